This is an optimization exercise on Yosys and OpenROAD, whose aim is small area, not a production implementation. RTL that was checked went through simulation tests only; none was proved equivalent to the original. Order is by start time. A run may have started before the one above it ended, and the first run may already hold edits. Not every run is shown, and edits may drop behaviour that the tests do not exercise. No functional check of the RTL was part of run 4. Power is estimated from default activity; no workload was simulated.

==> design/flow/design.v <==
`timescale 1ns / 1ps
module ALU32Bit(ALUControl, A, B, Shamt, RS, ALUResult, HiLoEn, HiLoWrite, HiLoRead, RegWrite);
	input [5:0] ALUControl;  
	input [31:0] A, B;	     
	input [4:0] Shamt, RS;        
    input [63:0] HiLoRead;
    output reg HiLoEn;
    output reg [63:0] HiLoWrite;
    output reg RegWrite;
	output reg [31:0] ALUResult;	 
    localparam [5:0] ADD        = 'b000000,
                     ADDU       = 'b000001,
                     SUB        = 'b000010,
                     MULT       = 'b000011,
                     MULTU      = 'b000100,
                     AND        = 'b000101,
                     OR         = 'b000110,
                     NOR        = 'b000111,
                     XOR        = 'b001000,
                     SLL        = 'b001001,
                     SRL        = 'b001010,
                     SLLV       = 'b001011,
                     SLT        = 'b001100,
                     MOVN       = 'b001101,
                     MOVZ       = 'b001110,
                     SRLV       = 'b001111,
                     SRA        = 'b010000,
                     SRAV       = 'b010001,       
                     SLTU       = 'b010010,
                     MUL        = 'b010011,
                     MADD       = 'b010100,
                     MSUB       = 'b010101,
                     SEH_SEB    = 'b010110,
                     MFHI       = 'b010111,  
                     MFLO       = 'b011000,  
                     MTHI       = 'b011001,  
                     MTLO       = 'b011010,  
                     EQ         = 'b011011,  
                     BLTZ_BGEZ  = 'b011100,  
                     BGTZ       = 'b011101,  
                     BLEZ       = 'b011110,  
                     JR         = 'b011111,  
                     LUI        = 'b100000;
    reg [5:0] Operation;
    reg [31:0] temp_1, temp_2;
    reg [63:0] temp64;
    always @(*) begin
        HiLoEn = 0;
        HiLoWrite = 64'd0;
        RegWrite = 0;
        ALUResult = 32'd0;
        temp_1 = 32'd0;
        temp_2 = 32'd0;
        temp64 = 64'd0;
        case(Operation)
            ADD: begin
                RegWrite = 1;  
                ALUResult = $signed(A) + $signed(B);
            end
            ADDU: begin
                RegWrite = 1;  
                ALUResult = A + B;
            end
            SUB: begin
            	RegWrite = 1;  
                ALUResult = $signed(A) - $signed(B);
            end
            MULT: begin
            	RegWrite = 0;  
            	HiLoEn = 1;
                temp64 = $signed(A) * $signed(B);
                HiLoWrite = temp64;
                ALUResult = 0;  
            end
            MULTU: begin
                RegWrite = 0;  
                HiLoEn = 1;
                temp64 = A * B;
                HiLoWrite = temp64;
                ALUResult = 0;  
            end
            AND: begin
            	RegWrite = 1;  
                ALUResult = A & B;
            end
            OR: begin
            	RegWrite = 1;  
                ALUResult = A | B;
            end
            NOR: begin
            	RegWrite = 1;  
                ALUResult = ~(A | B);
            end
            XOR: begin
            	RegWrite = 1;  
                ALUResult = A ^ B;
            end
            SLL: begin
            	RegWrite = 1;  
                ALUResult = B << Shamt;
            end
            SLLV: begin
                RegWrite = 1;  
                ALUResult = B << A;
            end
            SRL: begin
            	RegWrite = 1;  
                if(RS == 5'd0) begin
                    ALUResult = B >> Shamt;
                end else if(RS == 5'd1) begin
                    temp_1 = B >> Shamt;
                    if(Shamt > 0) begin
                        temp_2 = B << (32 - Shamt);
                        temp_1 = temp_1 | temp_2;
                    end
                    ALUResult = temp_1;
                end
            end
            SRLV: begin
                RegWrite = 1;  
                if(Shamt == 0) begin
                    ALUResult = B >> A;
                end else begin
                    temp_1 = B >> A;
                    if(B > 0) begin
                        temp_2 = B << (32 - A);
                        temp_1 = temp_1 | temp_2;
                    end
                ALUResult = temp_1;
                end
            end
            SLT: begin
            	RegWrite = 1;  
                ALUResult = ($signed(A) < $signed(B)) ? 1 : 0; 
            end
            SLTU: begin
                RegWrite = 1;  
                ALUResult = ($unsigned(A) < $unsigned(B)) ? 1 : 0;
            end
            MOVN: begin
                if(B != 0) begin
                    RegWrite = 1;  
                    ALUResult = A;
                end else begin
                	RegWrite = 0;  
            	end
            end
            MOVZ: begin
                if(B == 0) begin
                    RegWrite = 1;  
                    ALUResult = A;
                end else begin
                    RegWrite = 0;  
                end
            end
            SRA: begin  
                RegWrite = 1;  
                ALUResult = (B[30:0] >> Shamt) | (B[31] << 31);
            end
            SRAV: begin
            	RegWrite = 1;  
                ALUResult = (B[30:0] >> A) | (B[31] << 31);
            end
            MUL: begin
            	RegWrite = 1;  
                ALUResult = ($signed(A) * $signed(B));
            end
            MADD: begin
            	RegWrite = 0;  
            	HiLoEn = 1;
                temp64 = $signed(A) * $signed(B);
                HiLoWrite = temp64 + HiLoRead[63:0];
                ALUResult = 0;  
            end
            MSUB: begin
            	RegWrite = 0;  
            	HiLoEn = 1;
                temp64 = ($signed(A) * $signed(B));
                HiLoWrite =  HiLoRead[63:0] - temp64;
                ALUResult = 0;  
            end
            SEH_SEB: begin
            	RegWrite = 1;  
                if(Shamt == 'b11000) begin
                    ALUResult = {{16{B[15]}},B[15:0]};
                end else if(Shamt == 'b10000) begin
                    ALUResult = {{24{B[7]}},B[7:0]};
                end
            end
            MFHI: begin
                RegWrite = 1;  
                ALUResult = HiLoRead[63:32];
            end
            MFLO: begin
                RegWrite = 1;  
                ALUResult = HiLoRead[31:0];
            end
            MTHI: begin
                RegWrite = 0;  
                HiLoEn = 1;
                HiLoWrite = {A,HiLoRead[31:0]};
                ALUResult = 0;
            end
            MTLO: begin
                RegWrite = 0;
                HiLoEn = 1;
                HiLoWrite = {HiLoRead[63:32],A}; 
                ALUResult = 0;
            end 
            EQ: begin  
                RegWrite = 0;
                if(A != B)
                    ALUResult = 0;
                else
                    ALUResult = 1;
            end
            BLTZ_BGEZ: begin
                RegWrite = 0;
                if(B == 0) begin  
                    if($signed(A) < 0)
                        ALUResult = 1;   
                    else
                        ALUResult = 0;
                end
                else begin  
                      if($signed(A) >= 0)
                          ALUResult = 1;  
                      else
                          ALUResult = 0;
                end
            end
            BGTZ: begin
                RegWrite = 0;
                if($signed(A) > 0)  
                    ALUResult = 0;   
                else
                    ALUResult = 1;   
            end
            BLEZ: begin
                RegWrite = 0;
                if($signed(A) <= 0)  
                    ALUResult = 0;   
                else
                    ALUResult = 1;   
            end
            JR: begin
                RegWrite = 0;
                ALUResult = 0;
            end
            LUI: begin
                RegWrite = 1;
                ALUResult = B << 16;
            end
            default: begin
            	RegWrite = 0;  
                ALUResult = 0;
                HiLoEn = 0;
            end
        endcase
    end
    always @(*) begin
        Operation = ALUControl;
    end
endmodule
`timescale 1ns / 1ps
module ALU_Controller(AluOp, Funct, ALUControl);
    input [4:0] AluOp;            
    input [5:0] Funct;            
    output reg [5:0] ALUControl;  
    localparam [4:0] ALUOP_DC 		= 'b00000,  
                     ALUOP_ADDI 	= 'b00001,  
                     ALUOP_SUBI 	= 'b00010,  
                     ALUOP_ORI 		= 'b00011,  
                     ALUOP_ANDI 	= 'b00100,  
                     ALUOP_XORI 	= 'b00101,  
                     ALUOP_NORI 	= 'b00110,  
                     ALUOP_ADDUI 	= 'b00111,  
                     ALUOP_SUBUI 	= 'b01000,  
                     ALUOP_MULTUI 	= 'b01001,  
                     ALUOP_SLTI 	= 'b01010,  
                     ALUOP_SLTIU 	= 'b01011,  
                     ALUOP_MUL		= 'b01100,  
                     ALUOP_SE 		= 'b01101,  
                     ALUOP_BEQ      = 'b01110,  
                     ALUOP_BNE      = 'b01111,  
                     ALUOP_BLTZ_BGEZ= 'b10000,  
                     ALUOP_BGTZ     = 'b10001,  
                     ALUOP_BLEZ     = 'b10010,  
                     ALUOP_LUI      = 'b10011;  
    localparam [5:0] FC_add  	=  'b100000,	 
                     FC_addu 	=  'b100001,	 
                     FC_sub  	=  'b100010,	 
                     FC_mult 	=  'b011000,	 
                     FC_multu	=  'b011001,	 
                     FC_and  	=  'b100100,	 
                     FC_or   	=  'b100101,	 
                     FC_nor  	=  'b100111,	 
                     FC_xor  	=  'b100110,	 
                     FC_sll  	=  'b000000,	 
                     FC_srl  	=  'b000010,	 
                     FC_sllv 	=  'b000100,	 
                     FC_slt  	=  'b101010,	 
                     FC_movn 	=  'b001011,  	 
                     FC_movz 	=  'b001010,  	 
                     FC_srlv 	=  'b000110,  	 
                     FC_sra  	=  'b000011,  	 
                     FC_srav 	=  'b000111,  	 
                     FC_sltu 	=  'b101011,  	 
                     FC_mul  	=  'b000010,  	 
                     FC_madd 	=  'b000000,  	 
                     FC_msub 	=  'b000100,  	 
                     FC_mfhi 	=  'b010000, 	 
                     FC_mflo 	=  'b010010, 	 
                     FC_mthi 	=  'b010001, 	 
                     FC_mtlo 	=  'b010011, 	 
                     FC_jr      =  'b001000;     
    localparam [5:0] ADD        = 'b000000,  
                     ADDU       = 'b000001,  
                     SUB        = 'b000010,  
                     MULT       = 'b000011,  
                     MULTU      = 'b000100,  
                     AND        = 'b000101,  
                     OR         = 'b000110,  
                     NOR        = 'b000111,  
                     XOR        = 'b001000,  
                     SLL        = 'b001001,  
                     SRL        = 'b001010,  
                     SLLV       = 'b001011,  
                     SLT        = 'b001100,  
                     MOVN       = 'b001101,  
                     MOVZ       = 'b001110,  
                     SRLV       = 'b001111,  
                     SRA        = 'b010000,  
                     SRAV       = 'b010001,  
                     SLTU       = 'b010010,  
                     MUL        = 'b010011,  
                     MADD       = 'b010100,  
                     MSUB       = 'b010101,  
                     SE         = 'b010110,  
                     MFHI       = 'b010111,  
                     MFLO       = 'b011000,  
                     MTHI       = 'b011001,  
                     MTLO       = 'b011010,  
                     EQ         = 'b011011,  
                     BLTZ_BGEZ  = 'b011100,  
                     BGTZ       = 'b011101,  
                     BLEZ       = 'b011110,  
                     JR         = 'b011111,  
                     LUI        = 'b100000;  
    always @(*) begin
        if(AluOp == ALUOP_DC) begin  
            case(Funct)
                FC_add: begin   
                    ALUControl = ADD;
                end
                FC_addu: begin   
                    ALUControl = ADDU;
                end
                FC_sub: begin   
                    ALUControl = SUB;
                end
                FC_mult: begin   
                    ALUControl = MULT;
                end
                FC_multu: begin   
                    ALUControl = MULTU;
                end
                FC_and: begin   
                    ALUControl = AND;
                end
                FC_or: begin   
                    ALUControl = OR;
                end
                FC_nor: begin   
                    ALUControl = NOR;
                end
                FC_xor: begin   
                    ALUControl = XOR;
                end
                FC_sll: begin   
                    ALUControl = SLL;
                end
                FC_srl: begin   
                    ALUControl = SRL;
                end
                FC_sllv: begin   
                    ALUControl = SLLV;
                end
                FC_slt: begin   
                    ALUControl = SLT;
                end
                FC_movn: begin   
                    ALUControl = MOVN;
                end
                FC_movz: begin   
                    ALUControl = MOVZ;
                end
                FC_srlv: begin   
                    ALUControl = SRLV;
                end
                FC_sra: begin   
                    ALUControl = SRA;
                end
                FC_srav: begin   
                    ALUControl = SRAV;
                end
                FC_sltu: begin   
                    ALUControl = SLTU;
                end
                FC_mfhi: begin   
                    ALUControl = MFHI;
                end
                FC_mflo: begin   
                    ALUControl = MFLO;
                end
                FC_mthi: begin   
                    ALUControl = MTHI;
                end
                FC_mtlo: begin   
                    ALUControl = MTLO;
                end
                FC_jr: begin  
                    ALUControl = JR;
                end 
                default: begin
                    ALUControl = ADD;
                end
            endcase
        end else begin  
            case(AluOp)  
                ALUOP_ADDI: begin
                    ALUControl = ADD;
                end
                ALUOP_SUBI: begin
                    ALUControl = SUB;
                end
                ALUOP_ORI: begin
                    ALUControl = OR;
                end
                ALUOP_ANDI: begin
                    ALUControl = AND;
                end
                ALUOP_XORI: begin
                    ALUControl = XOR;
                end
                ALUOP_NORI: begin
                    ALUControl = NOR;
                end
                ALUOP_ADDUI: begin
                    ALUControl = ADDU;
                end
                ALUOP_SUBUI: begin
                    ALUControl = SUB;
                end
                ALUOP_MULTUI: begin
                    ALUControl = MULT;
                end
                ALUOP_SLTI: begin
                    ALUControl = SLT;
                end
                ALUOP_SLTIU: begin
                    ALUControl = SLTU;
                end
                ALUOP_MUL: begin
                    if(Funct == FC_mul) begin
                    	ALUControl = MUL;
                    end
                    else if(Funct == FC_madd) begin
                    	ALUControl = MADD;
                    end
                    else if(Funct == FC_msub) begin
                        ALUControl = MSUB;
                    end
                    else begin
                        ALUControl = ADD;
                    end
                end
                ALUOP_SE: begin
                    ALUControl = SE;
                end
                ALUOP_BEQ: begin
                    ALUControl = SUB;
                end
                ALUOP_BNE: begin
                    ALUControl = EQ;
                end
                ALUOP_BLTZ_BGEZ: begin  
                    ALUControl = BLTZ_BGEZ;
                end
                ALUOP_BGTZ: begin  
                    ALUControl = BGTZ;
                end
                ALUOP_BLEZ: begin  
                    ALUControl = BLEZ;
                end
                ALUOP_LUI: begin  
                    ALUControl = LUI;
                end
                default: begin
                    ALUControl = ADD;
                end
            endcase
        end 
    end
endmodule
`timescale 1ns / 1ps
module Adder(InA, InB, Out);
    input [31:0] InA, InB;
    output [31:0] Out;
    assign Out = InA + InB;
endmodule
`timescale 1ns / 1ps
module Comparator(Clock, InA, InB, Result, Control);
    input Clock;
    input [31:0] InA, InB;
    input [2:0] Control;
    output reg Result;
    localparam [2:0]    BEQ  = 'b000,  
                        BGEZ = 'b001,
                        BGTZ = 'b010,  
                        BLEZ = 'b011,  
                        BLTZ = 'b100,
                        BNE  = 'b101;  
    always @(*)begin
        Result = 0;
        case (Control)
            BEQ: begin
                Result = (InA == InB) ? 1 : 0;
            end
            BGEZ, BLTZ: begin
                if(InB == 32'd0)begin
                    Result = ($signed(InA) < 0) ? 1 : 0;
                end else if(InB == 32'd1) begin
                    Result = ($signed(InA) >= 0) ? 1 : 0;
                end
            end
            BGTZ: begin
                Result = ($signed(InA) > $signed(InB)) ? 1 : 0;
            end
            BLEZ: begin
                Result = ($signed(InA) <= $signed(InB)) ? 1 : 0;
            end
            BNE: begin
                Result = (InA != InB) ? 1 : 0;
            end
        endcase
    end
endmodule
`timescale 1ns / 1ps
module DatapathController(
    Clock, 
    OpCode, Funct,
    RegDest, RegWrite, AluSrc, AluOp, MemWrite, MemRead, Branch, MemToReg, SignExt, Jump, JumpMux, ByteSel, BCControl, BranchSourceMux, JAL
    );
    input Clock;
    input[5:0] OpCode, Funct;
    output reg RegWrite, AluSrc, MemWrite, MemRead, Branch, SignExt, Jump, JumpMux, BranchSourceMux, JAL;
    output reg [1:0] RegDest, MemToReg, ByteSel;
    output reg [2:0] BCControl;
    output reg [4:0] AluOp;
    localparam [5:0] INITIAL = 'b111111,     
                    OP_000000 = 'b000000,    
                    OP_000001 = 'b000001,    
                    OP_000010 = 'b000010,    
                    OP_000011 = 'b000011,    
                    OP_000100 = 'b000100,    
                    OP_000101 = 'b000101,    
                    OP_000110 = 'b000110,    
                    OP_000111 = 'b000111,    
                    OP_001000 = 'b001000,    
                    OP_001001 = 'b001001,    
                    OP_001010 = 'b001010,    
                    OP_001011 = 'b001011,    
                    OP_001100 = 'b001100,    
                    OP_001101 = 'b001101,    
                    OP_001110 = 'b001110,    
                    OP_001111 = 'b001111,    
                    OP_011100 = 'b011100,    
                    OP_011111 = 'b011111,    
                    OP_100000 = 'b100000,    
                    OP_100001 = 'b100001,	 
                    OP_100011 = 'b100011,	 
                    OP_101000 = 'b101000,	 
                    OP_101001 = 'b101001,	 
                    OP_101011 = 'b101011;    
    reg [5:0] State;
    always @ (*) begin
        case(State)
            INITIAL: begin 
                RegDest = 2'b00; RegWrite = 0; AluSrc = 0; 
                MemWrite = 0; MemRead = 0; Branch = 0; 
                MemToReg = 2'b00; SignExt = 0; AluOp = 'b00001;
                Jump = 0; JumpMux = 0; ByteSel = 2'b00;
                BCControl = 'b000; BranchSourceMux = 0; JAL = 0;
            end
            OP_000000: begin  
                RegDest = 2'b00; RegWrite = 1; AluSrc = 0; 
                MemWrite = 0; MemRead = 0; Branch = 0; 
                MemToReg = 2'b00; SignExt = 1; AluOp = 'b00000;
                JumpMux = 1; ByteSel = 2'b00;
                BCControl = 'b000; BranchSourceMux = 0; JAL = 0;
                Jump = (Funct == 6'b001000) ? 1 : 0;
            end
            OP_000001: begin  
                RegDest = 2'b01; RegWrite = 0; AluSrc = 0;
                MemWrite = 0; MemRead = 0; Branch = 1;
                MemToReg = 2'b11; SignExt = 1; AluOp = 'b10000;
                Jump = 0; JumpMux = 0; ByteSel = 2'b00;
                BCControl = 'b001; BranchSourceMux = 1; JAL = 0;
            end
            OP_000010: begin  
                RegDest = 2'b00; RegWrite = 0; AluSrc = 0; 
                MemWrite = 0; MemRead = 0; Branch = 0; 
                MemToReg = 2'b00; SignExt = 1; AluOp = 'b00000;
                Jump = 1; JumpMux = 0; ByteSel = 2'b00;
                BCControl = 'b000; BranchSourceMux = 0; JAL = 0;
            end
            OP_000011: begin  
                RegDest = 2'b10; RegWrite = 0; AluSrc = 0; 
                MemWrite = 0; MemRead = 0; Branch = 0; 
                MemToReg = 2'b10; SignExt = 1; AluOp = 'b00000;
                Jump = 1; JumpMux = 0; ByteSel = 2'b00;
                BCControl = 'b000; BranchSourceMux = 0; JAL = 1;
            end
            OP_000100: begin  
                RegDest = 2'b01; RegWrite = 0; AluSrc = 0;
                MemWrite = 0; MemRead = 0; Branch = 1;
                MemToReg = 2'b11; SignExt = 1; AluOp = 'b01110;
                Jump = 0; JumpMux = 0; ByteSel = 2'b00;
                BCControl = 'b000; BranchSourceMux = 0; JAL = 0;
            end
            OP_000101: begin  
                RegDest = 2'b01; RegWrite = 0; AluSrc = 0;
                MemWrite = 0; MemRead = 0; Branch = 1;
                MemToReg = 2'b11; SignExt = 1; AluOp = 'b01111;
                Jump = 0; JumpMux = 0; ByteSel = 2'b00;
                BCControl = 'b101; BranchSourceMux = 0; JAL = 0;
            end
            OP_000110: begin  
               RegDest = 2'b01; RegWrite = 0; AluSrc = 0;
                MemWrite = 0; MemRead = 0; Branch = 1;
                MemToReg = 2'b11; SignExt = 1; AluOp = 'b10010;
                Jump = 0; JumpMux = 0; ByteSel = 2'b00;
                BCControl = 'b011; BranchSourceMux = 0; JAL = 0;
            end
            OP_000111: begin  
                RegDest = 2'b01; RegWrite = 0; AluSrc = 0;
                MemWrite = 0; MemRead = 0; Branch = 1;
                MemToReg = 2'b11; SignExt = 1; AluOp = 'b10001;
                Jump = 0; JumpMux = 0; ByteSel = 2'b00;
                BCControl = 'b010; BranchSourceMux = 0; JAL = 0;
            end
            OP_001000: begin  
                RegDest = 2'b01; RegWrite = 1; AluSrc = 1; 
                MemWrite = 0; MemRead = 0; Branch = 0; 
                MemToReg = 2'b00; SignExt = 1; AluOp = 'b00001;
                Jump = 0; JumpMux = 0; ByteSel = 2'b00;
                BCControl = 'b000; BranchSourceMux = 0; JAL = 0;
            end
            OP_001001: begin  
                RegDest = 2'b01; RegWrite = 1; AluSrc = 1; 
                MemWrite = 0; MemRead = 0; Branch = 0; 
                MemToReg = 2'b00; SignExt = 1; AluOp = 'b00111;
                Jump = 0; JumpMux = 0; ByteSel = 2'b00;
                BCControl = 'b000; BranchSourceMux = 0; JAL = 0;
            end
            OP_001010: begin  
                RegDest = 2'b01; RegWrite = 1; AluSrc = 1; 
                MemWrite = 0; MemRead = 0; Branch = 0; 
                MemToReg = 2'b00; SignExt = 1; AluOp = 'b01010;
                Jump = 0; JumpMux = 0; ByteSel = 2'b00;
                BCControl = 'b000; BranchSourceMux = 0; JAL = 0;
            end
            OP_001011: begin  
                RegDest = 2'b01; RegWrite = 1; AluSrc = 1; 
                MemWrite = 0; MemRead = 0; Branch = 0; 
                MemToReg = 2'b00; SignExt = 1; AluOp = 'b01011;
                Jump = 0; JumpMux = 0; ByteSel = 2'b00;
                BCControl = 'b000; BranchSourceMux = 0; JAL = 0;
            end
            OP_001100: begin  
                RegDest = 2'b01; RegWrite = 1; AluSrc = 1; 
                MemWrite = 0; MemRead = 0; Branch = 0; 
                MemToReg = 2'b00; SignExt = 0; AluOp = 'b00100;
                Jump = 0; JumpMux = 0; ByteSel = 2'b00;
                BCControl = 'b000; BranchSourceMux = 0; JAL = 0;
            end
            OP_001101: begin  
                RegDest = 2'b01; RegWrite = 1; AluSrc = 1; 
                MemWrite = 0; MemRead = 0; Branch = 0; 
                MemToReg = 2'b000; SignExt = 0; AluOp = 'b00011;
                Jump = 0; JumpMux = 0; ByteSel = 2'b00;
                BCControl = 'b00; BranchSourceMux = 0; JAL = 0;
            end
            OP_001110: begin  
                RegDest = 2'b01; RegWrite = 1; AluSrc = 1; 
                MemWrite = 0; MemRead = 0; Branch = 0; 
                MemToReg = 2'b00; SignExt = 0; AluOp = 'b00101;
                Jump = 0; JumpMux = 0; ByteSel = 2'b00;
                BCControl = 'b000; BranchSourceMux = 0; JAL = 0;
            end
            OP_001111: begin  
                RegDest = 2'b01; RegWrite = 1; AluSrc = 1;
                MemWrite = 0; MemRead = 0; Branch = 0;
                MemToReg = 2'b00; SignExt = 1; AluOp = 'b01010;
                Jump = 0; JumpMux =0; ByteSel = 2'b00;
                BCControl = 'b000; BranchSourceMux = 0; JAL = 0;
            end
            OP_011100: begin  
                RegDest = 2'b00; RegWrite = 1; AluSrc = 0; 
                MemWrite = 0; MemRead = 0; Branch = 0; 
                MemToReg = 2'b00; SignExt = 1; AluOp = 'b01100;
                Jump = 0; JumpMux = 0; ByteSel = 2'b00;
                BCControl = 'b000; BranchSourceMux = 0; JAL = 0;
            end
            OP_011111: begin  
                RegDest = 2'b00; RegWrite = 1; AluSrc = 0; 
                MemWrite = 0; MemRead = 0; Branch = 0; 
                MemToReg = 2'b00; SignExt = 0; AluOp = 'b01101;
                Jump = 0; JumpMux = 0; ByteSel = 2'b00;
                BCControl = 'b000; BranchSourceMux = 0; JAL = 0;
            end
            OP_100000: begin  
                RegDest = 2'b01; RegWrite = 1; AluSrc = 1;
                MemWrite = 0; MemRead = 1; Branch = 0;
                MemToReg = 2'b01; SignExt = 1; AluOp = 'b00001;  
                Jump = 0; JumpMux = 0; ByteSel = 2'b01;
                BCControl = 'b000; BranchSourceMux = 0; JAL = 0;
            end
            OP_100001: begin  
                RegDest = 2'b01; RegWrite = 1; AluSrc = 1;
                MemWrite = 0; MemRead = 1; Branch = 0;
                MemToReg = 2'b01; SignExt = 1; AluOp = 'b00001;  
                Jump = 0; JumpMux = 0; ByteSel = 2'b11;
                BCControl = 'b000; BranchSourceMux = 0; JAL = 0;
            end
            OP_100011: begin  
                RegDest = 2'b01; RegWrite = 1; AluSrc = 1;
                MemWrite = 0; MemRead = 1; Branch = 0;
                MemToReg = 2'b01; SignExt = 1; AluOp = 'b00001;  
                Jump = 0; JumpMux = 0; ByteSel = 2'b00;
                BCControl = 'b000; BranchSourceMux = 0; JAL = 0;
            end
            OP_101000: begin  
                RegDest = 2'b01; RegWrite = 0; AluSrc = 1;
                MemWrite = 1; MemRead = 0; Branch = 0;
                MemToReg = 2'b11; SignExt = 1; AluOp = 'b00001;  
                Jump = 0; JumpMux = 0; ByteSel = 2'b01;
                BCControl = 'b000; BranchSourceMux = 0; JAL = 0;
            end
            OP_101001: begin  
                RegDest = 2'b01; RegWrite = 0; AluSrc = 1;
                MemWrite = 1; MemRead = 0; Branch = 0;
                MemToReg = 2'b11; SignExt = 1; AluOp = 'b00001;  
                Jump = 0; JumpMux = 0; ByteSel = 2'b11;
                BCControl = 'b000; BranchSourceMux = 0; JAL = 0;
            end
            OP_101011: begin  
            	RegDest = 2'b01; RegWrite = 0; AluSrc = 1;
            	MemWrite = 1; MemRead = 0; Branch = 0;
            	MemToReg = 2'b11; SignExt = 1; AluOp = 'b00001;  
            	Jump = 0; JumpMux = 0; ByteSel = 2'b00;
            	BCControl = 'b000; BranchSourceMux = 0; JAL = 0;
            end
            default: begin  
                RegDest = 2'b00; RegWrite = 0; AluSrc = 0;
                MemWrite = 0; MemRead = 0; Branch = 0;
                MemToReg = 2'b00; SignExt = 0; AluOp = 'b00000;
                Jump = 0; JumpMux = 0; ByteSel = 2'b00;
                BCControl = 'b000; BranchSourceMux = 0; JAL = 0;
            end
        endcase
     end
     always @(*) begin
            State = OpCode;
     end 
endmodule
`timescale 1ns / 1ps
module EX_STAGE(
    Clock, Reset, 
    ALUSrc, RegDestMuxControl, ALUOp,  RegWrite_In, FWMuxAControl, FWMuxBControl,
    PC, Instruction, RF_RD1, RF_RD2, SE_In, FWFromMEM, FWFromWB, MEM_ReadData,
    RegDest, RegWrite_Out,
    ALUResult, FWMuxB_Out);
    input Clock, Reset, ALUSrc, RegWrite_In;
    input [1:0] RegDestMuxControl, FWMuxAControl, FWMuxBControl;
    input [4:0] ALUOp;
    input [31:0] PC, Instruction, RF_RD1, RF_RD2, SE_In, FWFromMEM, FWFromWB, MEM_ReadData;
    output RegWrite_Out;
    output [4:0] RegDest;
    output [31:0] ALUResult;
    output wire [31:0] FWMuxB_Out;
    wire [63:0] HiLoWrite, HiLoRead;
    wire [31:0]  ALUSrc_Out, FWMuxA_Out;
    wire [5:0] ALUControl;
    wire ALURegWrite;
    Mux32Bit4To1 FWMuxA(
        .In0(RF_RD1),
        .In1(FWFromMEM),
        .In2(FWFromWB),
        .In3(MEM_ReadData),
        .Out(FWMuxA_Out),
        .Sel(FWMuxAControl));
    Mux32Bit4To1 FWMuxB(
        .In0(RF_RD2),
        .In1(FWFromMEM),
        .In2(FWFromWB),
        .In3(MEM_ReadData),
        .Out(FWMuxB_Out),
        .Sel(FWMuxBControl));
    ALU_Controller ALUController(
        .AluOp(ALUOp),
        .Funct(Instruction[5:0]),
        .ALUControl(ALUControl));
    Mux32Bit2To1 ALUSrcMux(
        .Out(ALUSrc_Out),
        .In0(FWMuxB_Out),
        .In1(SE_In),
        .Sel(ALUSrc));
    ALU32Bit ALU(
        .ALUControl(ALUControl),
        .A(FWMuxA_Out),
        .B(ALUSrc_Out),
        .Shamt(Instruction[10:6]),
        .RS(Instruction[25:21]),
        .ALUResult(ALUResult),
        .HiLoEn(HiLoEn),
        .HiLoWrite(HiLoWrite), 
        .HiLoRead(HiLoRead),
        .RegWrite(ALURegWrite));
    HiLoRegister HiLo(
        .WriteEnable(HiLoEn) , 
        .WriteData(HiLoWrite), 
        .HiLoReg(HiLoRead), 
        .Clock(Clock), 
        .Reset(Reset));
    Mux32Bit4To1 RegDestMux(
        .In0({27'b0,Instruction[15:11]}),
        .In1({27'b0,Instruction[20:16]}),
        .In2(32'b11111),
        .In3(32'b0),
        .Out(RegDest),
        .Sel(RegDestMuxControl));
    assign RegWrite_Out = RegWrite_In & ALURegWrite;
endmodule
`timescale 1ns / 1ps
module Forwarder(
    Clock,
    Reset,
    RegWriteFromEXMEM, RegWriteFromMEMWB,
    EX_Instruction, ID_Instruction, RegDestFromEXMEM, RegDestFromMEMWB,
    EXFWMuxAControl, EXFWMuxBControl, IDFWMuxAControl, IDFWMuxBControl);
    input Clock, Reset, RegWriteFromEXMEM, RegWriteFromMEMWB;
    input [4:0] RegDestFromEXMEM, RegDestFromMEMWB;
    input [31:0] ID_Instruction, EX_Instruction;
    output reg [1:0] EXFWMuxAControl, EXFWMuxBControl, IDFWMuxAControl, IDFWMuxBControl;
    reg [4:0] EX_RegRS, EX_RegRT, ID_RegRS, ID_RegRT;
    always @(*) begin
        EX_RegRS = EX_Instruction[25:21];
        EX_RegRT = EX_Instruction[20:16];
        ID_RegRS = ID_Instruction[25:21];
        ID_RegRT = ID_Instruction[20:16];
        EXFWMuxAControl = 2'b00;
        EXFWMuxBControl = 2'b00;
        IDFWMuxAControl = 2'b00;
        IDFWMuxBControl = 2'b00;
        if(RegWriteFromMEMWB) begin
            if(EX_RegRS == RegDestFromMEMWB && EX_RegRS != 5'b00000) EXFWMuxAControl = 2'b10;
            if(EX_RegRT == RegDestFromMEMWB) EXFWMuxBControl = 2'b10;
            if(ID_RegRS == RegDestFromMEMWB && ID_RegRS != 5'b00000) IDFWMuxAControl = 2'b10;
            if(ID_RegRT == RegDestFromMEMWB) IDFWMuxBControl = 2'b10;
        end
        if(RegWriteFromEXMEM) begin
            if(EX_RegRS == RegDestFromEXMEM && EX_RegRS != 5'b00000) EXFWMuxAControl = 2'b01;
            if(EX_RegRT == RegDestFromEXMEM && EX_RegRT != 5'b00000) EXFWMuxBControl = 2'b01;
            if(ID_RegRS == RegDestFromEXMEM && ID_RegRS != 5'b00000) IDFWMuxAControl = 2'b01;
            if(ID_RegRT == RegDestFromEXMEM && ID_RegRT != 5'b00000) IDFWMuxBControl = 2'b01;
        end
    end
endmodule
`timescale 1ns / 1ps
module HazardDetectionUnit(
    Reset, MemReadFromEXMEM, MemReadFromIDEX, MemReadFromID, BranchFromController, BranchFromBC, RegWriteFromIDEX, JumpFromController,
    IDInstruction, EXInstruction, MEMInstruction,
    IDEXFlush, PCWriteEnable, IFIDWriteEnable, Branch, Jump);
    input Reset, MemReadFromEXMEM, MemReadFromIDEX, MemReadFromID, BranchFromController, BranchFromBC, RegWriteFromIDEX, JumpFromController;
    input [31:0] IDInstruction, EXInstruction, MEMInstruction;
    output reg IDEXFlush, PCWriteEnable, IFIDWriteEnable, Branch, Jump;
    reg stall;
    always @(*) begin
        if(BranchFromController && MemReadFromEXMEM) begin 
            if((MEMInstruction[31:26] == 6'd0 && MEMInstruction[15:11] == IDInstruction[25:21]) ||
               (MEMInstruction[31:26] != 6'd0 && MEMInstruction[20:16] == IDInstruction[25:21]) ||
               ((IDInstruction[31:26] == 6'b000100 || IDInstruction[31:26] == 6'b000101) && MEMInstruction[31:26] == 6'd0 && MEMInstruction[15:11] == IDInstruction[20:16]) || 
               ((IDInstruction[31:26] == 6'b000100 || IDInstruction[31:26] == 6'b000101) && MEMInstruction[31:26] != 6'd0 && MEMInstruction[20:16] == IDInstruction[20:16])) begin 
                PCWriteEnable = 0;
                IFIDWriteEnable = 0;
                IDEXFlush = 1;
                Branch = 0;
                Jump = JumpFromController;
                stall = 1;
            end else begin
                PCWriteEnable = 1;
                IFIDWriteEnable = 1;
                IDEXFlush = 0;
                Branch = BranchFromController & BranchFromBC;
                Jump = JumpFromController;
                stall = 0;
            end
        end else if(BranchFromController && (RegWriteFromIDEX || MemReadFromIDEX)) begin  
            if((EXInstruction[31:26] == 6'd0 && EXInstruction[15:11] == IDInstruction[25:21]) ||
               (EXInstruction[31:26] != 6'd0 && EXInstruction[20:16] == IDInstruction[25:21]) ||
               ((IDInstruction[31:26] == 6'b000100 || IDInstruction[31:26] == 6'b000101) && EXInstruction[31:26] == 6'd0 && EXInstruction[15:11] == IDInstruction[20:16]) || 
               ((IDInstruction[31:26] == 6'b000100 || IDInstruction[31:26] == 6'b000101) && EXInstruction[31:26] != 6'd0 && EXInstruction[20:16] == IDInstruction[20:16])) begin 
                PCWriteEnable = 0;
                IFIDWriteEnable = 0;
                IDEXFlush = 1;
                Branch = 0;
                Jump = JumpFromController;
                stall = 1;
            end else begin
                PCWriteEnable = 1;
                IFIDWriteEnable = 1;
                IDEXFlush = 0;
                Branch = BranchFromController & BranchFromBC;
                Jump = JumpFromController;
                stall = 0;
            end
        end else if(JumpFromController && RegWriteFromIDEX) begin
            if((EXInstruction[31:26] == 6'd0 && EXInstruction[15:11] == 5'd31) ||
               (EXInstruction[31:26] != 6'd0 && EXInstruction[20:16] == 5'd31))begin
               PCWriteEnable = 0;
               IFIDWriteEnable = 0;
               IDEXFlush = 1;
               Branch = 0;
               Jump = 0;
               stall = 1;
            end else begin
               PCWriteEnable = 1;
               IFIDWriteEnable = 1;
               IDEXFlush = 0;
               Jump = JumpFromController;
               Branch = BranchFromController & BranchFromBC;
               stall = 0;
            end
        end else if((MemReadFromIDEX  )) begin  
            if((EXInstruction[31:26] == 6'd0 && EXInstruction[15:11] == IDInstruction[25:21]) ||  
               (EXInstruction[31:26] == 6'd0 && EXInstruction[15:11] == IDInstruction[20:16]) ||  
               (EXInstruction[31:26] != 6'd0 && EXInstruction[20:16] == IDInstruction[20:16]) ||  
               (EXInstruction[31:26] != 6'd0 && EXInstruction[20:16] == IDInstruction[25:21])) begin  
                PCWriteEnable = 0;
                IFIDWriteEnable = 0;
                IDEXFlush = 1;
                Branch = BranchFromController & BranchFromBC;
                Jump = JumpFromController;
                stall = 1;
            end else begin
                PCWriteEnable = 1;
                IFIDWriteEnable = 1;
                IDEXFlush = 0;
                Branch = BranchFromController & BranchFromBC;
                Jump = JumpFromController;
                stall = 0;
            end
        end else begin
            PCWriteEnable = 1;
            IFIDWriteEnable = 1;
            IDEXFlush = 0;
            Branch = BranchFromController & BranchFromBC;
            Jump = JumpFromController;
            stall = 0;
        end
    end
endmodule
`timescale 1ns / 1ps
module HiLoRegister(WriteEnable , WriteData, HiLoReg, Clock, Reset);
    input Reset, Clock, WriteEnable;
    input [63:0] WriteData;
    output reg [63:0] HiLoReg; 
    always @(posedge Clock) begin
        if(Reset) begin
            HiLoReg <= 64'd0;
        end else if(WriteEnable) begin
            HiLoReg <= WriteData;
        end
    end
endmodule
`timescale 1ns / 1ps
module ID_STAGE(
    Clock, Reset,
    RegWrite_In, MemReadFromEXMEM, MemReadFromIDEX, FWMuxAControl, FWMuxBControl, RegWriteFromIDEX,
    MEM_Instruction_In, EX_Instruction_In, Instruction, PC, WriteAddress, WriteData, FWFromMEM, FWFromWB,  
    IDEXFlush, ALUOp, RegWrite, ALUSrc, MemWrite, MemRead, Branch_Out, MemToReg, ByteSel, RegDestMuxControl, Jump, PC_WriteEnable, IFIDWriteEnable_Out, IFIDFlush,
    SE_Out, RF_RD1, RF_RD2, BranchDest, JumpDest);
    input Clock, Reset, RegWrite_In, MemReadFromIDEX, RegWriteFromIDEX, MemReadFromEXMEM;
    input [1:0] FWMuxAControl, FWMuxBControl;
    input [4:0] WriteAddress;
    input [31:0] Instruction, MEM_Instruction_In, EX_Instruction_In, WriteData, PC, FWFromMEM, FWFromWB;
    output wire [31:0] SE_Out, RF_RD1, RF_RD2, BranchDest;
    output IDEXFlush, RegWrite, ALUSrc, MemWrite, MemRead, Branch_Out, Jump, PC_WriteEnable, IFIDWriteEnable_Out, IFIDFlush;
    output [1:0] ByteSel, RegDestMuxControl, MemToReg;      
    output [4:0] ALUOp;
    output [31:0] JumpDest;
    wire SignExt, LoadMuxControl, Control_WriteEnableMux, Controller_Branch_Out, Controller_Jump_Out, JumpMuxSel, BC_Out, BranchSourceMuxControl, JAL;
    wire [2:0] BCControl;
    wire [31:0] BranchShift_Out, JumpShift_Out, WriteEnable, BranchSourceMux_Out, FWMuxA_Out, FWMuxB_Out;
    HazardDetectionUnit HDU(
        .Reset(Reset),
        .MemReadFromIDEX(MemReadFromIDEX),
        .MemReadFromID(MemRead),
        .MemReadFromEXMEM(MemReadFromEXMEM),
        .BranchFromController(Controller_Branch_Out),
        .BranchFromBC(BC_Out),
        .RegWriteFromIDEX(RegWriteFromIDEX),
        .JumpFromController(Controller_Jump_Out),
        .IDInstruction(Instruction),
        .EXInstruction(EX_Instruction_In),
        .MEMInstruction(MEM_Instruction_In),
        .PCWriteEnable(PC_WriteEnable),
        .IFIDWriteEnable(IFIDWriteEnable_Out),
        .IDEXFlush(IDEXFlush),
        .Branch(Branch_Out),
        .Jump(Jump));
    ShiftLeft JumpShift(
        .In({6'b0,Instruction[25:0]}),
        .Out(JumpShift_Out),
        .Shift(5'd2));
    Mux32Bit2To1 JumpMux(
        .In0({PC[31:28],JumpShift_Out[27:0]}),
        .In1(FWMuxA_Out),
        .Out(JumpDest),
        .Sel(JumpMuxSel));
    Adder BranchAdder(
        .InA(PC+4),
        .InB(BranchShift_Out),
        .Out(BranchDest));
    ShiftLeft BranchShift(
        .In(SE_Out),
        .Out(BranchShift_Out),
        .Shift(5'd2));
    Mux32Bit4To1 FWMuxA(
        .In0(RF_RD1),
        .In1(FWFromMEM),
        .In2(FWFromWB),
        .In3(32'b0),
        .Out(FWMuxA_Out),
        .Sel(FWMuxAControl));
    Mux32Bit4To1 FWMuxB(
        .In0(BranchSourceMux_Out),
        .In1(FWFromMEM),
        .In2(FWFromWB),
        .In3(32'b0),
        .Out(FWMuxB_Out),
        .Sel(FWMuxBControl));
    Mux32Bit2To1 BranchSourceMux(
        .In0(RF_RD2),
        .In1({27'b0,Instruction[20:16]}),
        .Out(BranchSourceMux_Out),
        .Sel(BranchSourceMuxControl));
    Comparator BranchComparator(
        .Clock(Clock),
        .InA(FWMuxA_Out),
        .InB(FWMuxB_Out),
        .Result(BC_Out),
        .Control(BCControl));
    DatapathController Controller(
        .Clock(Clock),
        .OpCode(Instruction[31:26]),
        .Funct(Instruction[5:0]),
        .AluOp(ALUOp),
        .RegDest(RegDestMuxControl),
        .RegWrite(RegWrite),
        .AluSrc(ALUSrc),
        .MemWrite(MemWrite),
        .MemRead(MemRead),
        .Branch(Controller_Branch_Out),
        .MemToReg(MemToReg),
        .SignExt(SignExt),
        .Jump(Controller_Jump_Out),
        .JumpMux(JumpMuxSel),
        .ByteSel(ByteSel),
        .BCControl(BCControl),
        .BranchSourceMux(BranchSourceMuxControl),
        .JAL(JAL));
     RegisterFile RF(
        .ReadRegister1(Instruction[25:21]),
        .ReadRegister2(Instruction[20:16]),
        .WriteRegister1(WriteAddress),
        .WriteRegister2(5'd31),
        .WriteData1(WriteData),
        .WriteData2(PC+4),
        .RegWrite(RegWrite_In),
        .JAL(JAL),
        .Clk(Clock),
        .ReadData1(RF_RD1),
        .ReadData2(RF_RD2),
        .Reset(Reset));
     SignExtension SE(
        .Control(SignExt),
        .In(Instruction[15:0]),
        .Out(SE_Out));
     assign IFIDFlush = Branch_Out | Jump;
endmodule
`timescale 1ns / 1ps
module IF_STAGE(Clock, Reset, Jump, Branch, BranchDest, JumpDest, Instruction_In, Instruction, PC_Out, WriteEnable);
    input Clock, Reset, Jump, Branch, WriteEnable;
    input [31:0] JumpDest, BranchDest;
    input [31:0] Instruction_In;       
    wire [31:0] NewPC, PC_Src_Out, JumpMux_Out;
    output wire [31:0] Instruction, PC_Out;            
    ProgramCounter PC(
        .WriteEnable(WriteEnable),
        .NewPC(PC_Src_Out),
        .PC(PC_Out),
        .Reset(Reset),
        .Clock(Clock)); 
    Adder PC_ADDER(
        .InA(PC_Out),
        .InB(32'd4),
        .Out(NewPC));
    assign Instruction = Instruction_In;
    Mux32Bit4To1 PC_Src_Mux(
        .Out(PC_Src_Out),
        .In0(NewPC),
        .In1(BranchDest),
        .In2(JumpDest),
        .In3(32'b0),
        .Sel({Jump, Branch}));    
endmodule
`timescale 1ns / 1ps
module MEM_STAGE(Clock, PC, WriteData, ReadData, WriteAddress, MemRead, MemWrite, ByteSel, Instruction,
                 DM_Addr, DM_Read, DM_WriteEn, DM_WriteData, DM_ReadData);
    input Clock, MemRead, MemWrite;
    input [1:0] ByteSel;     
    input [31:0] PC, WriteData, WriteAddress, Instruction;
    input [31:0] DM_ReadData;    
    output reg [31:0] ReadData;
    output [7:0] DM_Addr;
    output DM_Read;
    output reg [3:0] DM_WriteEn;
    output reg [31:0] DM_WriteData;
    wire [31:0] word = DM_ReadData;
    assign DM_Addr = WriteAddress[9:2];
    assign DM_Read = MemRead;
    always @(*) begin
        DM_WriteEn = 4'b0000;
        DM_WriteData = WriteData;
        if(MemWrite == 1) begin
            if(ByteSel == 'b00) begin  
                if(WriteAddress[1:0] == 'b00)
                    DM_WriteEn = 4'b1111;
            end else if(ByteSel == 'b01) begin   
                DM_WriteData = {4{WriteData[7:0]}};
                if(WriteAddress[1:0] == 'b00)
                    DM_WriteEn = 4'b0001;
                else if(WriteAddress[1:0] == 'b01)
                    DM_WriteEn = 4'b0010;
                else if(WriteAddress[1:0] == 'b10)
                    DM_WriteEn = 4'b0100;
                else
                    DM_WriteEn = 4'b1000;
            end else if(ByteSel == 'b11) begin  
                DM_WriteData = {2{WriteData[15:0]}};
                if(WriteAddress[1:0] == 'b00)
                    DM_WriteEn = 4'b0011;
                else if(WriteAddress[1:0] == 'b10)
                    DM_WriteEn = 4'b1100;
            end
        end
    end
    always @(*) begin
        ReadData = 32'd0;
        if(MemRead == 1) begin
            if(ByteSel == 'b00) begin
                if(WriteAddress[1:0] == 'b00)  
                    ReadData = word;
            end else if(ByteSel == 'b01) begin  
                if(WriteAddress[1:0] == 'b00)  
                    ReadData = {{24{word[7]}}, word[7:0]};
                else if(WriteAddress[1:0] == 'b01)  
                    ReadData = {{24{word[15]}}, word[15:8]};
                else if(WriteAddress[1:0] == 'b10)  
                    ReadData = {{24{word[15]}}, word[23:16]};
                else  
                    ReadData = {{24{word[15]}}, word[31:24]};
            end else if(ByteSel == 'b11) begin  
                if(WriteAddress[1:0] == 'b00)       
                    ReadData = {{16{word[15]}}, word[15:0]};
                else if(WriteAddress[1:0] == 'b10)  
                    ReadData = {{16{word[15]}}, word[31:16]};
            end
        end
    end
endmodule
`timescale 1ns / 1ps
module Mux32Bit2To1(Out, In0, In1, Sel);
    input [31:0] In0, In1;
    input Sel;
    output [31:0] Out;
    assign Out = (Sel) ? (In1):(In0);
endmodule
`timescale 1ns / 1ps
module Mux32Bit4To1(Out, In0, In1, In2, In3, Sel);
    output reg [31:0] Out;
    input [31:0] In0, In1, In2, In3;
    input [1:0] Sel;
    always @(*) begin
        case(Sel)
            2'b00: Out = In0;
            2'b01: Out = In1; 
            2'b10: Out = In2; 
            2'b11: Out = In3;
        endcase
    end
endmodule
`timescale 1ns / 1ps
 module ProgramCounter(NewPC, PC, Reset, Clock, WriteEnable);
 	input [31:0] NewPC;
 	input Reset, Clock, WriteEnable;
 	output reg [31:0] PC;
    reg hold;
    always @(posedge Clock, posedge Reset) begin
        if(Reset == 1)begin
            PC <= 0;
            hold <= 1;
        end else if(NewPC > 2048)begin
            PC <= 0;
        end else if(hold) begin
            hold <= 0;
            PC <= PC;
        end else if(WriteEnable) begin
            PC <= NewPC;
        end
    end
 endmodule
`timescale 1ns / 1ps
module RegisterFile(
    Clk, Reset,
    RegWrite, JAL,
    ReadRegister1, ReadRegister2, WriteRegister1, WriteRegister2, 
    WriteData1, WriteData2,  ReadData1, ReadData2);
    input [4:0] ReadRegister1, ReadRegister2, WriteRegister1, WriteRegister2;
    input [31:0] WriteData1, WriteData2;
    input RegWrite, Reset, JAL;
    input Clk;
    output reg [31:0] ReadData1, ReadData2;
    reg [31:0] registers [0:31];
    integer i;
    always @(posedge Clk, posedge Reset) begin
        if(Reset) begin
            for (i = 0; i < 32; i = i + 1)
                registers[i] <= 32'd0;
        end else begin
            for (i = 0; i < 32; i = i + 1) begin
                if(JAL && WriteRegister2 == i)
                    registers[i] <= WriteData2;
                else if(RegWrite && WriteRegister1 == i)
                    registers[i] <= WriteData1;
            end
        end
    end
    always @(*) begin
        if(RegWrite && WriteRegister1 == ReadRegister1)
            ReadData1 = WriteData1;
        else
            ReadData1 = registers[ReadRegister1];
        if(RegWrite && WriteRegister1 == ReadRegister2)
            ReadData2 = WriteData1;
        else
            ReadData2 = registers[ReadRegister2];
    end
endmodule
`timescale 1ns / 1ps
module IFID_Reg(Clock, Reset, Flush , WriteEnable, Instruction_In, Instruction_Out, PC_In, PC_Out);
    input Clock, Reset, Flush, WriteEnable;
    input [31:0] Instruction_In, PC_In;
    output reg [31:0] Instruction_Out, PC_Out;
    always @(posedge Clock) begin
        if(Reset || Flush) begin
            Instruction_Out <= 32'b0;
            PC_Out <= 32'b0;
        end else begin
            if(WriteEnable)begin
                PC_Out <= PC_In;
                Instruction_Out <= Instruction_In;
            end
        end
    end
endmodule
`timescale 1ns / 1ps
module IDEX_Reg(
    Clock, Reset,  Flush,
    RegWrite_In, ALUSrc_In, MemWrite_In, MemRead_In, MemToReg_In, ByteSel_In, RegDestMuxControl_In, ALUOp_In,
    Instruction_In,  SE_In, RF_RD1_In, RF_RD2_In, PC_In, 
    RegWrite_Out, ALUSrc_Out, MemWrite_Out, MemRead_Out, MemToReg_Out, ByteSel_Out, RegDestMuxControl_Out, ALUOp_Out,
    Instruction_Out, SE_Out, RF_RD1_Out, RF_RD2_Out, PC_Out);
    input Clock, Reset, Flush;
    input RegWrite_In, ALUSrc_In, MemWrite_In, MemRead_In;
    input [1:0] ByteSel_In, RegDestMuxControl_In, MemToReg_In;
    input [4:0] ALUOp_In;
    input [31:0] Instruction_In, SE_In, RF_RD1_In, RF_RD2_In, PC_In;
    output reg RegWrite_Out, ALUSrc_Out, MemWrite_Out, MemRead_Out;
    output reg [1:0] ByteSel_Out, RegDestMuxControl_Out, MemToReg_Out;
    output reg [4:0] ALUOp_Out;
    output reg [31:0] Instruction_Out, SE_Out, PC_Out, RF_RD1_Out, RF_RD2_Out;
    reg WriteEnable;
    always @(posedge Clock) begin
        if(Reset || Flush) begin
            RegWrite_Out            <= 0; 
            ALUSrc_Out              <= 0;
            MemWrite_Out            <= 0; 
            MemRead_Out             <= 0; 
            MemToReg_Out            <= 0; 
            ByteSel_Out             <= 0; 
            RegDestMuxControl_Out   <= 0; 
            ALUOp_Out               <= 0;
            PC_Out                  <= 0;
            RF_RD1_Out              <= 0;
            RF_RD2_Out              <= 0;
            SE_Out                  <= 0;
            Instruction_Out         <= 0;
        end else begin
                RegWrite_Out            <= RegWrite_In; 
                ALUSrc_Out              <= ALUSrc_In;
                MemWrite_Out            <= MemWrite_In; 
                MemRead_Out             <= MemRead_In; 
                MemToReg_Out            <= MemToReg_In; 
                ByteSel_Out             <= ByteSel_In; 
                RegDestMuxControl_Out   <= RegDestMuxControl_In; 
                ALUOp_Out               <= ALUOp_In;
                PC_Out                  <= PC_In;
                RF_RD1_Out              <= RF_RD1_In;
                RF_RD2_Out              <= RF_RD2_In;
                SE_Out                  <= SE_In;
                Instruction_Out         <= Instruction_In;
        end
    end       
endmodule
`timescale 1ns / 1ps
module EXMEM_Reg(
    Clock, Reset,
    MemRead_In, MemWrite_In,  ByteSel_In,
    ALUResult_In, Instruction_In, MemToReg_In, PC_In, RegDest_In, RegWrite_In, WriteData_In,
    MemRead_Out, MemWrite_Out, ByteSel_Out,
    ALUResult_Out, Instruction_Out, MemToReg_Out, PC_Out, RegDest_Out, RegWrite_Out, WriteData_Out);
    input Clock, Reset, MemRead_In, MemWrite_In, RegWrite_In;
    input [1:0] ByteSel_In, MemToReg_In;
    input [4:0] RegDest_In;
    input [31:0] ALUResult_In, Instruction_In, PC_In, WriteData_In;
    output reg MemRead_Out, MemWrite_Out, RegWrite_Out;
    output reg [1:0] ByteSel_Out, MemToReg_Out;
    output reg [4:0] RegDest_Out;
    output reg [31:0] ALUResult_Out, Instruction_Out, PC_Out, WriteData_Out;
    always @(posedge Clock) begin
        if(Reset) begin
            ALUResult_Out       <= 32'b0;
            ByteSel_Out         <= 2'b0;
            Instruction_Out     <= 32'b0;
            MemToReg_Out        <= 2'b0;
            MemRead_Out         <= 0;
            MemWrite_Out        <= 0;
            PC_Out              <= 32'b0;
            RegDest_Out         <= 5'b0;
            RegWrite_Out        <= 0;
            WriteData_Out       <= 32'b0;
        end else begin
            ALUResult_Out       <= ALUResult_In;
            ByteSel_Out         <= ByteSel_In;
            Instruction_Out     <= Instruction_In;
            MemToReg_Out        <= MemToReg_In;
            MemRead_Out         <= MemRead_In;
            MemWrite_Out        <= MemWrite_In;
            PC_Out              <= PC_In;
            RegDest_Out         <= RegDest_In;
            RegWrite_Out        <= RegWrite_In;
            WriteData_Out       <= WriteData_In;
        end
    end 
endmodule
`timescale 1ns / 1ps
module MEMWB_Reg(
    Clock, Reset,
    MemToReg_In, RegDest_In, RegWrite_In,
    ALUResult_In, PC_In, ReadData_In,  
    MemToReg_Out, RegDest_Out, RegWrite_Out,
    ALUResult_Out, PC_Out, ReadData_Out);
    input Clock, Reset, RegWrite_In;
    input [1:0] MemToReg_In;
    input [4:0] RegDest_In;
    input [31:0] ALUResult_In, PC_In, ReadData_In;
    output reg RegWrite_Out;
    output reg [1:0] MemToReg_Out;
    output reg [4:0] RegDest_Out;
    output reg [31:0] ALUResult_Out, PC_Out, ReadData_Out;
    always @(posedge Clock) begin
        if(Reset) begin
            ALUResult_Out       <= 0;
            MemToReg_Out        <= 0;
            PC_Out             <= 0;
            ReadData_Out        <= 0;
            RegDest_Out         <= 0;
            RegWrite_Out        <= 0;
        end else begin
            ALUResult_Out       <= ALUResult_In;
            MemToReg_Out        <= MemToReg_In;
            PC_Out              <= PC_In;
            ReadData_Out        <= ReadData_In;
            RegDest_Out         <= RegDest_In;
            RegWrite_Out        <= RegWrite_In;
        end
    end
endmodule
`timescale 1ns / 1ps
module ShiftLeft(In, Out, Shift);
    input [31:0] In;
    input [4:0] Shift;
    output [31:0] Out;
    assign Out = In <<< Shift;
endmodule
`timescale 1ns / 1ps
module SignExtension(In, Out, Control);
    input Control;
    input [15:0] In;
    output reg [31:0] Out;
    always @(*) begin
        if(Control) begin
            Out = {{16{In[15]}},In};
        end else begin
            Out = {16'b0, In};
        end
    end
endmodule
`timescale 1ns / 1ps
module WB_STAGE(MemToReg, ALUResult, ReadData, PC, MemToReg_Out);
    input [1:0] MemToReg;
    input [31:0] ALUResult, ReadData, PC;
    output [31:0] MemToReg_Out;
    Mux32Bit4To1 MemToRegMux(
        .Out(MemToReg_Out),
        .In0(ALUResult),
        .In1(ReadData),
        .In2(PC),
        .In3(32'b0),
        .Sel(MemToReg));
endmodule
`timescale 1ns / 1ps
module icarus_core(Clk, Rst, IM_Addr, IM_Data, DM_Addr, DM_Read, DM_WriteEn, DM_WriteData, DM_ReadData, WB_Enable, WB_Reg, WB_Data);
    input Clk, Rst;
    output [31:0] IM_Addr;
    input [31:0] IM_Data;
    output [7:0] DM_Addr;
    output DM_Read;
    output [3:0] DM_WriteEn;
    output [31:0] DM_WriteData;
    input [31:0] DM_ReadData;
    output WB_Enable;
    output [4:0] WB_Reg;
    output [31:0] WB_Data;
    wire ClkOut = Clk;
    wire [1:0] FU_EXFWMuxAControl_Out, FU_EXFWMuxBControl_Out, FU_IDFWMuxAControl_Out, FU_IDFWMuxBControl_Out;
    wire [31:0] IF_Instruction_Out, IF_PC_Out;
    wire [31:0] IFID_Instruction_Out, IFID_PC_Out;
    wire ID_IFIDFlush_Out, ID_Flush_Out, ID_RegWrite_Out, ID_ALUSrc_Out, ID_MemWrite_Out, ID_MemRead_Out, ID_Branch_Out, ID_SignExt_Out, ID_PCWriteEnable_Out, ID_IFIDWriteEnable_Out, ID_Jump_Out;
    wire [1:0] ID_ByteSel_Out, ID_RegDestMuxControl_Out, ID_MemToReg_Out;
    wire [4:0] ID_ALUOp_Out;
    wire [31:0] ID_RF_RD1_Out, ID_RF_RD2_Out, ID_SE_Out, ID_BranchDest_Out, ID_JumpDest_Out;
    wire IDEX_RegWrite_Out, IDEX_ALUSrc_Out, IDEX_MemWrite_Out, IDEX_MemRead_Out, IDEX_Branch_Out, IDEX_SignExt_Out;      
    wire [1:0] IDEX_ByteSel_Out, IDEX_RegDestMuxControl_Out, IDEX_MemToReg_Out;
    wire [4:0] IDEX_ALUOp_Out;
    wire [31:0] IDEX_Instruction_Out, IDEX_SE_Out, IDEX_RF_RD1_Out, IDEX_RF_RD2_Out, IDEX_PC_Out;
    wire EX_RegWrite_Out, EX_Zero_Out, EX_Jump_Out;
    wire [4:0] EX_RegDest_Out;
    wire [31:0] EX_ALUResult_Out, EX_WriteData_Out;
    wire EXMEM_RegWrite_Out, EXMEM_MemRead_Out, EXMEM_MemWrite_Out;
    wire [1:0] EXMEM_ByteSel_Out, EXMEM_MemToReg_Out;
    wire [4:0] EXMEM_RegDest_Out;
    wire [31:0] EXMEM_WriteData_Out, EXMEM_Instruction_Out;
    wire [31:0] EXMEM_ALUResult_Out, EXMEM_PC_Out;
    wire [31:0] MEM_ReadData_Out;
    wire MEMWB_RegWrite_Out;
    wire [1:0] MEMWB_MemToReg_Out;
    wire [4:0] MEMWB_RegDest_Out;
    wire [31:0] MEMWB_ALUResult_Out, MEMWB_ReadData_Out, MEMWB_WriteAddress_Out, MEMWB_PC_Out;
    wire [31:0] WB_MemToReg_Out;
    Forwarder FU(
        .Clock(ClkOut),
        .Reset(Rst),
        .RegWriteFromEXMEM(EXMEM_RegWrite_Out),
        .RegWriteFromMEMWB(MEMWB_RegWrite_Out),
        .RegDestFromMEMWB(MEMWB_RegDest_Out),
        .RegDestFromEXMEM(EXMEM_RegDest_Out),
        .ID_Instruction(IFID_Instruction_Out),
        .EX_Instruction(IDEX_Instruction_Out),
        .IDFWMuxAControl(FU_IDFWMuxAControl_Out),
        .IDFWMuxBControl(FU_IDFWMuxBControl_Out),
        .EXFWMuxAControl(FU_EXFWMuxAControl_Out),
        .EXFWMuxBControl(FU_EXFWMuxBControl_Out));
    IF_STAGE    IF(
        .Clock(ClkOut), 
        .Reset(Rst), 
        .Jump(ID_Jump_Out),
        .Branch(ID_Branch_Out), 
        .BranchDest(ID_BranchDest_Out), 
        .JumpDest(ID_JumpDest_Out),
        .WriteEnable(ID_PCWriteEnable_Out),
        .Instruction_In(IM_Data),
        .Instruction(IF_Instruction_Out),
        .PC_Out(IF_PC_Out));
    IFID_Reg     IFID_SR(
        .Clock(ClkOut), 
        .Reset(Rst),
        .Flush(ID_IFIDFlush_Out),
        .WriteEnable(ID_IFIDWriteEnable_Out),
        .Instruction_In(IF_Instruction_Out),
        .PC_In(IF_PC_Out),
        .Instruction_Out(IFID_Instruction_Out), 
        .PC_Out(IFID_PC_Out));
    ID_STAGE    ID(
        .Clock(ClkOut),
        .Reset(Rst),
        .FWMuxAControl(FU_IDFWMuxAControl_Out),
        .FWMuxBControl(FU_IDFWMuxBControl_Out),
        .RegWrite_In(MEMWB_RegWrite_Out),
        .RegWriteFromIDEX(IDEX_RegWrite_Out),
        .MemReadFromIDEX(IDEX_MemRead_Out),
        .MemReadFromEXMEM(EXMEM_MemRead_Out),
        .Instruction(IFID_Instruction_Out),
        .EX_Instruction_In(IDEX_Instruction_Out),
        .MEM_Instruction_In(EXMEM_Instruction_Out),
        .WriteAddress(MEMWB_RegDest_Out),
        .WriteData(WB_MemToReg_Out),
        .PC(IFID_PC_Out),
        .FWFromMEM(EXMEM_ALUResult_Out),
        .FWFromWB(WB_MemToReg_Out),
        .Jump(ID_Jump_Out),
        .ALUOp(ID_ALUOp_Out),
        .RegWrite(ID_RegWrite_Out),
        .ALUSrc(ID_ALUSrc_Out),
        .MemWrite(ID_MemWrite_Out),
        .MemRead(ID_MemRead_Out), 
        .Branch_Out(ID_Branch_Out),
        .MemToReg(ID_MemToReg_Out),
        .ByteSel(ID_ByteSel_Out), 
        .RegDestMuxControl(ID_RegDestMuxControl_Out),
        .PC_WriteEnable(ID_PCWriteEnable_Out),
        .IFIDWriteEnable_Out(ID_IFIDWriteEnable_Out),
        .IDEXFlush(ID_Flush_Out),
        .SE_Out(ID_SE_Out),
        .RF_RD1(ID_RF_RD1_Out),
        .RF_RD2(ID_RF_RD2_Out),
        .IFIDFlush(ID_IFIDFlush_Out),
        .JumpDest(ID_JumpDest_Out),
        .BranchDest(ID_BranchDest_Out));
     IDEX_Reg    IDEX_SR(
        .Clock(ClkOut),
        .Reset(Rst),
        .Flush(ID_Flush_Out),
        .RegWrite_In(ID_RegWrite_Out),
        .ALUSrc_In(ID_ALUSrc_Out),
        .MemWrite_In(ID_MemWrite_Out),
        .MemRead_In(ID_MemRead_Out),
        .MemToReg_In(ID_MemToReg_Out),
        .ByteSel_In(ID_ByteSel_Out),
        .RegDestMuxControl_In(ID_RegDestMuxControl_Out),
        .ALUOp_In(ID_ALUOp_Out), 
        .Instruction_In(IFID_Instruction_Out),
        .SE_In(ID_SE_Out),
        .PC_In(IFID_PC_Out),
        .RF_RD1_In(ID_RF_RD1_Out),
        .RF_RD2_In(ID_RF_RD2_Out),
        .RegWrite_Out(IDEX_RegWrite_Out),
        .ALUSrc_Out(IDEX_ALUSrc_Out),
        .MemWrite_Out(IDEX_MemWrite_Out),
        .MemRead_Out(IDEX_MemRead_Out),
        .MemToReg_Out(IDEX_MemToReg_Out),
        .ByteSel_Out(IDEX_ByteSel_Out),
        .RegDestMuxControl_Out(IDEX_RegDestMuxControl_Out),
        .ALUOp_Out(IDEX_ALUOp_Out),
        .Instruction_Out(IDEX_Instruction_Out),
        .PC_Out(IDEX_PC_Out),
        .RF_RD1_Out(IDEX_RF_RD1_Out),
        .RF_RD2_Out(IDEX_RF_RD2_Out),
        .SE_Out(IDEX_SE_Out));
    EX_STAGE    EX(
        .Clock(ClkOut),
        .Reset(Rst),
        .ALUSrc(IDEX_ALUSrc_Out),
        .Instruction(IDEX_Instruction_Out),
        .ALUOp(IDEX_ALUOp_Out),
        .RegDestMuxControl(IDEX_RegDestMuxControl_Out),
        .RegWrite_In(IDEX_RegWrite_Out),
        .FWMuxAControl(FU_EXFWMuxAControl_Out),
        .FWMuxBControl(FU_EXFWMuxBControl_Out),
        .PC(IDEX_PC_Out),
        .FWFromMEM(EXMEM_ALUResult_Out),
        .FWFromWB(WB_MemToReg_Out),
        .RF_RD1(IDEX_RF_RD1_Out),
        .RF_RD2(IDEX_RF_RD2_Out),
        .SE_In(IDEX_SE_Out),
        .MEM_ReadData(MEM_ReadData_Out),
        .RegWrite_Out(EX_RegWrite_Out),
        .ALUResult(EX_ALUResult_Out),
        .RegDest(EX_RegDest_Out),
        .FWMuxB_Out(EX_WriteData_Out));
    EXMEM_Reg EXMEM_SR(
        .Clock(ClkOut),
        .Reset(Rst),
        .Instruction_In(IDEX_Instruction_Out),
        .MemToReg_In(IDEX_MemToReg_Out),
        .RegWrite_In(EX_RegWrite_Out),
        .MemRead_In(IDEX_MemRead_Out),
        .MemWrite_In(IDEX_MemWrite_Out),
        .ByteSel_In(IDEX_ByteSel_Out),
        .ALUResult_In(EX_ALUResult_Out),
        .PC_In(IDEX_PC_Out),
        .WriteData_In(EX_WriteData_Out),
        .RegDest_In(EX_RegDest_Out),
        .MemToReg_Out(EXMEM_MemToReg_Out),
        .RegWrite_Out(EXMEM_RegWrite_Out),
        .MemRead_Out(EXMEM_MemRead_Out),
        .MemWrite_Out(EXMEM_MemWrite_Out),
        .ByteSel_Out(EXMEM_ByteSel_Out),
        .ALUResult_Out(EXMEM_ALUResult_Out),
        .Instruction_Out(EXMEM_Instruction_Out),
        .PC_Out(EXMEM_PC_Out),
        .WriteData_Out(EXMEM_WriteData_Out),
        .RegDest_Out(EXMEM_RegDest_Out));
    MEM_STAGE   MEM(
        .Clock(ClkOut),
        .MemRead(EXMEM_MemRead_Out),
        .MemWrite(EXMEM_MemWrite_Out),
        .ByteSel(EXMEM_ByteSel_Out),
        .Instruction(EXMEM_Instruction_Out),
        .PC(EXMEM_PC_Out),
        .WriteData(EXMEM_WriteData_Out),
        .WriteAddress(EXMEM_ALUResult_Out),
        .DM_ReadData(DM_ReadData),
        .ReadData(MEM_ReadData_Out),
        .DM_Addr(DM_Addr),
        .DM_Read(DM_Read),
        .DM_WriteEn(DM_WriteEn),
        .DM_WriteData(DM_WriteData));
    MEMWB_Reg   MEMWB_SR(
        .Clock(ClkOut),
        .Reset(Rst),
        .MemToReg_In(EXMEM_MemToReg_Out),
        .RegWrite_In(EXMEM_RegWrite_Out),
        .ALUResult_In(EXMEM_ALUResult_Out),
        .ReadData_In(MEM_ReadData_Out),
        .PC_In(EXMEM_PC_Out),
        .RegDest_In(EXMEM_RegDest_Out),
        .MemToReg_Out(MEMWB_MemToReg_Out),
        .RegWrite_Out(MEMWB_RegWrite_Out),
        .ALUResult_Out(MEMWB_ALUResult_Out),
        .ReadData_Out(MEMWB_ReadData_Out),
        .RegDest_Out(MEMWB_RegDest_Out),
        .PC_Out(MEMWB_PC_Out));
    WB_STAGE    WB(
        .MemToReg(MEMWB_MemToReg_Out),
        .ALUResult(MEMWB_ALUResult_Out),
        .ReadData(MEMWB_ReadData_Out),
        .PC(MEMWB_PC_Out),
        .MemToReg_Out(WB_MemToReg_Out));
    assign IM_Addr = IF_PC_Out;
    assign WB_Enable = MEMWB_RegWrite_Out;
    assign WB_Reg = MEMWB_RegDest_Out;
    assign WB_Data = WB_MemToReg_Out;
endmodule
==> design/flow/run.sh <==
#!/bin/bash
# synth_recipe.tcl (not shown) runs the flow's synth.tcl, then flattens the netlist and writes it again
# the make line also repeats each setting of config.mk as NAME=value (left out here)
make -C /OpenROAD-flow-scripts/flow DESIGN_CONFIG=/design/flow/config.mk WORK_HOME=/design/flow/orfs CLKGATE_MAP_FILE= SYNTH_SCRIPT=/design/flow/synth_recipe.tcl finish
==> design/flow/config.mk <==
export PLATFORM = sky130hd
export DESIGN_NAME = icarus_core
export DESIGN_NICKNAME = icarus_core
export VERILOG_FILES = /design/flow/design.v
export SDC_FILE = /design/flow/constraint.sdc
export NUM_CORES = 4
export LEC_CHECK = 0
export CAP_MARGIN = 20
export CORE_MARGIN = 2
export CORE_UTILIZATION = 25
export PLACE_DENSITY = 0.45
export SLEW_MARGIN = 20
==> design/flow/constraint.sdc <==
create_clock -name core_clock -period 20.0 [get_ports {Clk}]
set_input_delay 4.0000 -clock core_clock [delete_from_list [all_inputs] [get_ports {Clk}]]
set_output_delay 4.0000 -clock core_clock [all_outputs]
set_load 0.01 [all_outputs]
==> results of run 1 <==
-- placed cells by master, fill, tap and decap left out, drive strengths merged, types with 72 or more instances in the layout --
cell / netlist / layout
nor2: 2037 / 2037
nand2: 1883 / 1883
inv: 1788 / 1797
fa: 1477 / 1477
a21oi: 1421 / 1421
dfrtp: 1056 / 1056
o21ai: 1038 / 1038
nand3: 726 / 726
buf: 343 / 648
ha: 620 / 620
a22oi: 596 / 596
dfxtp: 506 / 506
nand4: 293 / 293
nor3: 275 / 275
clkbuf: 1038 / 265
xnor2: 263 / 263
mux2i: 215 / 215
and3: 207 / 207
nor2b: 193 / 193
clkdlybuf4s50: 0 / 179
a21o: 164 / 164
xor2: 162 / 162
a221oi: 145 / 145
nor4: 127 / 127
and2: 112 / 112
a211oi: 105 / 105
a31oi: 104 / 104
o211ai: 86 / 86
nand2b: 82 / 82
diode: 0 / 80
o31ai: 74 / 74
o22ai: 72 / 72
-- kinds of logic after synthesis --
group / after synthesis
simple gates: 6184
compound gates: 4417
buf+inv: 3189
fa+ha+maj: 2098
flops: 1563
xor+xnor: 426
mux: 304
-- routing by layer --
metal  GRT usage [%]  share of wire [%]  vias up
met5           0.345              0.075        -
met4            18.1                7.5       56
met3            9.19                 12     2484
met2            41.0                 39    10192
met1            40.6                 41    75611
li1                -                  -    61226
-- worst max-delay path: cells and delay by family (launching register included) --
family / cells / cell delay [ns]
and+or+nand+nor: 14 / 4.52
adders and majority gates: 10 / 4.60
xor gates and xnor gates: 3 / 0.64
AOI/OAI and AO/OA: 15 / 5.40
DFF: 1 / 0.84
buffers and inverters: 6 / 1.59
-- metrics by stage --
| step | area [um2] | power (mW) | setup slack, ns | hold slack [ns] | std cells |
|---|---|---|---|---|---|
| floorplan | 150000 | 10.9 | 4.92 | 0.414 | 18181 |
| global placement | 163000 | 15.9 | 2.79 | 0.417 | 25633 |
| detailed placement | 163000 | 15.8 | 2.93 | 0.420 | 25636 |
| CTS | 169000 | 19.5 | 2.85 | 0.425 | 25973 |
| global route | 169000 | 20.7 | 1.79 | 0.438 | 26020 |
| finish | 169000 | 19.9 | 2.20 | 0.419 | 26053 |
-- layout make-up --
cell class | instances | area share (%)
flip-flops and latches | 1563 | 21.6
multi-input cells | 13429 | 60.6
repair buffers | 828 | 4.06
clock buffers | 264 | 3.21
well taps | 8008 | 5.92
inverters | 1808 | 4.02
clock inverters | 73 | 0.441
diodes | 80 | 0.118
-- path summary, 6_finish.rpt --
path | end | from
hold reg to reg | MEMWB_SR.PC_Out[20] | EXMEM_SR.PC_Out[20]
setup / recovery | EX.HiLo.HiLoReg[62] | MEMWB_SR.RegDest_Out[2]
max in group asynchronous | ID.RF.registers[14][7] | Rst
setup reg to reg | EX.HiLo.HiLoReg[62] | MEMWB_SR.RegDest_Out[2]
min in group asynchronous | ID.RF.registers[31][20] | Rst
hold / removal | MEMWB_SR.PC_Out[20] | EXMEM_SR.PC_Out[20]
-- synth_stat cells, drive strengths merged (105+ instances only) --
master,instances,area [um2]
nor2,2037,7650
inv,1788,6710
a211oi,105,788
nor4,127,826
and2,112,703
nand3,726,3640
fa,1477,29600
buf,343,1720
a21o,164,1230
xor2,162,1420
and3,207,1290
dfrtp,1056,26400
a21oi,1421,7150
nand4,293,1830
xnor2,263,2300
mux2i,215,2150
nor3,275,1400
nor2b,193,1210
nand2,1883,7070
dfxtp,506,10100
a22oi,596,4470
ha,620,7760
a221oi,145,1300
clkbuf,1038,3900
o21ai,1038,5210
-- flip-flops by register name, summed over array words and instances (netlist names), 18 cells and up, named ones only --
signal and flops:
MEMWB_SR.PC_Out 32, IDEX_SR.RF_RD1_Out 32, MEMWB_SR.ALUResult_Out 32, EXMEM_SR.WriteData_Out 32, EX.HiLo.HiLoReg 64, IDEX_SR.SE_Out 18, IFID_SR.Instruction_Out 32, MEMWB_SR.ReadData_Out 32
EXMEM_SR.PC_Out 32, IFID_SR.PC_Out 32, EXMEM_SR.ALUResult_Out 32, IF.PC.PC 32, IDEX_SR.PC_Out 32, ID.RF.registers 1024, IDEX_SR.RF_RD2_Out 32
-- where the power goes --
group          total, mW  switching (mW)  internal [mW]
Sequential          3.63           0.339           3.29
Clock               3.63            1.62           2.02
Combinational       12.6            8.63           4.02
==> out/metrics.csv, run 1 <==
stage,metric,value,unit
critical_path,kind of critical path,register to register,
finish,fin util,28.3,%
synth,Synth Area in XOR/XNOR,2.50,%
route,DR vias,149569,
global_route,largest net degree at the start of global routing,158,
critical_path,CP Launch Type,register,
critical_path,Reg2Reg Setup Slack,2.20,ns
timing,RSZ-0062 raised after global routing,no,
hold_path,Hold WC Path Type,register to register,
floorplan,height of the chip,778,um
power_and_ir_drop,Pwr Density,118,nW/um2
clock_tree,clock buffer depth,4,
clock_tree,Num CTS Buffers,186,
route,DR vias/cell,5.74,
critical_path,"Top cell by count, worst path",fa_1,
global_route,GRT Residual Overflow,0,
timing,final-report setup violation count,0,
synth,post-synthesis compound-gate area fraction,18.7,%
timing,Fin Clk Skew,0.122,ns
finish,Storage cell area,36600,um2
synth,synthesized instance count,18181,
floorplan,# IOs,181,
floorplan,Die ar.,605000,um2
placement,RD Place Congestion,1.07,
floorplan,core area,597000,um2
critical_path,Critical Path RT,20.81,ns
route,1st-pass router iterations,8,
clock_tree,Root Driver,clkbuf_16,
route,WL/cell,35.8,um
clock_tree,Post-CTS Hold Buffers,0,
timing,Relative slew margins,14.1,%
timing,crit path time final,17.80,ns
synth,post-synthesis sequential area ratio,24.4,%
critical_path,R2R cell count,48,
status,status,timing/DRC/antenna clean,
run,total of max-cap violations,0,
finish,fraction of layout cells with a size suffix above 1,8.04,%
critical_path,Critical Path AT,18.61,ns
finish,fill count,64709,
timing,Fin. Hold Viols,0,
synth,synth warn,19,
synth,Simple-Gate Fraction of Synth Area,18.8,%
route,Antenna Nets Post-Route,0,
synth,"flops & latches, synth",1563,
critical_path,CP max FO,19,
global_route,antenna violations before repair,120,
clock_tree,clock latency (worst-skew pair),1.01,ns
power_and_ir_drop,Max VDD drop,0.000139,V
power_and_ir_drop,P_leak,73.5,nW
hold_path,Hold Path Depth,1,
critical_path,"Max stage delay cell, worst path",clkinv_1,
timing,max-slew violations,0,
synth,Mapped Area,150000,um2
synth,Mean Syn Cell Area,8.23,um2
synth,mux cell area share after synthesis,2.33,%
floorplan,std cell rows,284,
clock_tree,# Post-CTS Setup Buffers,0,
timing,Max Fclk,0.0562,GHz
placement,PortBufs,180,
synth,Post-Synth Adder-Cell Area,24.9,%
critical_path,Crit path largest cell delay,1.03,ns
floorplan,initial core utilization,25.1,%
global_route,vias in the first global route,142680,
clock_tree,clk slew on worst S/H paths,0.07,ns
clock_tree,CTS tree,yes,
clock_tree,PostCTS Resize Cnt,0,
route,DRC viols,0,
route,post-detailed-routing wire length,933,mm
finish,Area growth syn-to-layout,13.0,%
clock_tree,CTS HTree Levels,4,
clock_tree,clk sinks,1563,
route,DR iter-0 viols,21450,
synth,largest family of logic cells by synthesized area,adder cells,
placement,DP HPWL,685,mm
synth,prevailing post-synth register cell,dfrtp_1,
global_route,first-pass GRT wire length,1260,mm
finish,footprint of the multi-input gates,103000,um2
finish,fin nets,19979,
synth,"EDFF count, synth",0,
timing,Worst Max-Slew Pin Slew,1.28,ns
timing,Tcrit/Tclk final,89.0,%
timing,final setup TNS,0,ns
synth,Netlist cell types,117,
floorplan,Die Width,778,um
synth,asr flop ratio synth,67.6,%
global_route,gr usage total,29.8,%
critical_path,CP Capture Type,register,
## Run 2: large edit since run 1, in outline
design/flow/design.v: 1668 -> 2211 lines; modules unchanged: 0
  booth_mac: new, 1819 lines, shown in part
  mac_fa: new, 6 lines
  mac_ha: new, 6 lines
  rf_rdport: new, 27 lines
  g_aoi222: new, 5 lines
  g_nand4: new, 5 lines
  g_nand3: new, 5 lines
  g_or3: new, 5 lines
  icarus_core: edited, 222 -> 332 lines
  removed: ALU32Bit, ALU_Controller, Adder, Comparator, DatapathController, EX_STAGE, Forwarder, HazardDetectionUnit, HiLoRegister, ID_STAGE, IF_STAGE, MEM_STAGE, Mux32Bit2To1, Mux32Bit4To1, ProgramCounter, RegisterFile, IFID_Reg, IDEX_Reg, EXMEM_Reg, MEMWB_Reg, ShiftLeft, SignExtension, WB_STAGE
  code outside the modules changed too, not shown
==> module booth_mac as of run 2, first 35 of 1819 lines <==
module booth_mac(X, Y, n, C, P);
    input [32:0] X;
    input [32:0] Y;
    input n;
    input [63:0] C;
    output [63:0] P;
    wire one0 = Y[0] ^ 1'b0;
    wire two0 = (Y[1] & ~Y[0] & ~1'b0) | (~Y[1] & Y[0] & 1'b0);
    wire neg0 = Y[1] ^ n;
    wire pp0_0 = ((one0 & X[0]) | (two0 & 1'b0)) ^ neg0;
    wire pp0_1 = ((one0 & X[1]) | (two0 & X[0])) ^ neg0;
    wire pp0_2 = ((one0 & X[2]) | (two0 & X[1])) ^ neg0;
    wire pp0_3 = ((one0 & X[3]) | (two0 & X[2])) ^ neg0;
    wire pp0_4 = ((one0 & X[4]) | (two0 & X[3])) ^ neg0;
    wire pp0_5 = ((one0 & X[5]) | (two0 & X[4])) ^ neg0;
    wire pp0_6 = ((one0 & X[6]) | (two0 & X[5])) ^ neg0;
    wire pp0_7 = ((one0 & X[7]) | (two0 & X[6])) ^ neg0;
    wire pp0_8 = ((one0 & X[8]) | (two0 & X[7])) ^ neg0;
    wire pp0_9 = ((one0 & X[9]) | (two0 & X[8])) ^ neg0;
    wire pp0_10 = ((one0 & X[10]) | (two0 & X[9])) ^ neg0;
    wire pp0_11 = ((one0 & X[11]) | (two0 & X[10])) ^ neg0;
    wire pp0_12 = ((one0 & X[12]) | (two0 & X[11])) ^ neg0;
    wire pp0_13 = ((one0 & X[13]) | (two0 & X[12])) ^ neg0;
    wire pp0_14 = ((one0 & X[14]) | (two0 & X[13])) ^ neg0;
    wire pp0_15 = ((one0 & X[15]) | (two0 & X[14])) ^ neg0;
    wire pp0_16 = ((one0 & X[16]) | (two0 & X[15])) ^ neg0;
    wire pp0_17 = ((one0 & X[17]) | (two0 & X[16])) ^ neg0;
    wire pp0_18 = ((one0 & X[18]) | (two0 & X[17])) ^ neg0;
    wire pp0_19 = ((one0 & X[19]) | (two0 & X[18])) ^ neg0;
    wire pp0_20 = ((one0 & X[20]) | (two0 & X[19])) ^ neg0;
    wire pp0_21 = ((one0 & X[21]) | (two0 & X[20])) ^ neg0;
    wire pp0_22 = ((one0 & X[22]) | (two0 & X[21])) ^ neg0;
    wire pp0_23 = ((one0 & X[23]) | (two0 & X[22])) ^ neg0;
    wire pp0_24 = ((one0 & X[24]) | (two0 & X[23])) ^ neg0;
    wire pp0_25 = ((one0 & X[25]) | (two0 & X[24])) ^ neg0;
==> module mac_fa as of run 2 <==
module mac_fa(a, b, c, s, co);
    input a, b, c;
    output s, co;
    assign s = a ^ b ^ c;
    assign co = (a & b) | (a & c) | (b & c);
endmodule
==> module mac_ha as of run 2 <==
module mac_ha(a, b, s, co);
    input a, b;
    output s, co;
    assign s = a ^ b;
    assign co = a & b;
endmodule
==> module rf_rdport as of run 2 <==
module rf_rdport(q, sel, byp, wd, y);
    input [1023:0] q;
    input [31:0] sel;
    input byp;
    input [31:0] wd;
    output [31:0] y;
    genvar b;
    generate for (b = 0; b < 32; b = b + 1) begin : gb
        wire [10:0] t;
        g_aoi222 u0(.a1(sel[0]), .a2(q[0+b]), .b1(sel[1]), .b2(q[32+b]), .c1(sel[2]), .c2(q[64+b]), .y(t[0]));
        g_aoi222 u1(.a1(sel[3]), .a2(q[96+b]), .b1(sel[4]), .b2(q[128+b]), .c1(sel[5]), .c2(q[160+b]), .y(t[1]));
        g_aoi222 u2(.a1(sel[6]), .a2(q[192+b]), .b1(sel[7]), .b2(q[224+b]), .c1(sel[8]), .c2(q[256+b]), .y(t[2]));
        g_aoi222 u3(.a1(sel[9]), .a2(q[288+b]), .b1(sel[10]), .b2(q[320+b]), .c1(sel[11]), .c2(q[352+b]), .y(t[3]));
        g_aoi222 u4(.a1(sel[12]), .a2(q[384+b]), .b1(sel[13]), .b2(q[416+b]), .c1(sel[14]), .c2(q[448+b]), .y(t[4]));
        g_aoi222 u5(.a1(sel[15]), .a2(q[480+b]), .b1(sel[16]), .b2(q[512+b]), .c1(sel[17]), .c2(q[544+b]), .y(t[5]));
        g_aoi222 u6(.a1(sel[18]), .a2(q[576+b]), .b1(sel[19]), .b2(q[608+b]), .c1(sel[20]), .c2(q[640+b]), .y(t[6]));
        g_aoi222 u7(.a1(sel[21]), .a2(q[672+b]), .b1(sel[22]), .b2(q[704+b]), .c1(sel[23]), .c2(q[736+b]), .y(t[7]));
        g_aoi222 u8(.a1(sel[24]), .a2(q[768+b]), .b1(sel[25]), .b2(q[800+b]), .c1(sel[26]), .c2(q[832+b]), .y(t[8]));
        g_aoi222 u9(.a1(sel[27]), .a2(q[864+b]), .b1(sel[28]), .b2(q[896+b]), .c1(sel[29]), .c2(q[928+b]), .y(t[9]));
        g_aoi222 u10(.a1(sel[30]), .a2(q[960+b]), .b1(sel[31]), .b2(q[992+b]), .c1(byp), .c2(wd[b]), .y(t[10]));
        wire n0, n1, n2;
        g_nand4 v0(.a(t[0]), .b(t[1]), .c(t[2]), .d(t[3]), .y(n0));
        g_nand4 v1(.a(t[4]), .b(t[5]), .c(t[6]), .d(t[7]), .y(n1));
        g_nand3 v2(.a(t[8]), .b(t[9]), .c(t[10]), .y(n2));
        g_or3 v3(.a(n0), .b(n1), .c(n2), .y(y[b]));
    end endgenerate
endmodule
==> module g_aoi222 as of run 2 <==
module g_aoi222(a1, a2, b1, b2, c1, c2, y);
    input a1, a2, b1, b2, c1, c2;
    output y;
    assign y = ~((a1 & a2) | (b1 & b2) | (c1 & c2));
endmodule
==> module g_nand4 as of run 2 <==
module g_nand4(a, b, c, d, y);
    input a, b, c, d;
    output y;
    assign y = ~(a & b & c & d);
endmodule
==> module g_nand3 as of run 2 <==
module g_nand3(a, b, c, y);
    input a, b, c;
    output y;
    assign y = ~(a & b & c);
endmodule
==> module g_or3 as of run 2 <==
module g_or3(a, b, c, y);
    input a, b, c;
    output y;
    assign y = a | b | c;
endmodule
==> module icarus_core as of run 2 <==
module icarus_core(Clk, Rst, IM_Addr, IM_Data, DM_Addr, DM_Read, DM_WriteEn, DM_WriteData, DM_ReadData, WB_Enable, WB_Reg, WB_Data);
    input Clk, Rst;
    output [31:0] IM_Addr;
    input [31:0] IM_Data;
    output [7:0] DM_Addr;
    output DM_Read;
    output reg [3:0] DM_WriteEn;
    output [31:0] DM_WriteData;
    input [31:0] DM_ReadData;
    output WB_Enable;
    output [4:0] WB_Reg;
    output [31:0] WB_Data;
    localparam [3:0] C_ADD = 4'd0, C_SLT = 4'd1, C_SLTU = 4'd2, C_AND = 4'd3,
                     C_OR = 4'd4, C_XOR = 4'd5, C_R = 4'd6, C_M2 = 4'd7, C_SE = 4'd8;
    reg [11:0] pc;
    reg hold;
    reg [31:0] f_ins;
    reg [11:0] f_pc4;
    reg [31:0] e_rd1, e_rd2;
    reg [4:0] e_rs, e_rt;
    reg [15:0] e_imm;
    reg [3:0] e_cls;
    reg e_rw, e_mr, e_mw;
    reg [1:0] e_bs;
    reg [31:0] m_alu, m_wd;
    reg [4:0] m_dest;
    reg m_rw, m_mr, m_mw;
    reg [1:0] m_bs;
    reg [31:0] w_data;
    reg [4:0] w_dest;
    reg w_rw;
    reg [31:0] hi, lo;
    reg hv, lv;
    reg [1023:0] rf;
    reg [31:0] rv;
    wire [5:0] op = f_ins[31:26];
    wire [4:0] rs = f_ins[25:21];
    wire [4:0] rt = f_ins[20:16];
    wire [15:0] imm = f_ins[15:0];
    wire [5:0] fn = f_ins[5:0];
    wire op_ld = (op == 6'h20) | (op == 6'h21) | (op == 6'h23);
    wire op_st = (op == 6'h28) | (op == 6'h29) | (op == 6'h2b);
    wire op_immalu = (op[5:3] == 3'b001);
    wire d_rw = (op == 6'h00) | op_immalu | (op == 6'h1c) | (op == 6'h1f) | op_ld;
    wire d_br = (op == 6'h01) | (op[5:2] == 4'b0001);
    wire d_jmp = (op == 6'h02) | (op == 6'h03) | ((op == 6'h00) & (fn == 6'h08));
    wire d_jal = (op == 6'h03);
    wire d_beqne = (op == 6'h04) | (op == 6'h05);
    reg [3:0] d_cls;
    always @(*) begin
        case (op)
            6'h00, 6'h02, 6'h03: d_cls = C_R;
            6'h01, 6'h04, 6'h05, 6'h06, 6'h07: d_cls = C_ADD;
            6'h08, 6'h09: d_cls = C_ADD;
            6'h0a, 6'h0f: d_cls = C_SLT;
            6'h0b: d_cls = C_SLTU;
            6'h0c: d_cls = C_AND;
            6'h0d: d_cls = C_OR;
            6'h0e: d_cls = C_XOR;
            6'h1c: d_cls = C_M2;
            6'h1f: d_cls = C_SE;
            6'h20, 6'h21, 6'h23, 6'h28, 6'h29, 6'h2b, 6'h3f: d_cls = C_ADD;
            default: d_cls = C_R;
        endcase
    end
    wire byp_rs = w_rw & (w_dest == rs);
    wire byp_rt = w_rw & (w_dest == rt);
    reg [31:0] sel_rs, sel_rt;
    integer k;
    always @(*) begin
        for (k = 0; k < 32; k = k + 1) begin
            sel_rs[k] = (rs == k) & rv[k] & ~byp_rs;
            sel_rt[k] = (rt == k) & rv[k] & ~byp_rt;
        end
    end
    wire [31:0] rd1, rd2;
    rf_rdport rp1(.q(rf), .sel(sel_rs), .byp(byp_rs), .wd(w_data), .y(rd1));
    rf_rdport rp2(.q(rf), .sel(sel_rt), .byp(byp_rt), .wd(w_data), .y(rd2));
    wire idA_mem = m_rw & (m_dest == rs) & (rs != 5'd0);
    wire idB_mem = m_rw & (m_dest == rt) & (rt != 5'd0);
    wire [31:0] id_a = idA_mem ? m_alu : rd1;
    wire [31:0] id_b = idB_mem ? m_alu : (((op == 6'h01) & ~byp_rt) ? {27'd0, rt} : rd2);
    wire bc_eq = (id_a == id_b);
    wire bc_lt = ($signed(id_a) < $signed(id_b));
    reg bc;
    always @(*) begin
        case (op)
            6'h04: bc = bc_eq;
            6'h05: bc = ~bc_eq;
            6'h06: bc = bc_lt | bc_eq;
            6'h07: bc = ~(bc_lt | bc_eq);
            6'h01: bc = (id_b == 32'd0) ? id_a[31] : ((id_b == 32'd1) ? ~id_a[31] : 1'b0);
            default: bc = 1'b0;
        endcase
    end
    wire e_isR = (e_cls == C_R);
    wire [4:0] e_hd = e_isR ? e_imm[15:11] : e_rt;
    wire c1 = (m_dest == rs) | (d_beqne & (m_dest == rt));
    wire c2 = (e_hd == rs) | (d_beqne & (e_hd == rt));
    wire c3 = (e_hd == 5'd31);
    wire c4 = (e_hd == rs) | (e_hd == rt);
    reg stall, br_take, jmp_take;
    always @(*) begin
        stall = 1'b0;
        br_take = d_br & bc;
        jmp_take = d_jmp;
        if (d_br & m_mr) begin
            stall = c1;
            if (c1) br_take = 1'b0;
        end else if (d_br & (e_rw | e_mr)) begin
            stall = c2;
            if (c2) br_take = 1'b0;
        end else if (d_jmp & e_rw) begin
            stall = c3;
            if (c3) begin br_take = 1'b0; jmp_take = 1'b0; end
        end else if (e_mr) begin
            stall = c4;
        end
    end
    wire [11:0] pc4 = pc + 12'd4;
    wire signed [18:0] bd = $signed({7'd0, f_pc4}) + $signed({imm[15], imm, 2'b00});
    wire [31:0] jd = (op == 6'h00) ? id_a : {4'd0, f_ins[25:0], 2'b00};
    reg [31:0] npc;
    always @(*) begin
        case ({jmp_take, br_take})
            2'b00: npc = {20'd0, pc4};
            2'b01: npc = {{13{bd[18]}}, bd};
            2'b10: npc = jd;
            default: npc = 32'd0;
        endcase
    end
    wire npc_gt = (npc > 32'd2048);
    always @(posedge Clk or posedge Rst) begin
        if (Rst) begin
            pc <= 12'd0;
            hold <= 1'b1;
        end else if (npc_gt) begin
            pc <= 12'd0;
        end else if (hold) begin
            hold <= 1'b0;
        end else if (~stall) begin
            pc <= npc[11:0];
        end
    end
    assign IM_Addr = {20'd0, pc};
    always @(posedge Clk) begin
        if (Rst | br_take | jmp_take)
            f_ins <= 32'd0;
        else if (~stall)
            f_ins <= IM_Data;
        if (~stall)
            f_pc4 <= pc4;
    end
    always @(posedge Clk) begin
        if (Rst | stall) begin
            e_rw <= 1'b0; e_mr <= 1'b0; e_mw <= 1'b0; e_cls <= C_ADD;
        end else begin
            e_rw <= d_rw; e_mr <= op_ld; e_mw <= op_st; e_cls <= d_cls;
        end
        e_rd1 <= rd1;
        e_rd2 <= rd2;
        e_rs <= rs;
        e_rt <= rt;
        e_imm <= imm;
        e_bs <= op[1:0];
    end
    wire exA_mem = m_rw & (m_dest == e_rs) & (e_rs != 5'd0);
    wire exA_wb = w_rw & (w_dest == e_rs) & (e_rs != 5'd0);
    wire exB_mem = m_rw & (m_dest == e_rt) & (e_rt != 5'd0);
    wire exB_wb = w_rw & (w_dest == e_rt);
    wire [31:0] A = exA_mem ? m_alu : (exA_wb ? w_data : e_rd1);
    wire [31:0] FB = exB_mem ? m_alu : (exB_wb ? w_data : e_rd2);
    wire e_immcls = (e_cls <= C_XOR);
    wire e_sext = (e_cls <= C_SLTU);
    wire [31:0] SE = {e_sext ? {16{e_imm[15]}} : 16'd0, e_imm};
    wire [31:0] B = e_immcls ? SE : FB;
    wire [5:0] efn = e_imm[5:0];
    wire [4:0] esh = e_imm[10:6];
    wire [4:0] edest = e_immcls ? e_rt : e_imm[15:11];
    wire r = (e_cls == C_R);
    wire m2 = (e_cls == C_M2);
    wire fz = (efn[5:3] == 3'b000);
    wire f_mult  = r & (efn == 6'h18);
    wire f_multu = r & (efn == 6'h19);
    wire f_mthi  = r & (efn == 6'h11);
    wire f_mtlo  = r & (efn == 6'h13);
    wire f_mfhi  = r & (efn == 6'h10);
    wire f_mflo  = r & (efn == 6'h12);
    wire f_movn  = r & (efn == 6'h0b);
    wire f_movz  = r & (efn == 6'h0a);
    wire f_jr    = r & (efn == 6'h08);
    wire f_sub   = r & (efn == 6'h22);
    wire f_slt   = (r & (efn == 6'h2a)) | (e_cls == C_SLT);
    wire f_sltu  = (r & (efn == 6'h2b)) | (e_cls == C_SLTU);
    wire f_and   = (r & (efn == 6'h24)) | (e_cls == C_AND);
    wire f_or    = (r & (efn == 6'h25)) | (e_cls == C_OR);
    wire f_xor   = (r & (efn == 6'h26)) | (e_cls == C_XOR);
    wire f_nor   = r & (efn == 6'h27);
    wire f_sh    = r & fz & (efn[2:0] != 3'b001) & (efn[2:0] != 3'b101);
    wire f_madd  = m2 & (efn == 6'h00);
    wire f_msub  = m2 & (efn == 6'h04);
    wire f_mul   = m2 & (efn == 6'h02);
    wire f_se    = (e_cls == C_SE);
    wire f_add = ~(f_mult | f_multu | f_mthi | f_mtlo | f_mfhi | f_mflo | f_movn | f_movz | f_jr |
                   f_sub | f_slt | f_sltu | f_and | f_or | f_xor | f_nor | f_sh | f_madd | f_msub | f_mul | f_se);
    wire sh_var = efn[2], sh_right = efn[1], sh_arith = efn[0];
    wire [4:0] samt = sh_var ? A[4:0] : esh;
    wire sh_big = sh_var & (A[31:5] != 27'd0);
    wire sh_rot = sh_right & ~sh_arith & (sh_var ? (esh != 5'd0) : (e_rs == 5'd1));
    wire rot_ok = (A[31:6] == 26'd0) & (~A[5] | (A[4:0] == 5'd0));
    wire sh_zero = sh_rot ? (sh_var & ~rot_ok) : (sh_big | (~sh_var & sh_right & ~sh_arith & (e_rs[4:1] != 4'd0)));
    wire f_sra = f_sh & sh_arith;
    wire addlike = f_add | f_sub | f_slt | f_sltu;
    wire oh_en = addlike | (f_sh & ~sh_zero);
    wire a_en = f_mult | f_multu | f_mul | f_madd | f_msub;
    wire [4:0] kk = addlike ? 5'd0 : (sh_right ? (5'd0 - samt) : samt);
    reg [31:0] xoh;
    integer q;
    always @(*) begin
        for (q = 0; q < 32; q = q + 1)
            xoh[q] = oh_en & (kk == q);
    end
    wire msgn = ~(f_multu | f_sltu | f_sh);
    wire [32:0] mA = {a_en & msgn & A[31], ({32{a_en}} & A) | xoh};
    wire [32:0] mB = {msgn & B[31], B[31] & ~f_sra, B[30:0]};
    wire [31:0] hir = hv ? hi : 32'd0;
    wire [31:0] lor = lv ? lo : 32'd0;
    wire acc_hl = f_madd | f_msub | f_mfhi | f_mflo;
    wire acc_a = addlike | f_movn | f_movz | f_mtlo;
    wire [31:0] acc_lo = ({32{acc_hl}} & lor) | ({32{acc_a}} & A);
    wire [31:0] acc_hi = ({32{acc_hl}} & hir) | ({32{f_mthi}} & A) | {32{acc_a & ~f_sltu & A[31]}};
    wire mneg = f_msub | f_sub | f_slt | f_sltu;
    wire [63:0] P;
    booth_mac mac(.X(mA), .Y(mB), .n(mneg), .C({acc_hi, acc_lo}), .P(P));
    wire hi_we = f_mult | f_multu | f_madd | f_msub | f_mthi;
    wire lo_we = f_mult | f_multu | f_madd | f_msub | f_mtlo;
    always @(posedge Clk) begin
        if (Rst) begin
            hv <= 1'b0; lv <= 1'b0;
        end else begin
            if (hi_we) hv <= 1'b1;
            if (lo_we) lv <= 1'b1;
        end
        if (hi_we) hi <= P[63:32];
        if (lo_we) lo <= P[31:0];
    end
    wire lo_en = f_add | f_sub | f_mul | f_movn | f_movz | f_mflo |
                 (f_sh & (~sh_right | sh_rot | (samt == 5'd0)));
    wire hi_en = f_mfhi | (f_sh & sh_right);
    wire [31:0] logic_res = ({32{f_and}} & (A & B)) | ({32{f_or}} & (A | B)) |
                            ({32{f_xor}} & (A ^ B)) | ({32{f_nor}} & ~(A | B));
    wire se_h = f_se & (esh == 5'b11000);
    wire se_b = f_se & (esh == 5'b10000);
    wire [31:0] se_res = ({32{se_h}} & {{16{B[15]}}, B[15:0]}) | ({32{se_b}} & {{24{B[7]}}, B[7:0]});
    wire [31:0] res = ({32{lo_en}} & P[31:0]) | ({32{hi_en}} & P[63:32]) | logic_res | se_res |
                      {f_sra & B[31], 30'd0, (f_slt | f_sltu) & P[63]};
    wire alu_rw = ~(f_mult | f_multu | f_mthi | f_mtlo | f_jr | f_madd | f_msub |
                    (f_movn & (B == 32'd0)) | (f_movz & (B != 32'd0)));
    always @(posedge Clk) begin
        if (Rst) begin
            m_rw <= 1'b0; m_mr <= 1'b0; m_mw <= 1'b0;
        end else begin
            m_rw <= e_rw & alu_rw; m_mr <= e_mr; m_mw <= e_mw;
        end
        m_alu <= res;
        m_wd <= FB;
        m_dest <= edest;
        m_bs <= e_bs;
    end
    wire [1:0] ma = m_alu[1:0];
    assign DM_Addr = m_alu[9:2];
    assign DM_Read = m_mr;
    always @(*) begin
        DM_WriteEn = 4'b0000;
        if (m_mw) begin
            case (m_bs)
                2'b11: if (ma == 2'b00) DM_WriteEn = 4'b1111;
                2'b00: DM_WriteEn = 4'b0001 << ma;
                2'b01: if (ma == 2'b00) DM_WriteEn = 4'b0011; else if (ma == 2'b10) DM_WriteEn = 4'b1100;
                default: DM_WriteEn = 4'b0000;
            endcase
        end
    end
    assign DM_WriteData[7:0] = m_wd[7:0];
    assign DM_WriteData[15:8] = (m_bs == 2'b00) ? m_wd[7:0] : m_wd[15:8];
    assign DM_WriteData[23:16] = (m_bs == 2'b11) ? m_wd[23:16] : m_wd[7:0];
    assign DM_WriteData[31:24] = (m_bs == 2'b11) ? m_wd[31:24] : ((m_bs == 2'b00) ? m_wd[7:0] : m_wd[15:8]);
    wire [31:0] word = DM_ReadData;
    reg [31:0] ld;
    always @(*) begin
        ld = 32'd0;
        case (m_bs)
            2'b11: if (ma == 2'b00) ld = word;
            2'b00: case (ma)
                2'b00: ld = {{24{word[7]}}, word[7:0]};
                2'b01: ld = {{24{word[15]}}, word[15:8]};
                2'b10: ld = {{24{word[15]}}, word[23:16]};
                default: ld = {{24{word[15]}}, word[31:24]};
            endcase
            2'b01: if (ma == 2'b00) ld = {{16{word[15]}}, word[15:0]};
                   else if (ma == 2'b10) ld = {{16{word[15]}}, word[31:16]};
            default: ld = 32'd0;
        endcase
    end
    always @(posedge Clk) begin
        if (Rst) w_rw <= 1'b0;
        else w_rw <= m_rw;
        w_data <= m_mr ? ld : m_alu;
        w_dest <= m_dest;
    end
    assign WB_Enable = w_rw;
    assign WB_Reg = w_dest;
    assign WB_Data = w_data;
    integer i;
    always @(posedge Clk) begin
        for (i = 0; i < 32; i = i + 1) begin
            if (d_jal && i == 31)
                rf[i*32 +: 32] <= {20'd0, f_pc4};
            else if (w_rw && w_dest == i)
                rf[i*32 +: 32] <= w_data;
        end
    end
    always @(posedge Clk or posedge Rst) begin
        if (Rst)
            rv <= 32'd0;
        else begin
            for (i = 0; i < 32; i = i + 1)
                if ((d_jal && i == 31) || (w_rw && w_dest == i))
                    rv[i] <= 1'b1;
        end
    end
endmodule
--- a/design/flow/config.mk
+++ b/design/flow/config.mk
@@ -7,6 +7,11 @@
 export LEC_CHECK = 0
 export CAP_MARGIN = 20
 export CORE_MARGIN = 2
-export CORE_UTILIZATION = 25
+export CORE_UTILIZATION = 35
+export CTS_BUF_LIST = sky130_fd_sc_hd__clkbuf_16
+export CTS_CLUSTER_DIAMETER = 100
+export CTS_CLUSTER_SIZE = 20
 export PLACE_DENSITY = 0.45
 export SLEW_MARGIN = 20
+export SYNTH_HIERARCHICAL = 1
+export SYNTH_MINIMUM_KEEP_SIZE = 0
==> run 2 against run 1 <==
Clock skew down 0.047 ns. Die area fell by 57%. Largest cell class unchanged. Critical path type unchanged. Routed wire length fell by 54%.
==> out/metrics.csv, run 2 <==
stage,metric,value,unit,change
synth,top-count cell post-synth,edfxtp_1,,
critical_path,r2r startpoint,w_dest[1],,
global_route,antenna violations before repair,36,,-70%
timing,final-report setup violation count,0,,unchanged
critical_path,R2R cell count,35,,-27%
synth,synth warn,7,,-12
route,WL/cell,39.8,um,+11%
global_route,gr usage total,32.7,%,+2.9 points
floorplan,core area,252000,um2,-58%
critical_path,Critical Path AT,13.52,ns,-5.09 ns
critical_path,kind of critical path,register to register,,
route,DR iter-0 viols,13648,,-36%
global_route,vias in the first global route,71090,,-50%
synth,Mapped Area,88800,um2,-41%
finish,"commonest non-fill, non-tap cell in the layout",edfxtp_1,,
placement,PortBufs,160,,-11%
clock_tree,# Post-CTS Setup Buffers,0,,unchanged
placement,DP HPWL,288,mm,-58%
critical_path,Critical Path RT,20.59,ns,-0.22 ns
critical_path,"Top cell by count, worst path",fa_1,,
clock_tree,Num CTS Buffers,84,,-55%
floorplan,Die ar.,258000,um2,-57%
global_route,GRT Residual Overflow,0,,unchanged
placement,RD Place Congestion,0.971,,-9.4%
critical_path,Reg2Reg Setup Slack,7.07,ns,+4.87 ns
synth,prevailing post-synth register cell,edfxtp_1,,
route,1st-pass router iterations,12,,+4
clock_tree,clk sinks,1390,,-11%
hold_path,hold path endpoint,m_bs[0],,
synth,synthesized instance count,7424,,-59%
synth,post-synth top area share,36.5,%,+17 points
timing,Fin. Hold Viols,0,,unchanged
synth,asr flop ratio synth,3.24,%,-64 points
hold_path,Hold Path Depth,0,,-1
floorplan,std cell rows,184,,-35%
hold_path,Hold WC Path Type,register to register,,
timing,Worst Max-Slew Pin Slew,1.26,ns,-0.0163 ns
timing,final setup TNS,0,ns,unchanged
finish,fraction of layout cells with a size suffix above 1,10.7,%,+2.7 points
floorplan,# IOs,181,,unchanged
synth,"area leader, netlist",edfxtp_1,,
clock_tree,PostCTS Resize Cnt,0,,unchanged
synth,"flops & latches, synth",1390,,-11%
timing,Relative slew margins,15.3,%,+1.2 points
run,total of max-cap violations,0,,unchanged
floorplan,initial core utilization,35.2,%,+10 points
route,DRC viols,0,,unchanged
synth,Mean Syn Cell Area,12.0,um2,+45%
finish,Area growth syn-to-layout,10.9,%,
timing,Max Fclk,0.0773,GHz,+38%
global_route,largest net degree at the start of global routing,61,,-61%
status,status,timing/DRC/antenna clean,,
timing,RSZ-0062 raised after global routing,no,,
critical_path,CP Launch Type,register,,
synth,Netlist cell types,113,,-3.4%
clock_tree,clock latency (worst-skew pair),0.79,ns,-0.22 ns
floorplan,height of the chip,508,um,-35%
critical_path,FF-to-FF End,m_alu[29],,
synth,post-synthesis sequential area ratio,43.8,%,+19 points
hold_path,Min-Delay Startpoint,e_bs[0],,
floorplan,Die Width,508,um,-35%
clock_tree,clk slew on worst S/H paths,0.10,ns,+0.03 ns
route,Antenna Nets Post-Route,0,,unchanged
clock_tree,Post-CTS Hold Buffers,0,,unchanged
finish,max reg flops,1024,,unchanged
finish,largest reg by FF count,rf,,
finish,"commonest cells after routing, fill and taps aside","edfxtp_1 (1,080), a222oi_1 (704), xnor2_1 (667), a22oi_1 (554), fa_1 (545)",,
clock_tree,Root Driver,clkbuf_16,,
global_route,first-pass GRT wire length,593,mm,-53%
route,DR vias,73437,,-51%
critical_path,"Max stage delay cell, worst path",dfxtp_1,,
timing,Tcrit/Tclk final,64.6,%,-24 points
synth,"EDFF count, synth",1080,,"+1,080"
clock_tree,clock buffer depth,3,,-1
critical_path,CP Capture Type,register,,
finish,fill count,24264,,-63%
route,DR vias/cell,6.73,,+17%
timing,final hold slack,0.332,ns,-0.0872 ns
timing,max-slew violations,0,,unchanged
route,post-detailed-routing wire length,434,mm,-54%
synth,Area contributors post-synth,"edfxtp_1 (37%), fa_1 (12%), a222oi_1 (7.9%)",,
synth,most frequent cells after synthesis,"edfxtp_1 (1,080), a222oi_1 (704), xnor2_1 (667)",,
critical_path,CP max FO,34,,+15
finish,fin nets,8303,,-58%
timing,Fin Clk Skew,0.0754,ns,-0.0469 ns
clock_tree,CTS tree,yes,,
clock_tree,CTS HTree Levels,3,,-1
timing,crit path time final,12.93,ns,-4.87 ns
critical_path,Crit path largest cell delay,0.83,ns,-0.20 ns
## run 2: kinds of logic (layout without fill, tap and decap cells)
family | after synthesis | after routing | share of synthesized area, %
simple gates | 1519 | 1519 | 8.71
other cells | 2 | 79 | 0.00846
fa+ha+maj | 770 | 770 | 15.5
buf+inv | 705 | 764 | 3.32
compound gates | 2087 | 2087 | 18.8
xor+xnor | 733 | 733 | 7.26
flops | 1390 | 1390 | 43.8
mux | 218 | 218 | 2.67
## run 2: metrics by stage
stage,area [um2],std cells,util (%),worst slack [ns]
4_1_cts,98300,10865,39.0,7.29
6_report,98500,10908,39.1,7.07
5_1_grt,98400,10890,39.1,6.68
3_3_place_gp,95800,10728,38.0,7.31
3_5_place_dp,95800,10729,38.0,7.42
2_1_floorplan,88900,7458,-,10.05
## run 2: area by class of cell
cell class	instances	area (um2)	area share, %
Multi-Input combinational cell	5363	48200	48.9
Sequential cell	1390	38900	39.5
Tap cell	3348	4190	4.25
Timing Repair Buffer	470	3950	4.01
Clock buffer	84	2100	2.13
Inverter	158	593	0.602
Clock inverter	52	432	0.438
Antenna cell	43	108	0.109
## run 2: modules after synthesis, one instance, submodules excluded, excerpt
module	flip-flops and latches	cell area, um2
g_or3	0	6.26
g_nand3	0	5.00
g_aoi222	0	10.0
g_nand4	0	6.26
mac_fa	0	20.0
icarus_core	1390	53600
mac_ha	0	12.5
booth_mac	0	15100
## run 2: how the worst max path moves through the flow
stage / slack, ns / from / to
2_1_floorplan: 10.05 / w_dest[0] / m_alu[0]
3_3_place_gp: 7.31 / w_dest[1] / m_alu[29]
3_5_place_dp: 7.42 / w_dest[1] / m_alu[29]
4_1_cts: 7.29 / w_dest[1] / m_alu[29]
5_1_grt: 6.68 / w_dest[1] / m_alu[29]
6_report: 7.07 / w_dest[1] / m_alu[29]
## run 2: layer usage
layer  global-route usage [%]  share of wire (%)  vias to the layer above
li1                         -                  -                    29573
met1                     43.1                 39                    38222
met2                     50.3                 45                     4724
met3                     6.38                9.7                      908
met5                        0              0.017                        -
met4                     18.6                6.5                       10
## run 2: critical path: cells and delay by family (launching register included)
kind / cells / cell delay, ns
buffers and inverters: 1 / 0.56
XOR/XNOR: 2 / 0.41
multiplexers: 2 / 0.30
flip-flops: 1 / 0.83
AO/OA/AOI/OAI: 10 / 2.41
AND/OR/NAND/NOR: 12 / 4.35
adder cells (fa/ha/maj): 8 / 3.81
Power of run 2 is not shown: default switching activity piles up to over one toggle a cycle in this logic, so the estimate is an artifact.
==> run 3: changes to the inputs <==
--- a/design/flow/config.mk
+++ b/design/flow/config.mk
@@ -7,11 +7,11 @@
 export LEC_CHECK = 0
 export CAP_MARGIN = 20
 export CORE_MARGIN = 2
-export CORE_UTILIZATION = 35
+export CORE_UTILIZATION = 45
 export CTS_BUF_LIST = sky130_fd_sc_hd__clkbuf_16
 export CTS_CLUSTER_DIAMETER = 100
 export CTS_CLUSTER_SIZE = 20
-export PLACE_DENSITY = 0.45
+export PLACE_DENSITY = 0.55
 export SLEW_MARGIN = 20
 export SYNTH_HIERARCHICAL = 1
 export SYNTH_MINIMUM_KEEP_SIZE = 0
==> run 3 against run 2 <==
Final cell count decreased by 6.7%. Critical path depth rose by 2. Routed wire length is 6.9% lower. Global-route usage rose by 6.7 points. Final area fell by 1.3%. Worst hold slack improved by 0.079 ns. First-iteration DRC count rose by 4.3%. Register-to-register slack gained 0.31 ns. Setup slack better by 0.31 ns. Utilization is 10 points higher.
==> out/metrics.csv, run 3 <==
stage,metric,value,unit,change
route,Antenna Nets Post-Route,0,,unchanged
route,DR iter-0 viols,14241,,+4.3%
global_route,GRT Residual Overflow,0,,unchanged
route,1st-pass router iterations,14,,+2
global_route,gr usage total,39.4,%,+6.7 points
synth,post-synth top area share,36.5,%,unchanged
timing,final hold slack,0.411,ns,+0.0788 ns
critical_path,Reg2Reg Setup Slack,7.38,ns,+0.31 ns
synth,most frequent cells after synthesis,"edfxtp_1 (1,080), a222oi_1 (704), xnor2_1 (667)",,
synth,synthesized instance count,7424,,unchanged
clock_tree,CTS tree,yes,,
floorplan,Die Width,448,um,-12%
finish,largest reg by FF count,rf,,
critical_path,CP Capture Type,register,,
timing,Relative slew margins,12.9,%,-2.4 points
global_route,antenna violations before repair,39,,+8.3%
synth,asr flop ratio synth,3.24,%,unchanged
critical_path,Crit path largest cell delay,1.00,ns,+0.17 ns
synth,largest family of logic cells by synthesized area,compound AO/OA/AOI/OAI gates,,
placement,DP HPWL,264,mm,-8.4%
route,WL/cell,39.7,um,-0.22%
synth,Simple-Gate Fraction of Synth Area,8.71,%,unchanged
timing,Tcrit/Tclk final,63.1,%,-1.5 points
timing,Fin. Hold Viols,0,,unchanged
floorplan,initial core utilization,45.1,%,+9.9 points
timing,Worst Max-Slew Pin Slew,1.30,ns,+0.0367 ns
critical_path,"Top cell by count, worst path",fa_1,,
timing,Fin Clk Skew,0.0707,ns,-0.00476 ns
placement,RD Place Congestion,1.01,,+3.9%
critical_path,"Max stage delay cell, worst path",dfxtp_1,,
critical_path,Critical Path RT,20.73,ns,+0.14 ns
timing,max-slew violations,0,,unchanged
critical_path,CP Launch Type,register,,
finish,"commonest non-fill, non-tap cell in the layout",edfxtp_1,,
synth,top-count cell post-synth,edfxtp_1,,
synth,Post-Synth Adder-Cell Area,15.5,%,unchanged
placement,"Cell Area, Placed",94600,um2,-1.3%
critical_path,kind of critical path,register to register,,
clock_tree,Root Driver,clkbuf_16,,
synth,Area contributors post-synth,"edfxtp_1 (37%), fa_1 (12%), a222oi_1 (7.9%)",,
timing,final setup TNS,0,ns,unchanged
finish,fin util,49.4,%,+10 points
finish,design area,97200,um2,-1.3%
synth,"flops & latches, synth",1390,,unchanged
clock_tree,clk sinks,1390,,unchanged
synth,Mean Syn Cell Area,12.0,um2,unchanged
global_route,vias in the first global route,71977,,+1.2%
run,total of max-cap violations,0,,unchanged
synth,"area leader, netlist",edfxtp_1,,
clock_tree,clk slew on worst S/H paths,0.10,ns,about the same
clock_tree,CTS HTree Levels,3,,unchanged
finish,"commonest cells after routing, fill and taps aside","edfxtp_1 (1,080), a222oi_1 (704), xnor2_1 (667), a22oi_1 (554), fa_1 (545)",,
synth,mux cell area share after synthesis,2.67,%,unchanged
finish,fill count,17611,,-27%
global_route,largest net degree at the start of global routing,61,,unchanged
synth,post-synthesis compound-gate area fraction,18.8,%,unchanged
clock_tree,clock latency (worst-skew pair),0.82,ns,+0.03 ns
route,DRC viols,0,,unchanged
synth,prevailing post-synth register cell,edfxtp_1,,
floorplan,std cell rows,163,,-11%
timing,crit path time final,12.62,ns,-0.305 ns
timing,RSZ-0062 raised after global routing,no,,
floorplan,core area,197000,um2,-22%
synth,"EDFF count, synth",1080,,unchanged
floorplan,# IOs,181,,unchanged
timing,Max Fclk,0.0792,GHz,+2.4%
status,status,timing/DRC/antenna clean,,
global_route,first-pass GRT wire length,559,mm,-5.7%
clock_tree,# Post-CTS Setup Buffers,0,,unchanged
floorplan,height of the chip,448,um,-12%
finish,fraction of layout cells with a size suffix above 1,9.91,%,-0.80 points
finish,footprint of the multi-input gates,48000,um2,-0.41%
synth,Mapped Area,88800,um2,unchanged
clock_tree,PostCTS Resize Cnt,0,,unchanged
synth,synth warn,7,,unchanged
route,post-detailed-routing wire length,404,mm,-6.9%
finish,Area growth syn-to-layout,9.48,%,
hold_path,Hold WC Path Type,register to register,,
floorplan,Die ar.,201000,um2,-22%
timing,final-report setup violation count,0,,unchanged
clock_tree,Post-CTS Hold Buffers,0,,unchanged
placement,PortBufs,160,,unchanged
clock_tree,Num CTS Buffers,82,,-2.4%
critical_path,Critical Path AT,13.36,ns,-0.16 ns
finish,Storage cell area,38900,um2,about the same
finish,fin nets,8288,,-0.18%
clock_tree,clock buffer depth,3,,unchanged
finish,max reg flops,1024,,unchanged
route,DR vias/cell,7.29,,+8.3%
synth,Netlist cell types,113,,unchanged
synth,Synth Area in XOR/XNOR,7.26,%,unchanged
synth,post-synthesis sequential area ratio,43.8,%,unchanged
route,DR vias,74193,,+1.0%
critical_path,CP max FO,34,,unchanged
==> run 3: changes by cell type in the layout (fill, tap and decap cells not counted), sizes merged <==
cell / previous run / this run
diode: 43 / 30
clkinv: 12 / 7
bufinv: 1 / 0
buf: 310 / 297
inv: 196 / 210
clkbuf: 84 / 83
clkinvlp: 1 / 0
==> run 3: per-layer routing <==
| layer | global-route usage (%) | share of wire (%) | up-vias |
|---|---|---|---|
| met5 | 0 | 0.015 | - |
| met4 | 28.2 | 8.5 | 10 |
| met3 | 9.34 | 12 | 1295 |
| met2 | 58.9 | 44 | 5823 |
| met1 | 50.4 | 36 | 37571 |
| li1 | - | - | 29494 |
==> run 3: per-module statistics from Yosys, one instance, submodules excluded, a selection <==
| module | flip-flops and latches | area, um2 | cells inside | times used |
|---|---|---|---|---|
| g_nand4 | 0 | 6.26 | 1 | 128 |
| g_nand3 | 0 | 5.00 | 1 | 64 |
| g_or3 | 0 | 6.26 | 1 | 64 |
| mac_fa | 0 | 20.0 | 1 | 543 |
| mac_ha | 0 | 12.5 | 1 | 48 |
| g_aoi222 | 0 | 10.0 | 1 | 704 |
| icarus_core | 1390 | 53600 | 3701 | 1 |
| booth_mac | 0 | 15100 | 2172 | 1 |
==> run 3: stage by stage <==
stage               setup WS (ns)  instances
finish                       7.38      10180
global route                 7.00      10161
CTS                          7.70      10150
detailed placement           7.76      10008
global placement             8.04      10008
floorplan                   10.05       7458
==> run 3: path summary, 6_finish.rpt <==
kind                           start   endpoint  depth (start not counted)
setup / recovery           w_dest[1]   m_alu[0]                         37
hold / removal             f_ins[13]  e_imm[13]                          0
setup reg to reg           w_dest[1]   m_alu[0]                         37
hold reg to reg            f_ins[13]  e_imm[13]                          0
max in group asynchronous        Rst      rv[6]                          4
min in group asynchronous        Rst      pc[5]                          4
==> run 3: area by class of cell <==
| class | instances | share of cell area, % |
|---|---|---|
| sequential | 1390 | 40.0 |
| tap | 2640 | 3.40 |
| clock buffer | 83 | 2.14 |
| multi-input combinational | 5363 | 49.4 |
| timing repair buffer | 457 | 3.94 |
| clock inverter | 59 | 0.422 |
| inverter | 158 | 0.610 |
| antenna | 30 | 0.0773 |
==> run 3: critical path: cells and delay by family (launching register included) <==
family	cells	cell delay (ns)
adders and majority gates	9	4.15
AOI/OAI and AO/OA	12	2.69
and+or+nand+nor	9	2.28
xor gates and xnor gates	3	1.06
DFF	1	1.00
buffers and inverters	2	0.69
muxes	2	0.57
==> run 3: logic make-up after synthesis <==
group                    Yosys count
multiplexers                     218
adder cells (fa/ha/maj)          770
other                              2
AND/OR/NAND/NOR                 1519
AO/OA/AOI/OAI                   2087
flip-flops                      1390
XOR/XNOR                         733
buffers and inverters            705
Power of run 3 is left out for the same reason.
==> run 4: too many edits to list; what changed since run 3 <==
design/flow/design.v: 2211 -> 3703 lines; modules unchanged: 7
  booth_mac: edited, 1819 -> 3006 lines, shown in part
  g_oai22: new, 5 lines
  g_nor2: new, 5 lines
  g_xnor2: new, 5 lines
  g_xor2: new, 5 lines
  mac_bk64: new, 256 lines
  icarus_core: edited, 332 -> 356 lines
  g_majn: new, 5 lines
==> module booth_mac as of run 4, first 43 of 3006 lines <==
module booth_mac(X, Y, n, C, P);
    input [32:0] X;
    input [32:0] Y;
    input n;
    input [63:0] C;
    output [63:0] P;
    wire [32:0] Xn = ~X;
    wire one0 = Y[0] ^ 1'b0;
    wire two0 = (Y[1] & ~Y[0] & ~1'b0) | (~Y[1] & Y[0] & 1'b0);
    wire neg0 = Y[1] ^ n;
    wire onen0 = ~one0;
    wire twon0 = ~two0;
    wire pp0_0, t0_0;
    g_nor2 a0_0(.a(onen0), .b(Xn[0]), .y(t0_0));
    g_xor2 x0_0(.a(t0_0), .b(neg0), .y(pp0_0));
    wire pp0_1, t0_1;
    g_oai22 a0_1(.a1(onen0), .a2(Xn[1]), .b1(twon0), .b2(Xn[0]), .y(t0_1));
    g_xor2 x0_1(.a(t0_1), .b(neg0), .y(pp0_1));
    wire pp0_2, t0_2;
    g_oai22 a0_2(.a1(onen0), .a2(Xn[2]), .b1(twon0), .b2(Xn[1]), .y(t0_2));
    g_xor2 x0_2(.a(t0_2), .b(neg0), .y(pp0_2));
    wire pp0_3, t0_3;
    g_oai22 a0_3(.a1(onen0), .a2(Xn[3]), .b1(twon0), .b2(Xn[2]), .y(t0_3));
    g_xor2 x0_3(.a(t0_3), .b(neg0), .y(pp0_3));
    wire pp0_4, t0_4;
    g_oai22 a0_4(.a1(onen0), .a2(Xn[4]), .b1(twon0), .b2(Xn[3]), .y(t0_4));
    g_xor2 x0_4(.a(t0_4), .b(neg0), .y(pp0_4));
    wire pp0_5, t0_5;
    g_oai22 a0_5(.a1(onen0), .a2(Xn[5]), .b1(twon0), .b2(Xn[4]), .y(t0_5));
    g_xor2 x0_5(.a(t0_5), .b(neg0), .y(pp0_5));
    wire pp0_6, t0_6;
    g_oai22 a0_6(.a1(onen0), .a2(Xn[6]), .b1(twon0), .b2(Xn[5]), .y(t0_6));
    g_xor2 x0_6(.a(t0_6), .b(neg0), .y(pp0_6));
    wire pp0_7, t0_7;
    g_oai22 a0_7(.a1(onen0), .a2(Xn[7]), .b1(twon0), .b2(Xn[6]), .y(t0_7));
    g_xor2 x0_7(.a(t0_7), .b(neg0), .y(pp0_7));
    wire pp0_8, t0_8;
    g_oai22 a0_8(.a1(onen0), .a2(Xn[8]), .b1(twon0), .b2(Xn[7]), .y(t0_8));
    g_xor2 x0_8(.a(t0_8), .b(neg0), .y(pp0_8));
    wire pp0_9, t0_9;
    g_oai22 a0_9(.a1(onen0), .a2(Xn[9]), .b1(twon0), .b2(Xn[8]), .y(t0_9));
    g_xor2 x0_9(.a(t0_9), .b(neg0), .y(pp0_9));
    wire pp0_10, t0_10;
==> module g_oai22 as of run 4 <==
module g_oai22(a1, a2, b1, b2, y);
    input a1, a2, b1, b2;
    output y;
    assign y = ~((a1 | a2) & (b1 | b2));
endmodule
==> module g_nor2 as of run 4 <==
module g_nor2(a, b, y);
    input a, b;
    output y;
    assign y = ~(a | b);
endmodule
==> module g_xnor2 as of run 4 <==
module g_xnor2(a, b, y);
    input a, b;
    output y;
    assign y = ~(a ^ b);
endmodule
==> module g_xor2 as of run 4 <==
module g_xor2(a, b, y);
    input a, b;
    output y;
    assign y = a ^ b;
endmodule
==> module mac_bk64 as of run 4 <==
module mac_bk64(a, b, s);
    input [63:0] a, b;
    output [63:0] s;
    wire [63:0] p, g;
    genvar i;
    generate for (i = 0; i < 64; i = i + 1) begin : pg
        mac_ha h(.a(a[i]), .b(b[i]), .s(p[i]), .co(g[i]));
    end endgenerate
    wire G1 = g[1] | (p[1] & g[0]);
    wire P1 = p[1] & p[0];
    wire G2 = g[3] | (p[3] & g[2]);
    wire P2 = p[3] & p[2];
    wire G3 = g[5] | (p[5] & g[4]);
    wire P3 = p[5] & p[4];
    wire G4 = g[7] | (p[7] & g[6]);
    wire P4 = p[7] & p[6];
    wire G5 = g[9] | (p[9] & g[8]);
    wire P5 = p[9] & p[8];
    wire G6 = g[11] | (p[11] & g[10]);
    wire P6 = p[11] & p[10];
    wire G7 = g[13] | (p[13] & g[12]);
    wire P7 = p[13] & p[12];
    wire G8 = g[15] | (p[15] & g[14]);
    wire P8 = p[15] & p[14];
    wire G9 = g[17] | (p[17] & g[16]);
    wire P9 = p[17] & p[16];
    wire G10 = g[19] | (p[19] & g[18]);
    wire P10 = p[19] & p[18];
    wire G11 = g[21] | (p[21] & g[20]);
    wire P11 = p[21] & p[20];
    wire G12 = g[23] | (p[23] & g[22]);
    wire P12 = p[23] & p[22];
    wire G13 = g[25] | (p[25] & g[24]);
    wire P13 = p[25] & p[24];
    wire G14 = g[27] | (p[27] & g[26]);
    wire P14 = p[27] & p[26];
    wire G15 = g[29] | (p[29] & g[28]);
    wire P15 = p[29] & p[28];
    wire G16 = g[31] | (p[31] & g[30]);
    wire P16 = p[31] & p[30];
    wire G17 = g[33] | (p[33] & g[32]);
    wire P17 = p[33] & p[32];
    wire G18 = g[35] | (p[35] & g[34]);
    wire P18 = p[35] & p[34];
    wire G19 = g[37] | (p[37] & g[36]);
    wire P19 = p[37] & p[36];
    wire G20 = g[39] | (p[39] & g[38]);
    wire P20 = p[39] & p[38];
    wire G21 = g[41] | (p[41] & g[40]);
    wire P21 = p[41] & p[40];
    wire G22 = g[43] | (p[43] & g[42]);
    wire P22 = p[43] & p[42];
    wire G23 = g[45] | (p[45] & g[44]);
    wire P23 = p[45] & p[44];
    wire G24 = g[47] | (p[47] & g[46]);
    wire P24 = p[47] & p[46];
    wire G25 = g[49] | (p[49] & g[48]);
    wire P25 = p[49] & p[48];
    wire G26 = g[51] | (p[51] & g[50]);
    wire P26 = p[51] & p[50];
    wire G27 = g[53] | (p[53] & g[52]);
    wire P27 = p[53] & p[52];
    wire G28 = g[55] | (p[55] & g[54]);
    wire P28 = p[55] & p[54];
    wire G29 = g[57] | (p[57] & g[56]);
    wire P29 = p[57] & p[56];
    wire G30 = g[59] | (p[59] & g[58]);
    wire P30 = p[59] & p[58];
    wire G31 = g[61] | (p[61] & g[60]);
    wire P31 = p[61] & p[60];
    wire G32 = g[63] | (p[63] & g[62]);
    wire P32 = p[63] & p[62];
    wire G33 = G2 | (P2 & G1);
    wire P33 = P2 & P1;
    wire G34 = G4 | (P4 & G3);
    wire P34 = P4 & P3;
    wire G35 = G6 | (P6 & G5);
    wire P35 = P6 & P5;
    wire G36 = G8 | (P8 & G7);
    wire P36 = P8 & P7;
    wire G37 = G10 | (P10 & G9);
    wire P37 = P10 & P9;
    wire G38 = G12 | (P12 & G11);
    wire P38 = P12 & P11;
    wire G39 = G14 | (P14 & G13);
    wire P39 = P14 & P13;
    wire G40 = G16 | (P16 & G15);
    wire P40 = P16 & P15;
    wire G41 = G18 | (P18 & G17);
    wire P41 = P18 & P17;
    wire G42 = G20 | (P20 & G19);
    wire P42 = P20 & P19;
    wire G43 = G22 | (P22 & G21);
    wire P43 = P22 & P21;
    wire G44 = G24 | (P24 & G23);
    wire P44 = P24 & P23;
    wire G45 = G26 | (P26 & G25);
    wire P45 = P26 & P25;
    wire G46 = G28 | (P28 & G27);
    wire P46 = P28 & P27;
    wire G47 = G30 | (P30 & G29);
    wire P47 = P30 & P29;
    wire G48 = G32 | (P32 & G31);
    wire P48 = P32 & P31;
    wire G49 = G34 | (P34 & G33);
    wire P49 = P34 & P33;
    wire G50 = G36 | (P36 & G35);
    wire P50 = P36 & P35;
    wire G51 = G38 | (P38 & G37);
    wire P51 = P38 & P37;
    wire G52 = G40 | (P40 & G39);
    wire P52 = P40 & P39;
    wire G53 = G42 | (P42 & G41);
    wire P53 = P42 & P41;
    wire G54 = G44 | (P44 & G43);
    wire P54 = P44 & P43;
    wire G55 = G46 | (P46 & G45);
    wire P55 = P46 & P45;
    wire G56 = G48 | (P48 & G47);
    wire P56 = P48 & P47;
    wire G57 = G50 | (P50 & G49);
    wire P57 = P50 & P49;
    wire G58 = G52 | (P52 & G51);
    wire P58 = P52 & P51;
    wire G59 = G54 | (P54 & G53);
    wire P59 = P54 & P53;
    wire G60 = G56 | (P56 & G55);
    wire P60 = P56 & P55;
    wire G61 = G58 | (P58 & G57);
    wire P61 = P58 & P57;
    wire G62 = G60 | (P60 & G59);
    wire P62 = P60 & P59;
    wire G63 = G62 | (P62 & G61);
    wire P63 = P62 & P61;
    wire G64 = G59 | (P59 & G61);
    wire G65 = G51 | (P51 & G57);
    wire G66 = G53 | (P53 & G61);
    wire G67 = G55 | (P55 & G64);
    wire G68 = G35 | (P35 & G49);
    wire G69 = G37 | (P37 & G57);
    wire G70 = G39 | (P39 & G65);
    wire G71 = G41 | (P41 & G61);
    wire G72 = G43 | (P43 & G66);
    wire G73 = G45 | (P45 & G64);
    wire G74 = G47 | (P47 & G67);
    wire G75 = G3 | (P3 & G33);
    wire G76 = G5 | (P5 & G49);
    wire G77 = G7 | (P7 & G68);
    wire G78 = G9 | (P9 & G57);
    wire G79 = G11 | (P11 & G69);
    wire G80 = G13 | (P13 & G65);
    wire G81 = G15 | (P15 & G70);
    wire G82 = G17 | (P17 & G61);
    wire G83 = G19 | (P19 & G71);
    wire G84 = G21 | (P21 & G66);
    wire G85 = G23 | (P23 & G72);
    wire G86 = G25 | (P25 & G64);
    wire G87 = G27 | (P27 & G73);
    wire G88 = G29 | (P29 & G67);
    wire G89 = G31 | (P31 & G74);
    wire G90 = g[2] | (p[2] & G1);
    wire G91 = g[4] | (p[4] & G33);
    wire G92 = g[6] | (p[6] & G75);
    wire G93 = g[8] | (p[8] & G49);
    wire G94 = g[10] | (p[10] & G76);
    wire G95 = g[12] | (p[12] & G68);
    wire G96 = g[14] | (p[14] & G77);
    wire G97 = g[16] | (p[16] & G57);
    wire G98 = g[18] | (p[18] & G78);
    wire G99 = g[20] | (p[20] & G69);
    wire G100 = g[22] | (p[22] & G79);
    wire G101 = g[24] | (p[24] & G65);
    wire G102 = g[26] | (p[26] & G80);
    wire G103 = g[28] | (p[28] & G70);
    wire G104 = g[30] | (p[30] & G81);
    wire G105 = g[32] | (p[32] & G61);
    wire G106 = g[34] | (p[34] & G82);
    wire G107 = g[36] | (p[36] & G71);
    wire G108 = g[38] | (p[38] & G83);
    wire G109 = g[40] | (p[40] & G66);
    wire G110 = g[42] | (p[42] & G84);
    wire G111 = g[44] | (p[44] & G72);
    wire G112 = g[46] | (p[46] & G85);
    wire G113 = g[48] | (p[48] & G64);
    wire G114 = g[50] | (p[50] & G86);
    wire G115 = g[52] | (p[52] & G73);
    wire G116 = g[54] | (p[54] & G87);
    wire G117 = g[56] | (p[56] & G67);
    wire G118 = g[58] | (p[58] & G88);
    wire G119 = g[60] | (p[60] & G74);
    wire G120 = g[62] | (p[62] & G89);
    assign s[0] = p[0];
    assign s[1] = p[1] ^ g[0];
    assign s[2] = p[2] ^ G1;
    assign s[3] = p[3] ^ G90;
    assign s[4] = p[4] ^ G33;
    assign s[5] = p[5] ^ G91;
    assign s[6] = p[6] ^ G75;
    assign s[7] = p[7] ^ G92;
    assign s[8] = p[8] ^ G49;
    assign s[9] = p[9] ^ G93;
    assign s[10] = p[10] ^ G76;
    assign s[11] = p[11] ^ G94;
    assign s[12] = p[12] ^ G68;
    assign s[13] = p[13] ^ G95;
    assign s[14] = p[14] ^ G77;
    assign s[15] = p[15] ^ G96;
    assign s[16] = p[16] ^ G57;
    assign s[17] = p[17] ^ G97;
    assign s[18] = p[18] ^ G78;
    assign s[19] = p[19] ^ G98;
    assign s[20] = p[20] ^ G69;
    assign s[21] = p[21] ^ G99;
    assign s[22] = p[22] ^ G79;
    assign s[23] = p[23] ^ G100;
    assign s[24] = p[24] ^ G65;
    assign s[25] = p[25] ^ G101;
    assign s[26] = p[26] ^ G80;
    assign s[27] = p[27] ^ G102;
    assign s[28] = p[28] ^ G70;
    assign s[29] = p[29] ^ G103;
    assign s[30] = p[30] ^ G81;
    assign s[31] = p[31] ^ G104;
    assign s[32] = p[32] ^ G61;
    assign s[33] = p[33] ^ G105;
    assign s[34] = p[34] ^ G82;
    assign s[35] = p[35] ^ G106;
    assign s[36] = p[36] ^ G71;
    assign s[37] = p[37] ^ G107;
    assign s[38] = p[38] ^ G83;
    assign s[39] = p[39] ^ G108;
    assign s[40] = p[40] ^ G66;
    assign s[41] = p[41] ^ G109;
    assign s[42] = p[42] ^ G84;
    assign s[43] = p[43] ^ G110;
    assign s[44] = p[44] ^ G72;
    assign s[45] = p[45] ^ G111;
    assign s[46] = p[46] ^ G85;
    assign s[47] = p[47] ^ G112;
    assign s[48] = p[48] ^ G64;
    assign s[49] = p[49] ^ G113;
    assign s[50] = p[50] ^ G86;
    assign s[51] = p[51] ^ G114;
    assign s[52] = p[52] ^ G73;
    assign s[53] = p[53] ^ G115;
    assign s[54] = p[54] ^ G87;
    assign s[55] = p[55] ^ G116;
    assign s[56] = p[56] ^ G67;
    assign s[57] = p[57] ^ G117;
    assign s[58] = p[58] ^ G88;
    assign s[59] = p[59] ^ G118;
    assign s[60] = p[60] ^ G74;
    assign s[61] = p[61] ^ G119;
    assign s[62] = p[62] ^ G89;
    assign s[63] = p[63] ^ G120;
endmodule
==> module icarus_core, changes in run 4 <==
@@ -81,7 +81,13 @@
     wire [31:0] id_a = idA_mem ? m_alu : rd1;
     wire [31:0] id_b = idB_mem ? m_alu : (((op == 6'h01) & ~byp_rt) ? {27'd0, rt} : rd2);
     wire bc_eq = (id_a == id_b);
-    wire bc_lt = ($signed(id_a) < $signed(id_b));
+    wire [31:0] ltc;
+    assign ltc[0] = 1'b0;
+    genvar gl;
+    generate for (gl = 0; gl < 31; gl = gl + 1) begin : ltch
+        g_majn lm(.a(id_a[gl]), .b(id_b[gl]), .c(ltc[gl]), .y(ltc[gl+1]));
+    end endgenerate
+    wire bc_lt = (id_a[31] ^ id_b[31]) ? id_a[31] : ltc[31];
     reg bc;
     always @(*) begin
         case (op)
@@ -117,8 +123,26 @@
             stall = c4;
         end
     end
-    wire [11:0] pc4 = pc + 12'd4;
-    wire signed [18:0] bd = $signed({7'd0, f_pc4}) + $signed({imm[15], imm, 2'b00});
+    wire [11:0] pc4;
+    wire [10:0] pcc;
+    assign pc4[1:0] = pc[1:0];
+    assign pc4[2] = ~pc[2];
+    assign pcc[0] = pc[2];
+    genvar gp;
+    generate for (gp = 3; gp < 12; gp = gp + 1) begin : pcinc
+        mac_ha ph(.a(pc[gp]), .b(pcc[gp-3]), .s(pc4[gp]), .co(pcc[gp-2]));
+    end endgenerate
+    wire [18:0] bd;
+    wire [18:2] bdc;
+    assign bd[1:0] = f_pc4[1:0];
+    assign bdc[2] = 1'b0;
+    generate for (gp = 2; gp < 12; gp = gp + 1) begin : bdlo
+        mac_fa bf(.a(f_pc4[gp]), .b(imm[gp-2]), .c(bdc[gp]), .s(bd[gp]), .co(bdc[gp+1]));
+    end endgenerate
+    generate for (gp = 12; gp < 18; gp = gp + 1) begin : bdhi
+        mac_ha bh(.a(imm[gp-2]), .b(bdc[gp]), .s(bd[gp]), .co(bdc[gp+1]));
+    end endgenerate
+    assign bd[18] = imm[15] ^ bdc[18];
     wire [31:0] jd = (op == 6'h00) ? id_a : {4'd0, f_ins[25:0], 2'b00};
     reg [31:0] npc;
     always @(*) begin
==> module g_majn as of run 4 <==
module g_majn(a, b, c, y);
    input a, b, c;
    output y;
    assign y = (~a & b) | (~a & c) | (b & c);
endmodule
removed: design/flow/run.sh
==> design/flow/flow/run.sh (new file) <==
#!/bin/bash
# Standard layout flow; the port buffers use the smallest buffer cell.
set -e
export BUFFER_PORTS_ARGS="-buffer_cell sky130_fd_sc_hd__buf_1"
bash standard.sh > standard_flow.log 2>&1
==> design/flow/standard.sh (new file) <==
#!/bin/bash
# synth_recipe.tcl (not shown) runs the flow's synth.tcl, then flattens the netlist and writes it again
# the make line also repeats each setting of config.mk as NAME=value (left out here)
make -C /OpenROAD-flow-scripts/flow DESIGN_CONFIG=/design/flow/config.mk WORK_HOME=/design/flow/orfs CLKGATE_MAP_FILE= SYNTH_SCRIPT=/design/flow/synth_recipe.tcl "${@:-finish}"
==> run 4 against run 3 <==
Utilization increased by 0.38 points. Routed wire length increased by 0.37%. Largest cell class unchanged. Critical path depth increased by 19. Count of clock-buffer cells in the layout down 1. Clock skew fell by 0.034 ns. Non-clock buffer count grew 3. Worst hold slack got worse by 0.078 ns. Die area fell by 2.6%. Final cell count is 2.4% lower. Register-to-register slack lost 4.9 ns. Critical path type unchanged. Setup slack got worse by 4.9 ns. Still clean.
==> out/metrics.csv, run 4 <==
stage,metric,value,unit,change
status,status,timing/DRC/antenna clean,,
floorplan,std cell rows,160,,-1.8%
critical_path,kind of critical path,register to register,,
route,DR vias/cell,7.38,,+1.2%
synth,synth warn,7,,unchanged
route,post-detailed-routing wire length,405,mm,+0.37%
floorplan,Die Width,442,um,-1.3%
hold_path,Hold Path Depth,0,,unchanged
route,DR WL met2,179,mm,+1.8%
placement,DP HPWL,269,mm,+2.2%
timing,final-report setup violation count,0,,unchanged
route,WL met3,48.3,mm,+1.7%
timing,Relative slew margins,14.3,%,+1.4 points
timing,Max Fclk,0.0570,GHz,-28%
timing,final setup TNS,0,ns,unchanged
global_route,GRT Residual Overflow,0,,unchanged
global_route,largest net degree at the start of global routing,65,,+6.6%
route,Top Layer Used,met5,,
finish,fraction of layout cells with a size suffix above 1,9.62,%,-0.28 points
clock_tree,clock buffer depth,3,,unchanged
run,total of max-cap violations,0,,unchanged
finish,Area growth syn-to-layout,9.80,%,
route,WL/cell,40.8,um,+2.8%
clock_tree,CTS HTree Levels,3,,unchanged
finish,largest reg by FF count,rf,,
timing,Worst Max-Slew Pin Slew,1.29,ns,-0.0126 ns
finish,"commonest non-fill, non-tap cell in the layout",edfxtp_1,,
clock_tree,clock latency (worst-skew pair),0.74,ns,-0.08 ns
global_route,gr usage total,40.4,%,+0.93 points
clock_tree,Root Driver,clkbuf_16,,
finish,fin nets,8194,,-1.1%
clock_tree,clk slew on worst S/H paths,0.10,ns,about the same
floorplan,# IOs,181,,unchanged
synth,Mapped Area,86400,um2,-2.6%
route,M1 wire length,143,mm,-2.5%
timing,crit path time final,17.53,ns,+4.91 ns
clock_tree,PostCTS Resize Cnt,0,,unchanged
synth,post-synth top area share,37.5,%,+0.98 points
critical_path,Critical Path AT,18.15,ns,+4.79 ns
synth,Mean Syn Cell Area,12.4,um2,+3.4%
timing,RSZ-0062 raised after global routing,no,,
critical_path,CP Launch Type,register,,
global_route,vias in the first global route,70944,,-1.4%
finish,"commonest cells after routing, fill and taps aside","edfxtp_1 (1,080), a222oi_1 (736), o22ai_1 (632), xor2_1 (595), fa_1 (553)",,
synth,"area leader, netlist",edfxtp_1,,
synth,Netlist cell types,115,,+1.8%
critical_path,R2R cell count,56,,+51%
floorplan,initial core utilization,45.4,%,+0.21 points
critical_path,CP max FO,37,,+8.8%
critical_path,Crit path largest cell delay,0.80,ns,-0.20 ns
global_route,first-pass GRT wire length,562,mm,+0.44%
synth,"EDFF count, synth",1080,,unchanged
route,1st-pass router iterations,15,,+1
synth,Area contributors post-synth,"edfxtp_1 (38%), fa_1 (13%), a222oi_1 (8.5%)",,
clock_tree,Num CTS Buffers,81,,-1.2%
finish,max reg flops,1024,,unchanged
critical_path,"Top cell by count, worst path",maj3_2,,
synth,post-synthesis sequential area ratio,45.0,%,+1.2 points
floorplan,height of the chip,442,um,-1.3%
critical_path,Critical Path RT,20.62,ns,-0.11 ns
timing,Fin Clk Skew,0.0370,ns,-0.0337 ns
route,DRC viols,0,,unchanged
global_route,antenna violations before repair,48,,+23%
clock_tree,CTS tree,yes,,
synth,prevailing post-synth register cell,edfxtp_1,,
clock_tree,Post-CTS Hold Buffers,0,,unchanged
synth,most frequent cells after synthesis,"edfxtp_1 (1,080), a222oi_1 (736), o22ai_1 (632)",,
critical_path,"Max stage delay cell, worst path",dfxtp_1,,
clock_tree,clk sinks,1390,,unchanged
placement,RD Place Congestion,1.01,,-0.13%
synth,asr flop ratio synth,3.24,%,unchanged
critical_path,CP Capture Type,register,,
synth,"flops & latches, synth",1390,,unchanged
timing,max-slew violations,0,,unchanged
synth,top-count cell post-synth,edfxtp_1,,
floorplan,Die ar.,196000,um2,-2.6%
timing,Tcrit/Tclk final,87.7,%,+25 points
placement,PortBufs,160,,unchanged
route,Antenna Nets Post-Route,0,,unchanged
hold_path,Hold WC Path Type,register to register,,
synth,synthesized instance count,6993,,-5.8%
clock_tree,# Post-CTS Setup Buffers,0,,unchanged
timing,Fin. Hold Viols,0,,unchanged
route,DR vias,73292,,-1.2%
floorplan,core area,191000,um2,-3.1%
route,DR iter-0 viols,14662,,+3.0%
-- run 4: per-stage QoR --
| step | worst slack [ns] | hold WS, ns | util, % | area, um2 | std cells |
|---|---|---|---|---|---|
| after floorplan | 4.39 | 0.310 | - | 86700 | 7060 |
| after global placement | 2.98 | 0.311 | 48.4 | 92300 | 9766 |
| after detailed placement | 2.81 | 0.316 | 48.5 | 92400 | 9769 |
| after CTS | 2.76 | 0.334 | 49.7 | 94700 | 9897 |
| after global routing | 1.95 | 0.353 | 49.8 | 94900 | 9911 |
| final | 2.47 | 0.332 | 49.8 | 94900 | 9935 |
-- run 4: critical path, delay by kind of cell, from the launching register on --
family	cells	cell delay, ns
flops	1	0.80
fa+ha+maj	31	9.75
xor+xnor	1	0.21
buf+inv	4	0.87
simple gates	12	3.59
compound gates	8	2.13
-- run 4: modules after synthesis, one instance, submodules excluded, a selection --
module	cell area, um2	cells	flip-flops and latches	copies in the design
g_aoi222	10.0	1	0	704
g_majn	15.0	2	0	31
g_nand4	6.26	1	0	128
g_nor2	3.75	1	0	17
g_oai22	6.26	1	0	559
g_or3	6.26	1	0	64
icarus_core	53700	3778	1390	1
mac_bk64	1710	245	0	1
mac_fa	20.0	1	0	553
-- run 4: worst paths after layout --
kind | slack (ns) | to | startpoint
min in group asynchronous | 3.66 | pc[11] | Rst
setup / recovery | 2.47 | pc[2] | f_ins[20]
max in group asynchronous | 15.30 | rv[27] | Rst
hold / removal | 0.33 | m_bs[1] | e_bs[1]
hold reg to reg | 0.33 | m_bs[1] | e_bs[1]
setup reg to reg | 2.47 | pc[2] | f_ins[20]
-- run 4: final cells by class --
class / instances / area [um2]
multi-input combinational: 5201 / 46700
sequential: 1390 / 38900
fill: 16907 / 95700
clock buffer: 82 / 2050
inverter: 210 / 788
antenna: 35 / 87.6
timing repair buffer: 460 / 2940
clock inverter: 46 / 298
tap: 2511 / 3140
-- run 4: kinds of logic (layout without fill, tap and decap cells) --
logic type,after synthesis,in the layout,synth area share [%]
AO/OA/AOI/OAI,2043,2043,18.3
XOR/XNOR,715,715,7.26
adder cells (fa/ha/maj),815,815,16.6
buffers and inverters,469,798,2.41
flip-flops,1390,1390,45.0
multiplexers,185,185,2.31
other,2,104,0.00869
AND/OR/NAND/NOR,1374,1374,8.16
-- run 4: layer usage --
metal	vias up	GRT usage [%]
li1	29063	-
met1	36944	49.5
met2	5846	61.5
met3	1401	11.1
met4	38	29.2
met5	-	0
Power of run 4 is left out for the same reason.
==> run 5: changes to the inputs <==
--- a/design/flow/design.v
+++ b/design/flow/design.v
@@ -3534,8 +3534,14 @@
     wire exA_wb = w_rw & (w_dest == e_rs) & (e_rs != 5'd0);
     wire exB_mem = m_rw & (m_dest == e_rt) & (e_rt != 5'd0);
     wire exB_wb = w_rw & (w_dest == e_rt);
-    wire [31:0] A = exA_mem ? m_alu : (exA_wb ? w_data : e_rd1);
-    wire [31:0] FB = exB_mem ? m_alu : (exB_wb ? w_data : e_rd2);
+    wire [31:0] A, FB;
+    wire sA_m = exA_mem, sA_w = ~exA_mem & exA_wb, sA_r = ~exA_mem & ~exA_wb;
+    wire sB_m = exB_mem, sB_w = ~exB_mem & exB_wb, sB_r = ~exB_mem & ~exB_wb;
+    genvar gf;
+    generate for (gf = 0; gf < 32; gf = gf + 1) begin : fwd
+        g_mux3 ma(.s0(sA_m), .d0(m_alu[gf]), .s1(sA_w), .d1(w_data[gf]), .s2(sA_r), .d2(e_rd1[gf]), .y(A[gf]));
+        g_mux3 mb(.s0(sB_m), .d0(m_alu[gf]), .s1(sB_w), .d1(w_data[gf]), .s2(sB_r), .d2(e_rd2[gf]), .y(FB[gf]));
+    end endgenerate
     wire e_immcls = (e_cls <= C_XOR);
     wire e_sext = (e_cls <= C_SLTU);
     wire [31:0] SE = {e_sext ? {16{e_imm[15]}} : 16'd0, e_imm};
@@ -3613,13 +3619,21 @@
     wire lo_en = f_add | f_sub | f_mul | f_movn | f_movz | f_mflo |
                  (f_sh & (~sh_right | sh_rot | (samt == 5'd0)));
     wire hi_en = f_mfhi | (f_sh & sh_right);
-    wire [31:0] logic_res = ({32{f_and}} & (A & B)) | ({32{f_or}} & (A | B)) |
-                            ({32{f_xor}} & (A ^ B)) | ({32{f_nor}} & ~(A | B));
+    wire lt0 = f_nor, lt1 = f_or | f_xor, lt3 = f_and | f_or;
+    wire [31:0] logic_res;
+    genvar gq;
+    generate for (gq = 0; gq < 32; gq = gq + 1) begin : lgc
+        g_mux4 lu(.d0(lt0), .d1(lt1), .d2(lt1), .d3(lt3), .s0(B[gq]), .s1(A[gq]), .y(logic_res[gq]));
+    end endgenerate
     wire se_h = f_se & (esh == 5'b11000);
     wire se_b = f_se & (esh == 5'b10000);
     wire [31:0] se_res = ({32{se_h}} & {{16{B[15]}}, B[15:0]}) | ({32{se_b}} & {{24{B[7]}}, B[7:0]});
-    wire [31:0] res = ({32{lo_en}} & P[31:0]) | ({32{hi_en}} & P[63:32]) | logic_res | se_res |
-                      {f_sra & B[31], 30'd0, (f_slt | f_sltu) & P[63]};
+    wire [31:0] res_x = logic_res | se_res | {f_sra & B[31], 30'd0, (f_slt | f_sltu) & P[63]};
+    wire [31:0] res;
+    genvar gr;
+    generate for (gr = 0; gr < 32; gr = gr + 1) begin : rsel
+        g_ao221 ra(.a1(lo_en), .a2(P[gr]), .b1(hi_en), .b2(P[gr+32]), .c(res_x[gr]), .y(res[gr]));
+    end endgenerate
     wire alu_rw = ~(f_mult | f_multu | f_mthi | f_mtlo | f_jr | f_madd | f_msub |
                     (f_movn & (B == 32'd0)) | (f_movz & (B != 32'd0)));
     always @(posedge Clk) begin
@@ -3701,3 +3715,18 @@
     output y;
     assign y = (~a & b) | (~a & c) | (b & c);
 endmodule
+module g_mux3(s0, d0, s1, d1, s2, d2, y);
+    input s0, d0, s1, d1, s2, d2;
+    output y;
+    assign y = (s0 & d0) | (s1 & d1) | (s2 & d2);
+endmodule
+module g_ao221(a1, a2, b1, b2, c, y);
+    input a1, a2, b1, b2, c;
+    output y;
+    assign y = (a1 & a2) | (b1 & b2) | c;
+endmodule
+module g_mux4(d0, d1, d2, d3, s0, s1, y);
+    input d0, d1, d2, d3, s0, s1;
+    output y;
+    assign y = s1 ? (s0 ? d3 : d2) : (s0 ? d1 : d0);
+endmodule
==> design/flow/run.sh (new file) <==
#!/bin/bash
# synth_recipe.tcl (not shown) runs the flow's synth.tcl, then flattens the netlist and writes it again
# the make line also repeats each setting of config.mk as NAME=value (left out here)
make -C /OpenROAD-flow-scripts/flow DESIGN_CONFIG=/design/flow/config.mk WORK_HOME=/design/flow/orfs CLKGATE_MAP_FILE= SYNTH_SCRIPT=/design/flow/synth_recipe.tcl finish
removed: design/flow/flow/run.sh
removed: design/flow/standard.sh
==> run 5 against run 4 <==
Sequential share of layout area grew 0.087 points. Critical endpoint is now f_ins[19]. Final area shrank 0.20%. Critical path type unchanged. Clock skew shrank 0.0064 ns.
==> out/metrics.csv, run 5 <==
stage,metric,value,unit,change
status,status,timing/DRC/antenna clean,,
synth,post-synthesis sequential area ratio,45.7,%,+0.73 points
route,DRC viols,0,,unchanged
floorplan,Die Width,439,um,-0.80%
route,M1 wire length,145,mm,+1.4%
synth,asr flop ratio synth,3.24,%,unchanged
clock_tree,Num CTS Buffers,81,,unchanged
timing,Worst Max-Slew Pin Slew,1.30,ns,+0.0102 ns
synth,post-synth top area share,38.1,%,+0.61 points
finish,fill count,16481,,-2.5%
route,WL met3,47.4,mm,-1.8%
finish,fin nets,7841,,-4.3%
critical_path,Critical Path RT,20.61,ns,about the same
finish,"commonest non-fill, non-tap cell in the layout",edfxtp_1,,
finish,"commonest cells after routing, fill and taps aside","edfxtp_1 (1,080), a222oi_1 (768), xor2_1 (614), o22ai_1 (574), fa_1 (553)",,
critical_path,kind of critical path,register to register,,
clock_tree,clock latency (worst-skew pair),0.76,ns,+0.02 ns
floorplan,# IOs,181,,unchanged
placement,PortBufs,160,,unchanged
critical_path,r2r startpoint,w_dest[1],,
floorplan,std cell rows,159,,-0.63%
placement,DP HPWL,268,mm,-0.43%
critical_path,"Max stage delay cell, worst path",dfxtp_1,,
finish,Area growth syn-to-layout,11.4,%,
route,WL/cell,41.8,um,+2.4%
placement,RD Place Congestion,1.01,,+0.20%
clock_tree,CTS tree,yes,,
finish,largest reg by FF count,rf,,
floorplan,Die ar.,193000,um2,-1.6%
synth,synth warn,7,,unchanged
synth,"EDFF count, synth",1080,,unchanged
timing,final setup TNS,0,ns,unchanged
synth,prevailing post-synth register cell,edfxtp_1,,
synth,"area leader, netlist",edfxtp_1,,
clock_tree,CTS HTree Levels,3,,unchanged
clock_tree,# Post-CTS Setup Buffers,0,,unchanged
global_route,first-pass GRT wire length,556,mm,-0.96%
floorplan,initial core utilization,45.3,%,-0.066 points
placement,Placed Cells incl. Taps,9466,,-3.1%
global_route,gr usage total,40.9,%,+0.51 points
timing,RSZ-0062 raised after global routing,no,,
timing,final-report setup violation count,0,,unchanged
clock_tree,Post-CTS Hold Buffers,0,,unchanged
route,post-detailed-routing wire length,402,mm,-0.79%
hold_path,Hold Path Depth,0,,unchanged
critical_path,Worst setup startpoint,w_dest[1],,
synth,top-count cell post-synth,edfxtp_1,,
critical_path,Worst path top cell family by delay,adder cells,,
timing,max-slew violations,0,,unchanged
global_route,GRT Residual Overflow,0,,unchanged
clock_tree,clock buffer depth,3,,unchanged
route,Antenna Nets Post-Route,0,,unchanged
timing,Relative slew margins,13.0,%,-1.3 points
finish,fraction of layout cells with a size suffix above 1,10.4,%,+0.80 points
timing,Tcrit/Tclk final,89.6,%,+1.9 points
critical_path,"Top cell by count, worst path",maj3_2,,
run,total of max-cap violations,0,,unchanged
finish,fin util,50.4,%,+0.64 points
timing,Fin. Hold Viols,0,,unchanged
finish,max reg flops,1024,,unchanged
clock_tree,clk slew on worst S/H paths,0.09,ns,about the same
global_route,largest net degree at the start of global routing,65,,unchanged
hold_path,Hold WC Path Type,register to register,,
synth,Netlist cell types,103,,-10%
synth,Area contributors post-synth,"edfxtp_1 (38%), fa_1 (13%), a222oi_1 (9.0%)",,
clock_tree,Root Driver,clkbuf_16,,
synth,"flops & latches, synth",1390,,unchanged
route,Top Layer Used,met5,,
timing,Fin Clk Skew,0.0306,ns,-0.00637 ns
synth,most frequent cells after synthesis,"edfxtp_1 (1,080), a222oi_1 (768), xor2_1 (631)",,
route,DR iter-0 viols,14258,,-2.8%
critical_path,Crit path largest cell delay,0.81,ns,about the same
clock_tree,clk sinks,1390,,unchanged
critical_path,FF-to-FF End,f_ins[19],,
critical_path,Critical Path AT,18.52,ns,+0.37 ns
route,DR WL met2,176,mm,-1.6%
synth,Mean Syn Cell Area,12.8,um2,+3.3%
finish,Final Non-Filler Cells,9628,,-3.1%
critical_path,Reg2Reg Setup Slack,2.08,ns,-0.38 ns
critical_path,CP Depth,51,,-8.9%
global_route,antenna violations before repair,51,,+6.3%
timing,final hold slack,0.329,ns,-0.00357 ns
critical_path,crit path capture,f_ins[19],,
critical_path,R2R cell count,51,,-8.9%
route,1st-pass router iterations,22,,+7
critical_path,CP Launch Type,register,,
synth,Mapped Area,85100,um2,-1.6%
critical_path,CP max FO,32,,-14%
synth,synthesized instance count,6664,,-4.7%
route,DR vias/cell,7.47,,+1.3%
global_route,vias in the first global route,69205,,-2.5%
critical_path,WP buf/inv,0,,-4
floorplan,height of the chip,439,um,-0.80%
route,DR vias,71945,,-1.8%
timing,crit path time final,17.92,ns,+0.385 ns
floorplan,core area,188000,um2,-1.5%
critical_path,CP Capture Type,register,,
clock_tree,PostCTS Resize Cnt,0,,unchanged
timing,Max Fclk,0.0558,GHz,-2.1%
-- run 5: cell count changes in the layout (fill, tap and decap cells not counted), sizes merged, moves of 64 or more --
| cell | change |
|---|---|
| buf | -168 |
| ha | -64 |
| a21oi | -75 |
| o21ai | -83 |
| clkdlybuf4s50 | +160 |
| mux2i | -70 |
-- run 5: how the worst min path moves through the flow --
stage,from,end,slack (ns)
finish,e_bs[1],m_bs[1],0.33
global route,e_bs[1],m_bs[1],0.34
CTS,e_bs[1],m_bs[1],0.34
detailed placement,e_bs[1],m_bs[1],0.32
global placement,e_bs[1],m_bs[1],0.32
floorplan,e_bs[0],m_bs[0],0.31
-- run 5: kinds of logic after synthesis --
logic type      synth area share (%)
buf+inv                         2.05
flops                           45.7
simple gates                    7.64
xor+xnor                        7.60
compound gates                  18.6
fa+ha+maj                       15.9
mux                             2.51
other cells                  0.00883
-- run 5: modules after synthesis (local to each module, per instance), a selection --
module / area (um2) / flops+latches
g_mux4: 22.5 / 0
g_oai22: 6.26 / 0
mac_ha: 12.5 / 0
g_ao221: 10.0 / 0
g_aoi222: 10.0 / 0
g_nand3: 5.00 / 0
g_xnor2: 8.76 / 0
g_mux3: 13.8 / 0
icarus_core: 50400 / 1390
-- run 5: cell type report --
class,count,area [um2],share of cell area [%]
Clock buffer,83,2080,2.19
Sequential cell,1390,38900,41.1
Clock inverter,46,268,0.283
Tap cell,2495,3120,3.30
Timing Repair Buffer,452,3860,4.08
Inverter,190,713,0.753
Multi-Input combinational cell,4940,45700,48.2
Antenna cell,32,80.1,0.0845
-- run 5: through the flow --
stage / cell area, um2 / worst slack [ns]
after global routing: 94700 / 1.48
after detailed placement: 92300 / 2.34
after CTS: 94600 / 2.32
final: 94700 / 2.08
after floorplan: 85300 / 4.24
after global placement: 92200 / 2.18
-- run 5: layer usage --
metal / track usage [%] / vias to the layer above
met1: 52.1 / 36637
met4: 27.4 / 26
met3: 9.74 / 1278
met5: 0 / -
met2: 62.0 / 5815
li1: - / 28189
Power of run 5 is left out for the same reason.
==> run 6: changes to the inputs <==
==> design/flow/flow/run.sh (new file) <==
#!/bin/bash
# Standard layout flow; the port buffers use the smallest buffer cell.
set -e
export BUFFER_PORTS_ARGS="-buffer_cell sky130_fd_sc_hd__buf_1"
bash standard.sh > standard_flow.log 2>&1
==> design/flow/standard.sh (new file) <==
#!/bin/bash
# synth_recipe.tcl (not shown) runs the flow's synth.tcl, then flattens the netlist and writes it again
# the make line also repeats each setting of config.mk as NAME=value (left out here)
make -C /OpenROAD-flow-scripts/flow DESIGN_CONFIG=/design/flow/config.mk WORK_HOME=/design/flow/orfs CLKGATE_MAP_FILE= SYNTH_SCRIPT=/design/flow/synth_recipe.tcl "${@:-finish}"
removed: design/flow/run.sh
==> run 6 against run 5 <==
First-iteration DRC count rose by 4.7%. Sequential share of layout area increased by 0.47 points. Utilization down 0.57 points. Die area is the same. Fmax barely moved. Final cell count about the same. Final area is 1.1% lower. Sequential cell count unchanged. Clock skew grew 0.0089 ns. Count of clock-buffer cells in the layout did not move. Area after synthesis stayed put.
==> out/metrics.csv, run 6 <==
stage,metric,value,unit,change
synth,prevailing post-synth register cell,edfxtp_1,,
synth,synth warn,7,,unchanged
run,total of max-cap violations,0,,unchanged
global_route,first-pass GRT wire length,552,mm,-0.84%
finish,Area growth syn-to-layout,10.1,%,
clock_tree,CTS HTree Levels,3,,unchanged
critical_path,CP Launch Type,register,,
critical_path,"Max stage delay cell, worst path",a21oi_2,,
synth,"area leader, netlist",edfxtp_1,,
critical_path,CP Capture Type,register,,
synth,Netlist cell types,103,,unchanged
finish,fin util,49.9,%,-0.57 points
finish,"commonest non-fill, non-tap cell in the layout",edfxtp_1,,
timing,RSZ-0062 raised after global routing,no,,
synth,Mean Syn Cell Area,12.8,um2,unchanged
global_route,GRT Residual Overflow,0,,unchanged
timing,Fin Clk Skew,0.0395,ns,+0.00892 ns
clock_tree,clock buffer depth,3,,unchanged
clock_tree,Num CTS Buffers,81,,unchanged
placement,RD Place Congestion,0.988,,-2.2%
critical_path,R2R cell count,51,,unchanged
timing,Max Fclk,0.0558,GHz,about the same
critical_path,Reg2Reg Setup Slack,2.07,ns,about the same
route,DR vias/cell,7.44,,-0.50%
critical_path,Critical Path AT,18.54,ns,+0.02 ns
floorplan,initial core utilization,45.3,%,unchanged
global_route,largest net degree at the start of global routing,65,,unchanged
critical_path,Crit path largest cell delay,0.81,ns,about the same
synth,synthesized instance count,6664,,unchanged
clock_tree,Post-CTS Hold Buffers,0,,unchanged
clock_tree,clk slew on worst S/H paths,0.10,ns,about the same
clock_tree,CTS tree,yes,,
finish,design area,93700,um2,-1.1%
synth,post-synthesis sequential area ratio,45.7,%,unchanged
critical_path,CP max FO,32,,unchanged
synth,Mapped Area,85100,um2,unchanged
floorplan,Die ar.,193000,um2,unchanged
floorplan,core area,188000,um2,unchanged
route,DRC viols,0,,unchanged
critical_path,"Top cell by count, worst path",maj3_2,,
placement,DP HPWL,266,mm,-0.68%
synth,most frequent cells after synthesis,"edfxtp_1 (1,080), a222oi_1 (768), xor2_1 (631)",,
clock_tree,clk sinks,1390,,unchanged
timing,crit path time final,17.93,ns,+0.00889 ns
timing,Tcrit/Tclk final,89.6,%,about the same
global_route,gr usage total,40.6,%,-0.24 points
hold_path,Min-Delay Startpoint,e_bs[1],,
status,status,timing/DRC/antenna clean,,
synth,"flops & latches, synth",1390,,unchanged
floorplan,# IOs,181,,unchanged
critical_path,kind of critical path,register to register,,
critical_path,FF-to-FF End,pc[2],,
route,1st-pass router iterations,22,,unchanged
finish,max reg flops,1024,,unchanged
finish,"commonest cells after routing, fill and taps aside","edfxtp_1 (1,080), a222oi_1 (768), xor2_1 (614), o22ai_1 (574), fa_1 (553)",,
global_route,antenna violations before repair,60,,+18%
synth,top-count cell post-synth,edfxtp_1,,
clock_tree,PostCTS Resize Cnt,0,,unchanged
route,DR iter-0 viols,14924,,+4.7%
floorplan,Die Width,439,um,unchanged
clock_tree,# Post-CTS Setup Buffers,0,,unchanged
floorplan,height of the chip,439,um,unchanged
route,post-detailed-routing wire length,400,mm,-0.54%
synth,asr flop ratio synth,3.24,%,unchanged
route,WL/cell,41.5,um,-0.53%
timing,Worst Max-Slew Pin Slew,1.20,ns,-0.0931 ns
timing,final setup TNS,0,ns,unchanged
hold_path,Hold WC Path Type,register to register,,
timing,Fin. Hold Viols,0,,unchanged
critical_path,r2r startpoint,w_dest[1],,
finish,largest reg by FF count,rf,,
clock_tree,clock latency (worst-skew pair),0.75,ns,about the same
clock_tree,Root Driver,clkbuf_16,,
placement,"Cell Area, Placed",91200,um2,-1.2%
hold_path,hold path endpoint,m_bs[1],,
route,Antenna Nets Post-Route,0,,unchanged
timing,max-slew violations,0,,unchanged
route,DR vias,71580,,-0.51%
synth,Area contributors post-synth,"edfxtp_1 (38%), fa_1 (13%), a222oi_1 (9.0%)",,
synth,post-synth top area share,38.1,%,unchanged
global_route,vias in the first global route,68503,,-1.0%
hold_path,Hold Path Depth,0,,unchanged
critical_path,Critical Path RT,20.61,ns,about the same
timing,Relative slew margins,19.3,%,+6.2 points
finish,fin nets,7835,,-0.077%
finish,fraction of layout cells with a size suffix above 1,10.4,%,-0.048 points
timing,final-report setup violation count,0,,unchanged
placement,PortBufs,160,,unchanged
floorplan,std cell rows,159,,unchanged
synth,"EDFF count, synth",1080,,unchanged
run 6: cell counts after synthesis:
No cell type changed its count.
run 6: cells by family (layout without fill, tap and decap cells):
group	Yosys count	count (layout)	share of synthesized area [%]
AND/OR/NAND/NOR	1270	1270	7.64
multiplexers	158	158	2.51
buffers and inverters	401	765	2.05
XOR/XNOR	736	736	7.60
flip-flops	1390	1390	45.7
other	2	106	0.00883
AO/OA/AOI/OAI	1956	1956	18.6
adder cells (fa/ha/maj)	751	751	15.9
run 6: critical path, delay by kind of cell, from the launching register on:
family / cells / cell delay [ns]
adders and majority gates: 31 / 9.83
and+or+nand+nor: 7 / 2.70
muxes: 1 / 0.36
xor gates and xnor gates: 1 / 0.21
AOI/OAI and AO/OA: 11 / 3.86
DFF: 1 / 0.79
run 6: layer usage:
| layer | global-route usage [%] | part of all wire, % | vias to the layer above |
|---|---|---|---|
| met3 | 10.7 | 12 | 1337 |
| met5 | 0 | 0.067 | - |
| met2 | 62.1 | 44 | 5924 |
| met1 | 51.2 | 36 | 36076 |
| li1 | - | - | 28203 |
| met4 | 25.9 | 7.8 | 40 |
run 6: Yosys stat by module (local to each module, per instance), a selection:
module,copies in the design,cells,flops+latches
g_mux3,64,2,0
g_xor2,560,1,0
g_aoi222,704,1,0
mac_fa,553,1,0
g_xnor2,16,1,0
mac_bk64,1,245,0
g_majn,31,2,0
g_nand4,128,1,0
mac_ha,127,1,0
g_mux4,32,1,0
booth_mac,1,116,0
run 6: area by class of cell:
type,count,area (um2)
Antenna cell,37,92.6
Clock buffer,83,2080
Clock inverter,46,267
Fill cell,16531,94100
Inverter,190,713
Multi-Input combinational cell,4940,45700
Sequential cell,1390,38900
Tap cell,2495,3120
Timing Repair Buffer,446,2790
run 6: how the worst max path moves through the flow:
stage | start | end | slack (ns) | cells past startpoint
floorplan | w_dest[1] | pc[10] | 4.24 | 55
global placement | f_ins[19] | f_ins[23] | 2.23 | 51
detailed placement | w_dest[1] | f_ins[26] | 2.35 | 51
CTS | w_dest[1] | f_ins[4] | 2.29 | 51
global route | w_dest[1] | pc[2] | 1.56 | 51
finish | w_dest[1] | pc[2] | 2.07 | 51
run 6: through the flow:
step / instances / worst slack (ns) / hold WS (ns)
after floorplan: 6731 / 4.24 / 0.310
after global placement: 9459 / 2.23 / 0.313
after detailed placement: 9460 / 2.35 / 0.322
after CTS: 9589 / 2.29 / 0.342
after global routing: 9592 / 1.56 / 0.358
final: 9627 / 2.07 / 0.345
Power of run 6 is left out for the same reason.
==> run 7: changes to the inputs <==
--- a/design/flow/design.v
+++ b/design/flow/design.v
@@ -3420,8 +3420,18 @@
     rf_rdport rp2(.q(rf), .sel(sel_rt), .byp(byp_rt), .wd(w_data), .y(rd2));
     wire idA_mem = m_rw & (m_dest == rs) & (rs != 5'd0);
     wire idB_mem = m_rw & (m_dest == rt) & (rt != 5'd0);
-    wire [31:0] id_a = idA_mem ? m_alu : rd1;
-    wire [31:0] id_b = idB_mem ? m_alu : (((op == 6'h01) & ~byp_rt) ? {27'd0, rt} : rd2);
+    wire [31:0] id_a, id_b;
+    wire bgz_c = (op == 6'h01) & ~byp_rt & ~idB_mem;
+    wire idB_r = ~idB_mem & ~bgz_c;
+    genvar gi;
+    generate for (gi = 0; gi < 32; gi = gi + 1) begin : idf
+        g_mux2 fa(.a(rd1[gi]), .b(m_alu[gi]), .s(idA_mem), .y(id_a[gi]));
+        if (gi < 5) begin : lo5
+            g_mux3 fb(.s0(idB_mem), .d0(m_alu[gi]), .s1(idB_r), .d1(rd2[gi]), .s2(bgz_c), .d2(rt[gi]), .y(id_b[gi]));
+        end else begin : hi27
+            g_ao22 fb(.a1(idB_mem), .a2(m_alu[gi]), .b1(idB_r), .b2(rd2[gi]), .y(id_b[gi]));
+        end
+    end endgenerate
     wire bc_eq = (id_a == id_b);
     wire [31:0] ltc;
     assign ltc[0] = 1'b0;
@@ -3666,22 +3676,23 @@
     assign DM_WriteData[23:16] = (m_bs == 2'b11) ? m_wd[23:16] : m_wd[7:0];
     assign DM_WriteData[31:24] = (m_bs == 2'b11) ? m_wd[31:24] : ((m_bs == 2'b00) ? m_wd[7:0] : m_wd[15:8]);
     wire [31:0] word = DM_ReadData;
-    reg [31:0] ld;
-    always @(*) begin
-        ld = 32'd0;
-        case (m_bs)
-            2'b11: if (ma == 2'b00) ld = word;
-            2'b00: case (ma)
-                2'b00: ld = {{24{word[7]}}, word[7:0]};
-                2'b01: ld = {{24{word[15]}}, word[15:8]};
-                2'b10: ld = {{24{word[15]}}, word[23:16]};
-                default: ld = {{24{word[15]}}, word[31:24]};
-            endcase
-            2'b01: if (ma == 2'b00) ld = {{16{word[15]}}, word[15:0]};
-                   else if (ma == 2'b10) ld = {{16{word[15]}}, word[31:16]};
-            default: ld = 32'd0;
-        endcase
-    end
+    wire ld_b = (m_bs == 2'b00), ld_h = (m_bs == 2'b01), ld_w = m_bs[1];
+    wire ld_ok = ld_b | (ld_h & ~ma[0]) | (ma == 2'b00);
+    wire [1:0] lane = ld_b ? ma : {ld_h & ma[1], 1'b0};
+    wire ld_sgn = (ld_b & (ma == 2'b00)) ? word[7] : word[15];
+    wire [31:0] ld;
+    genvar gm;
+    generate for (gm = 0; gm < 8; gm = gm + 1) begin : ldlo
+        wire t;
+        g_mux4 lm(.d0(word[gm]), .d1(word[8+gm]), .d2(word[16+gm]), .d3(word[24+gm]), .s0(lane[0]), .s1(lane[1]), .y(t));
+        assign ld[gm] = ld_ok & t;
+    end endgenerate
+    generate for (gm = 8; gm < 16; gm = gm + 1) begin : ldmid
+        assign ld[gm] = ld_ok & (ld_b ? ld_sgn : (lane[1] ? word[16+gm] : word[gm]));
+    end endgenerate
+    generate for (gm = 16; gm < 32; gm = gm + 1) begin : ldhi
+        assign ld[gm] = ld_ok & (ld_w ? word[gm] : ld_sgn);
+    end endgenerate
     always @(posedge Clk) begin
         if (Rst) w_rw <= 1'b0;
         else w_rw <= m_rw;
@@ -3730,3 +3741,13 @@
     output y;
     assign y = s1 ? (s0 ? d3 : d2) : (s0 ? d1 : d0);
 endmodule
+module g_mux2(a, b, s, y);
+    input a, b, s;
+    output y;
+    assign y = s ? b : a;
+endmodule
+module g_ao22(a1, a2, b1, b2, y);
+    input a1, a2, b1, b2;
+    output y;
+    assign y = (a1 & a2) | (b1 & b2);
+endmodule
==> run 7 against run 6 <==
Highest routed layer unchanged. Critical endpoint is now f_ins[25]. Non-clock buffer count is 17 lower. Via count shrank 4.6%. Final cell count decreased by 3.6%. Sequential share of layout area rose by 0.82 points.
==> out/metrics.csv, run 7 <==
stage,metric,value,unit,change
status,status,timing/DRC/antenna clean,,
synth,most frequent cells after synthesis,"edfxtp_1 (1,080), a222oi_1 (773), xor2_1 (613)",,
global_route,antenna violations before repair,39,,-35%
route,DR iter-0 viols,15277,,+2.4%
placement,RD Place Congestion,1.03,,+4.1%
hold_path,Hold WC Path Type,register to register,,
critical_path,WP buf/inv,3,,+3
route,DR vias,68261,,-4.6%
synth,post-synthesis sequential area ratio,46.7,%,+1.0 points
route,DR vias/cell,7.36,,-1.1%
critical_path,CP Launch Type,register,,
finish,"commonest non-fill, non-tap cell in the layout",edfxtp_1,,
clock_tree,Root Driver,clkbuf_16,,
clock_tree,CTS tree,yes,,
synth,"flops & latches, synth",1390,,unchanged
critical_path,"Top cell by count, worst path",maj3_2,,
global_route,gr usage total,39.7,%,-0.91 points
synth,prevailing post-synth register cell,edfxtp_1,,
clock_tree,clock latency (worst-skew pair),0.77,ns,+0.02 ns
synth,Area contributors post-synth,"edfxtp_1 (39%), fa_1 (13%), a222oi_1 (9.3%)",,
clock_tree,CTS HTree Levels,3,,unchanged
timing,Tcrit/Tclk final,83.6,%,-6.0 points
synth,Mean Syn Cell Area,13.2,um2,+3.3%
floorplan,Die ar.,188000,um2,-2.2%
finish,Area growth syn-to-layout,10.4,%,
synth,Mapped Area,83200,um2,-2.2%
critical_path,"Max stage delay cell, worst path",dfxtp_1,,
route,DRC viols,0,,unchanged
global_route,largest net degree at the start of global routing,65,,unchanged
finish,"commonest cells after routing, fill and taps aside","edfxtp_1 (1,080), a222oi_1 (773), xor2_1 (596), o22ai_1 (584), fa_1 (553)",,
route,post-detailed-routing wire length,381,mm,-4.8%
critical_path,Critical Path RT,20.65,ns,+0.04 ns
placement,DP HPWL,248,mm,-7.1%
critical_path,Worst path top cell family by delay,adder cells,,
timing,Fin. Hold Viols,0,,unchanged
timing,Fin Clk Skew,0.0435,ns,+0.00402 ns
clock_tree,clk slew on worst S/H paths,0.10,ns,about the same
floorplan,core area,183000,um2,-2.4%
timing,max-slew violations,0,,unchanged
route,Antenna Nets Post-Route,0,,unchanged
critical_path,Critical Path AT,17.38,ns,-1.16 ns
synth,"area leader, netlist",edfxtp_1,,
timing,crit path time final,16.72,ns,-1.20 ns
synth,asr flop ratio synth,3.24,%,unchanged
clock_tree,clock buffer depth,3,,unchanged
global_route,GRT Residual Overflow,0,,unchanged
floorplan,initial core utilization,45.4,%,+0.076 points
timing,Max Fclk,0.0598,GHz,+7.2%
global_route,vias in the first global route,66387,,-3.1%
run,total of max-cap violations,0,,unchanged
critical_path,CP Capture Type,register,,
clock_tree,PostCTS Resize Cnt,0,,unchanged
timing,final setup TNS,0,ns,unchanged
hold_path,Hold Path Depth,0,,unchanged
synth,post-synth top area share,39.0,%,+0.88 points
critical_path,kind of critical path,register to register,,
critical_path,R2R cell count,51,,unchanged
critical_path,CP Depth,51,,unchanged
timing,RSZ-0062 raised after global routing,no,,
timing,final-report setup violation count,0,,unchanged
global_route,first-pass GRT wire length,524,mm,-5.0%
critical_path,Crit path largest cell delay,0.77,ns,-0.04 ns
finish,fin util,50.1,%,+0.23 points
placement,PortBufs,160,,unchanged
floorplan,# IOs,181,,unchanged
floorplan,Die Width,434,um,-1.1%
finish,fin nets,7514,,-4.1%
finish,largest reg by FF count,rf,,
synth,Netlist cell types,96,,-6.8%
synth,synthesized instance count,6305,,-5.4%
clock_tree,# Post-CTS Setup Buffers,0,,unchanged
synth,"EDFF count, synth",1080,,unchanged
synth,top-count cell post-synth,edfxtp_1,,
clock_tree,Post-CTS Hold Buffers,0,,unchanged
route,1st-pass router iterations,15,,-32%
critical_path,CP max FO,36,,+13%
finish,max reg flops,1024,,unchanged
finish,fraction of layout cells with a size suffix above 1,10.9,%,+0.53 points
timing,Worst Max-Slew Pin Slew,1.26,ns,+0.0607 ns
floorplan,std cell rows,157,,-1.3%
route,WL/cell,41.1,um,-1.2%
floorplan,height of the chip,434,um,-1.1%
synth,synth warn,7,,unchanged
timing,Relative slew margins,15.2,%,-4.1 points
clock_tree,clk sinks,1390,,unchanged
clock_tree,Num CTS Buffers,82,,+1.2%
==> run 7: changes by cell type after synthesis, moves of 17 or more <==
cell       change
inv_1         +25
a21oi_1       -27
clkbuf_1      -25
buf_2         -22
xor2_1        -18
mux2i_1       -46
mux2_4        +32
o2bb2ai_1     -33
a211o_1       -17
o21ai_0       -44
nand2_1       -39
nor2_1        -63
==> run 7: logic make-up (layout without fill, tap and decap cells) <==
logic type | Yosys count | count (layout) | synth area share, %
mux | 153 | 153 | 2.74
fa+ha+maj | 752 | 752 | 16.3
simple gates | 1121 | 1121 | 6.98
buf+inv | 374 | 781 | 1.95
xor+xnor | 726 | 726 | 7.65
compound gates | 1787 | 1787 | 17.7
other cells | 2 | 105 | 0.00903
flops | 1390 | 1390 | 46.7
==> run 7: worst register-to-register path, delay by kind of cell, from the launching register on <==
family | cells | cell delay [ns]
compound gates | 4 | 1.41
xor+xnor | 1 | 0.20
fa+ha+maj | 31 | 9.85
buf+inv | 3 | 0.75
flops | 1 | 0.77
mux | 3 | 0.73
simple gates | 9 | 2.91
==> run 7: area by class of cell <==
cell class                      instances  area (um2)
Clock inverter                         49         285
Fill cell                           15926       91400
Tap cell                             2464        3080
Antenna cell                           36        90.1
Multi-Input combinational cell       4608       43900
Timing Repair Buffer                  429        2620
Inverter                              217         815
Clock buffer                           86        2150
Sequential cell                      1390       38900
==> run 7: per-layer routing <==
metal | GRT usage [%] | vias to the layer above | wire length [um]
met5 | 0.546 | - | 255
met4 | 31.7 | 20 | 36800
met3 | 10.8 | 1433 | 43800
met2 | 61.7 | 5656 | 172000
met1 | 46.4 | 34269 | 128000
li1 | - | 26883 | -
==> run 7: modules after synthesis (local to each module, per instance), excerpt <==
module / cells / copies in the design
g_nand4: 1 / 128
g_ao22: 1 / 27
g_majn: 2 / 31
g_nand3: 1 / 64
g_oai22: 1 / 559
g_aoi222: 1 / 704
mac_bk64: 245 / 1
mac_fa: 1 / 553
g_xnor2: 1 / 16
==> run 7: through the flow <==
stage,instance area (um2),setup WS [ns],hold WS (ns),cells
6_report,91800,3.28,0.388,9279
5_1_grt,91800,2.73,0.398,9270
4_1_cts,91700,3.40,0.389,9242
3_5_place_dp,89300,3.47,0.397,9107
3_3_place_gp,89300,3.27,0.392,9106
2_1_floorplan,83400,4.16,0.310,6372
==> run 7: final timing paths <==
path                           start         to  slack (ns)
setup / recovery           w_dest[1]  f_ins[25]        3.28
hold / removal             f_ins[11]  e_imm[11]        0.39
setup reg to reg           w_dest[1]  f_ins[25]        3.28
hold reg to reg            f_ins[11]  e_imm[11]        0.39
max in group asynchronous        Rst     rv[17]       15.73
min in group asynchronous        Rst      pc[6]        3.69
Power of run 7 is left out for the same reason.
==> run 8: changes to the inputs <==
==> design/flow/run.sh (new file) <==
#!/bin/bash
# synth_recipe.tcl (not shown) runs the flow's synth.tcl, then flattens the netlist and writes it again
# the make line also repeats each setting of config.mk as NAME=value (left out here)
make -C /OpenROAD-flow-scripts/flow DESIGN_CONFIG=/design/flow/config.mk WORK_HOME=/design/flow/orfs CLKGATE_MAP_FILE= SYNTH_SCRIPT=/design/flow/synth_recipe.tcl finish
removed: design/flow/flow/run.sh
removed: design/flow/standard.sh
==> run 8 against run 7 <==
Highest routed layer unchanged. First-iteration DRC count grew 0.78%. Largest cell class unchanged. Still clean. Final cell count grew 0.22%. Fmax shrank 1.1%. Area after synthesis is the same. Synthesized cell count is the same. Non-clock buffer count grew 5.
==> out/metrics.csv, run 8 <==
stage,metric,value,unit,change
synth,asr flop ratio synth,3.24,%,unchanged
clock_tree,clk sinks,1390,,unchanged
synth,Mapped Area,83200,um2,unchanged
floorplan,Die Width,434,um,unchanged
status,status,timing/DRC/antenna clean,,
synth,top-count cell post-synth,edfxtp_1,,
finish,Area growth syn-to-layout,11.6,%,
synth,synth warn,7,,unchanged
floorplan,core area,183000,um2,unchanged
critical_path,CP Launch Type,register,,
global_route,first-pass GRT wire length,530,mm,+1.2%
timing,Tcrit/Tclk final,84.6,%,+0.97 points
route,WL/cell,41.2,um,+0.48%
hold_path,Hold WC Path Type,register to register,,
finish,"commonest non-fill, non-tap cell in the layout",edfxtp_1,,
critical_path,Crit path largest cell delay,0.82,ns,+0.05 ns
clock_tree,# Post-CTS Setup Buffers,0,,unchanged
floorplan,Die ar.,188000,um2,unchanged
synth,Mean Syn Cell Area,13.2,um2,unchanged
global_route,largest net degree at the start of global routing,65,,unchanged
synth,synthesized instance count,6305,,unchanged
route,1st-pass router iterations,14,,-1
synth,"area leader, netlist",edfxtp_1,,
placement,DP HPWL,255,mm,+2.9%
critical_path,"Max stage delay cell, worst path",dfxtp_1,,
route,DR iter-0 viols,15396,,+0.78%
synth,post-synth top area share,39.0,%,unchanged
critical_path,CP max FO,36,,unchanged
critical_path,kind of critical path,register to register,,
placement,RD Place Congestion,1.01,,-2.0%
synth,"flops & latches, synth",1390,,unchanged
finish,largest reg by FF count,rf,,
clock_tree,Num CTS Buffers,80,,-2.4%
clock_tree,clock latency (worst-skew pair),0.74,ns,-0.03 ns
floorplan,height of the chip,434,um,unchanged
synth,most frequent cells after synthesis,"edfxtp_1 (1,080), a222oi_1 (773), xor2_1 (613)",,
timing,final-report setup violation count,0,,unchanged
floorplan,initial core utilization,45.4,%,unchanged
timing,Fin Clk Skew,0.0316,ns,-0.0119 ns
synth,Netlist cell types,96,,unchanged
floorplan,# IOs,181,,unchanged
clock_tree,PostCTS Resize Cnt,0,,unchanged
synth,prevailing post-synth register cell,edfxtp_1,,
placement,PortBufs,160,,unchanged
global_route,antenna violations before repair,36,,-7.7%
critical_path,"Top cell by count, worst path",maj3_2,,
critical_path,Critical Path RT,20.66,ns,about the same
global_route,gr usage total,40.2,%,+0.45 points
global_route,vias in the first global route,67051,,+1.0%
global_route,GRT Residual Overflow,0,,unchanged
route,DR vias,68006,,-0.37%
floorplan,std cell rows,157,,unchanged
clock_tree,Root Driver,clkbuf_16,,
clock_tree,Post-CTS Hold Buffers,0,,unchanged
timing,max-slew violations,0,,unchanged
route,DRC viols,0,,unchanged
route,post-detailed-routing wire length,384,mm,+0.70%
timing,crit path time final,16.92,ns,+0.194 ns
synth,"EDFF count, synth",1080,,unchanged
critical_path,CP Capture Type,register,,
clock_tree,clk slew on worst S/H paths,0.09,ns,about the same
run,total of max-cap violations,0,,unchanged
finish,fraction of layout cells with a size suffix above 1,10.8,%,-0.057 points
timing,final setup TNS,0,ns,unchanged
clock_tree,CTS tree,yes,,
synth,Area contributors post-synth,"edfxtp_1 (39%), fa_1 (13%), a222oi_1 (9.3%)",,
clock_tree,CTS HTree Levels,3,,unchanged
clock_tree,clock buffer depth,3,,unchanged
timing,RSZ-0062 raised after global routing,no,,
critical_path,Critical Path AT,17.58,ns,+0.20 ns
timing,Worst Max-Slew Pin Slew,1.27,ns,+0.00612 ns
finish,max reg flops,1024,,unchanged
finish,fin nets,7517,,+0.040%
finish,"commonest cells after routing, fill and taps aside","edfxtp_1 (1,080), a222oi_1 (773), xor2_1 (596), o22ai_1 (584), fa_1 (553)",,
timing,Fin. Hold Viols,0,,unchanged
timing,Relative slew margins,14.8,%,-0.41 points
synth,post-synthesis sequential area ratio,46.7,%,unchanged
timing,Max Fclk,0.0591,GHz,-1.1%
route,DR vias/cell,7.31,,-0.59%
route,Antenna Nets Post-Route,0,,unchanged
==> run 8: cell counts after synthesis <==
No cell type changed its count.
==> run 8: final cells by class <==
cell class / count / area [um2]
fill: 15894 / 90500
multi-input combinational: 4608 / 43900
sequential: 1390 / 38900
timing repair buffer: 434 / 3660
tap: 2464 / 3080
clock buffer: 82 / 2050
inverter: 217 / 815
clock inverter: 47 / 230
antenna: 57 / 143
==> run 8: modules after synthesis, one instance, submodules excluded, a selection <==
| module | flip-flops and latches | cells | copies in the design | area (um2) |
|---|---|---|---|---|
| g_mux3 | 0 | 2 | 69 | 13.8 |
| icarus_core | 1390 | 2821 | 1 | 47500 |
| mac_bk64 | 0 | 245 | 1 | 1710 |
| g_xor2 | 0 | 1 | 560 | 8.76 |
| g_ao22 | 0 | 1 | 27 | 8.76 |
| g_nand4 | 0 | 1 | 128 | 6.26 |
| g_nor2 | 0 | 1 | 17 | 3.75 |
| g_mux4 | 0 | 1 | 40 | 22.5 |
| g_or3 | 0 | 1 | 64 | 6.26 |
| g_oai22 | 0 | 1 | 559 | 6.26 |
| booth_mac | 0 | 116 | 1 | 718 |
| mac_fa | 0 | 1 | 553 | 20.0 |
| g_mux2 | 0 | 1 | 32 | 15.0 |
==> run 8: path summary, 6_finish.rpt <==
kind	from	end	slack [ns]	cells after the start
setup / recovery	f_ins[22]	f_ins[31]	3.08	52
hold / removal	f_ins[11]	e_imm[11]	0.42	0
setup reg to reg	f_ins[22]	f_ins[31]	3.08	52
hold reg to reg	f_ins[11]	e_imm[11]	0.42	0
max in group asynchronous	Rst	rv[1]	15.14	3
min in group asynchronous	Rst	pc[0]	4.28	3
==> run 8: through the flow <==
stage / cells / hold WS, ns / utilization, % / worst slack (ns) / area, um2
5_1_grt: 9283 / 0.433 / 50.6 / 2.64 / 92700
2_1_floorplan: 6372 / 0.310 / - / 4.16 / 83400
3_3_place_gp: 9112 / 0.398 / 49.3 / 3.41 / 90300
3_5_place_dp: 9112 / 0.405 / 49.3 / 3.32 / 90300
6_report: 9299 / 0.422 / 50.6 / 3.08 / 92800
4_1_cts: 9241 / 0.417 / 50.5 / 3.25 / 92600
==> run 8: layer usage <==
| layer | global-route usage, % | share of wire (%) | up-vias |
|---|---|---|---|
| met3 | 9.30 | 11 | 1365 |
| li1 | - | - | 26896 |
| met1 | 48.0 | 34 | 34275 |
| met2 | 62.6 | 46 | 5450 |
| met5 | 0 | 0.035 | - |
| met4 | 31.9 | 9.3 | 20 |
==> run 8: worst max-delay path, delay by kind of cell (launching register included) <==
family | cells | cell delay [ns]
buffers and inverters | 4 | 1.09
adder cells (fa/ha/maj) | 31 | 9.84
AO/OA/AOI/OAI | 4 | 1.16
multiplexers | 3 | 0.73
XOR/XNOR | 1 | 0.20
flip-flops | 1 | 0.82
AND/OR/NAND/NOR | 9 | 2.94
==> run 8: cell families (layout without fill, tap and decap cells) <==
logic type	Yosys count	count (layout)	share of synthesized area [%]
AO/OA/AOI/OAI	1787	1787	17.7
flip-flops	1390	1390	46.7
AND/OR/NAND/NOR	1121	1121	6.98
adder cells (fa/ha/maj)	752	752	16.3
XOR/XNOR	726	726	7.65
buffers and inverters	374	780	1.95
multiplexers	153	153	2.74
other	2	126	0.00903
Power of run 8 is left out for the same reason.

what the ideal ports hide:
In the flow no input, the clock included, has a driving cell. The finished layouts below were timed again as built, in two steps.
Step 1 (the two cells are an assumption about what drives the block):
set clk [get_ports {Clk}]
set_driving_cell -lib_cell sky130_fd_sc_hd__clkbuf_16 $clk
set_driving_cell -lib_cell sky130_fd_sc_hd__buf_2 [delete_from_list [all_inputs] $clk]
Step 2 moves the port delays by t, midway between the first and last clock arrival at a register: inputs arrive t later, outputs are due t later. That takes back most of the time a late clock gives input paths.
Slacks: no drivers / after step 1 / after step 2; pairs: no drivers / after step 1.
run | t, ns | slack for setup (ns) | worst setup path at the end | worst register clock-pin slew, ns | worst data-port slew with drivers (ns)
run 1 | 1.056 | 2.202 / 2.202 / 2.202 | register to register | 0.07 / 0.07 | 0.13
run 2 | 0.855 | 7.070 / 7.070 / 7.070 | register to register | 0.11 / 0.11 | 0.12
run 3 | 0.871 | 7.375 / 7.375 / 7.375 | register to register | 0.11 / 0.11 | 0.10
run 4 | 0.805 | 2.466 / 2.466 / 2.466 | register to register | 0.10 / 0.10 | 0.08
run 5 | 0.816 | 2.081 / 2.081 / 2.081 | register to register | 0.10 / 0.10 | 0.06
run 6 | 0.821 | 2.072 / 2.072 / 2.072 | register to register | 0.10 / 0.10 | 0.08
run 7 | 0.825 | 3.276 / 3.276 / 3.276 | register to register | 0.10 / 0.10 | 0.04
run 8 | 0.804 | 3.082 / 3.082 / 3.082 | register to register | 0.10 / 0.10 | 0.05
After both steps every run listed still meets setup and hold.
